What follows belongs to an exercise in optimizing a design on an open flow for small area and a short achievable clock period; a production flow would make more cautious choices. In this exercise RTL edits were held to simulation tests only and were not proved equivalent to the original. The runs stand in the order in which they began. Some may have run side by side, so a run need not build on the results above it, and the first need not be the original design. The series may have gaps, and a smaller design here may also do less where the tests do not look.

`flow/config.mk`:
```
export PLATFORM = sky130hd
export DESIGN_NAME = ComplexALU
export DESIGN_NICKNAME = ComplexALU
export VERILOG_FILES = /design/flow/design.v
export SDC_FILE = /design/flow/constraint.sdc
export NUM_CORES = 4
export LEC_CHECK = 0
export CAP_MARGIN = 20
export CORE_MARGIN = 2
export CORE_UTILIZATION = 45
export PLACE_DENSITY = 0.6
export SLEW_MARGIN = 20
```
`flow/constraint.sdc`:
```
create_clock -name core_clock -period 190.0 [get_ports {clk}]
set_input_delay 38.0000 -clock core_clock [delete_from_list [all_inputs] [get_ports {clk}]]
set_output_delay 38.0000 -clock core_clock [all_outputs]
set_load 0.01 [all_outputs]
```
`flow/design.v`:
```
`timescale 1ns/1ps
  typedef struct packed {
  	logic [32-(10+1)-4:0]    tag;
  	logic [32-1:0]                  takenPC;
  	logic [2-1:0]              ctrlType;
  	logic                                 valid;
  } btbDataPkt;
typedef struct packed {
	logic                                 hit;
	logic [32-1:0]                  takenPC;
	logic [2-1:0]              ctrlType;
} btbPkt;
typedef struct packed {
	logic [31:0]                          seqNo;
	logic [32-1:0]                  pc;
	logic [64-1:0]         inst;
	logic                                 btbHit;
	logic [2-1:0]              ctrlType;
	logic [32-1:0]                  takenPC;
	logic                                 predDir;
  logic                                 valid;
} fs2Pkt;
typedef struct packed {
	logic [31:0]                          seqNo;
	logic [32-1:0]                  pc;
	logic [64-1:0]         inst;
	logic [2-1:0]              ctrlType;
	logic [32-1:0]                  predNPC;
	logic                                 predDir;
	logic [5-1:0]             ctiID;
	logic                                 valid;
} decPkt;
typedef struct packed {
	logic [6-1:0]             reg_id;
	logic                                 valid;
} log_reg;
typedef struct packed {
	logic [7-1:0]        reg_id;
	logic                                 valid;
} phys_reg;
typedef struct packed {
	logic [31:0]                          seqNo;
	logic [32-1:0]                  pc;
	logic [8-1:0]            opcode;
	logic [2-1:0]          fu;
	logic [6-1:0]             logDest;
	logic                                 logDestValid;
	logic [6-1:0]             logSrc1;
	logic                                 logSrc1Valid;
	logic [6-1:0]             logSrc2;
	logic                                 logSrc2Valid;
	logic [16-1:0]           immed;
	logic                                 immedValid;
	logic                                 isLoad;
	logic                                 isStore;
	logic [2-1:0]           ldstSize;
	logic [2-1:0]              ctrlType;
	logic [5-1:0]             ctiID;
	logic [32-1:0]                  predNPC;
	logic                                 predDir;
	logic                                 valid;
} renPkt;
typedef struct packed {
	logic [31:0]                          seqNo;
	logic [32-1:0]                  pc;
	logic [8-1:0]            opcode;
	logic [2-1:0]          fu;
	logic [6-1:0]             logDest;
	logic [7-1:0]        phyDest;
	logic                                 phyDestValid;
	logic [7-1:0]        phySrc1;
	logic                                 phySrc1Valid;
	logic [7-1:0]        phySrc2;
	logic                                 phySrc2Valid;
	logic [16-1:0]           immed;
	logic                                 immedValid;
	logic                                 isLoad;
	logic                                 isStore;
	logic [2-1:0]           ldstSize;
	logic [2-1:0]              ctrlType;
	logic [5-1:0]             ctiID;
	logic [32-1:0]                  predNPC;
	logic                                 predDir;
} disPkt;
typedef struct packed {
	logic [31:0]                          seqNo;
	logic                                 predLoadVio;
	logic [32-1:0]                  pc;
	logic [8-1:0]            opcode;
	logic [2-1:0]          fu;
	logic [6-1:0]             logDest;
	logic [7-1:0]        phyDest;
	logic                                 phyDestValid;
	logic [7-1:0]        phySrc1;
	logic                                 phySrc1Valid;
	logic [7-1:0]        phySrc2;
	logic                                 phySrc2Valid;
	logic [16-1:0]           immed;
	logic                                 immedValid;
	logic                                 isLoad;
	logic                                 isStore;
	logic [2-1:0]           ldstSize;
	logic                                 isSimple;
	logic [2-1:0]              ctrlType;
	logic [5-1:0]             ctiID;
	logic [32-1:0]                  predNPC;
	logic                                 predDir;
} iqPkt;
typedef struct packed {
	logic [31:0]                          seqNo;
	logic [32-1:0]                  pc;
	logic [6-1:0]             logDest;
	logic [7-1:0]        phyDest;
	logic                                 phyDestValid;
	logic                                 isLoad;
	logic                                 isStore;
} alPkt;
typedef struct packed {
	logic [31:0]                          seqNo;
	logic                                 predLoadVio;
	logic                                 isLoad;
	logic                                 isStore;
} lsqPkt;
typedef struct packed {
	logic [31:0]                          seqNo;
	logic [32-1:0]                  pc;
	logic [8-1:0]            opcode;
	logic [6-1:0]             logDest;
	logic [7-1:0]        phyDest;
	logic [7-1:0]        phySrc1;
	logic [7-1:0]        phySrc2;
	logic [4-1:0]             lsqID;
	logic [7-1:0]      alID;
	logic [16-1:0]           immed;
	logic [2-1:0]           ldstSize;
	logic                                 isSimple;
	logic [2-1:0]              ctrlType;
	logic [5-1:0]             ctiID;
	logic [32-1:0]                  predNPC;
	logic                                 predDir;
	logic                                 valid;
} payloadPkt;
typedef struct packed {
	logic [5-1:0]          id;
	logic                                 valid;
} iqEntryPkt;
typedef struct packed {
	logic [31:0]                          seqNo;
	logic [32-1:0]                  pc;
	logic [8-1:0]            opcode;
	logic [6-1:0]             logDest;
	logic [7-1:0]        phyDest;
	logic [7-1:0]        phySrc1;
	logic [32-1:0]                src1Data;
	logic [7-1:0]        phySrc2;
	logic [32-1:0]                src2Data;
	logic [4-1:0]             lsqID;
	logic [7-1:0]      alID;
	logic [16-1:0]           immed;
	logic                                 isSimple;
	logic [2-1:0]              ctrlType;
	logic [5-1:0]             ctiID;
	logic [32-1:0]                  predNPC;
	logic                                 predDir;
	logic                                 valid;
} fuPkt;
typedef struct packed {
	logic [6-1:0]             logDest;
	logic [7-1:0]        tag;
	logic [31:0]                          data;
	logic                                 valid;
} bypassPkt;
typedef struct packed {
	logic                                 isControl;    
	logic                                 ldSign;       
	logic                                 isPredicted;  
	logic                                 destValid;    
	logic                                 isFission;    
	logic                                 executed;     
	logic                                 exception;    
	logic                                 mispredict;   
} exeFlgs;
typedef struct packed {
	logic [31:0]                          seqNo;
	logic [32-1:0]                  pc;
	exeFlgs                               flags;
	logic [6-1:0]             logDest;
	logic [7-1:0]        phyDest;
	logic [32-1:0]                destData;
	logic [7-1:0]      alID;
	logic [32-1:0]                  nextPC;
	logic [2-1:0]              ctrlType;
	logic                                 ctrlDir;
	logic [5-1:0]             ctiID;
	logic                                 predDir;
	logic                                 valid;
} wbPkt;
typedef struct packed {
	logic [31:0]                          seqNo;
	logic [7-1:0]      alID;
	logic                                 valid;
} ldVioPkt;
typedef struct packed {
	logic [31:0]                          seqNo;
	logic [32-1:0]                  nextPC;
	logic [7-1:0]      alID;
	logic [8-1:0]          flags;
  logic                                 actualDir;
	logic                                 valid;
} ctrlPkt;
typedef struct packed {
	logic [31:0]                          seqNo;
	logic [32-1:0]                  pc;
	logic [8-1:0]          flags;
	logic [2-1:0]           ldstSize;
	logic [7-1:0]        phyDest;
	logic [32-1:0]                address;
	logic [32-1:0]                src2Data;
	logic [4-1:0]             lsqID;
	logic [7-1:0]      alID;
	logic                                 valid;
} memPkt;
typedef struct packed {
	logic [31:0]                          seqNo;
	logic [6-1:0]             logDest;
	logic [7-1:0]        phyDest;
	logic                                 valid;
} commitPkt;
typedef struct packed {
	logic [6-1:0]             logDest;
	logic [7-1:0]        phyDest;
} recoverPkt;
`timescale 1ns/1ps
`timescale 1ns/100ps
module DW03_pipe_reg #(
    parameter depth = 1,
    parameter width = 1
)(
    input              clk,
    input  [width-1:0] A,
    output [width-1:0] B
);
    logic [width-1:0] pipe [0:depth-1];
    always_ff @(posedge clk) begin
        pipe[0] <= A;
        for (int i = 1; i < depth; i = i + 1)
            pipe[i] <= pipe[i-1];
    end
    assign B = pipe[depth-1];
endmodule
module DW_mult_pipe #(
    parameter a_width    = 32,
    parameter b_width    = 32,
    parameter num_stages = 2,
    parameter stall_mode = 0,
    parameter rst_mode   = 2
)(
    input                          clk,
    input                          rst_n,
    input                          en,
    input                          tc,
    input  [a_width-1:0]           a,
    input  [b_width-1:0]           b,
    output [a_width+b_width-1:0]   product
);
    localparam W = a_width + b_width;
    logic [W-1:0] prod_c;
    logic [W-1:0] pipe [0:num_stages-2];
    always_comb begin
        if (tc)
            prod_c = $signed(a) * $signed(b);
        else
            prod_c = a * b;
    end
    always_ff @(posedge clk) begin
        if (!rst_n) begin
            for (int i = 0; i < num_stages-1; i = i + 1)
                pipe[i] <= '0;
        end
        else begin
            pipe[0] <= prod_c;
            for (int i = 1; i < num_stages-1; i = i + 1)
                pipe[i] <= pipe[i-1];
        end
    end
    assign product = pipe[num_stages-2];
endmodule
module DW_div_pipe #(
    parameter a_width    = 32,
    parameter b_width    = 32,
    parameter tc_mode    = 0,
    parameter rem_mode   = 1,
    parameter num_stages = 2,
    parameter stall_mode = 0,
    parameter rst_mode   = 2
)(
    input                  clk,
    input                  rst_n,
    input                  en,
    input  [a_width-1:0]   a,
    input  [b_width-1:0]   b,
    output [a_width-1:0]   quotient,
    output [b_width-1:0]   remainder,
    output                 divide_by_0
);
    logic [a_width-1:0] a_mag;
    logic [b_width-1:0] b_mag;
    logic               a_neg;
    logic               b_neg;
    logic [a_width-1:0] q_mag;
    logic [b_width:0]   r_mag;
    logic [a_width-1:0] q_c;
    logic [b_width-1:0] r_c;
    logic [a_width-1:0] qpipe [0:num_stages-2];
    logic [b_width-1:0] rpipe [0:num_stages-2];
    logic               zpipe [0:num_stages-2];
    always_comb begin
        a_neg = (tc_mode != 0) && a[a_width-1];
        b_neg = (tc_mode != 0) && b[b_width-1];
        a_mag = a_neg ? (~a + 1'b1) : a;
        b_mag = b_neg ? (~b + 1'b1) : b;
        r_mag = '0;
        q_mag = '0;
        for (int i = a_width-1; i >= 0; i = i - 1) begin
            r_mag = {r_mag[b_width-1:0], a_mag[i]};
            if (r_mag >= {1'b0, b_mag}) begin
                r_mag    = r_mag - {1'b0, b_mag};
                q_mag[i] = 1'b1;
            end
        end
        q_c = (a_neg ^ b_neg) ? (~q_mag + 1'b1) : q_mag;
        r_c = a_neg ? (~r_mag[b_width-1:0] + 1'b1) : r_mag[b_width-1:0];
    end
    always_ff @(posedge clk) begin
        if (!rst_n) begin
            for (int i = 0; i < num_stages-1; i = i + 1) begin
                qpipe[i] <= '0;
                rpipe[i] <= '0;
                zpipe[i] <= 1'b0;
            end
        end
        else begin
            qpipe[0] <= q_c;
            rpipe[0] <= r_c;
            zpipe[0] <= (b == '0);
            for (int i = 1; i < num_stages-1; i = i + 1) begin
                qpipe[i] <= qpipe[i-1];
                rpipe[i] <= rpipe[i-1];
                zpipe[i] <= zpipe[i-1];
            end
        end
    end
    assign quotient    = qpipe[num_stages-2];
    assign remainder   = rpipe[num_stages-2];
    assign divide_by_0 = zpipe[num_stages-2];
endmodule
`timescale 1ns/100ps
module Complex_ALU #(
    parameter DEPTH                     = 6
)(
    input                               clk,
    input                               reset,
    output                              toggleFlag_o, 
    input                               recoverFlag_i,
    input  fuPkt                        exePacket_i,
    input  [32-1:0]             data1_i,
    input  [32-1:0]             data2_i,
    input  [16-1:0]        immd_i,
    input  [8-1:0]         opcode_i,
    output wbPkt                        wbPacket_o
);
wire signed [32-1:0]        data1_s;
wire signed [32-1:0]        data2_s;
logic       [32-1:0]        signedProduct_l;
logic       [32-1:0]        signedProduct_h;
logic       [32-1:0]        unsignedProduct_l;
logic       [32-1:0]        unsignedProduct_h;
logic       [32-1:0]        signedQuotient;
logic       [32-1:0]        signedRemainder;
logic       [32-1:0]        unsignedQuotient;
logic       [32-1:0]        unsignedRemainder;
logic       [32-1:0]        divisor;
exeFlgs                             flags;
exeFlgs                             shiftFlagsOut;
logic [3:0]                         resultType;
logic [3:0]                         resultTypeShifted;
logic                               toggleFlag;
localparam SIGNED_PRODUCT_L     = 4'h0;
localparam SIGNED_PRODUCT_H     = 4'h1;
localparam UNSIGNED_PRODUCT_L   = 4'h2;
localparam UNSIGNED_PRODUCT_H   = 4'h3;
localparam SIGNED_QUOTIENT      = 4'h4;
localparam SIGNED_REMAINDER     = 4'h5;
localparam UNSIGNED_QUOTIENT    = 4'h6;
localparam UNSIGNED_REMAINDER   = 4'h7;
localparam TOGGLE               = 4'h8;
fuPkt                            shiftPacketOut;
logic [DEPTH:0]                     recoverFlag_reg;
always_ff @(posedge clk)
begin
    if (reset)
    begin
        recoverFlag_reg     <= 0;
    end
    else if (recoverFlag_i)
    begin
        recoverFlag_reg     <= {(DEPTH+1){1'h1}};
    end
    else
    begin
        recoverFlag_reg     <= recoverFlag_reg << 1;
    end
end
assign data1_s     = data1_i;
assign data2_s     = data2_i;
always_comb
begin
    if (recoverFlag_reg[DEPTH])
    begin
        wbPacket_o          = 0;
    end
    else
    begin
        wbPacket_o          = 0;
        wbPacket_o.logDest  = shiftPacketOut.logDest;
        wbPacket_o.phyDest  = shiftPacketOut.phyDest;
        wbPacket_o.alID     = shiftPacketOut.alID;
        wbPacket_o.flags    = shiftFlagsOut;
        wbPacket_o.valid    = shiftPacketOut.valid;
        case (resultTypeShifted)
            SIGNED_PRODUCT_L:   wbPacket_o.destData = signedProduct_l;
            SIGNED_PRODUCT_H:   wbPacket_o.destData = signedProduct_h;
            UNSIGNED_PRODUCT_L: wbPacket_o.destData = unsignedProduct_l;
            UNSIGNED_PRODUCT_H: wbPacket_o.destData = unsignedProduct_h;
            SIGNED_QUOTIENT:    wbPacket_o.destData = signedQuotient;
            SIGNED_REMAINDER:   wbPacket_o.destData = signedRemainder;
            UNSIGNED_QUOTIENT:  wbPacket_o.destData = unsignedQuotient;
            UNSIGNED_REMAINDER: wbPacket_o.destData = unsignedRemainder;
            TOGGLE            : wbPacket_o.destData = 0;
            default           : wbPacket_o.destData = 0;
        endcase
    end
end
always_comb
begin:ALU_OPERATION
    reg signed [32-1:0]  result1_s;
    reg signed [32-1:0]  result2_s;
    reg        [32-1:0]  result1;
    reg        [32-1:0]  result2;
    flags           = 0;
    resultType      = 4'h0;
    divisor         = 32'h1;
    toggleFlag      = 1'b0;
    case (opcode_i)
        16'hfe:
        begin
            flags.executed          = 1'h1;
            flags.isFission         = 1'h1;
            flags.destValid         = 1'h1;
            resultType              = SIGNED_PRODUCT_L;
        end
        16'hff:
        begin
            flags.executed          = 1'h1;
            flags.destValid         = 1'h1;
            resultType              = SIGNED_PRODUCT_H;
        end
        16'hfc:
        begin
            flags.executed          = 1'h1;
            flags.isFission         = 1'h1;
            flags.destValid         = 1'h1;
            resultType              = UNSIGNED_PRODUCT_L;
        end
        16'hfd:
        begin
            flags.executed          = 1'h1;
            flags.destValid         = 1'h1;
            resultType              = UNSIGNED_PRODUCT_H;
        end
        16'hfa:
        begin
            flags.exception         = (data2_s == 0) ? 1'b1 : 1'b0;
            flags.executed          = 1'h1;
            flags.isFission         = 1'h1;
            flags.destValid         = 1'h1;
            resultType              = SIGNED_QUOTIENT;
            divisor                 = data2_i;
        end
        16'hfb:
        begin
            flags.exception         = (data2_s == 0) ? 1'b1 : 1'b0;
            flags.executed          = 1'h1;
            flags.destValid         = 1'h1;
            resultType              = SIGNED_REMAINDER;
            divisor                 = data2_i;
        end
        16'hf8:
        begin
            flags.exception         = (data2_i == 0) ? 1'b1 : 1'b0;
            flags.executed          = 1'h1;
            flags.isFission         = 1'h1;
            flags.destValid         = 1'h1;
            resultType              = UNSIGNED_QUOTIENT;
            divisor                 = data2_i;
        end
        16'hf9:
        begin
            flags.exception         = (data2_i == 0) ? 1'b1 : 1'b0;
            flags.executed          = 1'h1;
            flags.destValid         = 1'h1;
            resultType              = UNSIGNED_REMAINDER;
            divisor                 = data2_i;
        end
        16'ha0:
        begin
            flags.executed          = 1'h1;
            flags.exception         = 1'h1;
        end
        16'he1:
        begin
            flags.executed          = 1'h1;
            flags.destValid         = 1'h1;
            resultType              = TOGGLE;
            toggleFlag              = 1'b1;
        end
    endcase
end
DW03_pipe_reg #(
    .depth          (DEPTH-1),   
    .width          (32+32+8+6+3*(7)+2*(32)+4+7+16+1+2+5+32+1+1)
)
    packetShifter ( 
    .clk            (clk), 
    .A              (exePacket_i), 
    .B              (shiftPacketOut) 
);
DW03_pipe_reg #(
    .depth          (DEPTH-1),   
    .width          (1)
)
    toggleShifter ( 
    .clk            (clk), 
    .A              (toggleFlag), 
    .B              (toggleFlag_o) 
);
DW03_pipe_reg #(
    .depth          (DEPTH-1),   
    .width          (8)
)
    flagShifter ( 
    .clk            (clk), 
    .A              (flags), 
    .B              (shiftFlagsOut) 
);
DW03_pipe_reg #(
    .depth          (DEPTH-1),   
    .width          (4)
)
    resultTypeShifter ( 
    .clk            (clk), 
    .A              (resultType), 
    .B              (resultTypeShifted) 
);
DW_mult_pipe #(
    .a_width        (32), 
    .b_width        (32), 
    .num_stages     (DEPTH),     
    .stall_mode     (0),         
    .rst_mode       (2)          
)
    signedMultiplier (
    .clk            (clk),
    .rst_n          (~reset),
    .en             (~reset),
    .tc             (1'h1),      
    .a              (data1_i),
    .b              (data2_i),
    .product        ({signedProduct_h, signedProduct_l}) 
);
DW_mult_pipe #(
    .a_width        (32), 
    .b_width        (32), 
    .num_stages     (DEPTH),     
    .stall_mode     (0),         
    .rst_mode       (2)          
)
    unsignedMultiplier (
    .clk            (clk),
    .rst_n          (~reset),
    .en             (~reset),
    .tc             (1'h0),      
    .a              (data1_i),
    .b              (data2_i),
    .product        ({unsignedProduct_h, unsignedProduct_l}) 
);
DW_div_pipe #(
    .a_width        (32),
    .b_width        (32),
    .tc_mode        (1),         
    .rem_mode       (1),         
    .num_stages     (DEPTH),     
    .stall_mode     (0),         
    .rst_mode       (2)          
)
    signedDivider (
    .clk            (clk),
    .rst_n          (~reset),
    .en             (~reset),
    .a              (data1_i),
    .b              (divisor),
    .quotient       (signedQuotient),
    .remainder      (signedRemainder),
    .divide_by_0    () 
);
DW_div_pipe #(
    .a_width        (32),
    .b_width        (32),
    .tc_mode        (0),         
    .rem_mode       (1),         
    .num_stages     (DEPTH),     
    .stall_mode     (0),         
    .rst_mode       (2)          
)
    unsignedDivider (
    .clk            (clk),
    .rst_n          (~reset),
    .en             (~reset),
    .a              (data1_i),
    .b              (divisor),
    .quotient       (unsignedQuotient),
    .remainder      (unsignedRemainder),
    .divide_by_0    () 
);
endmodule
`timescale 1ns/100ps
module ComplexALU (
    input                             clk,
    input                             reset,
    input                             recoverFlag_i,
    input                             valid_i,
    input  [8-1:0]       opcode_i,
    input  [32-1:0]           data1_i,
    input  [32-1:0]           data2_i,
    input  [6-1:0]        logDest_i,
    input  [7-1:0]   phyDest_i,
    input  [7-1:0] alID_i,
    output                            wbValid_o,
    output [7:0]                      wbFlags_o,
    output [32-1:0]           wbData_o,
    output [6-1:0]        wbLogDest_o,
    output [7-1:0]   wbPhyDest_o,
    output [7-1:0] wbAlID_o,
    output                            toggleFlag_o
);
fuPkt exePacket;
wbPkt wbPacket;
always_comb
begin
    exePacket         = '0;
    exePacket.opcode  = opcode_i;
    exePacket.logDest = logDest_i;
    exePacket.phyDest = phyDest_i;
    exePacket.src1Data = data1_i;
    exePacket.src2Data = data2_i;
    exePacket.alID    = alID_i;
    exePacket.valid   = valid_i;
end
Complex_ALU #(
    .DEPTH          (6)
)
    calu (
    .clk            (clk),
    .reset          (reset),
    .toggleFlag_o   (toggleFlag_o),
    .recoverFlag_i  (recoverFlag_i),
    .exePacket_i    (exePacket),
    .data1_i        (data1_i),
    .data2_i        (data2_i),
    .immd_i         ('0),
    .opcode_i       (opcode_i),
    .wbPacket_o     (wbPacket)
);
assign wbValid_o   = wbPacket.valid;
assign wbFlags_o   = wbPacket.flags;
assign wbData_o    = wbPacket.destData;
assign wbLogDest_o = wbPacket.logDest;
assign wbPhyDest_o = wbPacket.phyDest;
assign wbAlID_o    = wbPacket.alID;
endmodule
```
`flow/run.sh`:
```
#!/bin/bash
# synth_recipe.tcl (not shown) runs the flow's synth.tcl, then flattens the netlist and writes it again
# the make line also repeats each setting of config.mk as NAME=value (left out here)
make -C /OpenROAD-flow-scripts/flow DESIGN_CONFIG=/design/flow/config.mk WORK_HOME=/design/flow/orfs CLKGATE_MAP_FILE= SYNTH_SCRIPT=/design/flow/synth_recipe.tcl finish
```
==> results.txt, run 1 <==
- The run finished with no timing, DRC or antenna violations.
- The fraction of layout instances using a drive strength above 1 is between 20 and 30%.
- Of all nets on the critical path, the largest fanout is 28.
- The worst register-to-register path has a setup slack of 188.89 ns.
- The worst flop-to-flop path startpoint is calu.signedDivider.qpipe[0][22].
- The largest net degree at the start of global routing is between 150 and 200.
- For this configuration, the core starts out at a cell density of 45.2%.
- The number of cell instances on the worst register-to-register path is 1.
- The number of antenna violations at the first check in global routing is between 70 and 80.
- The area of all placed cells without fillers is roughly 270000 um^2.
- Grouping stages by cell kind, the critical path spends the most delay in compound AO/OA/AOI/OAI gates.
- After filler insertion, the fill cell instance count of the layout stands at between 40000 and 50000.
- The element type at the critical path end is a flip-flop.
- At the pin with the least slew margin, the transition time is 1.30 ns.
- In this run the horizontal extent of the chip is ~680 um.
- The synthesized design spends more area on one cell type than any other, namely sky130_fd_sc_hd__fa_1.
- The number of global-route vias before repair came to 204000.
- The share of the synthesized area in the top cell type is between 10% and 20%.
- The total routing resource utilization after global routing is 36.6%.
- The count of final max-slew check failures came to 0.
- The first global-routing pass estimated 1280000 um of wire.
- The TritonCTS clock tree is yes.
- Across the whole layout, storage elements account for 28600 um^2.
- STA puts the critical path data arrival time at 182.20 ns.
- For this block, wires on met1 add up to around 360000 um.
- The register with the most flip-flops in the layout has 320 of them.
- The clock sink count is roughly 1400.
- The post-synthesis instance area is roughly 200000 um^2.
- In this run the cell area measured after placement is around 260000 um^2.
- The depth of the worst hold-timing path is 0.
- The path with the worst hold slack has its endpoint at calu.packetShifter.pipe[1][151].
- The die height is 678 um.
- The post-route clock skew is 0.0421 ns.
- The final critical-path share of the clock period is between 90% and 100%.
- The critical path is of the in -> reg type.
- The tool flagged a number of max-cap violations equal to 0.
- The remaining max-slew budget at the tightest pin is between 10% and 20%.
- The maximum clock path buffer count is 3.
- The non-filler instance count after layout is approximately 37000.
- Following the worst setup path forward leads to its endpoint at calu.signedDivider.qpipe[0][30].
- The routed layout has just over 200k vias.
- The maximum clock frequency is 5.51 MHz.
- The first-pass iteration count of the detailed router is 9.
- The register containing the most flip-flops in the final layout is calu.unsignedMultiplier.pipe.
- In the detailed route, the total length drawn on met3 is a little under 80000 um.
- Among the stages of the critical path, the cell type that occurs most often is sky130_fd_sc_hd__o21ai_1.
- The master of the slowest instance on the critical path is sky130_fd_sc_hd__or4_1.
- The die outline area is 460000 um^2.
- The startpoint type of the worst setup path is an input pin.
- The count of buffers added on input and output ports is between 150 and 200.
- In the synthesized netlist the async set-or-reset flop fraction comes to 0%.
- The final routed wire length divided by cell count is between 20 and 25 um.
- The worst slack at placement is -17.99 ns.
- The top cell types in the final layout, fill and taps aside, are 6697 x sky130_fd_sc_hd__buf_4, 2747 x sky130_fd_sc_hd__inv_1, 2375 x sky130_fd_sc_hd__ha_1, 2158 x sky130_fd_sc_hd__nand2_1, 1981 x sky130_fd_sc_hd__nor2_1.
- The average cell area after synthesis is roughly 8.2 um^2.
- Wire segments on met2 add up to 378000 um in the final route.
- The synthesized design contains 0 enable-type register cells.
- The multi-input combinational cells in the finished layout cover a total of between 150000 and 200000 um^2.
- The capture point of the worst reg-to-reg path is calu.signedDivider.qpipe[1][22].
- In the final layout, the registers with the most flip-flops are calu.unsignedMultiplier.pipe: 320 flops, calu.signedMultiplier.pipe: 310 flops.
- The largest stage delay on the critical path is between 0.5 and 0.6 ns.
- For the worst-skew pair, the clock arrives at the later sink with an insertion delay of approximately 0.8 ns.
- The number of rows created at floorplan is approximately 250.
- The detail route stage leaves a number of antenna-violating nets equal to 0.
- After detailed routing, the number of vias per cell comes to between 5 and 6.
- Including well taps, the total number of placed cells is around 37000.
- The final worst slack is 8.47 ns.
- The final RePlAce weighted congestion is 1.04.
- The remaining design rule violation count is 0.
- After the last flow step, the layout net total stands at ~35000.
- The number of instances in the synthesized netlist is roughly 25000.
- The count of warnings emitted by yosys is 20.
- The critical path runs through a total of between 1000 and 1500 cells.
- The root buffer cell chosen for the clock tree is sky130_fd_sc_hd__clkbuf_16.
- The routed design has 870000 um of wire.
- The number of buffers created by CTS is ~140.
- Counting both buffers and inverters, the worst setup path holds a total of 53.
- Setup violations remaining at the end of the flow were counted as 0.
- The core area is 452000 um^2.
- After clock tree synthesis, the clock-pin slew on the worst setup and hold paths is roughly 0.070 ns.
- The critical path starts at data1_i[8].
- The library cell used most frequently in the layout, excluding fill and tap cells, is sky130_fd_sc_hd__buf_4.
- The hold buffer count at cts is 0.
- The highest metal layer with signal wires is met5.
- The first routing iteration left 18200 violations.
- The synthesized design contains about 1400 register bits.
- In this run the number of H-tree levels came out at 4.
- The tightest min-delay check is of the reg -> reg type.
- After synthesis, the netlist uses between 100 and 150 different library cells.
- Summed over all nets, the half-perimeter wirelength after detailed placement is 713000 um.
- The post-route core utilization is 59.5%.
- From synthesis to final layout, the design area changed by 31.6%.
- The number of top-level design ports is between 150 and 200.
- The critical hold path startpoint is calu.packetShifter.pipe[0][151].
- The leftover overflow at the end of global routing is 0.
- In the post-synthesis netlist, the biggest area contributors are sky130_fd_sc_hd__fa_1 15%, sky130_fd_sc_hd__ha_1 15%, sky130_fd_sc_hd__dfxtp_1 14%.
- The hold violation count in the final report is 0.
- The sequential-to-total area share from yosys stat is about 14%.
- The data required time of the worst path is 190.67 ns.
- The clock period minus final worst setup slack is about 180 ns.
- The predominant post-synthesis flop cell is sky130_fd_sc_hd__dfxtp_1.
## cell families after synthesis
kind of cell,synth area share (%)
and+or+nand+nor,18.1
AOI/OAI and AO/OA,16.7
adders and majority gates,29.6
buffers and inverters,6.77
muxes,8.52
xor gates and xnor gates,6.34
DFF,14.0
other,0.00183
## cells in the mapped netlist (all sizes together), types with 652 or more instances
library cell and n:
nor2 2007, xnor2 1008, a21oi 1239, nor2b 1248, fa 1534, dfxtp 1427
mux2 1285, inv 2760, ha 2377, nand2 2213, a21o 652, o21ai 1377
## routing by layer
metal | vias to the layer above | track usage, %
met4 | 38 | 18.8
li1 | 97700 | -
met2 | 8288 | 57.5
met1 | 99300 | 47.0
met5 | - | 0
met3 | 1874 | 8.40
## timing repair
item                                    in CTS  in global routing
buffers inserted                            26                 57
gates cloned                                 0                  1
gates resized for setup                    459                761
pin swaps                                   56                208
endpoints found under the setup margin      98                 99
## layout make-up
class	count	share of cell area [%]
antenna	51	0.0474
tap	5976	2.78
sequential	1427	10.6
timing repair buffer	6896	19.4
clock inverter	65	0.358
inverter	2770	3.87
multi-input combinational	19900	61.5
clock buffer	180	1.44
## per-stage QoR
stage | setup TNS [ns] | hold WS [ns]
6_report | 0 | 0.317
5_1_grt | -21.00 | 0.312
4_1_cts | 0 | 0.305
3_5_place_dp | -1296.79 | 0.312
3_3_place_gp | -1139.74 | 0.310
2_1_floorplan | 0 | 0.310
Power of run 1 is not shown: the default activity estimate is doubtful for this run.
==> inputs of run 2 (changes only) <==
==> flow/design.v (replaced) <==
`timescale 1ns/1ps
  typedef struct packed {
  	logic [32-(10+1)-4:0]    tag;
  	logic [32-1:0]                  takenPC;
  	logic [2-1:0]              ctrlType;
  	logic                                 valid;
  } btbDataPkt;
typedef struct packed {
	logic                                 hit;
	logic [32-1:0]                  takenPC;
	logic [2-1:0]              ctrlType;
} btbPkt;
typedef struct packed {
	logic [31:0]                          seqNo;
	logic [32-1:0]                  pc;
	logic [64-1:0]         inst;
	logic                                 btbHit;
	logic [2-1:0]              ctrlType;
	logic [32-1:0]                  takenPC;
	logic                                 predDir;
  logic                                 valid;
} fs2Pkt;
typedef struct packed {
	logic [31:0]                          seqNo;
	logic [32-1:0]                  pc;
	logic [64-1:0]         inst;
	logic [2-1:0]              ctrlType;
	logic [32-1:0]                  predNPC;
	logic                                 predDir;
	logic [5-1:0]             ctiID;
	logic                                 valid;
} decPkt;
typedef struct packed {
	logic [6-1:0]             reg_id;
	logic                                 valid;
} log_reg;
typedef struct packed {
	logic [7-1:0]        reg_id;
	logic                                 valid;
} phys_reg;
typedef struct packed {
	logic [31:0]                          seqNo;
	logic [32-1:0]                  pc;
	logic [8-1:0]            opcode;
	logic [2-1:0]          fu;
	logic [6-1:0]             logDest;
	logic                                 logDestValid;
	logic [6-1:0]             logSrc1;
	logic                                 logSrc1Valid;
	logic [6-1:0]             logSrc2;
	logic                                 logSrc2Valid;
	logic [16-1:0]           immed;
	logic                                 immedValid;
	logic                                 isLoad;
	logic                                 isStore;
	logic [2-1:0]           ldstSize;
	logic [2-1:0]              ctrlType;
	logic [5-1:0]             ctiID;
	logic [32-1:0]                  predNPC;
	logic                                 predDir;
	logic                                 valid;
} renPkt;
typedef struct packed {
	logic [31:0]                          seqNo;
	logic [32-1:0]                  pc;
	logic [8-1:0]            opcode;
	logic [2-1:0]          fu;
	logic [6-1:0]             logDest;
	logic [7-1:0]        phyDest;
	logic                                 phyDestValid;
	logic [7-1:0]        phySrc1;
	logic                                 phySrc1Valid;
	logic [7-1:0]        phySrc2;
	logic                                 phySrc2Valid;
	logic [16-1:0]           immed;
	logic                                 immedValid;
	logic                                 isLoad;
	logic                                 isStore;
	logic [2-1:0]           ldstSize;
	logic [2-1:0]              ctrlType;
	logic [5-1:0]             ctiID;
	logic [32-1:0]                  predNPC;
	logic                                 predDir;
} disPkt;
typedef struct packed {
	logic [31:0]                          seqNo;
	logic                                 predLoadVio;
	logic [32-1:0]                  pc;
	logic [8-1:0]            opcode;
	logic [2-1:0]          fu;
	logic [6-1:0]             logDest;
	logic [7-1:0]        phyDest;
	logic                                 phyDestValid;
	logic [7-1:0]        phySrc1;
	logic                                 phySrc1Valid;
	logic [7-1:0]        phySrc2;
	logic                                 phySrc2Valid;
	logic [16-1:0]           immed;
	logic                                 immedValid;
	logic                                 isLoad;
	logic                                 isStore;
	logic [2-1:0]           ldstSize;
	logic                                 isSimple;
	logic [2-1:0]              ctrlType;
	logic [5-1:0]             ctiID;
	logic [32-1:0]                  predNPC;
	logic                                 predDir;
} iqPkt;
typedef struct packed {
	logic [31:0]                          seqNo;
	logic [32-1:0]                  pc;
	logic [6-1:0]             logDest;
	logic [7-1:0]        phyDest;
	logic                                 phyDestValid;
	logic                                 isLoad;
	logic                                 isStore;
} alPkt;
typedef struct packed {
	logic [31:0]                          seqNo;
	logic                                 predLoadVio;
	logic                                 isLoad;
	logic                                 isStore;
} lsqPkt;
typedef struct packed {
	logic [31:0]                          seqNo;
	logic [32-1:0]                  pc;
	logic [8-1:0]            opcode;
	logic [6-1:0]             logDest;
	logic [7-1:0]        phyDest;
	logic [7-1:0]        phySrc1;
	logic [7-1:0]        phySrc2;
	logic [4-1:0]             lsqID;
	logic [7-1:0]      alID;
	logic [16-1:0]           immed;
	logic [2-1:0]           ldstSize;
	logic                                 isSimple;
	logic [2-1:0]              ctrlType;
	logic [5-1:0]             ctiID;
	logic [32-1:0]                  predNPC;
	logic                                 predDir;
	logic                                 valid;
} payloadPkt;
typedef struct packed {
	logic [5-1:0]          id;
	logic                                 valid;
} iqEntryPkt;
typedef struct packed {
	logic [31:0]                          seqNo;
	logic [32-1:0]                  pc;
	logic [8-1:0]            opcode;
	logic [6-1:0]             logDest;
	logic [7-1:0]        phyDest;
	logic [7-1:0]        phySrc1;
	logic [32-1:0]                src1Data;
	logic [7-1:0]        phySrc2;
	logic [32-1:0]                src2Data;
	logic [4-1:0]             lsqID;
	logic [7-1:0]      alID;
	logic [16-1:0]           immed;
	logic                                 isSimple;
	logic [2-1:0]              ctrlType;
	logic [5-1:0]             ctiID;
	logic [32-1:0]                  predNPC;
	logic                                 predDir;
	logic                                 valid;
} fuPkt;
typedef struct packed {
	logic [6-1:0]             logDest;
	logic [7-1:0]        tag;
	logic [31:0]                          data;
	logic                                 valid;
} bypassPkt;
typedef struct packed {
	logic                                 isControl;    
	logic                                 ldSign;       
	logic                                 isPredicted;  
	logic                                 destValid;    
	logic                                 isFission;    
	logic                                 executed;     
	logic                                 exception;    
	logic                                 mispredict;   
} exeFlgs;
typedef struct packed {
	logic [31:0]                          seqNo;
	logic [32-1:0]                  pc;
	exeFlgs                               flags;
	logic [6-1:0]             logDest;
	logic [7-1:0]        phyDest;
	logic [32-1:0]                destData;
	logic [7-1:0]      alID;
	logic [32-1:0]                  nextPC;
	logic [2-1:0]              ctrlType;
	logic                                 ctrlDir;
	logic [5-1:0]             ctiID;
	logic                                 predDir;
	logic                                 valid;
} wbPkt;
typedef struct packed {
	logic [31:0]                          seqNo;
	logic [7-1:0]      alID;
	logic                                 valid;
} ldVioPkt;
typedef struct packed {
	logic [31:0]                          seqNo;
	logic [32-1:0]                  nextPC;
	logic [7-1:0]      alID;
	logic [8-1:0]          flags;
  logic                                 actualDir;
	logic                                 valid;
} ctrlPkt;
typedef struct packed {
	logic [31:0]                          seqNo;
	logic [32-1:0]                  pc;
	logic [8-1:0]          flags;
	logic [2-1:0]           ldstSize;
	logic [7-1:0]        phyDest;
	logic [32-1:0]                address;
	logic [32-1:0]                src2Data;
	logic [4-1:0]             lsqID;
	logic [7-1:0]      alID;
	logic                                 valid;
} memPkt;
typedef struct packed {
	logic [31:0]                          seqNo;
	logic [6-1:0]             logDest;
	logic [7-1:0]        phyDest;
	logic                                 valid;
} commitPkt;
typedef struct packed {
	logic [6-1:0]             logDest;
	logic [7-1:0]        phyDest;
} recoverPkt;
`timescale 1ns/1ps
`timescale 1ns/100ps
module ComplexALU (
    input             clk,
    input             reset,
    input             recoverFlag_i,
    input             valid_i,
    input      [7:0]  opcode_i,
    input      [31:0] data1_i,
    input      [31:0] data2_i,
    input      [5:0]  logDest_i,
    input      [6:0]  phyDest_i,
    input      [6:0]  alID_i,
    output reg        wbValid_o,
    output     [7:0]  wbFlags_o,
    output reg [31:0] wbData_o,
    output reg [5:0]  wbLogDest_o,
    output reg [6:0]  wbPhyDest_o,
    output reg [6:0]  wbAlID_o,
    output reg        toggleFlag_o
);
reg [31:0] a0, b0;
reg [4:0]  op0;       
reg        v0;
reg [19:0] f0;        
always @(posedge clk) begin
    a0  <= data1_i;
    b0  <= data2_i;
    op0 <= {opcode_i[6], opcode_i[4], opcode_i[2], opcode_i[1], opcode_i[0]};
    v0  <= valid_i;
    f0  <= {alID_i, phyDest_i, logDest_i};
end
wire is_md  = op0[3];               
wire is_sys = ~op0[4];              
wire is_tog = op0[4] & ~op0[3];     
wire is_mul = op0[3] & op0[2];
wire is_sgn = op0[1];
wire is_hi  = op0[0];
wire a_neg = is_sgn & a0[31];
wire b_neg = is_sgn & b0[31];
wire [31:0] amag = a_neg ? (~a0 + 32'd1) : a0;
wire [31:0] bmag = b_neg ? (~b0 + 32'd1) : b0;
wire signed [32:0] ma = {a_neg, a0};
wire signed [32:0] mb = {b_neg, b0};
wire signed [63:0] prod = ma * mb;
wire [31:0] phalf = is_hi ? prod[63:32] : prod[31:0];
wire [5:0] c1_in;
assign c1_in[5] = is_tog;
assign c1_in[4] = is_sys;
assign c1_in[3] = is_mul;
assign c1_in[2] = is_hi;
assign c1_in[1] = ~is_mul & (is_hi ? a_neg : (a_neg ^ b_neg));
assign c1_in[0] = is_sys | (is_md & ~is_mul & (b0 == 32'd0));
wire [0:0] t0 = amag[31];
wire [1:0] d0 = {1'b0, t0} - {1'b0, bmag[0:0]};
wire qb0 = ~d0[1] & ~(|bmag[31:1]);
wire [0:0] r1 = qb0 ? d0[0:0] : t0;
wire [1:0] t1 = {r1, amag[30]};
wire [2:0] d1 = {1'b0, t1} - {1'b0, bmag[1:0]};
wire qb1 = ~d1[2] & ~(|bmag[31:2]);
wire [1:0] r2 = qb1 ? d1[1:0] : t1;
wire [2:0] t2 = {r2, amag[29]};
wire [3:0] d2 = {1'b0, t2} - {1'b0, bmag[2:0]};
wire qb2 = ~d2[3] & ~(|bmag[31:3]);
wire [2:0] r3 = qb2 ? d2[2:0] : t2;
wire [3:0] t3 = {r3, amag[28]};
wire [4:0] d3 = {1'b0, t3} - {1'b0, bmag[3:0]};
wire qb3 = ~d3[4] & ~(|bmag[31:4]);
wire [3:0] r4 = qb3 ? d3[3:0] : t3;
wire [4:0] t4 = {r4, amag[27]};
wire [5:0] d4 = {1'b0, t4} - {1'b0, bmag[4:0]};
wire qb4 = ~d4[5] & ~(|bmag[31:5]);
wire [4:0] r5 = qb4 ? d4[4:0] : t4;
wire [5:0] t5 = {r5, amag[26]};
wire [6:0] d5 = {1'b0, t5} - {1'b0, bmag[5:0]};
wire qb5 = ~d5[6] & ~(|bmag[31:6]);
wire [5:0] r6 = qb5 ? d5[5:0] : t5;
wire [6:0] t6 = {r6, amag[25]};
wire [7:0] d6 = {1'b0, t6} - {1'b0, bmag[6:0]};
wire qb6 = ~d6[7] & ~(|bmag[31:7]);
wire [6:0] r7 = qb6 ? d6[6:0] : t6;
wire [6:0] qn1 = {qb0, qb1, qb2, qb3, qb4, qb5, qb6};
reg [6:0] r_s1;
reg [6:0] q_s1;
reg [24:0] a_s1;
reg [31:0] d_s1;
reg [5:0]  c_s1;
reg        v_s1, t_s1;
reg [19:0] f_s1;
always @(posedge clk) begin
    r_s1 <= r7;
    q_s1 <= qn1;
    a_s1 <= amag[24:0];
    d_s1 <= is_mul ? phalf : bmag;
    t_s1 <= is_tog;
    c_s1 <= c1_in;
    v_s1 <= v0;
    f_s1 <= f0;
end
wire [7:0] t7 = {r_s1, a_s1[24]};
wire [8:0] d7 = {1'b0, t7} - {1'b0, d_s1[7:0]};
wire qb7 = ~d7[8] & ~(|d_s1[31:8]);
wire [7:0] r8 = qb7 ? d7[7:0] : t7;
wire [8:0] t8 = {r8, a_s1[23]};
wire [9:0] d8 = {1'b0, t8} - {1'b0, d_s1[8:0]};
wire qb8 = ~d8[9] & ~(|d_s1[31:9]);
wire [8:0] r9 = qb8 ? d8[8:0] : t8;
wire [9:0] t9 = {r9, a_s1[22]};
wire [10:0] d9 = {1'b0, t9} - {1'b0, d_s1[9:0]};
wire qb9 = ~d9[10] & ~(|d_s1[31:10]);
wire [9:0] r10 = qb9 ? d9[9:0] : t9;
wire [10:0] t10 = {r10, a_s1[21]};
wire [11:0] d10 = {1'b0, t10} - {1'b0, d_s1[10:0]};
wire qb10 = ~d10[11] & ~(|d_s1[31:11]);
wire [10:0] r11 = qb10 ? d10[10:0] : t10;
wire [11:0] t11 = {r11, a_s1[20]};
wire [12:0] d11 = {1'b0, t11} - {1'b0, d_s1[11:0]};
wire qb11 = ~d11[12] & ~(|d_s1[31:12]);
wire [11:0] r12 = qb11 ? d11[11:0] : t11;
wire [12:0] t12 = {r12, a_s1[19]};
wire [13:0] d12 = {1'b0, t12} - {1'b0, d_s1[12:0]};
wire qb12 = ~d12[13] & ~(|d_s1[31:13]);
wire [12:0] r13 = qb12 ? d12[12:0] : t12;
wire [13:0] t13 = {r13, a_s1[18]};
wire [14:0] d13 = {1'b0, t13} - {1'b0, d_s1[13:0]};
wire qb13 = ~d13[14] & ~(|d_s1[31:14]);
wire [13:0] r14 = qb13 ? d13[13:0] : t13;
wire [14:0] t14 = {r14, a_s1[17]};
wire [15:0] d14 = {1'b0, t14} - {1'b0, d_s1[14:0]};
wire qb14 = ~d14[15] & ~(|d_s1[31:15]);
wire [14:0] r15 = qb14 ? d14[14:0] : t14;
wire [14:0] qn2 = {q_s1, qb7, qb8, qb9, qb10, qb11, qb12, qb13, qb14};
reg [14:0] r_s2;
reg [14:0] q_s2;
reg [16:0] a_s2;
reg [31:0] d_s2;
reg [5:0]  c_s2;
reg        v_s2, t_s2;
reg [19:0] f_s2;
always @(posedge clk) begin
    r_s2 <= r15;
    q_s2 <= qn2;
    a_s2 <= a_s1[16:0];
    d_s2 <= d_s1;
    t_s2 <= t_s1;
    c_s2 <= c_s1;
    v_s2 <= v_s1;
    f_s2 <= f_s1;
end
wire [15:0] t15 = {r_s2, a_s2[16]};
wire [16:0] d15 = {1'b0, t15} - {1'b0, d_s2[15:0]};
wire qb15 = ~d15[16] & ~(|d_s2[31:16]);
wire [15:0] r16 = qb15 ? d15[15:0] : t15;
wire [16:0] t16 = {r16, a_s2[15]};
wire [17:0] d16 = {1'b0, t16} - {1'b0, d_s2[16:0]};
wire qb16 = ~d16[17] & ~(|d_s2[31:17]);
wire [16:0] r17 = qb16 ? d16[16:0] : t16;
wire [17:0] t17 = {r17, a_s2[14]};
wire [18:0] d17 = {1'b0, t17} - {1'b0, d_s2[17:0]};
wire qb17 = ~d17[18] & ~(|d_s2[31:18]);
wire [17:0] r18 = qb17 ? d17[17:0] : t17;
wire [18:0] t18 = {r18, a_s2[13]};
wire [19:0] d18 = {1'b0, t18} - {1'b0, d_s2[18:0]};
wire qb18 = ~d18[19] & ~(|d_s2[31:19]);
wire [18:0] r19 = qb18 ? d18[18:0] : t18;
wire [19:0] t19 = {r19, a_s2[12]};
wire [20:0] d19 = {1'b0, t19} - {1'b0, d_s2[19:0]};
wire qb19 = ~d19[20] & ~(|d_s2[31:20]);
wire [19:0] r20 = qb19 ? d19[19:0] : t19;
wire [20:0] t20 = {r20, a_s2[11]};
wire [21:0] d20 = {1'b0, t20} - {1'b0, d_s2[20:0]};
wire qb20 = ~d20[21] & ~(|d_s2[31:21]);
wire [20:0] r21 = qb20 ? d20[20:0] : t20;
wire [21:0] t21 = {r21, a_s2[10]};
wire [22:0] d21 = {1'b0, t21} - {1'b0, d_s2[21:0]};
wire qb21 = ~d21[22] & ~(|d_s2[31:22]);
wire [21:0] r22 = qb21 ? d21[21:0] : t21;
wire [22:0] t22 = {r22, a_s2[9]};
wire [23:0] d22 = {1'b0, t22} - {1'b0, d_s2[22:0]};
wire qb22 = ~d22[23] & ~(|d_s2[31:23]);
wire [22:0] r23 = qb22 ? d22[22:0] : t22;
wire [23:0] t23 = {r23, a_s2[8]};
wire [24:0] d23 = {1'b0, t23} - {1'b0, d_s2[23:0]};
wire qb23 = ~d23[24] & ~(|d_s2[31:24]);
wire [23:0] r24 = qb23 ? d23[23:0] : t23;
wire [23:0] qn3 = {q_s2, qb15, qb16, qb17, qb18, qb19, qb20, qb21, qb22, qb23};
reg [23:0] r_s3;
reg [23:0] q_s3;
reg [7:0] a_s3;
reg [31:0] d_s3;
reg [5:0]  c_s3;
reg        v_s3, t_s3;
reg [19:0] f_s3;
always @(posedge clk) begin
    r_s3 <= r24;
    q_s3 <= qn3;
    a_s3 <= a_s2[7:0];
    d_s3 <= d_s2;
    t_s3 <= t_s2;
    c_s3 <= c_s2;
    v_s3 <= v_s2;
    f_s3 <= f_s2;
end
wire [24:0] t24 = {r_s3, a_s3[7]};
wire [25:0] d24 = {1'b0, t24} - {1'b0, d_s3[24:0]};
wire qb24 = ~d24[25] & ~(|d_s3[31:25]);
wire [24:0] r25 = qb24 ? d24[24:0] : t24;
wire [25:0] t25 = {r25, a_s3[6]};
wire [26:0] d25 = {1'b0, t25} - {1'b0, d_s3[25:0]};
wire qb25 = ~d25[26] & ~(|d_s3[31:26]);
wire [25:0] r26 = qb25 ? d25[25:0] : t25;
wire [26:0] t26 = {r26, a_s3[5]};
wire [27:0] d26 = {1'b0, t26} - {1'b0, d_s3[26:0]};
wire qb26 = ~d26[27] & ~(|d_s3[31:27]);
wire [26:0] r27 = qb26 ? d26[26:0] : t26;
wire [27:0] t27 = {r27, a_s3[4]};
wire [28:0] d27 = {1'b0, t27} - {1'b0, d_s3[27:0]};
wire qb27 = ~d27[28] & ~(|d_s3[31:28]);
wire [27:0] r28 = qb27 ? d27[27:0] : t27;
wire [28:0] t28 = {r28, a_s3[3]};
wire [29:0] d28 = {1'b0, t28} - {1'b0, d_s3[28:0]};
wire qb28 = ~d28[29] & ~(|d_s3[31:29]);
wire [28:0] r29 = qb28 ? d28[28:0] : t28;
wire [29:0] t29 = {r29, a_s3[2]};
wire [30:0] d29 = {1'b0, t29} - {1'b0, d_s3[29:0]};
wire qb29 = ~d29[30] & ~(|d_s3[31:30]);
wire [29:0] r30 = qb29 ? d29[29:0] : t29;
wire [30:0] t30 = {r30, a_s3[1]};
wire [31:0] d30 = {1'b0, t30} - {1'b0, d_s3[30:0]};
wire qb30 = ~d30[31] & ~(|d_s3[31:31]);
wire [30:0] r31 = qb30 ? d30[30:0] : t30;
wire [31:0] t31 = {r31, a_s3[0]};
wire [32:0] d31 = {1'b0, t31} - {1'b0, d_s3[31:0]};
wire qb31 = ~d31[32];
wire [31:0] r32 = qb31 ? d31[31:0] : t31;
wire [31:0] qn4 = {q_s3, qb24, qb25, qb26, qb27, qb28, qb29, qb30, qb31};
wire [31:0] qmag = qn4;
wire [31:0] rmag = r32;
wire [31:0] dres = c_s3[2] ? rmag : qmag;
wire [31:0] dout = c_s3[1] ? (~dres + 32'd1) : dres;
reg [2:0] rec_cnt;    
always @(posedge clk) begin
    if (reset)
        rec_cnt <= 3'd0;
    else if (recoverFlag_i)
        rec_cnt <= 3'd6;
    else if (rec_cnt != 3'd0)
        rec_cnt <= rec_cnt - 3'd1;
end
reg [2:0] fl;    
always @(posedge clk) begin
    wbValid_o    <= v_s3 & ~recoverFlag_i & (rec_cnt == 3'd0);
    toggleFlag_o <= t_s3;
    wbData_o     <= c_s3[5] ? 32'd0 : (c_s3[3] ? d_s3 : dout);
    fl           <= {~c_s3[4], ~c_s3[4] & ~c_s3[5] & ~c_s3[2], c_s3[0]};
    {wbAlID_o, wbPhyDest_o, wbLogDest_o} <= f_s3;
end
assign wbFlags_o = {3'b000, fl[2], fl[1], 1'b1, fl[0], 1'b0};
endmodule
==> results.txt, run 2 <==
- The number of cell instances on the worst register-to-register path is 114 (was 1).
- Most used standard cells in the synthesized netlist: 1468 x sky130_fd_sc_hd__inv_1, 1243 x sky130_fd_sc_hd__nand2_1, 1156 x sky130_fd_sc_hd__fa_1, 744 x sky130_fd_sc_hd__ha_1, 553 x sky130_fd_sc_hd__nor2_1 (was 2755 x sky130_fd_sc_hd__inv_1, 2377 x sky130_fd_sc_hd__ha_1, 2212 x sky130_fd_sc_hd__nand2_1, 2006 x sky130_fd_sc_hd__nor2_1, 1534 x sky130_fd_sc_hd__fa_1).
- The library cell with the largest summed area after synthesis is sky130_fd_sc_hd__fa_1 (unchanged).
- The dominant delay contributor by cell family on the critical path is buffers and inverters (was compound AO/OA/AOI/OAI gates).
- The depth of the worst hold-timing path is 0 (unchanged).
- The final critical-path share of the clock period is 20.8% (was 95.5%).
- The reported max-cap violation count was 0 (unchanged).
- The hold violation count in the final report is 0 (unchanged).
- The worst flop-to-flop path startpoint is d_s2[1] (was calu.signedDivider.qpipe[0][22]).
- The synthesized flop and latch total came to 469 (was 1427).
- The number of nets with antenna violations after detailed routing is 0 (unchanged).
- The endpoint of the worst hold path is a_s2[2] (was calu.packetShifter.pipe[1][151]).
- The master of the slowest instance on the critical path is sky130_fd_sc_hd__clkdlybuf4s50_1 (was sky130_fd_sc_hd__or4_1).
- The count of filler cells inserted in the layout was 17500 (was 41000).
- The number of antenna violations at the first check in global routing is 6 (was 76).
- The initial standard-cell utilization of the core is 45.2% (about the same).
- Most used cells in the layout excluding fill and tap cells: 1467 x sky130_fd_sc_hd__inv_1, 1242 x sky130_fd_sc_hd__nand2_1, 1156 x sky130_fd_sc_hd__fa_1, 744 x sky130_fd_sc_hd__ha_1, 553 x sky130_fd_sc_hd__nor2_1 (was 6697 x sky130_fd_sc_hd__buf_4, 2747 x sky130_fd_sc_hd__inv_1, 2375 x sky130_fd_sc_hd__ha_1, 2158 x sky130_fd_sc_hd__nand2_1, 1981 x sky130_fd_sc_hd__nor2_1).
- The TritonCTS clock tree was yes (unchanged).
- The die outline area is 185000 um^2 (was 460000 um^2).
- The average cell area after synthesis is 8.37 um^2 (was 8.22 um^2).
- The number of rows created at floorplan is 156 (was 247).
- Traced cell by cell, the critical path runs through clkdlybuf4s50_1.
- The most frequent cell after synthesis is sky130_fd_sc_hd__inv_1 (unchanged).
- The later-pin clock latency in the skew report is 0.70 ns (was 0.81 ns).
- The number of instances in the synthesized netlist is 9745 (was 24900).
- The synthesis-to-finish area growth is 7.32% (was 31.6%).
- The number of stages on the worst setup path is 1 (was 1130).
- The leftover overflow at the end of global routing is 0 (unchanged).
- The core area came to 180000 um^2 (was 452000 um^2).
- The fraction of layout instances using a drive strength above 1 was 5.54% (was 29.4%).
- The maximum clock path buffer count came to 3 (unchanged).
- The transition time of the tightest slew-check pin came to 1.18 ns (was 1.30 ns).
- The post-route clock skew is 0.0839 ns (was 0.0421 ns).
- The count of warnings emitted by yosys was 1 (was 20).
- The worst hold-check path type is reg -> reg (unchanged).
- The iteration-0 DRC count of the detailed router is 4750 (was 18200).
- The total routing resource utilization after global routing came to 28.5% (was 36.6%).
- The clock period minus final worst setup slack is 39.60 ns (was 181.53 ns).
- The first-pass iteration count of the detailed router is 6 (was 9).
- The final RePlAce weighted congestion is 0.985 (was 1.04).
- The first-pass GRT wire length came to 408000 um (was 1280000 um).
- The number of enable-type register cells in the synthesized netlist is 0 (unchanged).
- The hold buffer count at cts is 0 (unchanged).
- The vias after detailed routing is 68600 (was 207000).
- The capture point of the worst reg-to-reg path is r_s3[19] (was calu.signedDivider.qpipe[1][22]).
- The wire length after detailed routing is 263000 um (was 870000 um).
- The count of buffering cells on the critical path with inverters included came to 1 (was 53).
- The number of top-level design ports was 158 (unchanged).
- The clock transition at the registers of the reported paths is 0.06 ns (was 0.07 ns).
- The data required time of the worst path was 152.00 ns (was 190.67 ns).
- The number of global-route vias before repair is 69900 (was 204000).
- The number of buffers created by CTS came to 57 (was 137).
- The post-synthesis instance area is 81500 um^2 (was 204000 um^2).
- The most frequent standard cell in the layout excluding fill and tap cells is sky130_fd_sc_hd__inv_1 (was sky130_fd_sc_hd__buf_4).
- The via density per instance came to 5.66 (was 5.56).
- The remaining max-slew budget at the tightest pin is 20.3% (was 12.9%).
- The maximum clock frequency is 25.2 MHz (was 5.51 MHz).
- The largest net degree at the start of global routing was 48 (was 190).
- The critical path class is reg -> out (was in -> reg).
- The sequential-to-total area share from yosys stat came to 11.5% (was 14.0%).
- The remaining design rule violation count was 0 (unchanged).
- Outcome: timing/DRC/antenna clean (unchanged).
- The maximum level of the CTS H-tree was 2 (was 4).
- The setup slack of the most critical reg-to-reg path is 156.84 ns (was 188.89 ns).
- The setup TNS is 0 ns (unchanged).
- The number of endpoints failing setup at the final stage is 0 (unchanged).
- The critical hold path startpoint is a_s1[2] (was calu.packetShifter.pipe[0][151]).
- The post-layout net count came to 11700 (was 35100).
- The post-cts sizing count was 0 (was 459).
- The share of the synthesized area in the top cell type is 28.4% (was 15.0%).
- The final routed wire length divided by cell count is 21.7 um (was 23.3 um).
- The data arrival time of the critical path was 1.60 ns (was 182.20 ns).
- The count of final max-slew check failures was 0 (unchanged).
- Most area-consuming cells after synthesis: sky130_fd_sc_hd__fa_1 28%, sky130_fd_sc_hd__dfxtp_1 12%, sky130_fd_sc_hd__ha_1 11% (was sky130_fd_sc_hd__fa_1 15%, sky130_fd_sc_hd__ha_1 15%, sky130_fd_sc_hd__dfxtp_1 14%).
- The largest stage delay on the critical path was 0.61 ns (was 0.58 ns).
- The width of the die is 430 um (was 678 um).
- The number of input and output port buffers inserted is 149 (was 153).
- The element type at the critical path end was a primary output (was flip-flop).
- The clock sink count came to 469 (was 1427).
- The predominant post-synthesis flop cell is sky130_fd_sc_hd__dfxtp_1 (unchanged).
- Setup repair after global routing left no endpoint under its margin.
- The share of flip-flops with an asynchronous set or reset is 0% (unchanged).
- The die height is 430 um (was 678 um).
- The post-DP HPWL is 210000 um (was 713000 um).
- The post-CTS setup repair buffer count came to 0 (was 26).
- The maximum fanout along the worst path came to 1 (was 28).
- The startpoint type of the worst setup path is a flip-flop (was input pin).
- The number of distinct library cell variants in the gate-level netlist after synthesis was 106 (was 130).
- The library cell used as clock root buffer is sky130_fd_sc_hd__clkbuf_16 (unchanged).
run 2: cell count changes in the layout (fill, tap and decap cells not counted), sizes merged, moves of 444 or more:
cell / delta
buf: -6664
o21ai: -995
nor2b: -1159
dfxtp: -958
a21oi: -719
mux2: -1140
nand2: -967
ha: -1633
a21boi: -444
inv: -1291
xnor2: -708
nor2: -1451
run 2: worst max path at each step:
| stage | startpoint | end | slack (ns) |
|---|---|---|---|
| 3_5_place_dp | wbData_o[0] | wbData_o[0] | 151.10 |
| 6_report | wbData_o[1] | wbData_o[1] | 150.40 |
| 3_3_place_gp | wbData_o[0] | wbData_o[0] | 151.10 |
| 4_1_cts | wbData_o[1] | wbData_o[1] | 150.32 |
| 5_1_grt | wbData_o[1] | wbData_o[1] | 150.33 |
| 2_1_floorplan | recoverFlag_i | rec_cnt[2] | 151.65 |
run 2: layer usage:
metal	wire [um]	global-route usage, %	vias up	share of wire [%]
met3	16300	3.94	470	6.2
met4	12700	11.9	0	4.8
met5	0	0	-	0
met2	127000	48.8	2156	48
li1	-	-	31800	-
met1	107000	35.9	34100	41
run 2: logic make-up (layout without fill, tap and decap cells):
family	Yosys count	count (layout)	share of synthesized area, %
compound gates	1949	1949	15.7
xor+xnor	485	485	5.21
fa+ha+maj	1900	1900	39.8
buf+inv	1879	1868	8.72
flops	469	469	11.5
mux	202	202	2.70
other cells	2	7	0.00921
simple gates	2859	2859	16.3
run 2: worst reg2reg max path: cells and delay by family (launching register included):
| kind | cells | cell delay (ns) |
|---|---|---|
| muxes | 2 | 0.76 |
| AOI/OAI and AO/OA | 77 | 22.26 |
| adders and majority gates | 9 | 3.37 |
| DFF | 1 | 0.64 |
| buffers and inverters | 10 | 3.59 |
| and+or+nand+nor | 16 | 2.55 |
run 2: metrics by stage:
step                setup WS [ns]  hold slack, ns  instances  area, um^2  utilization [%]
floorplan                  151.65           0.310       9748       81600                -
CTS                        150.32           0.321      12100       87500             48.5
global placement           151.10           0.310      12000       85600             47.4
global route               150.33           0.326      12100       87500             48.5
finish                     150.40           0.318      12100       87500             48.5
detailed placement         151.10           0.312      12000       85600             47.5
run 2: cell type report:
type | instances | area [um^2] | share of cell area [%]
Antenna cell | 2 | 5.00 | 0.00572
Clock buffer | 68 | 1520 | 1.73
Clock inverter | 34 | 402 | 0.459
Inverter | 1476 | 5540 | 6.33
Multi-Input combinational cell | 7400 | 65100 | 74.4
Sequential cell | 469 | 9420 | 10.8
Tap cell | 2370 | 2970 | 3.39
Timing Repair Buffer | 290 | 2550 | 2.91
Power of run 2 is left out: the tool's default activity adds up to more than one toggle a clock period on the data nets, which glitch-free logic cannot reach.
==> inputs of run 3 (changes only) <==
--- a/flow/design.v
+++ b/flow/design.v
@@ -271,10 +271,9 @@
 wire a_neg = is_sgn & a0[31];
 wire b_neg = is_sgn & b0[31];
 wire [31:0] amag = a_neg ? (~a0 + 32'd1) : a0;
-wire [31:0] bmag = b_neg ? (~b0 + 32'd1) : b0;
-wire signed [32:0] ma = {a_neg, a0};
-wire signed [32:0] mb = {b_neg, b0};
-wire signed [63:0] prod = ma * mb;
+wire [31:0] dn   = b_neg ? (b0 - 32'd1) : ~b0;    
+wire [63:0] prod;
+booth_mul mul (.ma({a_neg, a0}), .mb({b_neg, b0}), .p(prod));
 wire [31:0] phalf = is_hi ? prod[63:32] : prod[31:0];
 wire [5:0] c1_in;
 assign c1_in[5] = is_tog;
@@ -284,188 +283,476 @@
 assign c1_in[1] = ~is_mul & (is_hi ? a_neg : (a_neg ^ b_neg));
 assign c1_in[0] = is_sys | (is_md & ~is_mul & (b0 == 32'd0));
 wire [0:0] t0 = amag[31];
-wire [1:0] d0 = {1'b0, t0} - {1'b0, bmag[0:0]};
-wire qb0 = ~d0[1] & ~(|bmag[31:1]);
-wire [0:0] r1 = qb0 ? d0[0:0] : t0;
+wire [1:0] c0;
+wire [0:0] d0;
+assign c0[0] = 1'b1;
+assign d0[0] = t0[0] ^ dn[0] ^ c0[0];
+assign c0[1] = (t0[0] & dn[0]) | (c0[0] & (t0[0] | dn[0]));
+wire nb0 = c0[1];
+wire qb0 = nb0 & (&dn[31:1]);
+wire [0:0] r1 = qb0 ? d0 : t0;
 wire [1:0] t1 = {r1, amag[30]};
-wire [2:0] d1 = {1'b0, t1} - {1'b0, bmag[1:0]};
-wire qb1 = ~d1[2] & ~(|bmag[31:2]);
-wire [1:0] r2 = qb1 ? d1[1:0] : t1;
+wire [2:0] c1;
+wire [1:0] d1;
+assign c1[0] = 1'b1;
+assign d1[0] = t1[0] ^ dn[0] ^ c1[0];
+assign c1[1] = (t1[0] & dn[0]) | (c1[0] & (t1[0] | dn[0]));
+assign d1[1] = t1[1] ^ dn[1] ^ c1[1];
+assign c1[2] = (t1[1] & dn[1]) | (c1[1] & (t1[1] | dn[1]));
+wire nb1 = c1[2];
+wire qb1 = nb1 & (&dn[31:2]);
+wire [1:0] r2 = qb1 ? d1 : t1;
 wire [2:0] t2 = {r2, amag[29]};
-wire [3:0] d2 = {1'b0, t2} - {1'b0, bmag[2:0]};
-wire qb2 = ~d2[3] & ~(|bmag[31:3]);
-wire [2:0] r3 = qb2 ? d2[2:0] : t2;
+wire [3:0] c2;
+wire [2:0] d2;
+assign c2[0] = 1'b1;
+assign d2[0] = t2[0] ^ dn[0] ^ c2[0];
+assign c2[1] = (t2[0] & dn[0]) | (c2[0] & (t2[0] | dn[0]));
+assign d2[1] = t2[1] ^ dn[1] ^ c2[1];
+assign c2[2] = (t2[1] & dn[1]) | (c2[1] & (t2[1] | dn[1]));
+assign d2[2] = t2[2] ^ dn[2] ^ c2[2];
+assign c2[3] = (t2[2] & dn[2]) | (c2[2] & (t2[2] | dn[2]));
+wire nb2 = c2[3];
+wire qb2 = nb2 & (&dn[31:3]);
+wire [2:0] r3 = qb2 ? d2 : t2;
 wire [3:0] t3 = {r3, amag[28]};
-wire [4:0] d3 = {1'b0, t3} - {1'b0, bmag[3:0]};
-wire qb3 = ~d3[4] & ~(|bmag[31:4]);
-wire [3:0] r4 = qb3 ? d3[3:0] : t3;
+wire [4:0] c3;
+wire [3:0] d3;
+assign c3[0] = 1'b1;
+assign d3[0] = t3[0] ^ dn[0] ^ c3[0];
+assign c3[1] = (t3[0] & dn[0]) | (c3[0] & (t3[0] | dn[0]));
+assign d3[1] = t3[1] ^ dn[1] ^ c3[1];
+assign c3[2] = (t3[1] & dn[1]) | (c3[1] & (t3[1] | dn[1]));
+assign d3[2] = t3[2] ^ dn[2] ^ c3[2];
+assign c3[3] = (t3[2] & dn[2]) | (c3[2] & (t3[2] | dn[2]));
+assign d3[3] = t3[3] ^ dn[3] ^ c3[3];
+assign c3[4] = (t3[3] & dn[3]) | (c3[3] & (t3[3] | dn[3]));
+wire nb3 = c3[4];
+wire qb3 = nb3 & (&dn[31:4]);
+wire [3:0] r4 = qb3 ? d3 : t3;
 wire [4:0] t4 = {r4, amag[27]};
-wire [5:0] d4 = {1'b0, t4} - {1'b0, bmag[4:0]};
-wire qb4 = ~d4[5] & ~(|bmag[31:5]);
-wire [4:0] r5 = qb4 ? d4[4:0] : t4;
+wire [5:0] c4;
+wire [4:0] d4;
+assign c4[0] = 1'b1;
+assign d4[0] = t4[0] ^ dn[0] ^ c4[0];
+assign c4[1] = (t4[0] & dn[0]) | (c4[0] & (t4[0] | dn[0]));
+assign d4[1] = t4[1] ^ dn[1] ^ c4[1];
+assign c4[2] = (t4[1] & dn[1]) | (c4[1] & (t4[1] | dn[1]));
+assign d4[2] = t4[2] ^ dn[2] ^ c4[2];
+assign c4[3] = (t4[2] & dn[2]) | (c4[2] & (t4[2] | dn[2]));
+assign d4[3] = t4[3] ^ dn[3] ^ c4[3];
+assign c4[4] = (t4[3] & dn[3]) | (c4[3] & (t4[3] | dn[3]));
+assign d4[4] = t4[4] ^ dn[4] ^ c4[4];
+assign c4[5] = (t4[4] & dn[4]) | (c4[4] & (t4[4] | dn[4]));
+wire nb4 = c4[5];
+wire qb4 = nb4 & (&dn[31:5]);
+wire [4:0] r5 = qb4 ? d4 : t4;
 wire [5:0] t5 = {r5, amag[26]};
-wire [6:0] d5 = {1'b0, t5} - {1'b0, bmag[5:0]};
-wire qb5 = ~d5[6] & ~(|bmag[31:6]);
-wire [5:0] r6 = qb5 ? d5[5:0] : t5;
+wire [6:0] c5;
+wire [5:0] d5;
+assign c5[0] = 1'b1;
+assign d5[0] = t5[0] ^ dn[0] ^ c5[0];
+assign c5[1] = (t5[0] & dn[0]) | (c5[0] & (t5[0] | dn[0]));
+assign d5[1] = t5[1] ^ dn[1] ^ c5[1];
+assign c5[2] = (t5[1] & dn[1]) | (c5[1] & (t5[1] | dn[1]));
+assign d5[2] = t5[2] ^ dn[2] ^ c5[2];
+assign c5[3] = (t5[2] & dn[2]) | (c5[2] & (t5[2] | dn[2]));
+assign d5[3] = t5[3] ^ dn[3] ^ c5[3];
+assign c5[4] = (t5[3] & dn[3]) | (c5[3] & (t5[3] | dn[3]));
+assign d5[4] = t5[4] ^ dn[4] ^ c5[4];
+assign c5[5] = (t5[4] & dn[4]) | (c5[4] & (t5[4] | dn[4]));
+assign d5[5] = t5[5] ^ dn[5] ^ c5[5];
+assign c5[6] = (t5[5] & dn[5]) | (c5[5] & (t5[5] | dn[5]));
+wire nb5 = c5[6];
+wire qb5 = nb5 & (&dn[31:6]);
+wire [5:0] r6 = qb5 ? d5 : t5;
 wire [6:0] t6 = {r6, amag[25]};
-wire [7:0] d6 = {1'b0, t6} - {1'b0, bmag[6:0]};
-wire qb6 = ~d6[7] & ~(|bmag[31:7]);
-wire [6:0] r7 = qb6 ? d6[6:0] : t6;
-wire [6:0] qn1 = {qb0, qb1, qb2, qb3, qb4, qb5, qb6};
-reg [6:0] r_s1;
-reg [6:0] q_s1;
-reg [24:0] a_s1;
+wire [7:0] c6;
+wire [6:0] d6;
+assign c6[0] = 1'b1;
+assign d6[0] = t6[0] ^ dn[0] ^ c6[0];
+assign c6[1] = (t6[0] & dn[0]) | (c6[0] & (t6[0] | dn[0]));
+assign d6[1] = t6[1] ^ dn[1] ^ c6[1];
+assign c6[2] = (t6[1] & dn[1]) | (c6[1] & (t6[1] | dn[1]));
+assign d6[2] = t6[2] ^ dn[2] ^ c6[2];
+assign c6[3] = (t6[2] & dn[2]) | (c6[2] & (t6[2] | dn[2]));
+assign d6[3] = t6[3] ^ dn[3] ^ c6[3];
+assign c6[4] = (t6[3] & dn[3]) | (c6[3] & (t6[3] | dn[3]));
+assign d6[4] = t6[4] ^ dn[4] ^ c6[4];
+assign c6[5] = (t6[4] & dn[4]) | (c6[4] & (t6[4] | dn[4]));
+assign d6[5] = t6[5] ^ dn[5] ^ c6[5];
+assign c6[6] = (t6[5] & dn[5]) | (c6[5] & (t6[5] | dn[5]));
+assign d6[6] = t6[6] ^ dn[6] ^ c6[6];
+assign c6[7] = (t6[6] & dn[6]) | (c6[6] & (t6[6] | dn[6]));
+wire nb6 = c6[7];
+wire qb6 = nb6 & (&dn[31:7]);
+wire [6:0] r7 = qb6 ? d6 : t6;
+wire [7:0] t7 = {r7, amag[24]};
+wire [8:0] c7;
+wire [7:0] d7;
+assign c7[0] = 1'b1;
+assign d7[0] = t7[0] ^ dn[0] ^ c7[0];
+assign c7[1] = (t7[0] & dn[0]) | (c7[0] & (t7[0] | dn[0]));
+assign d7[1] = t7[1] ^ dn[1] ^ c7[1];
+assign c7[2] = (t7[1] & dn[1]) | (c7[1] & (t7[1] | dn[1]));
+assign d7[2] = t7[2] ^ dn[2] ^ c7[2];
+assign c7[3] = (t7[2] & dn[2]) | (c7[2] & (t7[2] | dn[2]));
+assign d7[3] = t7[3] ^ dn[3] ^ c7[3];
+assign c7[4] = (t7[3] & dn[3]) | (c7[3] & (t7[3] | dn[3]));
+assign d7[4] = t7[4] ^ dn[4] ^ c7[4];
+assign c7[5] = (t7[4] & dn[4]) | (c7[4] & (t7[4] | dn[4]));
+assign d7[5] = t7[5] ^ dn[5] ^ c7[5];
+assign c7[6] = (t7[5] & dn[5]) | (c7[5] & (t7[5] | dn[5]));
+assign d7[6] = t7[6] ^ dn[6] ^ c7[6];
+assign c7[7] = (t7[6] & dn[6]) | (c7[6] & (t7[6] | dn[6]));
+assign d7[7] = t7[7] ^ dn[7] ^ c7[7];
+assign c7[8] = (t7[7] & dn[7]) | (c7[7] & (t7[7] | dn[7]));
+wire nb7 = c7[8];
+wire qb7 = nb7 & (&dn[31:8]);
+wire [7:0] r8 = qb7 ? d7 : t7;
+wire [8:0] t8 = {r8, amag[23]};
+wire [9:0] c8;
+wire [8:0] d8;
+assign c8[0] = 1'b1;
+assign d8[0] = t8[0] ^ dn[0] ^ c8[0];
+assign c8[1] = (t8[0] & dn[0]) | (c8[0] & (t8[0] | dn[0]));
+assign d8[1] = t8[1] ^ dn[1] ^ c8[1];
+assign c8[2] = (t8[1] & dn[1]) | (c8[1] & (t8[1] | dn[1]));
+assign d8[2] = t8[2] ^ dn[2] ^ c8[2];
+assign c8[3] = (t8[2] & dn[2]) | (c8[2] & (t8[2] | dn[2]));
+assign d8[3] = t8[3] ^ dn[3] ^ c8[3];
+assign c8[4] = (t8[3] & dn[3]) | (c8[3] & (t8[3] | dn[3]));
+assign d8[4] = t8[4] ^ dn[4] ^ c8[4];
+assign c8[5] = (t8[4] & dn[4]) | (c8[4] & (t8[4] | dn[4]));
+assign d8[5] = t8[5] ^ dn[5] ^ c8[5];
+assign c8[6] = (t8[5] & dn[5]) | (c8[5] & (t8[5] | dn[5]));
+assign d8[6] = t8[6] ^ dn[6] ^ c8[6];
+assign c8[7] = (t8[6] & dn[6]) | (c8[6] & (t8[6] | dn[6]));
+assign d8[7] = t8[7] ^ dn[7] ^ c8[7];
+assign c8[8] = (t8[7] & dn[7]) | (c8[7] & (t8[7] | dn[7]));
+assign d8[8] = t8[8] ^ dn[8] ^ c8[8];
+assign c8[9] = (t8[8] & dn[8]) | (c8[8] & (t8[8] | dn[8]));
+wire nb8 = c8[9];
+wire qb8 = nb8 & (&dn[31:9]);
+wire [8:0] r9 = qb8 ? d8 : t8;
+wire [9:0] t9 = {r9, amag[22]};
+wire [10:0] c9;
+wire [9:0] d9;
+assign c9[0] = 1'b1;
+assign d9[0] = t9[0] ^ dn[0] ^ c9[0];
+assign c9[1] = (t9[0] & dn[0]) | (c9[0] & (t9[0] | dn[0]));
+assign d9[1] = t9[1] ^ dn[1] ^ c9[1];
+assign c9[2] = (t9[1] & dn[1]) | (c9[1] & (t9[1] | dn[1]));
+assign d9[2] = t9[2] ^ dn[2] ^ c9[2];
+assign c9[3] = (t9[2] & dn[2]) | (c9[2] & (t9[2] | dn[2]));
+assign d9[3] = t9[3] ^ dn[3] ^ c9[3];
+assign c9[4] = (t9[3] & dn[3]) | (c9[3] & (t9[3] | dn[3]));
+assign d9[4] = t9[4] ^ dn[4] ^ c9[4];
+assign c9[5] = (t9[4] & dn[4]) | (c9[4] & (t9[4] | dn[4]));
+assign d9[5] = t9[5] ^ dn[5] ^ c9[5];
+assign c9[6] = (t9[5] & dn[5]) | (c9[5] & (t9[5] | dn[5]));
+assign d9[6] = t9[6] ^ dn[6] ^ c9[6];
+assign c9[7] = (t9[6] & dn[6]) | (c9[6] & (t9[6] | dn[6]));
+assign d9[7] = t9[7] ^ dn[7] ^ c9[7];
+assign c9[8] = (t9[7] & dn[7]) | (c9[7] & (t9[7] | dn[7]));
+assign d9[8] = t9[8] ^ dn[8] ^ c9[8];
+assign c9[9] = (t9[8] & dn[8]) | (c9[8] & (t9[8] | dn[8]));
+assign d9[9] = t9[9] ^ dn[9] ^ c9[9];
+assign c9[10] = (t9[9] & dn[9]) | (c9[9] & (t9[9] | dn[9]));
+wire nb9 = c9[10];
+wire qb9 = nb9 & (&dn[31:10]);
+wire [9:0] r10 = qb9 ? d9 : t9;
+wire [9:0] qn1 = {qb0, qb1, qb2, qb3, qb4, qb5, qb6, qb7, qb8, qb9};
+reg [9:0] r_s1;
+reg [9:0] q_s1;
+reg [21:0] a_s1;
 reg [31:0] d_s1;
 reg [5:0]  c_s1;
 reg        v_s1, t_s1;
 reg [19:0] f_s1;
 always @(posedge clk) begin
-    r_s1 <= r7;
+    r_s1 <= r10;
     q_s1 <= qn1;
-    a_s1 <= amag[24:0];
-    d_s1 <= is_mul ? phalf : bmag;
+    a_s1 <= amag[21:0];
+    d_s1 <= is_mul ? phalf : dn;
     t_s1 <= is_tog;
     c_s1 <= c1_in;
     v_s1 <= v0;
     f_s1 <= f0;
 end
-wire [7:0] t7 = {r_s1, a_s1[24]};
-wire [8:0] d7 = {1'b0, t7} - {1'b0, d_s1[7:0]};
-wire qb7 = ~d7[8] & ~(|d_s1[31:8]);
-wire [7:0] r8 = qb7 ? d7[7:0] : t7;
-wire [8:0] t8 = {r8, a_s1[23]};
-wire [9:0] d8 = {1'b0, t8} - {1'b0, d_s1[8:0]};
-wire qb8 = ~d8[9] & ~(|d_s1[31:9]);
-wire [8:0] r9 = qb8 ? d8[8:0] : t8;
-wire [9:0] t9 = {r9, a_s1[22]};
-wire [10:0] d9 = {1'b0, t9} - {1'b0, d_s1[9:0]};
-wire qb9 = ~d9[10] & ~(|d_s1[31:10]);
-wire [9:0] r10 = qb9 ? d9[9:0] : t9;
-wire [10:0] t10 = {r10, a_s1[21]};
-wire [11:0] d10 = {1'b0, t10} - {1'b0, d_s1[10:0]};
-wire qb10 = ~d10[11] & ~(|d_s1[31:11]);
-wire [10:0] r11 = qb10 ? d10[10:0] : t10;
+wire [10:0] t10 = {r_s1, a_s1[21]};
+wire [11:0] c10;
+wire [10:0] d10;
+assign c10[0] = 1'b1;
+assign d10[0] = t10[0] ^ d_s1[0] ^ c10[0];
+assign c10[1] = (t10[0] & d_s1[0]) | (c10[0] & (t10[0] | d_s1[0]));
+assign d10[1] = t10[1] ^ d_s1[1] ^ c10[1];
+assign c10[2] = (t10[1] & d_s1[1]) | (c10[1] & (t10[1] | d_s1[1]));
+assign d10[2] = t10[2] ^ d_s1[2] ^ c10[2];
+assign c10[3] = (t10[2] & d_s1[2]) | (c10[2] & (t10[2] | d_s1[2]));
+assign d10[3] = t10[3] ^ d_s1[3] ^ c10[3];
+assign c10[4] = (t10[3] & d_s1[3]) | (c10[3] & (t10[3] | d_s1[3]));
+assign d10[4] = t10[4] ^ d_s1[4] ^ c10[4];
+assign c10[5] = (t10[4] & d_s1[4]) | (c10[4] & (t10[4] | d_s1[4]));
+assign d10[5] = t10[5] ^ d_s1[5] ^ c10[5];
+assign c10[6] = (t10[5] & d_s1[5]) | (c10[5] & (t10[5] | d_s1[5]));
+assign d10[6] = t10[6] ^ d_s1[6] ^ c10[6];
+assign c10[7] = (t10[6] & d_s1[6]) | (c10[6] & (t10[6] | d_s1[6]));
+assign d10[7] = t10[7] ^ d_s1[7] ^ c10[7];
+assign c10[8] = (t10[7] & d_s1[7]) | (c10[7] & (t10[7] | d_s1[7]));
+assign d10[8] = t10[8] ^ d_s1[8] ^ c10[8];
+assign c10[9] = (t10[8] & d_s1[8]) | (c10[8] & (t10[8] | d_s1[8]));
+assign d10[9] = t10[9] ^ d_s1[9] ^ c10[9];
+assign c10[10] = (t10[9] & d_s1[9]) | (c10[9] & (t10[9] | d_s1[9]));
+assign d10[10] = t10[10] ^ d_s1[10] ^ c10[10];
+assign c10[11] = (t10[10] & d_s1[10]) | (c10[10] & (t10[10] | d_s1[10]));
+wire nb10 = c10[11];
+wire qb10 = nb10 & (&d_s1[31:11]);
+wire [10:0] r11 = qb10 ? d10 : t10;
 wire [11:0] t11 = {r11, a_s1[20]};
-wire [12:0] d11 = {1'b0, t11} - {1'b0, d_s1[11:0]};
-wire qb11 = ~d11[12] & ~(|d_s1[31:12]);
-wire [11:0] r12 = qb11 ? d11[11:0] : t11;
+wire [12:0] c11;
+wire [11:0] d11;
+assign c11[0] = 1'b1;
+assign d11[0] = t11[0] ^ d_s1[0] ^ c11[0];
+assign c11[1] = (t11[0] & d_s1[0]) | (c11[0] & (t11[0] | d_s1[0]));
+assign d11[1] = t11[1] ^ d_s1[1] ^ c11[1];
+assign c11[2] = (t11[1] & d_s1[1]) | (c11[1] & (t11[1] | d_s1[1]));
+assign d11[2] = t11[2] ^ d_s1[2] ^ c11[2];
+assign c11[3] = (t11[2] & d_s1[2]) | (c11[2] & (t11[2] | d_s1[2]));
+assign d11[3] = t11[3] ^ d_s1[3] ^ c11[3];
+assign c11[4] = (t11[3] & d_s1[3]) | (c11[3] & (t11[3] | d_s1[3]));
+assign d11[4] = t11[4] ^ d_s1[4] ^ c11[4];
+assign c11[5] = (t11[4] & d_s1[4]) | (c11[4] & (t11[4] | d_s1[4]));
+assign d11[5] = t11[5] ^ d_s1[5] ^ c11[5];
+assign c11[6] = (t11[5] & d_s1[5]) | (c11[5] & (t11[5] | d_s1[5]));
+assign d11[6] = t11[6] ^ d_s1[6] ^ c11[6];
+assign c11[7] = (t11[6] & d_s1[6]) | (c11[6] & (t11[6] | d_s1[6]));
+assign d11[7] = t11[7] ^ d_s1[7] ^ c11[7];
+assign c11[8] = (t11[7] & d_s1[7]) | (c11[7] & (t11[7] | d_s1[7]));
+assign d11[8] = t11[8] ^ d_s1[8] ^ c11[8];
+assign c11[9] = (t11[8] & d_s1[8]) | (c11[8] & (t11[8] | d_s1[8]));
+assign d11[9] = t11[9] ^ d_s1[9] ^ c11[9];
+assign c11[10] = (t11[9] & d_s1[9]) | (c11[9] & (t11[9] | d_s1[9]));
+assign d11[10] = t11[10] ^ d_s1[10] ^ c11[10];
+assign c11[11] = (t11[10] & d_s1[10]) | (c11[10] & (t11[10] | d_s1[10]));
+assign d11[11] = t11[11] ^ d_s1[11] ^ c11[11];
+assign c11[12] = (t11[11] & d_s1[11]) | (c11[11] & (t11[11] | d_s1[11]));
+wire nb11 = c11[12];
+wire qb11 = nb11 & (&d_s1[31:12]);
+wire [11:0] r12 = qb11 ? d11 : t11;
 wire [12:0] t12 = {r12, a_s1[19]};
-wire [13:0] d12 = {1'b0, t12} - {1'b0, d_s1[12:0]};
-wire qb12 = ~d12[13] & ~(|d_s1[31:13]);
-wire [12:0] r13 = qb12 ? d12[12:0] : t12;
+wire [13:0] c12;
+wire [12:0] d12;
+assign c12[0] = 1'b1;
+assign d12[0] = t12[0] ^ d_s1[0] ^ c12[0];
+assign c12[1] = (t12[0] & d_s1[0]) | (c12[0] & (t12[0] | d_s1[0]));
+assign d12[1] = t12[1] ^ d_s1[1] ^ c12[1];
+assign c12[2] = (t12[1] & d_s1[1]) | (c12[1] & (t12[1] | d_s1[1]));
+assign d12[2] = t12[2] ^ d_s1[2] ^ c12[2];
+assign c12[3] = (t12[2] & d_s1[2]) | (c12[2] & (t12[2] | d_s1[2]));
+assign d12[3] = t12[3] ^ d_s1[3] ^ c12[3];
+assign c12[4] = (t12[3] & d_s1[3]) | (c12[3] & (t12[3] | d_s1[3]));
+assign d12[4] = t12[4] ^ d_s1[4] ^ c12[4];
+assign c12[5] = (t12[4] & d_s1[4]) | (c12[4] & (t12[4] | d_s1[4]));
+assign d12[5] = t12[5] ^ d_s1[5] ^ c12[5];
+assign c12[6] = (t12[5] & d_s1[5]) | (c12[5] & (t12[5] | d_s1[5]));
+assign d12[6] = t12[6] ^ d_s1[6] ^ c12[6];
+assign c12[7] = (t12[6] & d_s1[6]) | (c12[6] & (t12[6] | d_s1[6]));
+assign d12[7] = t12[7] ^ d_s1[7] ^ c12[7];
+assign c12[8] = (t12[7] & d_s1[7]) | (c12[7] & (t12[7] | d_s1[7]));
+assign d12[8] = t12[8] ^ d_s1[8] ^ c12[8];
+assign c12[9] = (t12[8] & d_s1[8]) | (c12[8] & (t12[8] | d_s1[8]));
+assign d12[9] = t12[9] ^ d_s1[9] ^ c12[9];
+assign c12[10] = (t12[9] & d_s1[9]) | (c12[9] & (t12[9] | d_s1[9]));
+assign d12[10] = t12[10] ^ d_s1[10] ^ c12[10];
+assign c12[11] = (t12[10] & d_s1[10]) | (c12[10] & (t12[10] | d_s1[10]));
+assign d12[11] = t12[11] ^ d_s1[11] ^ c12[11];
+assign c12[12] = (t12[11] & d_s1[11]) | (c12[11] & (t12[11] | d_s1[11]));
+assign d12[12] = t12[12] ^ d_s1[12] ^ c12[12];
+assign c12[13] = (t12[12] & d_s1[12]) | (c12[12] & (t12[12] | d_s1[12]));
+wire nb12 = c12[13];
+wire qb12 = nb12 & (&d_s1[31:13]);
+wire [12:0] r13 = qb12 ? d12 : t12;
 wire [13:0] t13 = {r13, a_s1[18]};
-wire [14:0] d13 = {1'b0, t13} - {1'b0, d_s1[13:0]};
-wire qb13 = ~d13[14] & ~(|d_s1[31:14]);
-wire [13:0] r14 = qb13 ? d13[13:0] : t13;
+wire [14:0] c13;
+wire [13:0] d13;
+assign c13[0] = 1'b1;
+assign d13[0] = t13[0] ^ d_s1[0] ^ c13[0];
+assign c13[1] = (t13[0] & d_s1[0]) | (c13[0] & (t13[0] | d_s1[0]));
+assign d13[1] = t13[1] ^ d_s1[1] ^ c13[1];
+assign c13[2] = (t13[1] & d_s1[1]) | (c13[1] & (t13[1] | d_s1[1]));
+assign d13[2] = t13[2] ^ d_s1[2] ^ c13[2];
+assign c13[3] = (t13[2] & d_s1[2]) | (c13[2] & (t13[2] | d_s1[2]));
+assign d13[3] = t13[3] ^ d_s1[3] ^ c13[3];
+assign c13[4] = (t13[3] & d_s1[3]) | (c13[3] & (t13[3] | d_s1[3]));
+assign d13[4] = t13[4] ^ d_s1[4] ^ c13[4];
+assign c13[5] = (t13[4] & d_s1[4]) | (c13[4] & (t13[4] | d_s1[4]));
+assign d13[5] = t13[5] ^ d_s1[5] ^ c13[5];
+assign c13[6] = (t13[5] & d_s1[5]) | (c13[5] & (t13[5] | d_s1[5]));
+assign d13[6] = t13[6] ^ d_s1[6] ^ c13[6];
+assign c13[7] = (t13[6] & d_s1[6]) | (c13[6] & (t13[6] | d_s1[6]));
+assign d13[7] = t13[7] ^ d_s1[7] ^ c13[7];
+assign c13[8] = (t13[7] & d_s1[7]) | (c13[7] & (t13[7] | d_s1[7]));
+assign d13[8] = t13[8] ^ d_s1[8] ^ c13[8];
+assign c13[9] = (t13[8] & d_s1[8]) | (c13[8] & (t13[8] | d_s1[8]));
+assign d13[9] = t13[9] ^ d_s1[9] ^ c13[9];
+assign c13[10] = (t13[9] & d_s1[9]) | (c13[9] & (t13[9] | d_s1[9]));
+assign d13[10] = t13[10] ^ d_s1[10] ^ c13[10];
+assign c13[11] = (t13[10] & d_s1[10]) | (c13[10] & (t13[10] | d_s1[10]));
+assign d13[11] = t13[11] ^ d_s1[11] ^ c13[11];
+assign c13[12] = (t13[11] & d_s1[11]) | (c13[11] & (t13[11] | d_s1[11]));
+assign d13[12] = t13[12] ^ d_s1[12] ^ c13[12];
+assign c13[13] = (t13[12] & d_s1[12]) | (c13[12] & (t13[12] | d_s1[12]));
+assign d13[13] = t13[13] ^ d_s1[13] ^ c13[13];
+assign c13[14] = (t13[13] & d_s1[13]) | (c13[13] & (t13[13] | d_s1[13]));
+wire nb13 = c13[14];
+wire qb13 = nb13 & (&d_s1[31:14]);
+wire [13:0] r14 = qb13 ? d13 : t13;
 wire [14:0] t14 = {r14, a_s1[17]};
-wire [15:0] d14 = {1'b0, t14} - {1'b0, d_s1[14:0]};
-wire qb14 = ~d14[15] & ~(|d_s1[31:15]);
-wire [14:0] r15 = qb14 ? d14[14:0] : t14;
-wire [14:0] qn2 = {q_s1, qb7, qb8, qb9, qb10, qb11, qb12, qb13, qb14};
-reg [14:0] r_s2;
-reg [14:0] q_s2;
-reg [16:0] a_s2;
+wire [15:0] s14 = {1'b0, t14} + {1'b0, d_s1[14:0]} + 16'd1;
+wire [14:0] d14 = s14[14:0];
+wire nb14 = s14[15];
+wire qb14 = nb14 & (&d_s1[31:15]);
+wire [14:0] r15 = qb14 ? d14 : t14;
+wire [15:0] t15 = {r15, a_s1[16]};
+wire [16:0] s15 = {1'b0, t15} + {1'b0, d_s1[15:0]} + 17'd1;
+wire [15:0] d15 = s15[15:0];
+wire nb15 = s15[16];
+wire qb15 = nb15 & (&d_s1[31:16]);
+wire [15:0] r16 = qb15 ? d15 : t15;
+wire [16:0] t16 = {r16, a_s1[15]};
+wire [17:0] s16 = {1'b0, t16} + {1'b0, d_s1[16:0]} + 18'd1;
+wire [16:0] d16 = s16[16:0];
+wire nb16 = s16[17];
+wire qb16 = nb16 & (&d_s1[31:17]);
+wire [16:0] r17 = qb16 ? d16 : t16;
+wire [17:0] t17 = {r17, a_s1[14]};
+wire [18:0] s17 = {1'b0, t17} + {1'b0, d_s1[17:0]} + 19'd1;
+wire [17:0] d17 = s17[17:0];
+wire nb17 = s17[18];
+wire qb17 = nb17 & (&d_s1[31:18]);
+wire [17:0] r18 = qb17 ? d17 : t17;
+wire [17:0] qn2 = {q_s1, qb10, qb11, qb12, qb13, qb14, qb15, qb16, qb17};
+reg [17:0] r_s2;
+reg [17:0] q_s2;
+reg [13:0] a_s2;
 reg [31:0] d_s2;
 reg [5:0]  c_s2;
 reg        v_s2, t_s2;
 reg [19:0] f_s2;
 always @(posedge clk) begin
-    r_s2 <= r15;
+    r_s2 <= r18;
     q_s2 <= qn2;
-    a_s2 <= a_s1[16:0];
+    a_s2 <= a_s1[13:0];
     d_s2 <= d_s1;
     t_s2 <= t_s1;
     c_s2 <= c_s1;
     v_s2 <= v_s1;
     f_s2 <= f_s1;
 end
-wire [15:0] t15 = {r_s2, a_s2[16]};
-wire [16:0] d15 = {1'b0, t15} - {1'b0, d_s2[15:0]};
-wire qb15 = ~d15[16] & ~(|d_s2[31:16]);
-wire [15:0] r16 = qb15 ? d15[15:0] : t15;
-wire [16:0] t16 = {r16, a_s2[15]};
-wire [17:0] d16 = {1'b0, t16} - {1'b0, d_s2[16:0]};
-wire qb16 = ~d16[17] & ~(|d_s2[31:17]);
-wire [16:0] r17 = qb16 ? d16[16:0] : t16;
-wire [17:0] t17 = {r17, a_s2[14]};
-wire [18:0] d17 = {1'b0, t17} - {1'b0, d_s2[17:0]};
-wire qb17 = ~d17[18] & ~(|d_s2[31:18]);
-wire [17:0] r18 = qb17 ? d17[17:0] : t17;
-wire [18:0] t18 = {r18, a_s2[13]};
-wire [19:0] d18 = {1'b0, t18} - {1'b0, d_s2[18:0]};
-wire qb18 = ~d18[19] & ~(|d_s2[31:19]);
-wire [18:0] r19 = qb18 ? d18[18:0] : t18;
+wire [18:0] t18 = {r_s2, a_s2[13]};
+wire [19:0] s18 = {1'b0, t18} + {1'b0, d_s2[18:0]} + 20'd1;
+wire [18:0] d18 = s18[18:0];
+wire nb18 = s18[19];
+wire qb18 = nb18 & (&d_s2[31:19]);
+wire [18:0] r19 = qb18 ? d18 : t18;
 wire [19:0] t19 = {r19, a_s2[12]};
-wire [20:0] d19 = {1'b0, t19} - {1'b0, d_s2[19:0]};
-wire qb19 = ~d19[20] & ~(|d_s2[31:20]);
-wire [19:0] r20 = qb19 ? d19[19:0] : t19;
+wire [20:0] s19 = {1'b0, t19} + {1'b0, d_s2[19:0]} + 21'd1;
+wire [19:0] d19 = s19[19:0];
+wire nb19 = s19[20];
+wire qb19 = nb19 & (&d_s2[31:20]);
+wire [19:0] r20 = qb19 ? d19 : t19;
 wire [20:0] t20 = {r20, a_s2[11]};
-wire [21:0] d20 = {1'b0, t20} - {1'b0, d_s2[20:0]};
-wire qb20 = ~d20[21] & ~(|d_s2[31:21]);
-wire [20:0] r21 = qb20 ? d20[20:0] : t20;
+wire [21:0] s20 = {1'b0, t20} + {1'b0, d_s2[20:0]} + 22'd1;
+wire [20:0] d20 = s20[20:0];
+wire nb20 = s20[21];
+wire qb20 = nb20 & (&d_s2[31:21]);
+wire [20:0] r21 = qb20 ? d20 : t20;
 wire [21:0] t21 = {r21, a_s2[10]};
-wire [22:0] d21 = {1'b0, t21} - {1'b0, d_s2[21:0]};
-wire qb21 = ~d21[22] & ~(|d_s2[31:22]);
-wire [21:0] r22 = qb21 ? d21[21:0] : t21;
+wire [22:0] s21 = {1'b0, t21} + {1'b0, d_s2[21:0]} + 23'd1;
+wire [21:0] d21 = s21[21:0];
+wire nb21 = s21[22];
+wire qb21 = nb21 & (&d_s2[31:22]);
+wire [21:0] r22 = qb21 ? d21 : t21;
 wire [22:0] t22 = {r22, a_s2[9]};
-wire [23:0] d22 = {1'b0, t22} - {1'b0, d_s2[22:0]};
-wire qb22 = ~d22[23] & ~(|d_s2[31:23]);
-wire [22:0] r23 = qb22 ? d22[22:0] : t22;
+wire [23:0] s22 = {1'b0, t22} + {1'b0, d_s2[22:0]} + 24'd1;
+wire [22:0] d22 = s22[22:0];
+wire nb22 = s22[23];
+wire qb22 = nb22 & (&d_s2[31:23]);
+wire [22:0] r23 = qb22 ? d22 : t22;
 wire [23:0] t23 = {r23, a_s2[8]};
-wire [24:0] d23 = {1'b0, t23} - {1'b0, d_s2[23:0]};
-wire qb23 = ~d23[24] & ~(|d_s2[31:24]);
-wire [23:0] r24 = qb23 ? d23[23:0] : t23;
-wire [23:0] qn3 = {q_s2, qb15, qb16, qb17, qb18, qb19, qb20, qb21, qb22, qb23};
-reg [23:0] r_s3;
-reg [23:0] q_s3;
-reg [7:0] a_s3;
+wire [24:0] s23 = {1'b0, t23} + {1'b0, d_s2[23:0]} + 25'd1;
+wire [23:0] d23 = s23[23:0];
+wire nb23 = s23[24];
+wire qb23 = nb23 & (&d_s2[31:24]);
+wire [23:0] r24 = qb23 ? d23 : t23;
+wire [24:0] t24 = {r24, a_s2[7]};
+wire [25:0] s24 = {1'b0, t24} + {1'b0, d_s2[24:0]} + 26'd1;
+wire [24:0] d24 = s24[24:0];
+wire nb24 = s24[25];
+wire qb24 = nb24 & (&d_s2[31:25]);
+wire [24:0] r25 = qb24 ? d24 : t24;
+wire [24:0] qn3 = {q_s2, qb18, qb19, qb20, qb21, qb22, qb23, qb24};
+reg [24:0] r_s3;
+reg [24:0] q_s3;
+reg [6:0] a_s3;
 reg [31:0] d_s3;
 reg [5:0]  c_s3;
 reg        v_s3, t_s3;
 reg [19:0] f_s3;
 always @(posedge clk) begin
-    r_s3 <= r24;
+    r_s3 <= r25;
     q_s3 <= qn3;
-    a_s3 <= a_s2[7:0];
+    a_s3 <= a_s2[6:0];
     d_s3 <= d_s2;
     t_s3 <= t_s2;
     c_s3 <= c_s2;
     v_s3 <= v_s2;
     f_s3 <= f_s2;
 end
-wire [24:0] t24 = {r_s3, a_s3[7]};
-wire [25:0] d24 = {1'b0, t24} - {1'b0, d_s3[24:0]};
-wire qb24 = ~d24[25] & ~(|d_s3[31:25]);
-wire [24:0] r25 = qb24 ? d24[24:0] : t24;
-wire [25:0] t25 = {r25, a_s3[6]};
-wire [26:0] d25 = {1'b0, t25} - {1'b0, d_s3[25:0]};
-wire qb25 = ~d25[26] & ~(|d_s3[31:26]);
-wire [25:0] r26 = qb25 ? d25[25:0] : t25;
+wire [25:0] t25 = {r_s3, a_s3[6]};
+wire [26:0] s25 = {1'b0, t25} + {1'b0, d_s3[25:0]} + 27'd1;
+wire [25:0] d25 = s25[25:0];
+wire nb25 = s25[26];
+wire qb25 = nb25 & (&d_s3[31:26]);
+wire [25:0] r26 = qb25 ? d25 : t25;
 wire [26:0] t26 = {r26, a_s3[5]};
-wire [27:0] d26 = {1'b0, t26} - {1'b0, d_s3[26:0]};
-wire qb26 = ~d26[27] & ~(|d_s3[31:27]);
-wire [26:0] r27 = qb26 ? d26[26:0] : t26;
+wire [27:0] s26 = {1'b0, t26} + {1'b0, d_s3[26:0]} + 28'd1;
+wire [26:0] d26 = s26[26:0];
+wire nb26 = s26[27];
+wire qb26 = nb26 & (&d_s3[31:27]);
+wire [26:0] r27 = qb26 ? d26 : t26;
 wire [27:0] t27 = {r27, a_s3[4]};
-wire [28:0] d27 = {1'b0, t27} - {1'b0, d_s3[27:0]};
-wire qb27 = ~d27[28] & ~(|d_s3[31:28]);
-wire [27:0] r28 = qb27 ? d27[27:0] : t27;
+wire [28:0] s27 = {1'b0, t27} + {1'b0, d_s3[27:0]} + 29'd1;
+wire [27:0] d27 = s27[27:0];
+wire nb27 = s27[28];
+wire qb27 = nb27 & (&d_s3[31:28]);
+wire [27:0] r28 = qb27 ? d27 : t27;
 wire [28:0] t28 = {r28, a_s3[3]};
-wire [29:0] d28 = {1'b0, t28} - {1'b0, d_s3[28:0]};
-wire qb28 = ~d28[29] & ~(|d_s3[31:29]);
-wire [28:0] r29 = qb28 ? d28[28:0] : t28;
+wire [29:0] s28 = {1'b0, t28} + {1'b0, d_s3[28:0]} + 30'd1;
+wire [28:0] d28 = s28[28:0];
+wire nb28 = s28[29];
+wire qb28 = nb28 & (&d_s3[31:29]);
+wire [28:0] r29 = qb28 ? d28 : t28;
 wire [29:0] t29 = {r29, a_s3[2]};
-wire [30:0] d29 = {1'b0, t29} - {1'b0, d_s3[29:0]};
-wire qb29 = ~d29[30] & ~(|d_s3[31:30]);
-wire [29:0] r30 = qb29 ? d29[29:0] : t29;
+wire [30:0] s29 = {1'b0, t29} + {1'b0, d_s3[29:0]} + 31'd1;
+wire [29:0] d29 = s29[29:0];
+wire nb29 = s29[30];
+wire qb29 = nb29 & (&d_s3[31:30]);
+wire [29:0] r30 = qb29 ? d29 : t29;
 wire [30:0] t30 = {r30, a_s3[1]};
-wire [31:0] d30 = {1'b0, t30} - {1'b0, d_s3[30:0]};
-wire qb30 = ~d30[31] & ~(|d_s3[31:31]);
-wire [30:0] r31 = qb30 ? d30[30:0] : t30;
+wire [31:0] s30 = {1'b0, t30} + {1'b0, d_s3[30:0]} + 32'd1;
+wire [30:0] d30 = s30[30:0];
+wire nb30 = s30[31];
+wire qb30 = nb30 & (&d_s3[31:31]);
+wire [30:0] r31 = qb30 ? d30 : t30;
 wire [31:0] t31 = {r31, a_s3[0]};
-wire [32:0] d31 = {1'b0, t31} - {1'b0, d_s3[31:0]};
-wire qb31 = ~d31[32];
-wire [31:0] r32 = qb31 ? d31[31:0] : t31;
-wire [31:0] qn4 = {q_s3, qb24, qb25, qb26, qb27, qb28, qb29, qb30, qb31};
+wire [32:0] s31 = {1'b0, t31} + {1'b0, d_s3[31:0]} + 33'd1;
+wire [31:0] d31 = s31[31:0];
+wire nb31 = s31[32];
+wire qb31 = nb31;
+wire [31:0] r32 = qb31 ? d31 : t31;
+wire [31:0] qn4 = {q_s3, qb25, qb26, qb27, qb28, qb29, qb30, qb31};
 wire [31:0] qmag = qn4;
 wire [31:0] rmag = r32;
 wire [31:0] dres = c_s3[2] ? rmag : qmag;
@@ -489,3 +776,130 @@
 end
 assign wbFlags_o = {3'b000, fl[2], fl[1], 1'b1, fl[0], 1'b0};
 endmodule
+module booth_mul(input [32:0] ma, input [32:0] mb, output [63:0] p);
+wire [34:0] a35 = {ma[32], ma[32], ma};
+wire [34:0] b35 = {mb[32], mb[32], mb};
+wire bl0 = 1'b0, bm0 = b35[0], bh0 = b35[1];
+wire s1_0 = bm0 ^ bl0;
+wire s2_0 = (bh0 & ~bm0 & ~bl0) | (~bh0 & bm0 & bl0);
+wire ng0 = bh0;
+wire [34:0] mg0 = ({35{s1_0}} & a35) | ({35{s2_0}} & {a35[33:0],1'b0});
+wire [34:0] pp0 = mg0 ^ {35{ng0}};
+wire [63:0] R0 = {28'd0, {~pp0[34], pp0}};
+wire bl1 = b35[1], bm1 = b35[2], bh1 = b35[3];
+wire s1_1 = bm1 ^ bl1;
+wire s2_1 = (bh1 & ~bm1 & ~bl1) | (~bh1 & bm1 & bl1);
+wire ng1 = bh1;
+wire [34:0] mg1 = ({35{s1_1}} & a35) | ({35{s2_1}} & {a35[33:0],1'b0});
+wire [34:0] pp1 = mg1 ^ {35{ng1}};
+wire [63:0] R1 = {26'd0, {~pp1[34], pp1}, 1'b0, ng0};
+wire bl2 = b35[3], bm2 = b35[4], bh2 = b35[5];
+wire s1_2 = bm2 ^ bl2;
+wire s2_2 = (bh2 & ~bm2 & ~bl2) | (~bh2 & bm2 & bl2);
+wire ng2 = bh2;
+wire [34:0] mg2 = ({35{s1_2}} & a35) | ({35{s2_2}} & {a35[33:0],1'b0});
+wire [34:0] pp2 = mg2 ^ {35{ng2}};
+wire [63:0] R2 = {24'd0, {~pp2[34], pp2}, 1'b0, ng1, 2'd0};
+wire bl3 = b35[5], bm3 = b35[6], bh3 = b35[7];
+wire s1_3 = bm3 ^ bl3;
+wire s2_3 = (bh3 & ~bm3 & ~bl3) | (~bh3 & bm3 & bl3);
+wire ng3 = bh3;
+wire [34:0] mg3 = ({35{s1_3}} & a35) | ({35{s2_3}} & {a35[33:0],1'b0});
+wire [34:0] pp3 = mg3 ^ {35{ng3}};
+wire [63:0] R3 = {22'd0, {~pp3[34], pp3}, 1'b0, ng2, 4'd0};
+wire bl4 = b35[7], bm4 = b35[8], bh4 = b35[9];
+wire s1_4 = bm4 ^ bl4;
+wire s2_4 = (bh4 & ~bm4 & ~bl4) | (~bh4 & bm4 & bl4);
+wire ng4 = bh4;
+wire [34:0] mg4 = ({35{s1_4}} & a35) | ({35{s2_4}} & {a35[33:0],1'b0});
+wire [34:0] pp4 = mg4 ^ {35{ng4}};
+wire [63:0] R4 = {20'd0, {~pp4[34], pp4}, 1'b0, ng3, 6'd0};
+wire bl5 = b35[9], bm5 = b35[10], bh5 = b35[11];
+wire s1_5 = bm5 ^ bl5;
+wire s2_5 = (bh5 & ~bm5 & ~bl5) | (~bh5 & bm5 & bl5);
+wire ng5 = bh5;
+wire [34:0] mg5 = ({35{s1_5}} & a35) | ({35{s2_5}} & {a35[33:0],1'b0});
+wire [34:0] pp5 = mg5 ^ {35{ng5}};
+wire [63:0] R5 = {18'd0, {~pp5[34], pp5}, 1'b0, ng4, 8'd0};
+wire bl6 = b35[11], bm6 = b35[12], bh6 = b35[13];
+wire s1_6 = bm6 ^ bl6;
+wire s2_6 = (bh6 & ~bm6 & ~bl6) | (~bh6 & bm6 & bl6);
+wire ng6 = bh6;
+wire [34:0] mg6 = ({35{s1_6}} & a35) | ({35{s2_6}} & {a35[33:0],1'b0});
+wire [34:0] pp6 = mg6 ^ {35{ng6}};
+wire [63:0] R6 = {16'd0, {~pp6[34], pp6}, 1'b0, ng5, 10'd0};
+wire bl7 = b35[13], bm7 = b35[14], bh7 = b35[15];
+wire s1_7 = bm7 ^ bl7;
+wire s2_7 = (bh7 & ~bm7 & ~bl7) | (~bh7 & bm7 & bl7);
+wire ng7 = bh7;
+wire [34:0] mg7 = ({35{s1_7}} & a35) | ({35{s2_7}} & {a35[33:0],1'b0});
+wire [34:0] pp7 = mg7 ^ {35{ng7}};
+wire [63:0] R7 = {14'd0, {~pp7[34], pp7}, 1'b0, ng6, 12'd0};
+wire bl8 = b35[15], bm8 = b35[16], bh8 = b35[17];
+wire s1_8 = bm8 ^ bl8;
+wire s2_8 = (bh8 & ~bm8 & ~bl8) | (~bh8 & bm8 & bl8);
+wire ng8 = bh8;
+wire [34:0] mg8 = ({35{s1_8}} & a35) | ({35{s2_8}} & {a35[33:0],1'b0});
+wire [34:0] pp8 = mg8 ^ {35{ng8}};
+wire [63:0] R8 = {12'd0, {~pp8[34], pp8}, 1'b0, ng7, 14'd0};
+wire bl9 = b35[17], bm9 = b35[18], bh9 = b35[19];
+wire s1_9 = bm9 ^ bl9;
+wire s2_9 = (bh9 & ~bm9 & ~bl9) | (~bh9 & bm9 & bl9);
+wire ng9 = bh9;
+wire [34:0] mg9 = ({35{s1_9}} & a35) | ({35{s2_9}} & {a35[33:0],1'b0});
+wire [34:0] pp9 = mg9 ^ {35{ng9}};
+wire [63:0] R9 = {10'd0, {~pp9[34], pp9}, 1'b0, ng8, 16'd0};
+wire bl10 = b35[19], bm10 = b35[20], bh10 = b35[21];
+wire s1_10 = bm10 ^ bl10;
+wire s2_10 = (bh10 & ~bm10 & ~bl10) | (~bh10 & bm10 & bl10);
+wire ng10 = bh10;
+wire [34:0] mg10 = ({35{s1_10}} & a35) | ({35{s2_10}} & {a35[33:0],1'b0});
+wire [34:0] pp10 = mg10 ^ {35{ng10}};
+wire [63:0] R10 = {8'd0, {~pp10[34], pp10}, 1'b0, ng9, 18'd0};
+wire bl11 = b35[21], bm11 = b35[22], bh11 = b35[23];
+wire s1_11 = bm11 ^ bl11;
+wire s2_11 = (bh11 & ~bm11 & ~bl11) | (~bh11 & bm11 & bl11);
+wire ng11 = bh11;
+wire [34:0] mg11 = ({35{s1_11}} & a35) | ({35{s2_11}} & {a35[33:0],1'b0});
+wire [34:0] pp11 = mg11 ^ {35{ng11}};
+wire [63:0] R11 = {6'd0, {~pp11[34], pp11}, 1'b0, ng10, 20'd0};
+wire bl12 = b35[23], bm12 = b35[24], bh12 = b35[25];
+wire s1_12 = bm12 ^ bl12;
+wire s2_12 = (bh12 & ~bm12 & ~bl12) | (~bh12 & bm12 & bl12);
+wire ng12 = bh12;
+wire [34:0] mg12 = ({35{s1_12}} & a35) | ({35{s2_12}} & {a35[33:0],1'b0});
+wire [34:0] pp12 = mg12 ^ {35{ng12}};
+wire [63:0] R12 = {4'd0, {~pp12[34], pp12}, 1'b0, ng11, 22'd0};
+wire bl13 = b35[25], bm13 = b35[26], bh13 = b35[27];
+wire s1_13 = bm13 ^ bl13;
+wire s2_13 = (bh13 & ~bm13 & ~bl13) | (~bh13 & bm13 & bl13);
+wire ng13 = bh13;
+wire [34:0] mg13 = ({35{s1_13}} & a35) | ({35{s2_13}} & {a35[33:0],1'b0});
+wire [34:0] pp13 = mg13 ^ {35{ng13}};
+wire [63:0] R13 = {2'd0, {~pp13[34], pp13}, 1'b0, ng12, 24'd0};
+wire bl14 = b35[27], bm14 = b35[28], bh14 = b35[29];
+wire s1_14 = bm14 ^ bl14;
+wire s2_14 = (bh14 & ~bm14 & ~bl14) | (~bh14 & bm14 & bl14);
+wire ng14 = bh14;
+wire [34:0] mg14 = ({35{s1_14}} & a35) | ({35{s2_14}} & {a35[33:0],1'b0});
+wire [34:0] pp14 = mg14 ^ {35{ng14}};
+wire [35:0] pp_r14 = {~pp14[34], pp14};
+wire [63:0] R14 = {pp_r14[35:0], 1'b0, ng13, 26'd0};
+wire bl15 = b35[29], bm15 = b35[30], bh15 = b35[31];
+wire s1_15 = bm15 ^ bl15;
+wire s2_15 = (bh15 & ~bm15 & ~bl15) | (~bh15 & bm15 & bl15);
+wire ng15 = bh15;
+wire [34:0] mg15 = ({35{s1_15}} & a35) | ({35{s2_15}} & {a35[33:0],1'b0});
+wire [34:0] pp15 = mg15 ^ {35{ng15}};
+wire [35:0] pp_r15 = {~pp15[34], pp15};
+wire [63:0] R15 = {pp_r15[33:0], 1'b0, ng14, 28'd0};
+wire bl16 = b35[31], bm16 = b35[32], bh16 = b35[33];
+wire s1_16 = bm16 ^ bl16;
+wire s2_16 = (bh16 & ~bm16 & ~bl16) | (~bh16 & bm16 & bl16);
+wire ng16 = bh16;
+wire [34:0] mg16 = ({35{s1_16}} & a35) | ({35{s2_16}} & {a35[33:0],1'b0});
+wire [34:0] pp16 = mg16 ^ {35{ng16}};
+wire [35:0] pp_r16 = {~pp16[34], pp16};
+wire [63:0] R16 = {pp_r16[31:0], 1'b0, ng15, 30'd0};
+assign p = R0 + R1 + R2 + R3 + R4 + R5 + R6 + R7 + R8 + R9 + R10 + R11 + R12 + R13 + R14 + R15 + R16 + 64'h5555555800000000 + {31'd0, ng16, 32'd0};
+endmodule
--- a/flow/config.mk
+++ b/flow/config.mk
@@ -5,6 +5,7 @@
 export SDC_FILE = /design/flow/constraint.sdc
 export NUM_CORES = 4
 export LEC_CHECK = 0
+export ABC_AREA = 1
 export CAP_MARGIN = 20
 export CORE_MARGIN = 2
 export CORE_UTILIZATION = 45
==> results.txt, run 3 <==
- Outcome: timing/DRC/antenna clean (unchanged).
- The data required time of the worst path came to 152.00 ns (about the same).
- The remaining max-slew budget at the tightest pin was 22.2% (was 20.3%).
- The first-pass GRT wire length is 407000 um (was 408000 um).
- The first-pass iteration count of the detailed router is 7 (was 6).
- The share of flip-flops with an asynchronous set or reset is 0% (unchanged).
- The initial standard-cell utilization of the core was 45.4% (was 45.2%).
- The setup TNS is 0 ns (unchanged).
- The dominant delay contributor by cell family on the critical path was buffers and inverters (unchanged).
- The final RePlAce weighted congestion is 0.984 (was 0.985).
- The via density per instance is 5.74 (was 5.66).
- The synthesized flop and latch total came to 476 (was 469).
- The critical hold path startpoint is f_s2[9] (was a_s1[2]).
- The post-cts sizing count is 0 (unchanged).
- The leftover overflow at the end of global routing is 0 (unchanged).
- The die height is 402 um (was 430 um).
- The critical path class is reg -> out (unchanged).
- The final routed wire length divided by cell count came to 22.6 um (was 21.7 um).
- The final critical-path share of the clock period was 20.8% (about the same).
- The largest stage delay on the critical path is 0.58 ns (was 0.61 ns).
- The most frequent cell after synthesis is sky130_fd_sc_hd__nand2_1 (was sky130_fd_sc_hd__inv_1).
- The number of cell instances on the worst register-to-register path was 135 (was 114).
- The clock sink count is 476 (was 469).
- The post-CTS setup repair buffer count came to 0 (unchanged).
- The number of global-route vias before repair was 67700 (was 69900).
- Most used cells in the layout excluding fill and tap cells: 1999 x sky130_fd_sc_hd__nand2_1, 1196 x sky130_fd_sc_hd__inv_1, 817 x sky130_fd_sc_hd__xor2_1, 700 x sky130_fd_sc_hd__ha_1, 648 x sky130_fd_sc_hd__a21oi_1 (was 1467 x sky130_fd_sc_hd__inv_1, 1242 x sky130_fd_sc_hd__nand2_1, 1156 x sky130_fd_sc_hd__fa_1, 744 x sky130_fd_sc_hd__ha_1, 553 x sky130_fd_sc_hd__nor2_1).
- The number of endpoints failing setup at the final stage was 0 (unchanged).
- The worst flop-to-flop path startpoint is d_s1[1] (was d_s2[1]).
- The post-layout net count was 11200 (was 11700).
- The hold violation count in the final report was 0 (unchanged).
- The sequential-to-total area share from yosys stat is 13.4% (was 11.5%).
- The die outline area is 161000 um^2 (was 185000 um^2).
- The later-pin clock latency in the skew report was 0.68 ns (was 0.70 ns).
- The width of the die is 402 um (was 430 um).
- The maximum fanout along the worst path is 1 (unchanged).
- The area of placed instances is 74500 um^2 (was 85600 um^2).
- The first element of the critical path is wbData_o[10] (was wbData_o[1]).
- Most used standard cells in the synthesized netlist: 2000 x sky130_fd_sc_hd__nand2_1, 1207 x sky130_fd_sc_hd__inv_1, 817 x sky130_fd_sc_hd__xor2_1, 700 x sky130_fd_sc_hd__ha_1, 648 x sky130_fd_sc_hd__a21oi_1 (was 1468 x sky130_fd_sc_hd__inv_1, 1243 x sky130_fd_sc_hd__nand2_1, 1156 x sky130_fd_sc_hd__fa_1, 744 x sky130_fd_sc_hd__ha_1, 553 x sky130_fd_sc_hd__nor2_1).
- The worst hold-check path type is reg -> reg (unchanged).
- The count of filler cells inserted in the layout was 15900 (was 17500).
- The wire length after detailed routing is 270000 um (was 263000 um).
- The post-DP HPWL is 212000 um (was 210000 um).
- The number of rows created at floorplan is 145 (was 156).
- The total routing resource utilization after global routing is 32.9% (was 28.5%).
- The element type at the critical path end is a primary output (unchanged).
- The clock period minus final worst setup slack was 39.53 ns (was 39.60 ns).
- The footprint of the multi-input gates is 55200 um^2 (was 65100 um^2).
- The number of input and output port buffers inserted is 149 (unchanged).
- The core area came to 157000 um^2 (was 180000 um^2).
- The count of final max-slew check failures is 0 (unchanged).
- The library cell with the largest summed area after synthesis is sky130_fd_sc_hd__fa_1 (unchanged).
- The number of distinct library cell variants in the gate-level netlist after synthesis is 78 (was 106).
- The hold buffer count at cts was 0 (unchanged).
- The most frequent standard cell in the layout excluding fill and tap cells was sky130_fd_sc_hd__nand2_1 (was sky130_fd_sc_hd__inv_1).
- The maximum clock path buffer count is 3 (unchanged).
- Unrepaired setup endpoints after global routing: no (unchanged).
- The vias after detailed routing is 68500 (was 68600).
- The master of the slowest instance on the critical path is sky130_fd_sc_hd__clkdlybuf4s50_1 (unchanged).
- The TritonCTS clock tree is yes (unchanged).
- The average cell area after synthesis was 7.20 um^2 (was 8.37 um^2).
- The number of instances in the synthesized netlist came to 9883 (was 9745).
- The number of antenna violations at the first check in global routing is 7 (was 6).
- Most area-consuming cells after synthesis: sky130_fd_sc_hd__fa_1 16%, sky130_fd_sc_hd__dfxtp_1 13%, sky130_fd_sc_hd__ha_1 12% (was sky130_fd_sc_hd__fa_1 28%, sky130_fd_sc_hd__dfxtp_1 12%, sky130_fd_sc_hd__ha_1 11%).
- The area of all placed cells without fillers is 76300 um^2 (was 87500 um^2).
- The maximum level of the CTS H-tree is 2 (unchanged).
- The post-synthesis instance area is 71200 um^2 (was 81500 um^2).
- The count of buffering cells on the critical path with inverters included is 1 (unchanged).
- The fraction of layout instances using a drive strength above 1 is 4.71% (was 5.54%).
- The share of the synthesized area in the top cell type is 15.6% (was 28.4%).
- The clock transition at the registers of the reported paths is 0.06 ns (about the same).
- The largest net degree at the start of global routing is 61 (was 48).
- The post-route clock skew came to 0.0507 ns (was 0.0839 ns).
- The number of buffers created by CTS is 53 (was 57).
- The transition time of the tightest slew-check pin is 1.16 ns (was 1.18 ns).
- The number of stages on the worst setup path is 1 (unchanged).
- The count of warnings emitted by yosys is 1 (unchanged).
- The maximum clock frequency is 25.3 MHz (was 25.2 MHz).
- The number of enable-type register cells in the synthesized netlist is 0 (unchanged).
- The iteration-0 DRC count of the detailed router is 5811 (was 4750).
- The synthesis-to-finish area growth is 7.19% (was 7.32%).
- The predominant post-synthesis flop cell is sky130_fd_sc_hd__dfxtp_1 (unchanged).
- The remaining design rule violation count was 0 (unchanged).
- The worst hold margin is 0.311 ns (was 0.318 ns).
- The number of top-level design ports is 158 (unchanged).
- The data arrival time of the critical path is 1.53 ns (was 1.60 ns).
- The startpoint type of the worst setup path is a flip-flop (unchanged).
- The library cell used as clock root buffer is sky130_fd_sc_hd__clkbuf_16 (unchanged).
- The depth of the worst hold-timing path is 0 (unchanged).
- Cell breakdown of the critical path: clkdlybuf4s50_1 (unchanged).
- The number of nets with antenna violations after detailed routing is 0 (unchanged).
- The reported max-cap violation count is 0 (unchanged).
- The total area of sequential cells is 9550 um^2 (was 9420 um^2).
-- run 3: changes by cell type in the layout (fill, tap and decap cells not counted), sizes merged, moves of 146 or more --
cell and change:
inv -244, fa -602, and2 -222, o22ai +496
nand3 +397, a21o -174, xor2 +633, nand2 +793
o21ai +146
-- run 3: worst reg2reg max path, delay by kind of cell, from the launching register on --
kind            cells  cell delay, ns
fa+ha+maj          49           17.40
flops               1            0.32
simple gates       37            4.98
buf+inv            18            2.48
compound gates     30            6.09
mux                 1            0.18
-- run 3: final timing paths --
path,endpoint,slack (ns)
min reg2reg,f_s3[9],0.31
max,wbData_o[10],150.47
max reg2reg,r_s2[15],158.43
min,f_s3[9],0.31
-- run 3: metal layers --
| layer | wire length (um) | vias up | global-route usage [%] |
|---|---|---|---|
| met1 | 105000 | 32100 | 39.0 |
| met3 | 21300 | 872 | 5.60 |
| met5 | 11 | - | 0 |
| met2 | 124000 | 2979 | 55.0 |
| li1 | - | 32500 | - |
| met4 | 20500 | 2 | 21.0 |
-- run 3: logic make-up (layout without fill, tap and decap cells) --
| kind of cell | Yosys count | after routing | share of synthesized area, % |
|---|---|---|---|
| fa+ha+maj | 1254 | 1254 | 27.9 |
| simple gates | 3511 | 3511 | 21.2 |
| mux | 6 | 6 | 0.0862 |
| compound gates | 1998 | 1998 | 16.2 |
| other cells | 2 | 13 | 0.0106 |
| flops | 476 | 476 | 13.4 |
| buf+inv | 1644 | 1627 | 9.00 |
| xor+xnor | 992 | 992 | 12.2 |
-- run 3: final cells by class --
class	instances	share of cell area, %
multi-input cells	7766	72.4
flip-flops and latches	476	12.5
inverters	1264	6.23
well taps	2058	3.38
repair buffers	266	3.11
clock buffers	72	2.02
clock inverters	25	0.312
diodes	8	0.0262
-- run 3: per-stage QoR --
step,utilization [%],setup WS (ns),std cells
finish,48.7,150.47,11900
global route,48.7,150.42,11900
CTS,48.7,150.42,11900
detailed placement,47.6,151.07,11800
global placement,47.6,151.08,11800
floorplan,-,151.66,9886
Power of run 3 is left out for the same reason.
--- run 4: outline of the changes from run 3 ---
flow/design.v: 905 -> 3033 lines; modules unchanged: 0
  ComplexALU: edited, 544 -> 1592 lines, shown in part
  booth_mul: edited, 127 -> 1207 lines, not shown
==> module ComplexALU, changes in run 4, first 45 of 1222 lines <==
@@ -375,27 +375,197 @@
 wire qb13 = nb13 & (&d_s1[31:14]);
 wire [13:0] r14 = qb13 ? d13 : t13;
 wire [14:0] t14 = {r14, a_s1[17]};
-wire [15:0] s14 = {1'b0, t14} + {1'b0, d_s1[14:0]} + 16'd1;
-wire [14:0] d14 = s14[14:0];
-wire nb14 = s14[15];
+wire [14:0] p14 = t14 ^ d_s1[14:0];
+wire [14:0] g14 = t14 & d_s1[14:0];
+wire [15:0] c14;
+wire [4:0] bc14;
+assign bc14[0] = 1'b1;
+wire gg14_0_0 = g14[0];
+wire gg14_0_1 = g14[1] | (p14[1] & gg14_0_0);
+wire gg14_0_2 = g14[2] | (p14[2] & gg14_0_1);
+wire gg14_0_3 = g14[3] | (p14[3] & gg14_0_2);
+assign bc14[1] = gg14_0_3 | ((&p14[3:0]) & bc14[0]);
+assign c14[0] = bc14[0];
+assign c14[1] = g14[0] | (p14[0] & c14[0]);
+assign c14[2] = g14[1] | (p14[1] & c14[1]);
+assign c14[3] = g14[2] | (p14[2] & c14[2]);
+wire gg14_1_4 = g14[4];
+wire gg14_1_5 = g14[5] | (p14[5] & gg14_1_4);
+wire gg14_1_6 = g14[6] | (p14[6] & gg14_1_5);
+wire gg14_1_7 = g14[7] | (p14[7] & gg14_1_6);
+assign bc14[2] = gg14_1_7 | ((&p14[7:4]) & bc14[1]);
+assign c14[4] = bc14[1];
+assign c14[5] = g14[4] | (p14[4] & c14[4]);
+assign c14[6] = g14[5] | (p14[5] & c14[5]);
+assign c14[7] = g14[6] | (p14[6] & c14[6]);
+wire gg14_2_8 = g14[8];
+wire gg14_2_9 = g14[9] | (p14[9] & gg14_2_8);
+wire gg14_2_10 = g14[10] | (p14[10] & gg14_2_9);
+wire gg14_2_11 = g14[11] | (p14[11] & gg14_2_10);
+assign bc14[3] = gg14_2_11 | ((&p14[11:8]) & bc14[2]);
+assign c14[8] = bc14[2];
+assign c14[9] = g14[8] | (p14[8] & c14[8]);
+assign c14[10] = g14[9] | (p14[9] & c14[9]);
+assign c14[11] = g14[10] | (p14[10] & c14[10]);
+wire gg14_3_12 = g14[12];
+wire gg14_3_13 = g14[13] | (p14[13] & gg14_3_12);
+wire gg14_3_14 = g14[14] | (p14[14] & gg14_3_13);
+assign bc14[4] = gg14_3_14 | ((&p14[14:12]) & bc14[3]);
+assign c14[12] = bc14[3];
+assign c14[13] = g14[12] | (p14[12] & c14[12]);
==> results.txt, run 4 <==
- The fraction of layout instances using a drive strength above 1 is 6.80% (was 4.71%).
- The transition time of the tightest slew-check pin is 1.15 ns (was 1.16 ns).
- The initial standard-cell utilization of the core was 45.4% (about the same).
- The maximum level of the CTS H-tree is 2 (unchanged).
- The synthesis-to-finish area growth is 8.05% (was 7.19%).
- The capture point of the worst reg-to-reg path is r_s2[15] (unchanged).
- The core area was 144000 um^2 (was 157000 um^2).
- The number of global-route vias before repair is 55500 (was 67700).
- The clock period minus final worst setup slack is 39.51 ns (was 39.53 ns).
- The number of endpoints failing setup at the final stage is 0 (unchanged).
- The final worst slack came to 150.49 ns (was 150.47 ns).
- The number of distinct library cell variants in the gate-level netlist after synthesis came to 73 (was 78).
- The iteration-0 DRC count of the detailed router was 4813 (was 5811).
- The maximum fanout along the worst path is 1 (unchanged).
- Outcome: timing/DRC/antenna clean (unchanged).
- The number of antenna violations at the first check in global routing is 6 (was 7).
- The final routed wire length divided by cell count came to 22.8 um (was 22.6 um).
- Most used cells in the layout excluding fill and tap cells: 1219 x sky130_fd_sc_hd__inv_1, 1173 x sky130_fd_sc_hd__nand2_1, 931 x sky130_fd_sc_hd__fa_1, 638 x sky130_fd_sc_hd__xor2_1, 540 x sky130_fd_sc_hd__o22ai_1 (was 1999 x sky130_fd_sc_hd__nand2_1, 1196 x sky130_fd_sc_hd__inv_1, 817 x sky130_fd_sc_hd__xor2_1, 700 x sky130_fd_sc_hd__ha_1, 648 x sky130_fd_sc_hd__a21oi_1).
- The remaining max-slew budget at the tightest pin is 22.7% (was 22.2%).
- The average cell area after synthesis is 8.38 um^2 (was 7.20 um^2).
- The count of warnings emitted by yosys is 1 (unchanged).
- The library cell with the largest summed area after synthesis is sky130_fd_sc_hd__fa_1 (unchanged).
- The TritonCTS clock tree is yes (unchanged).
- The element type at the critical path end is a primary output (unchanged).
- The critical hold path startpoint is q_s2[1] (was f_s2[9]).
- Most used standard cells in the synthesized netlist: 1229 x sky130_fd_sc_hd__inv_1, 1173 x sky130_fd_sc_hd__nand2_1, 931 x sky130_fd_sc_hd__fa_1, 640 x sky130_fd_sc_hd__xor2_1, 540 x sky130_fd_sc_hd__o22ai_1 (was 2000 x sky130_fd_sc_hd__nand2_1, 1207 x sky130_fd_sc_hd__inv_1, 817 x sky130_fd_sc_hd__xor2_1, 700 x sky130_fd_sc_hd__ha_1, 648 x sky130_fd_sc_hd__a21oi_1).
- The number of top-level design ports is 158 (unchanged).
- The number of rows created at floorplan is 139 (was 145).
- The dominant delay contributor by cell family on the critical path is buffers and inverters (unchanged).
- The post-cts sizing count is 0 (unchanged).
- The post-synthesis simple-gate area fraction was 15.0% (was 21.2%).
- The post-CTS setup repair buffer count is 0 (unchanged).
- The adder-cell share of the synthesized area is 38.9% (was 27.9%).
- The number of instances in the synthesized netlist was 7777 (was 9883).
- The count of buffering cells on the critical path with inverters included is 1 (unchanged).
- The hold buffer count at cts is 0 (unchanged).
- The reported max-cap violation count was 0 (unchanged).
- The data arrival time of the critical path came to 1.51 ns (was 1.53 ns).
- The worst hold-check path type was reg -> reg (unchanged).
- The clock sink count is 476 (unchanged).
- The compound-gate portion of the synthesized area is 11.7% (was 16.2%).
- The number of buffers created by CTS is 52 (was 53).
- The master of the slowest instance on the critical path is sky130_fd_sc_hd__clkdlybuf4s50_1 (unchanged).
- The final critical-path share of the clock period came to 20.8% (about the same).
- The largest stage delay on the critical path is 0.54 ns (was 0.58 ns).
- The library cell used as clock root buffer is sky130_fd_sc_hd__clkbuf_16 (unchanged).
- The share of the synthesized area in the top cell type is 28.6% (was 15.6%).
- The later-pin clock latency in the skew report is 0.68 ns (about the same).
- The most frequent cell after synthesis is sky130_fd_sc_hd__inv_1 (was sky130_fd_sc_hd__nand2_1).
- The number of cell instances on the worst register-to-register path came to 140 (was 135).
- The endpoint of the worst hold path is q_s3[8] (was f_s3[9]).
- The post-route core utilization is 49.0% (was 48.7%).
- The count of final max-slew check failures is 0 (unchanged).
- The count of filler cells inserted in the layout is 13900 (was 15900).
- The most frequent standard cell in the layout excluding fill and tap cells was sky130_fd_sc_hd__inv_1 (was sky130_fd_sc_hd__nand2_1).
- The share of flip-flops with an asynchronous set or reset was 0% (unchanged).
- The final RePlAce weighted congestion is 0.979 (was 0.984).
- The predominant post-synthesis flop cell was sky130_fd_sc_hd__dfxtp_1 (unchanged).
- The synthesized flop and latch total is 476 (unchanged).
- The width of the die is 385 um (was 402 um).
- The die height was 385 um (was 402 um).
- Cell breakdown of the critical path: clkdlybuf4s50_1 (unchanged).
- The vias after detailed routing is 54200 (was 68500).
- The maximum clock path buffer count is 3 (unchanged).
- The worst flop-to-flop path startpoint is d_s1[0] (was d_s1[1]).
- The die outline area was 148000 um^2 (was 161000 um^2).
- The hold violation count in the final report was 0 (unchanged).
- The combinational family with the most area after synthesis is adder cells (unchanged).
- The setup TNS is 0 ns (unchanged).
- The number of input and output port buffers inserted is 149 (unchanged).
- The maximum clock frequency came to 25.3 MHz (about the same).
- The remaining design rule violation count was 0 (unchanged).
- The post-synthesis instance area came to 65200 um^2 (was 71200 um^2).
- The data required time of the worst path is 152.00 ns (about the same).
- The worst slack at placement is 151.04 ns (was 151.07 ns).
- The via density per instance was 5.58 (was 5.74).
- The clock transition at the registers of the reported paths was 0.06 ns (about the same).
- The first-pass iteration count of the detailed router was 18 (was 7).
- The critical path class is reg -> out (unchanged).
- The leftover overflow at the end of global routing is 0 (unchanged).
- The total routing resource utilization after global routing is 30.2% (was 32.9%).
- The first-pass GRT wire length is 338000 um (was 407000 um).
- The number of nets with antenna violations after detailed routing is 0 (unchanged).
- The post-route clock skew is 0.0654 ns (was 0.0507 ns).
- The largest net degree at the start of global routing is 60 (was 61).
- The setup slack of the most critical reg-to-reg path is 155.76 ns (was 158.43 ns).
- The number of enable-type register cells in the synthesized netlist is 0 (unchanged).
- The depth of the worst hold-timing path came to 0 (unchanged).
- The share of synthesized area spent on multiplexers is 0.148% (was 0.0862%).
- The wire length after detailed routing is 221000 um (was 270000 um).
- Most area-consuming cells after synthesis: sky130_fd_sc_hd__fa_1 29%, sky130_fd_sc_hd__dfxtp_1 15%, sky130_fd_sc_hd__ha_1 10% (was sky130_fd_sc_hd__fa_1 16%, sky130_fd_sc_hd__dfxtp_1 13%, sky130_fd_sc_hd__ha_1 12%).
- The post-layout net count is 9322 (was 11200).
- The startpoint type of the worst setup path is a flip-flop (unchanged).
- The sequential-to-total area share from yosys stat is 14.6% (was 13.4%).
- The synthesized-area fraction occupied by xor and xnor cells is 9.64% (was 12.2%).
- The post-DP HPWL is 170000 um (was 212000 um).
- Unrepaired setup endpoints after global routing: no (unchanged).
## run 4: cell types whose count changed after synthesis, sizes merged, moves of 34 or more
cell | previous run | this run
nand2 | 2039 | 1247
a21oi | 653 | 238
fa | 554 | 931
nor2 | 588 | 371
o21ai | 528 | 330
nand3 | 517 | 340
xor2 | 818 | 643
ha | 700 | 536
xnor2 | 174 | 72
and2 | 73 | 27
nor3 | 78 | 33
a31oi | 55 | 17
a21boi | 40 | 6
## run 4: area by class of cell
type                    count  area [um^2]  share of cell area (%)
diodes                      5         12.5                  0.0178
clock buffers              64         1410                    2.00
inverters                1295         4860                    6.91
well taps                1903         2380                    3.38
flip-flops and latches    476         9530                    13.5
clock inverters            29          363                   0.515
repair buffers            310         2710                    3.85
multi-input cells        5624        49200                    69.8
## run 4: through the flow
| step | instance area [um^2] | hold WS [ns] | std cells |
|---|---|---|---|
| 3_3_place_gp | 68600 | 0.309 | 9606 |
| 5_1_grt | 70400 | 0.294 | 9701 |
| 4_1_cts | 70400 | 0.291 | 9699 |
| 6_report | 70400 | 0.298 | 9706 |
| 3_5_place_dp | 68600 | 0.312 | 9606 |
| 2_1_floorplan | 65200 | 0.310 | 7780 |
## run 4: worst max path at each step
stage,startpoint,endpoint,slack [ns],cells after the start
finish,fl[2],wbFlags_o[4],150.49,1
global route,wbData_o[1],wbData_o[1],150.41,1
CTS,wbLogDest_o[0],wbLogDest_o[0],150.42,1
detailed placement,recoverFlag_i,rec_cnt[1],151.04,4
global placement,recoverFlag_i,rec_cnt[1],151.09,4
floorplan,recoverFlag_i,rec_cnt[1],151.66,3
## run 4: cells by family after synthesis
group / Yosys count
AO/OA/AOI/OAI: 1270
AND/OR/NAND/NOR: 2159
flip-flops: 476
other: 2
buffers and inverters: 1680
multiplexers: 8
adder cells (fa/ha/maj): 1467
XOR/XNOR: 715
## run 4: per-layer routing
metal	track usage (%)	vias up	share of wire, %
met5	0	-	0.024
met1	36.0	26300	38
met4	18.4	8	7.7
met3	6.76	718	8.8
li1	-	24700	-
met2	49.6	2442	46
Power of run 4 is left out for the same reason.
==> inputs of run 5 (changes only) <==
--- a/flow/config.mk
+++ b/flow/config.mk
@@ -8,6 +8,6 @@
 export ABC_AREA = 1
 export CAP_MARGIN = 20
 export CORE_MARGIN = 2
-export CORE_UTILIZATION = 45
-export PLACE_DENSITY = 0.6
+export CORE_UTILIZATION = 60
+export PLACE_DENSITY = 0.7
 export SLEW_MARGIN = 20
==> results.txt, run 5 <==
- Outcome: timing/DRC/antenna clean (unchanged).
- The footprint of the multi-input gates is 49200 um^2 (about the same).
- The count of warnings emitted by yosys was 1 (unchanged).
- The number of cell instances on the worst register-to-register path was 140 (unchanged).
- The predominant post-synthesis flop cell is sky130_fd_sc_hd__dfxtp_1 (unchanged).
- The final critical-path share of the clock period is 20.8% (about the same).
- The share of flip-flops with an asynchronous set or reset was 0% (unchanged).
- The area of all placed cells without fillers came to 69600 um^2 (was 70400 um^2).
- The remaining max-slew budget at the tightest pin is 15.2% (was 22.7%).
- Most used standard cells in the synthesized netlist: 1229 x sky130_fd_sc_hd__inv_1, 1173 x sky130_fd_sc_hd__nand2_1, 931 x sky130_fd_sc_hd__fa_1, 640 x sky130_fd_sc_hd__xor2_1, 540 x sky130_fd_sc_hd__o22ai_1 (unchanged).
- The core area is 107000 um^2 (was 144000 um^2).
- The number of antenna violations at the first check in global routing came to 13 (was 6).
- The worst hold-check path type was reg -> reg (unchanged).
- The total area of sequential cells is 9530 um^2 (unchanged).
- The startpoint type of the worst setup path is a flip-flop (unchanged).
- The initial standard-cell utilization of the core is 60.7% (was 45.4%).
- The number of instances in the synthesized netlist is 7777 (unchanged).
- Most used cells in the layout excluding fill and tap cells: 1227 x sky130_fd_sc_hd__inv_1, 1172 x sky130_fd_sc_hd__nand2_1, 931 x sky130_fd_sc_hd__fa_1, 639 x sky130_fd_sc_hd__xor2_1, 540 x sky130_fd_sc_hd__o22ai_1 (was 1219 x sky130_fd_sc_hd__inv_1, 1173 x sky130_fd_sc_hd__nand2_1, 931 x sky130_fd_sc_hd__fa_1, 638 x sky130_fd_sc_hd__xor2_1, 540 x sky130_fd_sc_hd__o22ai_1).
- The hold buffer count at cts is 0 (unchanged).
- The number of endpoints failing setup at the final stage is 0 (unchanged).
- The average cell area after synthesis is 8.38 um^2 (unchanged).
- The later-pin clock latency in the skew report came to 0.65 ns (was 0.68 ns).
- The first-pass iteration count of the detailed router is 11 (was 18).
- The synthesis-to-finish area growth is 6.83% (was 8.05%).
- The number of enable-type register cells in the synthesized netlist is 0 (unchanged).
- The number of global-route vias before repair was 57300 (was 55500).
- The post-cts sizing count is 0 (unchanged).
- The count of filler cells inserted in the layout came to 9222 (was 13900).
- The hold violation count in the final report came to 0 (unchanged).
- The total routing resource utilization after global routing is 40.2% (was 30.2%).
- The number of input and output port buffers inserted is 149 (unchanged).
- The library cell with the largest summed area after synthesis is sky130_fd_sc_hd__fa_1 (unchanged).
- The non-filler instance count after layout is 9185 (was 9706).
- The data required time of the worst path is 152.00 ns (about the same).
- The leftover overflow at the end of global routing is 0 (unchanged).
- The most frequent standard cell in the layout excluding fill and tap cells is sky130_fd_sc_hd__inv_1 (unchanged).
- The reported max-cap violation count came to 0 (unchanged).
- The TritonCTS clock tree is yes (unchanged).
- The largest stage delay on the critical path is 0.55 ns (was 0.54 ns).
- Cell breakdown of the critical path: clkdlybuf4s50_1 (unchanged).
- The sequential-to-total area share from yosys stat is 14.6% (unchanged).
- The vias after detailed routing is 55600 (was 54200).
- The final RePlAce weighted congestion is 1.05 (was 0.979).
- The transition time of the tightest slew-check pin is 1.27 ns (was 1.15 ns).
- The number of distinct library cell variants in the gate-level netlist after synthesis came to 73 (unchanged).
- The synthesized flop and latch total is 476 (unchanged).
- The remaining design rule violation count is 0 (unchanged).
- The number of buffers created by CTS is 48 (was 52).
- The post-synthesis instance area is 65200 um^2 (unchanged).
- The final routed wire length divided by cell count is 24.1 um (was 22.8 um).
- The number of nets with antenna violations after detailed routing is 0 (unchanged).
- The count of buffering cells on the critical path with inverters included is 1 (unchanged).
- The clock transition at the registers of the reported paths is 0.06 ns (about the same).
- The maximum level of the CTS H-tree is 2 (unchanged).
- The depth of the worst hold-timing path is 0 (unchanged).
- The dominant delay contributor by cell family on the critical path is buffers and inverters (unchanged).
- The maximum clock frequency is 25.3 MHz (about the same).
- The via density per instance came to 6.05 (was 5.58).
- The first-pass GRT wire length is 338000 um (about the same).
- The die outline area came to 111000 um^2 (was 148000 um^2).
- The post-layout net count came to 9302 (was 9322).
- The setup TNS is 0 ns (unchanged).
- The area of placed instances is 67900 um^2 (was 68600 um^2).
- The post-CTS setup repair buffer count is 0 (unchanged).
- The cell count after placement came to 9091 (was 9606).
- The die height is 334 um (was 385 um).
- The library cell used as clock root buffer is sky130_fd_sc_hd__clkbuf_16 (unchanged).
- Unrepaired setup endpoints after global routing: no (unchanged).
- The maximum clock path buffer count came to 3 (unchanged).
- Most area-consuming cells after synthesis: sky130_fd_sc_hd__fa_1 29%, sky130_fd_sc_hd__dfxtp_1 15%, sky130_fd_sc_hd__ha_1 10% (unchanged).
- The setup slack of the most critical reg-to-reg path is 155.67 ns (was 155.76 ns).
- The largest net degree at the start of global routing is 61 (was 60).
- The number of stages on the worst setup path came to 1 (unchanged).
- The post-route clock skew is 0.0156 ns (was 0.0654 ns).
- The most frequent cell after synthesis is sky130_fd_sc_hd__inv_1 (unchanged).
- The clock sink count is 476 (unchanged).
- The master of the slowest instance on the critical path is sky130_fd_sc_hd__clkdlybuf4s50_1 (unchanged).
- The fraction of layout instances using a drive strength above 1 is 6.52% (was 6.80%).
- The maximum fanout along the worst path was 1 (unchanged).
- The first element of the critical path is wbPhyDest_o[1] (was fl[2]).
- The number of top-level design ports is 158 (unchanged).
- The post-DP HPWL came to 165000 um (was 170000 um).
- The data arrival time of the critical path is 1.51 ns (about the same).
- The element type at the critical path end is a primary output (unchanged).
- The wire length after detailed routing is 221000 um (about the same).
- The count of final max-slew check failures is 0 (unchanged).
- The worst flop-to-flop path startpoint was d_s1[0] (unchanged).
- The critical path class is reg -> out (unchanged).
- The iteration-0 DRC count of the detailed router came to 5389 (was 4813).
- The critical hold path startpoint is f0[4] (was q_s2[1]).
- The clock period minus final worst setup slack is 39.51 ns (about the same).
- The share of the synthesized area in the top cell type was 28.6% (unchanged).
- The number of rows created at floorplan is 120 (was 139).
- The width of the die is 334 um (was 385 um).
run 5: changes by cell type in the layout (fill, tap and decap cells not counted), moves of 2 or more:
cell / previous run / this run
sky130_fd_sc_hd__clkinv_1: 40 / 33
sky130_fd_sc_hd__clkinvlp_4: 5 / 3
sky130_fd_sc_hd__clkbuf_1: 6 / 8
sky130_fd_sc_hd__inv_1: 1219 / 1227
sky130_fd_sc_hd__clkinv_2: 8 / 5
sky130_fd_sc_hd__buf_4: 159 / 144
sky130_fd_sc_hd__clkbuf_16: 52 / 48
sky130_fd_sc_hd__clkinv_16: 3 / 0
sky130_fd_sc_hd__bufinv_16: 3 / 6
sky130_fd_sc_hd__clkbuf_8: 6 / 11
sky130_fd_sc_hd__inv_6: 7 / 3
run 5: layer usage:
layer | wire length [um] | track usage (%) | part of all wire, %
met3 | 24100 | 11.9 | 11
met4 | 23000 | 32.9 | 10
met5 | 210 | 0.695 | 0.095
met1 | 76200 | 45.1 | 34
met2 | 97600 | 63.4 | 44
run 5: final timing paths:
check / to
worst min register to register: f_s1[4]
worst min-delay path: f_s1[4]
worst max register to register: r_s2[15]
worst max-delay path: wbPhyDest_o[1]
run 5: cell type report:
class | count | share of cell area [%]
Multi-Input combinational cell | 5624 | 70.6
Sequential cell | 476 | 13.7
Inverter | 1295 | 6.99
Timing Repair Buffer | 294 | 3.72
Tap cell | 1403 | 2.52
Clock buffer | 67 | 1.99
Clock inverter | 22 | 0.483
Antenna cell | 4 | 0.0144
run 5: metrics by stage:
| step | hold WS, ns | util (%) | worst slack [ns] |
|---|---|---|---|
| finish | 0.320 | 64.9 | 150.49 |
| global route | 0.327 | 64.8 | 150.44 |
| CTS | 0.317 | 64.8 | 150.45 |
| detailed placement | 0.312 | 63.2 | 151.07 |
| global placement | 0.310 | 63.2 | 151.09 |
| floorplan | 0.310 | - | 151.66 |
run 5: logic make-up after synthesis:
logic type | Yosys count | share of synthesized area, %
AOI/OAI and AO/OA | 1270 | 11.7
and+or+nand+nor | 2159 | 15.0
xor gates and xnor gates | 715 | 9.64
adders and majority gates | 1467 | 38.9
muxes | 8 | 0.148
buffers and inverters | 1680 | 10.0
DFF | 476 | 14.6
other | 2 | 0.0115
Power of run 5 is left out for the same reason.
--- run 6: outline of the changes from run 5 ---
flow/design.v: 3033 -> 3031 lines; modules unchanged: 0
  ComplexALU: edited, 1592 -> 1600 lines
  booth_mul: edited, 1207 -> 1197 lines, shown in part
==> module ComplexALU, changes in run 6 <==
@@ -1570,7 +1570,15 @@
 wire [31:0] qmag = qn4;
 wire [31:0] rmag = r32;
 wire [31:0] dres = c_s3[2] ? rmag : qmag;
-wire [31:0] dout = c_s3[1] ? (~dres + 32'd1) : dres;
+wire [31:0] dx = dres ^ {32{c_s3[1]}};
+wire [32:0] nc;
+wire [31:0] dout;
+assign nc[0] = c_s3[1];
+genvar gn;
+generate for (gn = 0; gn < 32; gn = gn + 1) begin : negc
+    assign dout[gn]   = dx[gn] ^ nc[gn];
+    assign nc[gn + 1] = dx[gn] & nc[gn];
+end endgenerate
 reg [2:0] rec_cnt;    
 always @(posedge clk) begin
     if (reset)
==> module booth_mul, changes in run 6, first 39 of 2222 lines <==
@@ -81,1127 +81,1117 @@
 wire s2_15 = (bh15 & ~bm15 & ~bl15) | (~bh15 & bm15 & bl15);
 wire ng15 = bh15;
 wire [34:0] pp15 = (({35{s1_15}} & a35) | ({35{s2_15}} & {a35[33:0],1'b0})) ^ {35{ng15}};
-wire bl16 = b36[31], bm16 = b36[32], bh16 = b36[33];
-wire s1_16 = bm16 ^ bl16;
-wire s2_16 = (bh16 & ~bm16 & ~bl16) | (~bh16 & bm16 & bl16);
-wire ng16 = bh16;
-wire [34:0] pp16 = (({35{s1_16}} & a35) | ({35{s2_16}} & {a35[33:0],1'b0})) ^ {35{ng16}};
+wire u16 = mb[31] & ~mb[32];
 wire fs0 = pp0[24] ^ pp1[22];
 wire fc0 = pp0[24] & pp1[22];
 wire fs1 = pp0[25] ^ pp1[23];
 wire fc1 = pp0[25] & pp1[23];
-wire fs2 = pp0[26] ^ pp1[24] ^ pp2[22];
-wire fc2 = (pp0[26] & pp1[24]) | (pp0[26] & pp2[22]) | (pp1[24] & pp2[22]);
+wire fs2, fc2;
+assign {fc2, fs2} = {1'b0, pp0[26]} + {1'b0, pp1[24]} + {1'b0, pp2[22]};
 wire fs3 = pp3[20] ^ pp4[18];
 wire fc3 = pp3[20] & pp4[18];
-wire fs4 = pp0[27] ^ pp1[25] ^ pp2[23];
-wire fc4 = (pp0[27] & pp1[25]) | (pp0[27] & pp2[23]) | (pp1[25] & pp2[23]);
+wire fs4, fc4;
+assign {fc4, fs4} = {1'b0, pp0[27]} + {1'b0, pp1[25]} + {1'b0, pp2[23]};
 wire fs5 = pp3[21] ^ pp4[19];
 wire fc5 = pp3[21] & pp4[19];
-wire fs6 = pp0[28] ^ pp1[26] ^ pp2[24];
-wire fc6 = (pp0[28] & pp1[26]) | (pp0[28] & pp2[24]) | (pp1[26] & pp2[24]);
-wire fs7 = pp3[22] ^ pp4[20] ^ pp5[18];
-wire fc7 = (pp3[22] & pp4[20]) | (pp3[22] & pp5[18]) | (pp4[20] & pp5[18]);
+wire fs6, fc6;
+assign {fc6, fs6} = {1'b0, pp0[28]} + {1'b0, pp1[26]} + {1'b0, pp2[24]};
+wire fs7, fc7;
+assign {fc7, fs7} = {1'b0, pp3[22]} + {1'b0, pp4[20]} + {1'b0, pp5[18]};
 wire fs8 = pp6[16] ^ pp7[14];
 wire fc8 = pp6[16] & pp7[14];
-wire fs9 = pp0[29] ^ pp1[27] ^ pp2[25];
-wire fc9 = (pp0[29] & pp1[27]) | (pp0[29] & pp2[25]) | (pp1[27] & pp2[25]);
-wire fs10 = pp3[23] ^ pp4[21] ^ pp5[19];
--- a/flow/config.mk
+++ b/flow/config.mk
@@ -8,6 +8,6 @@
 export ABC_AREA = 1
 export CAP_MARGIN = 20
 export CORE_MARGIN = 2
-export CORE_UTILIZATION = 60
-export PLACE_DENSITY = 0.7
+export CORE_UTILIZATION = 50
+export PLACE_DENSITY = 0.65
 export SLEW_MARGIN = 20
==> results.txt, run 6 <==
- Outcome: timing/DRC/antenna clean (unchanged).
- The final RePlAce weighted congestion is 1.09 (was 1.05).
- The synthesized flop and latch total is 476 (unchanged).
- Most used cells in the layout excluding fill and tap cells: 1245 x sky130_fd_sc_hd__nand2_1, 950 x sky130_fd_sc_hd__inv_1, 932 x sky130_fd_sc_hd__fa_1, 635 x sky130_fd_sc_hd__xor2_1, 562 x sky130_fd_sc_hd__ha_1 (was 1227 x sky130_fd_sc_hd__inv_1, 1172 x sky130_fd_sc_hd__nand2_1, 931 x sky130_fd_sc_hd__fa_1, 639 x sky130_fd_sc_hd__xor2_1, 540 x sky130_fd_sc_hd__o22ai_1).
- The leftover overflow at the end of global routing is 0 (unchanged).
- The most frequent standard cell in the layout excluding fill and tap cells is sky130_fd_sc_hd__nand2_1 (was sky130_fd_sc_hd__inv_1).
- The largest stage delay on the critical path is 0.55 ns (about the same).
- The clock transition at the registers of the reported paths was 0.06 ns (about the same).
- The maximum level of the CTS H-tree is 2 (unchanged).
- The post-CTS setup repair buffer count is 0 (unchanged).
- The most frequent cell after synthesis is sky130_fd_sc_hd__nand2_1 (was sky130_fd_sc_hd__inv_1).
- The first-pass GRT wire length is 343000 um (was 338000 um).
- The number of enable-type register cells in the synthesized netlist was 0 (unchanged).
- The number of input and output port buffers inserted is 149 (unchanged).
- The die height is 362 um (was 334 um).
- The reported max-cap violation count is 0 (unchanged).
- Most used standard cells in the synthesized netlist: 1245 x sky130_fd_sc_hd__nand2_1, 961 x sky130_fd_sc_hd__inv_1, 932 x sky130_fd_sc_hd__fa_1, 635 x sky130_fd_sc_hd__xor2_1, 562 x sky130_fd_sc_hd__ha_1 (was 1229 x sky130_fd_sc_hd__inv_1, 1173 x sky130_fd_sc_hd__nand2_1, 931 x sky130_fd_sc_hd__fa_1, 640 x sky130_fd_sc_hd__xor2_1, 540 x sky130_fd_sc_hd__o22ai_1).
- The post-layout net count is 9087 (was 9302).
- The fraction of layout instances using a drive strength above 1 was 6.69% (was 6.52%).
- The predominant post-synthesis flop cell is sky130_fd_sc_hd__dfxtp_1 (unchanged).
- The wire length after detailed routing is 227000 um (was 221000 um).
- The number of antenna violations at the first check in global routing is 18 (was 13).
- The cell count after placement is 9105 (was 9091).
- The met3 capacity usage during global routing came to 9.15% (was 11.9%).
- The total routing resource utilization after global routing is 34.9% (was 40.2%).
- The maximum clock path buffer count is 3 (unchanged).
- The non-filler instance count after layout came to 9203 (was 9185).
- The synthesis-to-finish area growth is 7.93% (was 6.83%).
- The number of distinct library cell variants in the gate-level netlist after synthesis is 72 (was 73).
- The final critical-path share of the clock period is 20.8% (about the same).
- The maximum clock frequency is 25.3 MHz (about the same).
- The worst hold-check path type is reg -> reg (unchanged).
- The fraction of met1 tracks used by global routing was 43.0% (was 45.1%).
- The initial standard-cell utilization of the core is 50.3% (was 60.7%).
- The count of buffering cells on the critical path with inverters included came to 1 (unchanged).
- The fraction of met2 tracks used by global routing is 54.7% (was 63.4%).
- The largest net degree at the start of global routing came to 65 (was 61).
- The width of the die is 362 um (was 334 um).
- The library cell used as clock root buffer is sky130_fd_sc_hd__clkbuf_16 (unchanged).
- The iteration-0 DRC count of the detailed router is 5575 (was 5389).
- The number of nets with antenna violations after detailed routing was 0 (unchanged).
- The clock sink count came to 476 (unchanged).
- The sequential-to-total area share from yosys stat came to 14.9% (was 14.6%).
- The final routed wire length divided by cell count is 24.6 um (was 24.1 um).
- The data arrival time of the critical path was 1.53 ns (was 1.51 ns).
- The hold violation count in the final report was 0 (unchanged).
- The number of instances in the synthesized netlist is 7509 (was 7777).
- The number of rows created at floorplan is 131 (was 120).
- The core area was 127000 um^2 (was 107000 um^2).
- The share of flip-flops with an asynchronous set or reset is 0% (unchanged).
- The count of final max-slew check failures is 0 (unchanged).
- The hold buffer count at cts came to 0 (unchanged).
- The master of the slowest instance on the critical path is sky130_fd_sc_hd__clkdlybuf4s50_1 (unchanged).
- The startpoint type of the worst setup path is a flip-flop (unchanged).
- The library cell with the largest summed area after synthesis is sky130_fd_sc_hd__fa_1 (unchanged).
- The number of buffers created by CTS came to 51 (was 48).
- The number of global-route vias before repair is 55200 (was 57300).
- The number of endpoints failing setup at the final stage is 0 (unchanged).
- The critical path class was reg -> out (unchanged).
- The die outline area was 131000 um^2 (was 111000 um^2).
- The via density per instance is 5.89 (was 6.05).
- The post-synthesis instance area is 64100 um^2 (was 65200 um^2).
- The remaining design rule violation count is 0 (unchanged).
- The dominant delay contributor by cell family on the critical path is buffers and inverters (unchanged).
- Most area-consuming cells after synthesis: sky130_fd_sc_hd__fa_1 29%, sky130_fd_sc_hd__dfxtp_1 15%, sky130_fd_sc_hd__ha_1 11% (was sky130_fd_sc_hd__fa_1 29%, sky130_fd_sc_hd__dfxtp_1 15%, sky130_fd_sc_hd__ha_1 10%).
- The post-route clock skew is 0.0670 ns (was 0.0156 ns).
- The TritonCTS clock tree is yes (unchanged).
- The layer with the highest usage after global routing is met2 (unchanged).
- The maximum fanout along the worst path is 1 (unchanged).
- The element type at the critical path end is a primary output (unchanged).
- The later-pin clock latency in the skew report came to 0.69 ns (was 0.65 ns).
- The first-pass iteration count of the detailed router is 6 (was 11).
- Unrepaired setup endpoints after global routing: no (unchanged).
- The clock period minus final worst setup slack is 39.53 ns (was 39.51 ns).
- The share of the synthesized area in the top cell type is 29.1% (was 28.6%).
- The setup TNS is 0 ns (unchanged).
- The transition time of the tightest slew-check pin came to 1.01 ns (was 1.27 ns).
- The data required time of the worst path is 152.00 ns (about the same).
- Cell breakdown of the critical path: clkdlybuf4s50_1 (unchanged).
- The remaining max-slew budget at the tightest pin is 32.9% (was 15.2%).
- The post-DP HPWL is 171000 um (was 165000 um).
- The count of warnings emitted by yosys came to 1 (unchanged).
- The post-cts sizing count came to 0 (unchanged).
- The average cell area after synthesis was 8.53 um^2 (was 8.38 um^2).
- The vias after detailed routing is 54200 (was 55600).
- The number of top-level design ports came to 158 (unchanged).
==> run 6: worst paths after layout <==
check / to / cells after the start / slack [ns] / from
max: wbData_o[0] / 1 / 150.47 / wbData_o[0]
max reg2reg: r_s2[15] / 139 / 156.79 / d_s1[0]
min reg2reg: q_s2[11] / 0 / 0.30 / q_s1[3]
min: q_s2[11] / 0 / 0.30 / q_s1[3]
==> run 6: logic make-up (layout without fill, tap and decap cells) <==
family / after synthesis / in the layout / synth area share, %
AND/OR/NAND/NOR: 2239 / 2239 / 15.6
adder cells (fa/ha/maj): 1494 / 1494 / 40.1
buffers and inverters: 1413 / 1439 / 8.45
AO/OA/AOI/OAI: 1160 / 1160 / 10.9
XOR/XNOR: 717 / 717 / 9.84
flip-flops: 476 / 476 / 14.9
multiplexers: 8 / 8 / 0.133
other: 2 / 8 / 0.0117
==> run 6: final cells by class <==
type	instances	area (um^2)
fill	11800	58200
multi-input combinational	5623	49100
sequential	476	9530
inverter	1024	3850
timing repair buffer	321	2780
tap	1662	2080
clock buffer	64	1420
clock inverter	30	335
antenna	3	7.51
==> run 6: metrics by stage <==
step           worst slack, ns  hold slack [ns]  utilization (%)  area [um^2]
2_1_floorplan           151.66            0.310                -        64100
3_3_place_gp            151.09            0.310             52.9        67400
3_5_place_dp            151.06            0.312             52.9        67400
4_1_cts                 150.43            0.304             54.3        69100
5_1_grt                 150.43            0.317             54.3        69100
6_report                150.47            0.301             54.3        69100
==> run 6: layer usage <==
metal  vias to the layer above  wire length [um]  part of all wire [%]
met5                         -               106                 0.047
met4                        16             17500                   7.7
met3                       851             24000                    11
met2                      2925             99900                    44
met1                     26200             84900                    37
li1                      24200                 -                     -
Power of run 6 is left out for the same reason.
==> inputs of run 7 (changes only) <==
--- a/flow/design.v
+++ b/flow/design.v
@@ -1179,70 +1179,59 @@
 wire qb23 = nb23 & (&d_s2[31:24]);
 wire [23:0] r24 = qb23 ? d23 : t23;
 wire [24:0] t24 = {r24, a_s2[7]};
-wire [24:0] p24 = t24 ^ d_s2[24:0];
-wire [24:0] g24 = t24 & d_s2[24:0];
 wire [25:0] c24;
-wire [7:0] bc24;
-assign bc24[0] = 1'b1;
-wire gg24_0_0 = g24[0];
-wire gg24_0_1 = g24[1] | (p24[1] & gg24_0_0);
-wire gg24_0_2 = g24[2] | (p24[2] & gg24_0_1);
-wire gg24_0_3 = g24[3] | (p24[3] & gg24_0_2);
-assign bc24[1] = gg24_0_3 | ((&p24[3:0]) & bc24[0]);
-assign c24[0] = bc24[0];
-assign c24[1] = g24[0] | (p24[0] & c24[0]);
-assign c24[2] = g24[1] | (p24[1] & c24[1]);
-assign c24[3] = g24[2] | (p24[2] & c24[2]);
-wire gg24_1_4 = g24[4];
-wire gg24_1_5 = g24[5] | (p24[5] & gg24_1_4);
-wire gg24_1_6 = g24[6] | (p24[6] & gg24_1_5);
-wire gg24_1_7 = g24[7] | (p24[7] & gg24_1_6);
-assign bc24[2] = gg24_1_7 | ((&p24[7:4]) & bc24[1]);
-assign c24[4] = bc24[1];
-assign c24[5] = g24[4] | (p24[4] & c24[4]);
-assign c24[6] = g24[5] | (p24[5] & c24[5]);
-assign c24[7] = g24[6] | (p24[6] & c24[6]);
-wire gg24_2_8 = g24[8];
-wire gg24_2_9 = g24[9] | (p24[9] & gg24_2_8);
-wire gg24_2_10 = g24[10] | (p24[10] & gg24_2_9);
-wire gg24_2_11 = g24[11] | (p24[11] & gg24_2_10);
-assign bc24[3] = gg24_2_11 | ((&p24[11:8]) & bc24[2]);
-assign c24[8] = bc24[2];
-assign c24[9] = g24[8] | (p24[8] & c24[8]);
-assign c24[10] = g24[9] | (p24[9] & c24[9]);
-assign c24[11] = g24[10] | (p24[10] & c24[10]);
-wire gg24_3_12 = g24[12];
-wire gg24_3_13 = g24[13] | (p24[13] & gg24_3_12);
-wire gg24_3_14 = g24[14] | (p24[14] & gg24_3_13);
-wire gg24_3_15 = g24[15] | (p24[15] & gg24_3_14);
-assign bc24[4] = gg24_3_15 | ((&p24[15:12]) & bc24[3]);
-assign c24[12] = bc24[3];
-assign c24[13] = g24[12] | (p24[12] & c24[12]);
-assign c24[14] = g24[13] | (p24[13] & c24[13]);
-assign c24[15] = g24[14] | (p24[14] & c24[14]);
-wire gg24_4_16 = g24[16];
-wire gg24_4_17 = g24[17] | (p24[17] & gg24_4_16);
-wire gg24_4_18 = g24[18] | (p24[18] & gg24_4_17);
-wire gg24_4_19 = g24[19] | (p24[19] & gg24_4_18);
-assign bc24[5] = gg24_4_19 | ((&p24[19:16]) & bc24[4]);
-assign c24[16] = bc24[4];
-assign c24[17] = g24[16] | (p24[16] & c24[16]);
-assign c24[18] = g24[17] | (p24[17] & c24[17]);
-assign c24[19] = g24[18] | (p24[18] & c24[18]);
-wire gg24_5_20 = g24[20];
-wire gg24_5_21 = g24[21] | (p24[21] & gg24_5_20);
-wire gg24_5_22 = g24[22] | (p24[22] & gg24_5_21);
-wire gg24_5_23 = g24[23] | (p24[23] & gg24_5_22);
-assign bc24[6] = gg24_5_23 | ((&p24[23:20]) & bc24[5]);
-assign c24[20] = bc24[5];
-assign c24[21] = g24[20] | (p24[20] & c24[20]);
-assign c24[22] = g24[21] | (p24[21] & c24[21]);
-assign c24[23] = g24[22] | (p24[22] & c24[22]);
-wire gg24_6_24 = g24[24];
-assign bc24[7] = gg24_6_24 | ((&p24[24:24]) & bc24[6]);
-assign c24[24] = bc24[6];
-assign c24[25] = bc24[7];
-wire [24:0] d24 = p24 ^ c24[24:0];
+wire [24:0] d24;
+assign c24[0] = 1'b1;
+assign d24[0] = t24[0] ^ d_s2[0] ^ c24[0];
+assign c24[1] = (t24[0] & d_s2[0]) | (c24[0] & (t24[0] | d_s2[0]));
+assign d24[1] = t24[1] ^ d_s2[1] ^ c24[1];
+assign c24[2] = (t24[1] & d_s2[1]) | (c24[1] & (t24[1] | d_s2[1]));
+assign d24[2] = t24[2] ^ d_s2[2] ^ c24[2];
+assign c24[3] = (t24[2] & d_s2[2]) | (c24[2] & (t24[2] | d_s2[2]));
+assign d24[3] = t24[3] ^ d_s2[3] ^ c24[3];
+assign c24[4] = (t24[3] & d_s2[3]) | (c24[3] & (t24[3] | d_s2[3]));
+assign d24[4] = t24[4] ^ d_s2[4] ^ c24[4];
+assign c24[5] = (t24[4] & d_s2[4]) | (c24[4] & (t24[4] | d_s2[4]));
+assign d24[5] = t24[5] ^ d_s2[5] ^ c24[5];
+assign c24[6] = (t24[5] & d_s2[5]) | (c24[5] & (t24[5] | d_s2[5]));
+assign d24[6] = t24[6] ^ d_s2[6] ^ c24[6];
+assign c24[7] = (t24[6] & d_s2[6]) | (c24[6] & (t24[6] | d_s2[6]));
+assign d24[7] = t24[7] ^ d_s2[7] ^ c24[7];
+assign c24[8] = (t24[7] & d_s2[7]) | (c24[7] & (t24[7] | d_s2[7]));
+assign d24[8] = t24[8] ^ d_s2[8] ^ c24[8];
+assign c24[9] = (t24[8] & d_s2[8]) | (c24[8] & (t24[8] | d_s2[8]));
+assign d24[9] = t24[9] ^ d_s2[9] ^ c24[9];
+assign c24[10] = (t24[9] & d_s2[9]) | (c24[9] & (t24[9] | d_s2[9]));
+assign d24[10] = t24[10] ^ d_s2[10] ^ c24[10];
+assign c24[11] = (t24[10] & d_s2[10]) | (c24[10] & (t24[10] | d_s2[10]));
+assign d24[11] = t24[11] ^ d_s2[11] ^ c24[11];
+assign c24[12] = (t24[11] & d_s2[11]) | (c24[11] & (t24[11] | d_s2[11]));
+assign d24[12] = t24[12] ^ d_s2[12] ^ c24[12];
+assign c24[13] = (t24[12] & d_s2[12]) | (c24[12] & (t24[12] | d_s2[12]));
+assign d24[13] = t24[13] ^ d_s2[13] ^ c24[13];
+assign c24[14] = (t24[13] & d_s2[13]) | (c24[13] & (t24[13] | d_s2[13]));
+assign d24[14] = t24[14] ^ d_s2[14] ^ c24[14];
+assign c24[15] = (t24[14] & d_s2[14]) | (c24[14] & (t24[14] | d_s2[14]));
+assign d24[15] = t24[15] ^ d_s2[15] ^ c24[15];
+assign c24[16] = (t24[15] & d_s2[15]) | (c24[15] & (t24[15] | d_s2[15]));
+assign d24[16] = t24[16] ^ d_s2[16] ^ c24[16];
+assign c24[17] = (t24[16] & d_s2[16]) | (c24[16] & (t24[16] | d_s2[16]));
+assign d24[17] = t24[17] ^ d_s2[17] ^ c24[17];
+assign c24[18] = (t24[17] & d_s2[17]) | (c24[17] & (t24[17] | d_s2[17]));
+assign d24[18] = t24[18] ^ d_s2[18] ^ c24[18];
+assign c24[19] = (t24[18] & d_s2[18]) | (c24[18] & (t24[18] | d_s2[18]));
+assign d24[19] = t24[19] ^ d_s2[19] ^ c24[19];
+assign c24[20] = (t24[19] & d_s2[19]) | (c24[19] & (t24[19] | d_s2[19]));
+assign d24[20] = t24[20] ^ d_s2[20] ^ c24[20];
+assign c24[21] = (t24[20] & d_s2[20]) | (c24[20] & (t24[20] | d_s2[20]));
+assign d24[21] = t24[21] ^ d_s2[21] ^ c24[21];
+assign c24[22] = (t24[21] & d_s2[21]) | (c24[21] & (t24[21] | d_s2[21]));
+assign d24[22] = t24[22] ^ d_s2[22] ^ c24[22];
+assign c24[23] = (t24[22] & d_s2[22]) | (c24[22] & (t24[22] | d_s2[22]));
+assign d24[23] = t24[23] ^ d_s2[23] ^ c24[23];
+assign c24[24] = (t24[23] & d_s2[23]) | (c24[23] & (t24[23] | d_s2[23]));
+assign d24[24] = t24[24] ^ d_s2[24] ^ c24[24];
+assign c24[25] = (t24[24] & d_s2[24]) | (c24[24] & (t24[24] | d_s2[24]));
 wire nb24 = c24[25];
 wire qb24 = nb24 & (&d_s2[31:25]);
 wire [24:0] r25 = qb24 ? d24 : t24;
@@ -1718,85 +1707,73 @@
 wire qb30 = nb30 & (&d_s3[31:31]);
 wire [30:0] r31 = qb30 ? d30 : t30;
 wire [31:0] t31 = {r31, a_s3[0]};
-wire [31:0] p31 = t31 ^ d_s3[31:0];
-wire [31:0] g31 = t31 & d_s3[31:0];
 wire [32:0] c31;
-wire [8:0] bc31;
-assign bc31[0] = 1'b1;
-wire gg31_0_0 = g31[0];
-wire gg31_0_1 = g31[1] | (p31[1] & gg31_0_0);
-wire gg31_0_2 = g31[2] | (p31[2] & gg31_0_1);
-wire gg31_0_3 = g31[3] | (p31[3] & gg31_0_2);
-assign bc31[1] = gg31_0_3 | ((&p31[3:0]) & bc31[0]);
-assign c31[0] = bc31[0];
-assign c31[1] = g31[0] | (p31[0] & c31[0]);
-assign c31[2] = g31[1] | (p31[1] & c31[1]);
-assign c31[3] = g31[2] | (p31[2] & c31[2]);
-wire gg31_1_4 = g31[4];
-wire gg31_1_5 = g31[5] | (p31[5] & gg31_1_4);
-wire gg31_1_6 = g31[6] | (p31[6] & gg31_1_5);
-wire gg31_1_7 = g31[7] | (p31[7] & gg31_1_6);
-assign bc31[2] = gg31_1_7 | ((&p31[7:4]) & bc31[1]);
-assign c31[4] = bc31[1];
-assign c31[5] = g31[4] | (p31[4] & c31[4]);
-assign c31[6] = g31[5] | (p31[5] & c31[5]);
-assign c31[7] = g31[6] | (p31[6] & c31[6]);
-wire gg31_2_8 = g31[8];
-wire gg31_2_9 = g31[9] | (p31[9] & gg31_2_8);
-wire gg31_2_10 = g31[10] | (p31[10] & gg31_2_9);
-wire gg31_2_11 = g31[11] | (p31[11] & gg31_2_10);
-assign bc31[3] = gg31_2_11 | ((&p31[11:8]) & bc31[2]);
-assign c31[8] = bc31[2];
-assign c31[9] = g31[8] | (p31[8] & c31[8]);
-assign c31[10] = g31[9] | (p31[9] & c31[9]);
-assign c31[11] = g31[10] | (p31[10] & c31[10]);
-wire gg31_3_12 = g31[12];
-wire gg31_3_13 = g31[13] | (p31[13] & gg31_3_12);
-wire gg31_3_14 = g31[14] | (p31[14] & gg31_3_13);
-wire gg31_3_15 = g31[15] | (p31[15] & gg31_3_14);
-assign bc31[4] = gg31_3_15 | ((&p31[15:12]) & bc31[3]);
-assign c31[12] = bc31[3];
-assign c31[13] = g31[12] | (p31[12] & c31[12]);
-assign c31[14] = g31[13] | (p31[13] & c31[13]);
-assign c31[15] = g31[14] | (p31[14] & c31[14]);
-wire gg31_4_16 = g31[16];
-wire gg31_4_17 = g31[17] | (p31[17] & gg31_4_16);
-wire gg31_4_18 = g31[18] | (p31[18] & gg31_4_17);
-wire gg31_4_19 = g31[19] | (p31[19] & gg31_4_18);
-assign bc31[5] = gg31_4_19 | ((&p31[19:16]) & bc31[4]);
-assign c31[16] = bc31[4];
-assign c31[17] = g31[16] | (p31[16] & c31[16]);
-assign c31[18] = g31[17] | (p31[17] & c31[17]);
-assign c31[19] = g31[18] | (p31[18] & c31[18]);
-wire gg31_5_20 = g31[20];
-wire gg31_5_21 = g31[21] | (p31[21] & gg31_5_20);
-wire gg31_5_22 = g31[22] | (p31[22] & gg31_5_21);
-wire gg31_5_23 = g31[23] | (p31[23] & gg31_5_22);
-assign bc31[6] = gg31_5_23 | ((&p31[23:20]) & bc31[5]);
-assign c31[20] = bc31[5];
-assign c31[21] = g31[20] | (p31[20] & c31[20]);
-assign c31[22] = g31[21] | (p31[21] & c31[21]);
-assign c31[23] = g31[22] | (p31[22] & c31[22]);
-wire gg31_6_24 = g31[24];
-wire gg31_6_25 = g31[25] | (p31[25] & gg31_6_24);
-wire gg31_6_26 = g31[26] | (p31[26] & gg31_6_25);
-wire gg31_6_27 = g31[27] | (p31[27] & gg31_6_26);
-assign bc31[7] = gg31_6_27 | ((&p31[27:24]) & bc31[6]);
-assign c31[24] = bc31[6];
-assign c31[25] = g31[24] | (p31[24] & c31[24]);
-assign c31[26] = g31[25] | (p31[25] & c31[25]);
-assign c31[27] = g31[26] | (p31[26] & c31[26]);
-wire gg31_7_28 = g31[28];
-wire gg31_7_29 = g31[29] | (p31[29] & gg31_7_28);
-wire gg31_7_30 = g31[30] | (p31[30] & gg31_7_29);
-wire gg31_7_31 = g31[31] | (p31[31] & gg31_7_30);
-assign bc31[8] = gg31_7_31 | ((&p31[31:28]) & bc31[7]);
-assign c31[28] = bc31[7];
-assign c31[29] = g31[28] | (p31[28] & c31[28]);
-assign c31[30] = g31[29] | (p31[29] & c31[29]);
-assign c31[31] = g31[30] | (p31[30] & c31[30]);
-assign c31[32] = bc31[8];
-wire [31:0] d31 = p31 ^ c31[31:0];
+wire [31:0] d31;
+assign c31[0] = 1'b1;
+assign d31[0] = t31[0] ^ d_s3[0] ^ c31[0];
+assign c31[1] = (t31[0] & d_s3[0]) | (c31[0] & (t31[0] | d_s3[0]));
+assign d31[1] = t31[1] ^ d_s3[1] ^ c31[1];
+assign c31[2] = (t31[1] & d_s3[1]) | (c31[1] & (t31[1] | d_s3[1]));
+assign d31[2] = t31[2] ^ d_s3[2] ^ c31[2];
+assign c31[3] = (t31[2] & d_s3[2]) | (c31[2] & (t31[2] | d_s3[2]));
+assign d31[3] = t31[3] ^ d_s3[3] ^ c31[3];
+assign c31[4] = (t31[3] & d_s3[3]) | (c31[3] & (t31[3] | d_s3[3]));
+assign d31[4] = t31[4] ^ d_s3[4] ^ c31[4];
+assign c31[5] = (t31[4] & d_s3[4]) | (c31[4] & (t31[4] | d_s3[4]));
+assign d31[5] = t31[5] ^ d_s3[5] ^ c31[5];
+assign c31[6] = (t31[5] & d_s3[5]) | (c31[5] & (t31[5] | d_s3[5]));
+assign d31[6] = t31[6] ^ d_s3[6] ^ c31[6];
+assign c31[7] = (t31[6] & d_s3[6]) | (c31[6] & (t31[6] | d_s3[6]));
+assign d31[7] = t31[7] ^ d_s3[7] ^ c31[7];
+assign c31[8] = (t31[7] & d_s3[7]) | (c31[7] & (t31[7] | d_s3[7]));
+assign d31[8] = t31[8] ^ d_s3[8] ^ c31[8];
+assign c31[9] = (t31[8] & d_s3[8]) | (c31[8] & (t31[8] | d_s3[8]));
+assign d31[9] = t31[9] ^ d_s3[9] ^ c31[9];
+assign c31[10] = (t31[9] & d_s3[9]) | (c31[9] & (t31[9] | d_s3[9]));
+assign d31[10] = t31[10] ^ d_s3[10] ^ c31[10];
+assign c31[11] = (t31[10] & d_s3[10]) | (c31[10] & (t31[10] | d_s3[10]));
+assign d31[11] = t31[11] ^ d_s3[11] ^ c31[11];
+assign c31[12] = (t31[11] & d_s3[11]) | (c31[11] & (t31[11] | d_s3[11]));
+assign d31[12] = t31[12] ^ d_s3[12] ^ c31[12];
+assign c31[13] = (t31[12] & d_s3[12]) | (c31[12] & (t31[12] | d_s3[12]));
+assign d31[13] = t31[13] ^ d_s3[13] ^ c31[13];
+assign c31[14] = (t31[13] & d_s3[13]) | (c31[13] & (t31[13] | d_s3[13]));
+assign d31[14] = t31[14] ^ d_s3[14] ^ c31[14];
+assign c31[15] = (t31[14] & d_s3[14]) | (c31[14] & (t31[14] | d_s3[14]));
+assign d31[15] = t31[15] ^ d_s3[15] ^ c31[15];
+assign c31[16] = (t31[15] & d_s3[15]) | (c31[15] & (t31[15] | d_s3[15]));
+assign d31[16] = t31[16] ^ d_s3[16] ^ c31[16];
+assign c31[17] = (t31[16] & d_s3[16]) | (c31[16] & (t31[16] | d_s3[16]));
+assign d31[17] = t31[17] ^ d_s3[17] ^ c31[17];
+assign c31[18] = (t31[17] & d_s3[17]) | (c31[17] & (t31[17] | d_s3[17]));
+assign d31[18] = t31[18] ^ d_s3[18] ^ c31[18];
+assign c31[19] = (t31[18] & d_s3[18]) | (c31[18] & (t31[18] | d_s3[18]));
+assign d31[19] = t31[19] ^ d_s3[19] ^ c31[19];
+assign c31[20] = (t31[19] & d_s3[19]) | (c31[19] & (t31[19] | d_s3[19]));
+assign d31[20] = t31[20] ^ d_s3[20] ^ c31[20];
+assign c31[21] = (t31[20] & d_s3[20]) | (c31[20] & (t31[20] | d_s3[20]));
+assign d31[21] = t31[21] ^ d_s3[21] ^ c31[21];
+assign c31[22] = (t31[21] & d_s3[21]) | (c31[21] & (t31[21] | d_s3[21]));
+assign d31[22] = t31[22] ^ d_s3[22] ^ c31[22];
+assign c31[23] = (t31[22] & d_s3[22]) | (c31[22] & (t31[22] | d_s3[22]));
+assign d31[23] = t31[23] ^ d_s3[23] ^ c31[23];
+assign c31[24] = (t31[23] & d_s3[23]) | (c31[23] & (t31[23] | d_s3[23]));
+assign d31[24] = t31[24] ^ d_s3[24] ^ c31[24];
+assign c31[25] = (t31[24] & d_s3[24]) | (c31[24] & (t31[24] | d_s3[24]));
+assign d31[25] = t31[25] ^ d_s3[25] ^ c31[25];
+assign c31[26] = (t31[25] & d_s3[25]) | (c31[25] & (t31[25] | d_s3[25]));
+assign d31[26] = t31[26] ^ d_s3[26] ^ c31[26];
+assign c31[27] = (t31[26] & d_s3[26]) | (c31[26] & (t31[26] | d_s3[26]));
+assign d31[27] = t31[27] ^ d_s3[27] ^ c31[27];
+assign c31[28] = (t31[27] & d_s3[27]) | (c31[27] & (t31[27] | d_s3[27]));
+assign d31[28] = t31[28] ^ d_s3[28] ^ c31[28];
+assign c31[29] = (t31[28] & d_s3[28]) | (c31[28] & (t31[28] | d_s3[28]));
+assign d31[29] = t31[29] ^ d_s3[29] ^ c31[29];
+assign c31[30] = (t31[29] & d_s3[29]) | (c31[29] & (t31[29] | d_s3[29]));
+assign d31[30] = t31[30] ^ d_s3[30] ^ c31[30];
+assign c31[31] = (t31[30] & d_s3[30]) | (c31[30] & (t31[30] | d_s3[30]));
+assign d31[31] = t31[31] ^ d_s3[31] ^ c31[31];
+assign c31[32] = (t31[31] & d_s3[31]) | (c31[31] & (t31[31] | d_s3[31]));
 wire nb31 = c31[32];
 wire qb31 = nb31;
 wire [31:0] r32 = qb31 ? d31 : t31;
==> results.txt, run 7 <==
- Outcome: timing/DRC/antenna clean (unchanged).
- Most used standard cells in the synthesized netlist: 1169 x sky130_fd_sc_hd__nand2_1, 945 x sky130_fd_sc_hd__fa_1, 936 x sky130_fd_sc_hd__inv_1, 647 x sky130_fd_sc_hd__xor2_1, 534 x sky130_fd_sc_hd__o22ai_1 (was 1245 x sky130_fd_sc_hd__nand2_1, 961 x sky130_fd_sc_hd__inv_1, 932 x sky130_fd_sc_hd__fa_1, 635 x sky130_fd_sc_hd__xor2_1, 562 x sky130_fd_sc_hd__ha_1).
- The post-DP HPWL is 162000 um (was 171000 um).
- The area of placed instances is 65500 um^2 (was 67400 um^2).
- The wire length after detailed routing is 218000 um (was 227000 um).
- The most frequent cell after synthesis is sky130_fd_sc_hd__nand2_1 (unchanged).
- Most used cells in the layout excluding fill and tap cells: 1169 x sky130_fd_sc_hd__nand2_1, 945 x sky130_fd_sc_hd__fa_1, 930 x sky130_fd_sc_hd__inv_1, 647 x sky130_fd_sc_hd__xor2_1, 534 x sky130_fd_sc_hd__o22ai_1 (was 1245 x sky130_fd_sc_hd__nand2_1, 950 x sky130_fd_sc_hd__inv_1, 932 x sky130_fd_sc_hd__fa_1, 635 x sky130_fd_sc_hd__xor2_1, 562 x sky130_fd_sc_hd__ha_1).
- The data required time of the worst path is 190.52 ns (was 152.00 ns).
- The TritonCTS clock tree is yes (unchanged).
- The startpoint type of the worst setup path was a flip-flop (unchanged).
- The via density per instance came to 5.87 (was 5.89).
- The post-cts sizing count came to 0 (unchanged).
- The setup TNS is 0 ns (unchanged).
- The number of distinct library cell variants in the gate-level netlist after synthesis was 66 (was 72).
- The width of the die is 357 um (was 362 um).
- The library cell with the largest summed area after synthesis is sky130_fd_sc_hd__fa_1 (unchanged).
- The maximum fanout along the worst path is 51 (was 1).
- The depth of the worst hold-timing path is 0 (unchanged).
- The count of final max-slew check failures came to 0 (unchanged).
- The number of cell instances on the worst register-to-register path is 200 (was 139).
- The share of flip-flops with an asynchronous set or reset is 0% (unchanged).
- The number of buffers created by CTS came to 51 (unchanged).
- The library cell used as clock root buffer is sky130_fd_sc_hd__clkbuf_16 (unchanged).
- The first element of the critical path is d_s3[1] (was wbData_o[0]).
- The critical hold path startpoint is q_s2[14] (was q_s1[3]).
- The predominant post-synthesis flop cell was sky130_fd_sc_hd__dfxtp_1 (unchanged).
- The maximum clock frequency was 24.9 MHz (was 25.3 MHz).
- The total routing resource utilization after global routing was 34.7% (was 34.9%).
- The number of top-level design ports is 158 (unchanged).
- The sequential-to-total area share from yosys stat is 15.3% (was 14.9%).
- The maximum clock path buffer count was 3 (unchanged).
- The setup slack of the most critical reg-to-reg path is 149.88 ns (was 156.79 ns).
- The capture point of the worst reg-to-reg path is wbData_o[31] (was r_s2[15]).
- The synthesis-to-finish area growth came to 7.93% (about the same).
- The count of warnings emitted by yosys is 1 (unchanged).
- The area of all placed cells without fillers is 67300 um^2 (was 69100 um^2).
- The number of rows created at floorplan is 129 (was 131).
- The iteration-0 DRC count of the detailed router came to 5278 (was 5575).
- The final RePlAce weighted congestion is 1.04 (was 1.09).
- The hold violation count in the final report is 0 (unchanged).
- The largest net degree at the start of global routing is 69 (was 65).
- The transition time of the tightest slew-check pin is 0.985 ns (was 1.01 ns).
- The number of nets with antenna violations after detailed routing was 0 (unchanged).
- The leftover overflow at the end of global routing is 0 (unchanged).
- The first-pass GRT wire length is 331000 um (was 343000 um).
- The count of buffering cells on the critical path with inverters included was 19 (was 1).
- The count of filler cells inserted in the layout was 11500 (was 11800).
- The final critical-path share of the clock period is 21.1% (was 20.8%).
- The maximum level of the CTS H-tree is 2 (unchanged).
- The endpoint of the worst hold path is q_s3[21] (was q_s2[11]).
- Most area-consuming cells after synthesis: sky130_fd_sc_hd__fa_1 30%, sky130_fd_sc_hd__dfxtp_1 15%, sky130_fd_sc_hd__ha_1 10% (was sky130_fd_sc_hd__fa_1 29%, sky130_fd_sc_hd__dfxtp_1 15%, sky130_fd_sc_hd__ha_1 11%).
- The core area came to 124000 um^2 (was 127000 um^2).
- The remaining max-slew budget at the tightest pin came to 34.2% (was 32.9%).
- The synthesized flop and latch total is 476 (unchanged).
- The share of the synthesized area in the top cell type is 30.4% (was 29.1%).
- The later-pin clock latency in the skew report was 0.71 ns (was 0.69 ns).
- The clock sink count is 476 (unchanged).
- The most frequent standard cell in the layout excluding fill and tap cells is sky130_fd_sc_hd__nand2_1 (unchanged).
- The number of global-route vias before repair came to 53800 (was 55200).
- The most used cell along the critical path is sky130_fd_sc_hd__nand2_1.
- The data arrival time of the critical path is 40.65 ns (was 1.53 ns).
- The footprint of the multi-input gates is 47600 um^2 (was 49100 um^2).
- The clock transition at the registers of the reported paths is 0.06 ns (about the same).
- The hold buffer count at cts is 0 (unchanged).
- The number of endpoints failing setup at the final stage is 0 (unchanged).
- The worst flop-to-flop path startpoint is d_s3[1] (was d_s1[0]).
- The number of antenna violations at the first check in global routing is 14 (was 18).
- The dominant delay contributor by cell family on the critical path is adder cells (was buffers and inverters).
- The final routed wire length divided by cell count is 24.5 um (was 24.6 um).
- The critical path class was reg -> reg (was reg -> out).
- The post-synthesis instance area is 62300 um^2 (was 64100 um^2).
- The element type at the critical path end is a flip-flop (was primary output).
- The vias after detailed routing came to 52400 (was 54200).
- The clock period minus final worst setup slack is 40.12 ns (was 39.53 ns).
- The die outline area is 127000 um^2 (was 131000 um^2).
- The reported max-cap violation count is 0 (unchanged).
- Unrepaired setup endpoints after global routing: no (unchanged).
- The die height is 357 um (was 362 um).
- The post-route clock skew is 0.0883 ns (was 0.0670 ns).
- The worst hold-check path type is reg -> reg (unchanged).
- The remaining design rule violation count is 0 (unchanged).
- The initial standard-cell utilization of the core came to 50.4% (was 50.3%).
- The post-layout net count is 8788 (was 9087).
- The number of enable-type register cells in the synthesized netlist was 0 (unchanged).
- The average cell area after synthesis was 8.59 um^2 (was 8.53 um^2).
- The total area of sequential cells was 9530 um^2 (unchanged).
- The master of the slowest instance on the critical path is sky130_fd_sc_hd__dfxtp_1 (was sky130_fd_sc_hd__clkdlybuf4s50_1).
- The first-pass iteration count of the detailed router is 9 (was 6).
- The number of instances in the synthesized netlist is 7260 (was 7509).
- The largest stage delay on the critical path is 0.86 ns (was 0.55 ns).
- The post-CTS setup repair buffer count came to 0 (unchanged).
- The fraction of layout instances using a drive strength above 1 is 5.65% (was 6.69%).
- The number of input and output port buffers inserted is 149 (unchanged).
==> run 7: cell count changes after synthesis, moves of 30 or more <==
cell,delta
sky130_fd_sc_hd__nor2_1,+84
sky130_fd_sc_hd__nand2_1,-76
sky130_fd_sc_hd__nand3_1,-68
sky130_fd_sc_hd__ha_1,-55
sky130_fd_sc_hd__o21ai_0,+55
sky130_fd_sc_hd__o21ai_1,-35
sky130_fd_sc_hd__a21oi_1,-30
==> run 7: kinds of logic after synthesis <==
family | synth area share, %
AOI/OAI and AO/OA | 11.0
xor gates and xnor gates | 10.1
adders and majority gates | 40.5
buffers and inverters | 8.44
and+or+nand+nor | 14.4
other | 0.0120
DFF | 15.3
muxes | 0.219
==> run 7: worst max-delay path by stage <==
stage / end / slack, ns / depth (start not counted)
finish: wbData_o[31] / 149.88 / 200
global route: wbData_o[31] / 147.10 / 200
CTS: wbData_o[31] / 150.10 / 200
detailed placement: wbData_o[31] / 150.28 / 200
global placement: wbData_o[31] / 150.66 / 199
floorplan: rec_cnt[1] / 151.66 / 3
==> run 7: layout make-up <==
| cell class | count | area share, % |
|---|---|---|
| Multi-Input combinational cell | 5416 | 70.7 |
| Tap cell | 1637 | 3.04 |
| Clock buffer | 63 | 2.04 |
| Timing Repair Buffer | 307 | 3.98 |
| Antenna cell | 4 | 0.0149 |
| Clock inverter | 30 | 0.521 |
| Inverter | 988 | 5.53 |
| Sequential cell | 476 | 14.2 |
==> run 7: metrics by stage <==
step | hold WS, ns | util (%) | setup WS [ns] | std cells
detailed placement | 0.312 | 53.0 | 150.28 | 8824
CTS | 0.264 | 54.4 | 150.10 | 8917
global route | 0.283 | 54.4 | 147.10 | 8917
finish | 0.259 | 54.4 | 149.88 | 8921
global placement | 0.310 | 53.0 | 150.66 | 8824
floorplan | 0.310 | - | 151.66 | 7263
==> run 7: routing by layer <==
layer	track usage [%]	vias to the layer above	part of all wire (%)	routed length, um
li1	-	23300	-	-
met1	42.4	25300	37	81000
met2	54.5	2840	44	96200
met3	9.68	918	11	23800
met4	21.4	20	7.9	17300
met5	0	-	0.059	129
Power of run 7 is left out for the same reason.
==> inputs of run 8 (changes only) <==
--- a/flow/design.v
+++ b/flow/design.v
@@ -462,54 +462,54 @@
 wire nb9 = c9[10];
 wire qb9 = nb9 & (&dn[31:10]);
 wire [9:0] r10 = qb9 ? d9 : t9;
-wire [9:0] qn1 = {qb0, qb1, qb2, qb3, qb4, qb5, qb6, qb7, qb8, qb9};
-reg [9:0] r_s1;
-reg [9:0] q_s1;
-reg [21:0] a_s1;
+wire [10:0] t10 = {r10, amag[21]};
+wire [11:0] c10;
+wire [10:0] d10;
+assign c10[0] = 1'b1;
+assign d10[0] = t10[0] ^ dn[0] ^ c10[0];
+assign c10[1] = (t10[0] & dn[0]) | (c10[0] & (t10[0] | dn[0]));
+assign d10[1] = t10[1] ^ dn[1] ^ c10[1];
+assign c10[2] = (t10[1] & dn[1]) | (c10[1] & (t10[1] | dn[1]));
+assign d10[2] = t10[2] ^ dn[2] ^ c10[2];
+assign c10[3] = (t10[2] & dn[2]) | (c10[2] & (t10[2] | dn[2]));
+assign d10[3] = t10[3] ^ dn[3] ^ c10[3];
+assign c10[4] = (t10[3] & dn[3]) | (c10[3] & (t10[3] | dn[3]));
+assign d10[4] = t10[4] ^ dn[4] ^ c10[4];
+assign c10[5] = (t10[4] & dn[4]) | (c10[4] & (t10[4] | dn[4]));
+assign d10[5] = t10[5] ^ dn[5] ^ c10[5];
+assign c10[6] = (t10[5] & dn[5]) | (c10[5] & (t10[5] | dn[5]));
+assign d10[6] = t10[6] ^ dn[6] ^ c10[6];
+assign c10[7] = (t10[6] & dn[6]) | (c10[6] & (t10[6] | dn[6]));
+assign d10[7] = t10[7] ^ dn[7] ^ c10[7];
+assign c10[8] = (t10[7] & dn[7]) | (c10[7] & (t10[7] | dn[7]));
+assign d10[8] = t10[8] ^ dn[8] ^ c10[8];
+assign c10[9] = (t10[8] & dn[8]) | (c10[8] & (t10[8] | dn[8]));
+assign d10[9] = t10[9] ^ dn[9] ^ c10[9];
+assign c10[10] = (t10[9] & dn[9]) | (c10[9] & (t10[9] | dn[9]));
+assign d10[10] = t10[10] ^ dn[10] ^ c10[10];
+assign c10[11] = (t10[10] & dn[10]) | (c10[10] & (t10[10] | dn[10]));
+wire nb10 = c10[11];
+wire qb10 = nb10 & (&dn[31:11]);
+wire [10:0] r11 = qb10 ? d10 : t10;
+wire [10:0] qn1 = {qb0, qb1, qb2, qb3, qb4, qb5, qb6, qb7, qb8, qb9, qb10};
+reg [10:0] r_s1;
+reg [10:0] q_s1;
+reg [20:0] a_s1;
 reg [31:0] d_s1;
 reg [5:0]  c_s1;
 reg        v_s1, t_s1;
 reg [19:0] f_s1;
 always @(posedge clk) begin
-    r_s1 <= r10;
+    r_s1 <= r11;
     q_s1 <= qn1;
-    a_s1 <= amag[21:0];
+    a_s1 <= amag[20:0];
     d_s1 <= is_mul ? phalf : dn;
     t_s1 <= is_tog;
     c_s1 <= c1_in;
     v_s1 <= v0;
     f_s1 <= f0;
 end
-wire [10:0] t10 = {r_s1, a_s1[21]};
-wire [11:0] c10;
-wire [10:0] d10;
-assign c10[0] = 1'b1;
-assign d10[0] = t10[0] ^ d_s1[0] ^ c10[0];
-assign c10[1] = (t10[0] & d_s1[0]) | (c10[0] & (t10[0] | d_s1[0]));
-assign d10[1] = t10[1] ^ d_s1[1] ^ c10[1];
-assign c10[2] = (t10[1] & d_s1[1]) | (c10[1] & (t10[1] | d_s1[1]));
-assign d10[2] = t10[2] ^ d_s1[2] ^ c10[2];
-assign c10[3] = (t10[2] & d_s1[2]) | (c10[2] & (t10[2] | d_s1[2]));
-assign d10[3] = t10[3] ^ d_s1[3] ^ c10[3];
-assign c10[4] = (t10[3] & d_s1[3]) | (c10[3] & (t10[3] | d_s1[3]));
-assign d10[4] = t10[4] ^ d_s1[4] ^ c10[4];
-assign c10[5] = (t10[4] & d_s1[4]) | (c10[4] & (t10[4] | d_s1[4]));
-assign d10[5] = t10[5] ^ d_s1[5] ^ c10[5];
-assign c10[6] = (t10[5] & d_s1[5]) | (c10[5] & (t10[5] | d_s1[5]));
-assign d10[6] = t10[6] ^ d_s1[6] ^ c10[6];
-assign c10[7] = (t10[6] & d_s1[6]) | (c10[6] & (t10[6] | d_s1[6]));
-assign d10[7] = t10[7] ^ d_s1[7] ^ c10[7];
-assign c10[8] = (t10[7] & d_s1[7]) | (c10[7] & (t10[7] | d_s1[7]));
-assign d10[8] = t10[8] ^ d_s1[8] ^ c10[8];
-assign c10[9] = (t10[8] & d_s1[8]) | (c10[8] & (t10[8] | d_s1[8]));
-assign d10[9] = t10[9] ^ d_s1[9] ^ c10[9];
-assign c10[10] = (t10[9] & d_s1[9]) | (c10[9] & (t10[9] | d_s1[9]));
-assign d10[10] = t10[10] ^ d_s1[10] ^ c10[10];
-assign c10[11] = (t10[10] & d_s1[10]) | (c10[10] & (t10[10] | d_s1[10]));
-wire nb10 = c10[11];
-wire qb10 = nb10 & (&d_s1[31:11]);
-wire [10:0] r11 = qb10 ? d10 : t10;
-wire [11:0] t11 = {r11, a_s1[20]};
+wire [11:0] t11 = {r_s1, a_s1[20]};
 wire [12:0] c11;
 wire [11:0] d11;
 assign c11[0] = 1'b1;
@@ -609,47 +609,39 @@
 wire qb13 = nb13 & (&d_s1[31:14]);
 wire [13:0] r14 = qb13 ? d13 : t13;
 wire [14:0] t14 = {r14, a_s1[17]};
-wire [14:0] p14 = t14 ^ d_s1[14:0];
-wire [14:0] g14 = t14 & d_s1[14:0];
 wire [15:0] c14;
-wire [4:0] bc14;
-assign bc14[0] = 1'b1;
-wire gg14_0_0 = g14[0];
-wire gg14_0_1 = g14[1] | (p14[1] & gg14_0_0);
-wire gg14_0_2 = g14[2] | (p14[2] & gg14_0_1);
-wire gg14_0_3 = g14[3] | (p14[3] & gg14_0_2);
-assign bc14[1] = gg14_0_3 | ((&p14[3:0]) & bc14[0]);
-assign c14[0] = bc14[0];
-assign c14[1] = g14[0] | (p14[0] & c14[0]);
-assign c14[2] = g14[1] | (p14[1] & c14[1]);
-assign c14[3] = g14[2] | (p14[2] & c14[2]);
-wire gg14_1_4 = g14[4];
-wire gg14_1_5 = g14[5] | (p14[5] & gg14_1_4);
-wire gg14_1_6 = g14[6] | (p14[6] & gg14_1_5);
-wire gg14_1_7 = g14[7] | (p14[7] & gg14_1_6);
-assign bc14[2] = gg14_1_7 | ((&p14[7:4]) & bc14[1]);
-assign c14[4] = bc14[1];
-assign c14[5] = g14[4] | (p14[4] & c14[4]);
-assign c14[6] = g14[5] | (p14[5] & c14[5]);
-assign c14[7] = g14[6] | (p14[6] & c14[6]);
-wire gg14_2_8 = g14[8];
-wire gg14_2_9 = g14[9] | (p14[9] & gg14_2_8);
-wire gg14_2_10 = g14[10] | (p14[10] & gg14_2_9);
-wire gg14_2_11 = g14[11] | (p14[11] & gg14_2_10);
-assign bc14[3] = gg14_2_11 | ((&p14[11:8]) & bc14[2]);
-assign c14[8] = bc14[2];
-assign c14[9] = g14[8] | (p14[8] & c14[8]);
-assign c14[10] = g14[9] | (p14[9] & c14[9]);
-assign c14[11] = g14[10] | (p14[10] & c14[10]);
-wire gg14_3_12 = g14[12];
-wire gg14_3_13 = g14[13] | (p14[13] & gg14_3_12);
-wire gg14_3_14 = g14[14] | (p14[14] & gg14_3_13);
-assign bc14[4] = gg14_3_14 | ((&p14[14:12]) & bc14[3]);
-assign c14[12] = bc14[3];
-assign c14[13] = g14[12] | (p14[12] & c14[12]);
-assign c14[14] = g14[13] | (p14[13] & c14[13]);
-assign c14[15] = bc14[4];
-wire [14:0] d14 = p14 ^ c14[14:0];
+wire [14:0] d14;
+assign c14[0] = 1'b1;
+assign d14[0] = t14[0] ^ d_s1[0] ^ c14[0];
+assign c14[1] = (t14[0] & d_s1[0]) | (c14[0] & (t14[0] | d_s1[0]));
+assign d14[1] = t14[1] ^ d_s1[1] ^ c14[1];
+assign c14[2] = (t14[1] & d_s1[1]) | (c14[1] & (t14[1] | d_s1[1]));
+assign d14[2] = t14[2] ^ d_s1[2] ^ c14[2];
+assign c14[3] = (t14[2] & d_s1[2]) | (c14[2] & (t14[2] | d_s1[2]));
+assign d14[3] = t14[3] ^ d_s1[3] ^ c14[3];
+assign c14[4] = (t14[3] & d_s1[3]) | (c14[3] & (t14[3] | d_s1[3]));
+assign d14[4] = t14[4] ^ d_s1[4] ^ c14[4];
+assign c14[5] = (t14[4] & d_s1[4]) | (c14[4] & (t14[4] | d_s1[4]));
+assign d14[5] = t14[5] ^ d_s1[5] ^ c14[5];
+assign c14[6] = (t14[5] & d_s1[5]) | (c14[5] & (t14[5] | d_s1[5]));
+assign d14[6] = t14[6] ^ d_s1[6] ^ c14[6];
+assign c14[7] = (t14[6] & d_s1[6]) | (c14[6] & (t14[6] | d_s1[6]));
+assign d14[7] = t14[7] ^ d_s1[7] ^ c14[7];
+assign c14[8] = (t14[7] & d_s1[7]) | (c14[7] & (t14[7] | d_s1[7]));
+assign d14[8] = t14[8] ^ d_s1[8] ^ c14[8];
+assign c14[9] = (t14[8] & d_s1[8]) | (c14[8] & (t14[8] | d_s1[8]));
+assign d14[9] = t14[9] ^ d_s1[9] ^ c14[9];
+assign c14[10] = (t14[9] & d_s1[9]) | (c14[9] & (t14[9] | d_s1[9]));
+assign d14[10] = t14[10] ^ d_s1[10] ^ c14[10];
+assign c14[11] = (t14[10] & d_s1[10]) | (c14[10] & (t14[10] | d_s1[10]));
+assign d14[11] = t14[11] ^ d_s1[11] ^ c14[11];
+assign c14[12] = (t14[11] & d_s1[11]) | (c14[11] & (t14[11] | d_s1[11]));
+assign d14[12] = t14[12] ^ d_s1[12] ^ c14[12];
+assign c14[13] = (t14[12] & d_s1[12]) | (c14[12] & (t14[12] | d_s1[12]));
+assign d14[13] = t14[13] ^ d_s1[13] ^ c14[13];
+assign c14[14] = (t14[13] & d_s1[13]) | (c14[13] & (t14[13] | d_s1[13]));
+assign d14[14] = t14[14] ^ d_s1[14] ^ c14[14];
+assign c14[15] = (t14[14] & d_s1[14]) | (c14[14] & (t14[14] | d_s1[14]));
 wire nb14 = c14[15];
 wire qb14 = nb14 & (&d_s1[31:15]);
 wire [14:0] r15 = qb14 ? d14 : t14;
@@ -802,7 +794,7 @@
 wire nb17 = c17[18];
 wire qb17 = nb17 & (&d_s1[31:18]);
 wire [17:0] r18 = qb17 ? d17 : t17;
-wire [17:0] qn2 = {q_s1, qb10, qb11, qb12, qb13, qb14, qb15, qb16, qb17};
+wire [17:0] qn2 = {q_s1, qb11, qb12, qb13, qb14, qb15, qb16, qb17};
 reg [17:0] r_s2;
 reg [17:0] q_s2;
 reg [13:0] a_s2;
@@ -1707,73 +1699,85 @@
 wire qb30 = nb30 & (&d_s3[31:31]);
 wire [30:0] r31 = qb30 ? d30 : t30;
 wire [31:0] t31 = {r31, a_s3[0]};
+wire [31:0] p31 = t31 ^ d_s3[31:0];
+wire [31:0] g31 = t31 & d_s3[31:0];
 wire [32:0] c31;
-wire [31:0] d31;
-assign c31[0] = 1'b1;
-assign d31[0] = t31[0] ^ d_s3[0] ^ c31[0];
-assign c31[1] = (t31[0] & d_s3[0]) | (c31[0] & (t31[0] | d_s3[0]));
-assign d31[1] = t31[1] ^ d_s3[1] ^ c31[1];
-assign c31[2] = (t31[1] & d_s3[1]) | (c31[1] & (t31[1] | d_s3[1]));
-assign d31[2] = t31[2] ^ d_s3[2] ^ c31[2];
-assign c31[3] = (t31[2] & d_s3[2]) | (c31[2] & (t31[2] | d_s3[2]));
-assign d31[3] = t31[3] ^ d_s3[3] ^ c31[3];
-assign c31[4] = (t31[3] & d_s3[3]) | (c31[3] & (t31[3] | d_s3[3]));
-assign d31[4] = t31[4] ^ d_s3[4] ^ c31[4];
-assign c31[5] = (t31[4] & d_s3[4]) | (c31[4] & (t31[4] | d_s3[4]));
-assign d31[5] = t31[5] ^ d_s3[5] ^ c31[5];
-assign c31[6] = (t31[5] & d_s3[5]) | (c31[5] & (t31[5] | d_s3[5]));
-assign d31[6] = t31[6] ^ d_s3[6] ^ c31[6];
-assign c31[7] = (t31[6] & d_s3[6]) | (c31[6] & (t31[6] | d_s3[6]));
-assign d31[7] = t31[7] ^ d_s3[7] ^ c31[7];
-assign c31[8] = (t31[7] & d_s3[7]) | (c31[7] & (t31[7] | d_s3[7]));
-assign d31[8] = t31[8] ^ d_s3[8] ^ c31[8];
-assign c31[9] = (t31[8] & d_s3[8]) | (c31[8] & (t31[8] | d_s3[8]));
-assign d31[9] = t31[9] ^ d_s3[9] ^ c31[9];
-assign c31[10] = (t31[9] & d_s3[9]) | (c31[9] & (t31[9] | d_s3[9]));
-assign d31[10] = t31[10] ^ d_s3[10] ^ c31[10];
-assign c31[11] = (t31[10] & d_s3[10]) | (c31[10] & (t31[10] | d_s3[10]));
-assign d31[11] = t31[11] ^ d_s3[11] ^ c31[11];
-assign c31[12] = (t31[11] & d_s3[11]) | (c31[11] & (t31[11] | d_s3[11]));
-assign d31[12] = t31[12] ^ d_s3[12] ^ c31[12];
-assign c31[13] = (t31[12] & d_s3[12]) | (c31[12] & (t31[12] | d_s3[12]));
-assign d31[13] = t31[13] ^ d_s3[13] ^ c31[13];
-assign c31[14] = (t31[13] & d_s3[13]) | (c31[13] & (t31[13] | d_s3[13]));
-assign d31[14] = t31[14] ^ d_s3[14] ^ c31[14];
-assign c31[15] = (t31[14] & d_s3[14]) | (c31[14] & (t31[14] | d_s3[14]));
-assign d31[15] = t31[15] ^ d_s3[15] ^ c31[15];
-assign c31[16] = (t31[15] & d_s3[15]) | (c31[15] & (t31[15] | d_s3[15]));
-assign d31[16] = t31[16] ^ d_s3[16] ^ c31[16];
-assign c31[17] = (t31[16] & d_s3[16]) | (c31[16] & (t31[16] | d_s3[16]));
-assign d31[17] = t31[17] ^ d_s3[17] ^ c31[17];
-assign c31[18] = (t31[17] & d_s3[17]) | (c31[17] & (t31[17] | d_s3[17]));
-assign d31[18] = t31[18] ^ d_s3[18] ^ c31[18];
-assign c31[19] = (t31[18] & d_s3[18]) | (c31[18] & (t31[18] | d_s3[18]));
-assign d31[19] = t31[19] ^ d_s3[19] ^ c31[19];
-assign c31[20] = (t31[19] & d_s3[19]) | (c31[19] & (t31[19] | d_s3[19]));
-assign d31[20] = t31[20] ^ d_s3[20] ^ c31[20];
-assign c31[21] = (t31[20] & d_s3[20]) | (c31[20] & (t31[20] | d_s3[20]));
-assign d31[21] = t31[21] ^ d_s3[21] ^ c31[21];
-assign c31[22] = (t31[21] & d_s3[21]) | (c31[21] & (t31[21] | d_s3[21]));
-assign d31[22] = t31[22] ^ d_s3[22] ^ c31[22];
-assign c31[23] = (t31[22] & d_s3[22]) | (c31[22] & (t31[22] | d_s3[22]));
-assign d31[23] = t31[23] ^ d_s3[23] ^ c31[23];
-assign c31[24] = (t31[23] & d_s3[23]) | (c31[23] & (t31[23] | d_s3[23]));
-assign d31[24] = t31[24] ^ d_s3[24] ^ c31[24];
-assign c31[25] = (t31[24] & d_s3[24]) | (c31[24] & (t31[24] | d_s3[24]));
-assign d31[25] = t31[25] ^ d_s3[25] ^ c31[25];
-assign c31[26] = (t31[25] & d_s3[25]) | (c31[25] & (t31[25] | d_s3[25]));
-assign d31[26] = t31[26] ^ d_s3[26] ^ c31[26];
-assign c31[27] = (t31[26] & d_s3[26]) | (c31[26] & (t31[26] | d_s3[26]));
-assign d31[27] = t31[27] ^ d_s3[27] ^ c31[27];
-assign c31[28] = (t31[27] & d_s3[27]) | (c31[27] & (t31[27] | d_s3[27]));
-assign d31[28] = t31[28] ^ d_s3[28] ^ c31[28];
-assign c31[29] = (t31[28] & d_s3[28]) | (c31[28] & (t31[28] | d_s3[28]));
-assign d31[29] = t31[29] ^ d_s3[29] ^ c31[29];
-assign c31[30] = (t31[29] & d_s3[29]) | (c31[29] & (t31[29] | d_s3[29]));
-assign d31[30] = t31[30] ^ d_s3[30] ^ c31[30];
-assign c31[31] = (t31[30] & d_s3[30]) | (c31[30] & (t31[30] | d_s3[30]));
-assign d31[31] = t31[31] ^ d_s3[31] ^ c31[31];
-assign c31[32] = (t31[31] & d_s3[31]) | (c31[31] & (t31[31] | d_s3[31]));
+wire [8:0] bc31;
+assign bc31[0] = 1'b1;
+wire gg31_0_0 = g31[0];
+wire gg31_0_1 = g31[1] | (p31[1] & gg31_0_0);
+wire gg31_0_2 = g31[2] | (p31[2] & gg31_0_1);
+wire gg31_0_3 = g31[3] | (p31[3] & gg31_0_2);
+assign bc31[1] = gg31_0_3 | ((&p31[3:0]) & bc31[0]);
+assign c31[0] = bc31[0];
+assign c31[1] = g31[0] | (p31[0] & c31[0]);
+assign c31[2] = g31[1] | (p31[1] & c31[1]);
+assign c31[3] = g31[2] | (p31[2] & c31[2]);
+wire gg31_1_4 = g31[4];
+wire gg31_1_5 = g31[5] | (p31[5] & gg31_1_4);
+wire gg31_1_6 = g31[6] | (p31[6] & gg31_1_5);
+wire gg31_1_7 = g31[7] | (p31[7] & gg31_1_6);
+assign bc31[2] = gg31_1_7 | ((&p31[7:4]) & bc31[1]);
+assign c31[4] = bc31[1];
+assign c31[5] = g31[4] | (p31[4] & c31[4]);
+assign c31[6] = g31[5] | (p31[5] & c31[5]);
+assign c31[7] = g31[6] | (p31[6] & c31[6]);
+wire gg31_2_8 = g31[8];
+wire gg31_2_9 = g31[9] | (p31[9] & gg31_2_8);
+wire gg31_2_10 = g31[10] | (p31[10] & gg31_2_9);
+wire gg31_2_11 = g31[11] | (p31[11] & gg31_2_10);
+assign bc31[3] = gg31_2_11 | ((&p31[11:8]) & bc31[2]);
+assign c31[8] = bc31[2];
+assign c31[9] = g31[8] | (p31[8] & c31[8]);
+assign c31[10] = g31[9] | (p31[9] & c31[9]);
+assign c31[11] = g31[10] | (p31[10] & c31[10]);
+wire gg31_3_12 = g31[12];
+wire gg31_3_13 = g31[13] | (p31[13] & gg31_3_12);
+wire gg31_3_14 = g31[14] | (p31[14] & gg31_3_13);
+wire gg31_3_15 = g31[15] | (p31[15] & gg31_3_14);
+assign bc31[4] = gg31_3_15 | ((&p31[15:12]) & bc31[3]);
+assign c31[12] = bc31[3];
+assign c31[13] = g31[12] | (p31[12] & c31[12]);
+assign c31[14] = g31[13] | (p31[13] & c31[13]);
+assign c31[15] = g31[14] | (p31[14] & c31[14]);
+wire gg31_4_16 = g31[16];
+wire gg31_4_17 = g31[17] | (p31[17] & gg31_4_16);
+wire gg31_4_18 = g31[18] | (p31[18] & gg31_4_17);
+wire gg31_4_19 = g31[19] | (p31[19] & gg31_4_18);
+assign bc31[5] = gg31_4_19 | ((&p31[19:16]) & bc31[4]);
+assign c31[16] = bc31[4];
+assign c31[17] = g31[16] | (p31[16] & c31[16]);
+assign c31[18] = g31[17] | (p31[17] & c31[17]);
+assign c31[19] = g31[18] | (p31[18] & c31[18]);
+wire gg31_5_20 = g31[20];
+wire gg31_5_21 = g31[21] | (p31[21] & gg31_5_20);
+wire gg31_5_22 = g31[22] | (p31[22] & gg31_5_21);
+wire gg31_5_23 = g31[23] | (p31[23] & gg31_5_22);
+assign bc31[6] = gg31_5_23 | ((&p31[23:20]) & bc31[5]);
+assign c31[20] = bc31[5];
+assign c31[21] = g31[20] | (p31[20] & c31[20]);
+assign c31[22] = g31[21] | (p31[21] & c31[21]);
+assign c31[23] = g31[22] | (p31[22] & c31[22]);
+wire gg31_6_24 = g31[24];
+wire gg31_6_25 = g31[25] | (p31[25] & gg31_6_24);
+wire gg31_6_26 = g31[26] | (p31[26] & gg31_6_25);
+wire gg31_6_27 = g31[27] | (p31[27] & gg31_6_26);
+assign bc31[7] = gg31_6_27 | ((&p31[27:24]) & bc31[6]);
+assign c31[24] = bc31[6];
+assign c31[25] = g31[24] | (p31[24] & c31[24]);
+assign c31[26] = g31[25] | (p31[25] & c31[25]);
+assign c31[27] = g31[26] | (p31[26] & c31[26]);
+wire gg31_7_28 = g31[28];
+wire gg31_7_29 = g31[29] | (p31[29] & gg31_7_28);
+wire gg31_7_30 = g31[30] | (p31[30] & gg31_7_29);
+wire gg31_7_31 = g31[31] | (p31[31] & gg31_7_30);
+assign bc31[8] = gg31_7_31 | ((&p31[31:28]) & bc31[7]);
+assign c31[28] = bc31[7];
+assign c31[29] = g31[28] | (p31[28] & c31[28]);
+assign c31[30] = g31[29] | (p31[29] & c31[29]);
+assign c31[31] = g31[30] | (p31[30] & c31[30]);
+assign c31[32] = bc31[8];
+wire [31:0] d31 = p31 ^ c31[31:0];
 wire nb31 = c31[32];
 wire qb31 = nb31;
 wire [31:0] r32 = qb31 ? d31 : t31;
==> results.txt, run 8 <==
- The first-pass GRT wire length is 342000 um (was 331000 um).
- The width of the die is 359 um (was 357 um).
- The post-CTS setup repair buffer count came to 0 (unchanged).
- The number of nets with antenna violations after detailed routing is 0 (unchanged).
- The iteration-0 DRC count of the detailed router is 5155 (was 5278).
- The synthesis-to-finish area growth is 8.20% (was 7.93%).
- The number of endpoints failing setup at the final stage was 0 (unchanged).
- The element type at the critical path end is a primary output (was flip-flop).
- The most frequent cell after synthesis was sky130_fd_sc_hd__nand2_1 (unchanged).
- The vias after detailed routing is 53900 (was 52400).
- The maximum clock path buffer count is 3 (unchanged).
- The post-route clock skew came to 0.0787 ns (was 0.0883 ns).
- The clock period minus final worst setup slack is 39.53 ns (was 40.12 ns).
- Most used cells in the layout excluding fill and tap cells: 1307 x sky130_fd_sc_hd__nand2_1, 942 x sky130_fd_sc_hd__fa_1, 932 x sky130_fd_sc_hd__inv_1, 627 x sky130_fd_sc_hd__xor2_1, 534 x sky130_fd_sc_hd__o22ai_1 (was 1169 x sky130_fd_sc_hd__nand2_1, 945 x sky130_fd_sc_hd__fa_1, 930 x sky130_fd_sc_hd__inv_1, 647 x sky130_fd_sc_hd__xor2_1, 534 x sky130_fd_sc_hd__o22ai_1).
- The number of instances in the synthesized netlist is 7446 (was 7260).
- The data arrival time of the critical path was 1.53 ns (was 40.65 ns).
- The final critical-path share of the clock period is 20.8% (was 21.1%).
- The count of buffering cells on the critical path with inverters included is 1 (was 19).
- The count of warnings emitted by yosys came to 1 (unchanged).
- The transition time of the tightest slew-check pin is 1.16 ns (was 0.985 ns).
- The fraction of layout instances using a drive strength above 1 came to 6.11% (was 5.65%).
- The post-DP HPWL is 170000 um (was 162000 um).
- The initial standard-cell utilization of the core is 50.4% (about the same).
- The first-pass iteration count of the detailed router is 6 (was 9).
- The worst hold-check path type is reg -> reg (unchanged).
- The number of distinct library cell variants in the gate-level netlist after synthesis is 68 (was 66).
- The final RePlAce weighted congestion came to 1.06 (was 1.04).
- The number of enable-type register cells in the synthesized netlist is 0 (unchanged).
- Most area-consuming cells after synthesis: sky130_fd_sc_hd__fa_1 30%, sky130_fd_sc_hd__dfxtp_1 15%, sky130_fd_sc_hd__ha_1 10% (unchanged).
- The leftover overflow at the end of global routing is 0 (unchanged).
- The TritonCTS clock tree is yes (unchanged).
- The cell count after placement is 9032 (was 8824).
- The largest stage delay on the critical path is 0.54 ns (was 0.86 ns).
- The maximum fanout along the worst path is 1 (was 51).
- The later-pin clock latency in the skew report was 0.70 ns (was 0.71 ns).
- The remaining design rule violation count is 0 (unchanged).
- The library cell with the largest summed area after synthesis is sky130_fd_sc_hd__fa_1 (unchanged).
- The number of buffers created by CTS is 51 (unchanged).
- The sequential-to-total area share from yosys stat is 15.1% (was 15.3%).
- The critical path class is reg -> out (was reg -> reg).
- The hold buffer count at cts is 0 (unchanged).
- Outcome: timing/DRC/antenna clean (unchanged).
- The wire length after detailed routing came to 227000 um (was 218000 um).
- The reported max-cap violation count came to 0 (unchanged).
- The library cell used as clock root buffer was sky130_fd_sc_hd__clkbuf_16 (unchanged).
- The count of final max-slew check failures is 0 (unchanged).
- The signal on the critical path passes through clkdlybuf4s50_1.
- The share of the synthesized area in the top cell type was 29.9% (was 30.4%).
- The synthesized flop and latch total is 477 (was 476).
- The number of rows created at floorplan is 130 (was 129).
- The data required time of the worst path was 152.00 ns (was 190.52 ns).
- The startpoint type of the worst setup path is a flip-flop (unchanged).
- The largest net degree at the start of global routing was 56 (was 69).
- The area of placed instances came to 66500 um^2 (was 65500 um^2).
- The final routed wire length divided by cell count is 24.9 um (was 24.5 um).
- The clock transition at the registers of the reported paths came to 0.06 ns (about the same).
- Unrepaired setup endpoints after global routing: no (unchanged).
- The share of flip-flops with an asynchronous set or reset was 0% (unchanged).
- The maximum level of the CTS H-tree came to 2 (unchanged).
- The die outline area was 129000 um^2 (was 127000 um^2).
- The maximum clock frequency is 25.3 MHz (was 24.9 MHz).
- The number of antenna violations at the first check in global routing is 11 (was 14).
- Most used standard cells in the synthesized netlist: 1307 x sky130_fd_sc_hd__nand2_1, 943 x sky130_fd_sc_hd__inv_1, 942 x sky130_fd_sc_hd__fa_1, 627 x sky130_fd_sc_hd__xor2_1, 534 x sky130_fd_sc_hd__o22ai_1 (was 1169 x sky130_fd_sc_hd__nand2_1, 945 x sky130_fd_sc_hd__fa_1, 936 x sky130_fd_sc_hd__inv_1, 647 x sky130_fd_sc_hd__xor2_1, 534 x sky130_fd_sc_hd__o22ai_1).
- The total routing resource utilization after global routing is 35.3% (was 34.7%).
- The clock sink count is 477 (was 476).
- The via density per instance is 5.90 (was 5.87).
- The number of global-route vias before repair came to 54600 (was 53800).
- The non-filler instance count after layout came to 9138 (was 8921).
- The post-layout net count is 8996 (was 8788).
- The count of filler cells inserted in the layout is 11500 (about the same).
- The most frequent standard cell in the layout excluding fill and tap cells is sky130_fd_sc_hd__nand2_1 (unchanged).
- The dominant delay contributor by cell family on the critical path is buffers and inverters (was adder cells).
- The predominant post-synthesis flop cell is sky130_fd_sc_hd__dfxtp_1 (unchanged).
- The post-synthesis instance area is 63200 um^2 (was 62300 um^2).
- The number of top-level design ports is 158 (unchanged).
- The remaining max-slew budget at the tightest pin is 22.1% (was 34.2%).
- The die height is 359 um (was 357 um).
- The hold violation count in the final report was 0 (unchanged).
- The number of input and output port buffers inserted is 149 (unchanged).
- The post-cts sizing count is 0 (unchanged).
- The area of all placed cells without fillers was 68300 um^2 (was 67300 um^2).
- The average cell area after synthesis was 8.48 um^2 (was 8.59 um^2).
- The setup TNS is 0 ns (unchanged).
- The core area is 125000 um^2 (was 124000 um^2).
- The master of the slowest instance on the critical path was sky130_fd_sc_hd__clkdlybuf4s50_1 (was sky130_fd_sc_hd__dfxtp_1).
## run 8: routing by layer
metal,global-route usage [%],vias to the layer above,part of all wire [%]
li1,-,23900,-
met1,42.7,26000,37
met2,55.6,3041,44
met3,9.49,882,11
met4,22.6,12,8.1
met5,0,-,0.032
## run 8: path summary, 6_finish.rpt
kind	start	to	slack, ns	cells past startpoint
worst max-delay path	wbData_o[31]	wbData_o[31]	150.47	1
worst min register to register	c_s1[2]	c_s2[2]	0.28	0
worst min-delay path	c_s1[2]	c_s2[2]	0.28	0
worst max register to register	d_s1[0]	r_s2[15]	157.07	128
## run 8: kinds of logic after synthesis
logic type | Yosys count | synth area share [%]
adder cells (fa/ha/maj) | 1465 | 40.2
AO/OA/AOI/OAI | 1101 | 10.5
other | 2 | 0.0119
multiplexers | 11 | 0.184
AND/OR/NAND/NOR | 2316 | 16.0
XOR/XNOR | 698 | 9.70
buffers and inverters | 1376 | 8.34
flip-flops | 477 | 15.1
## run 8: through the flow
| stage | hold WS [ns] | utilization [%] | setup WS, ns |
|---|---|---|---|
| final | 0.283 | 54.5 | 150.47 |
| after global routing | 0.311 | 54.5 | 150.44 |
| after CTS | 0.276 | 54.5 | 150.43 |
| after detailed placement | 0.312 | 53.0 | 151.08 |
| after global placement | 0.310 | 53.0 | 151.09 |
| after floorplan | 0.310 | - | 151.66 |
## run 8: cell type report
class                   count  area (um^2)  share of cell area [%]
flip-flops and latches    477         9550                    14.0
inverters                 985         3710                    5.42
clock buffers              57         1330                    1.94
multi-input cells        5596        48400                    70.8
diodes                     13         32.5                  0.0476
well taps                1650         2060                    3.02
clock inverters            36          480                   0.703
repair buffers            324         2810                    4.10
Power of run 8 is left out for the same reason.
==> inputs of run 9 (changes only) <==
--- a/flow/design.v
+++ b/flow/design.v
@@ -462,54 +462,54 @@
 wire nb9 = c9[10];
 wire qb9 = nb9 & (&dn[31:10]);
 wire [9:0] r10 = qb9 ? d9 : t9;
-wire [10:0] t10 = {r10, amag[21]};
-wire [11:0] c10;
-wire [10:0] d10;
-assign c10[0] = 1'b1;
-assign d10[0] = t10[0] ^ dn[0] ^ c10[0];
-assign c10[1] = (t10[0] & dn[0]) | (c10[0] & (t10[0] | dn[0]));
-assign d10[1] = t10[1] ^ dn[1] ^ c10[1];
-assign c10[2] = (t10[1] & dn[1]) | (c10[1] & (t10[1] | dn[1]));
-assign d10[2] = t10[2] ^ dn[2] ^ c10[2];
-assign c10[3] = (t10[2] & dn[2]) | (c10[2] & (t10[2] | dn[2]));
-assign d10[3] = t10[3] ^ dn[3] ^ c10[3];
-assign c10[4] = (t10[3] & dn[3]) | (c10[3] & (t10[3] | dn[3]));
-assign d10[4] = t10[4] ^ dn[4] ^ c10[4];
-assign c10[5] = (t10[4] & dn[4]) | (c10[4] & (t10[4] | dn[4]));
-assign d10[5] = t10[5] ^ dn[5] ^ c10[5];
-assign c10[6] = (t10[5] & dn[5]) | (c10[5] & (t10[5] | dn[5]));
-assign d10[6] = t10[6] ^ dn[6] ^ c10[6];
-assign c10[7] = (t10[6] & dn[6]) | (c10[6] & (t10[6] | dn[6]));
-assign d10[7] = t10[7] ^ dn[7] ^ c10[7];
-assign c10[8] = (t10[7] & dn[7]) | (c10[7] & (t10[7] | dn[7]));
-assign d10[8] = t10[8] ^ dn[8] ^ c10[8];
-assign c10[9] = (t10[8] & dn[8]) | (c10[8] & (t10[8] | dn[8]));
-assign d10[9] = t10[9] ^ dn[9] ^ c10[9];
-assign c10[10] = (t10[9] & dn[9]) | (c10[9] & (t10[9] | dn[9]));
-assign d10[10] = t10[10] ^ dn[10] ^ c10[10];
-assign c10[11] = (t10[10] & dn[10]) | (c10[10] & (t10[10] | dn[10]));
-wire nb10 = c10[11];
-wire qb10 = nb10 & (&dn[31:11]);
-wire [10:0] r11 = qb10 ? d10 : t10;
-wire [10:0] qn1 = {qb0, qb1, qb2, qb3, qb4, qb5, qb6, qb7, qb8, qb9, qb10};
-reg [10:0] r_s1;
-reg [10:0] q_s1;
-reg [20:0] a_s1;
+wire [9:0] qn1 = {qb0, qb1, qb2, qb3, qb4, qb5, qb6, qb7, qb8, qb9};
+reg [9:0] r_s1;
+reg [9:0] q_s1;
+reg [21:0] a_s1;
 reg [31:0] d_s1;
 reg [5:0]  c_s1;
 reg        v_s1, t_s1;
 reg [19:0] f_s1;
 always @(posedge clk) begin
-    r_s1 <= r11;
+    r_s1 <= r10;
     q_s1 <= qn1;
-    a_s1 <= amag[20:0];
+    a_s1 <= amag[21:0];
     d_s1 <= is_mul ? phalf : dn;
     t_s1 <= is_tog;
     c_s1 <= c1_in;
     v_s1 <= v0;
     f_s1 <= f0;
 end
-wire [11:0] t11 = {r_s1, a_s1[20]};
+wire [10:0] t10 = {r_s1, a_s1[21]};
+wire [11:0] c10;
+wire [10:0] d10;
+assign c10[0] = 1'b1;
+assign d10[0] = t10[0] ^ d_s1[0] ^ c10[0];
+assign c10[1] = (t10[0] & d_s1[0]) | (c10[0] & (t10[0] | d_s1[0]));
+assign d10[1] = t10[1] ^ d_s1[1] ^ c10[1];
+assign c10[2] = (t10[1] & d_s1[1]) | (c10[1] & (t10[1] | d_s1[1]));
+assign d10[2] = t10[2] ^ d_s1[2] ^ c10[2];
+assign c10[3] = (t10[2] & d_s1[2]) | (c10[2] & (t10[2] | d_s1[2]));
+assign d10[3] = t10[3] ^ d_s1[3] ^ c10[3];
+assign c10[4] = (t10[3] & d_s1[3]) | (c10[3] & (t10[3] | d_s1[3]));
+assign d10[4] = t10[4] ^ d_s1[4] ^ c10[4];
+assign c10[5] = (t10[4] & d_s1[4]) | (c10[4] & (t10[4] | d_s1[4]));
+assign d10[5] = t10[5] ^ d_s1[5] ^ c10[5];
+assign c10[6] = (t10[5] & d_s1[5]) | (c10[5] & (t10[5] | d_s1[5]));
+assign d10[6] = t10[6] ^ d_s1[6] ^ c10[6];
+assign c10[7] = (t10[6] & d_s1[6]) | (c10[6] & (t10[6] | d_s1[6]));
+assign d10[7] = t10[7] ^ d_s1[7] ^ c10[7];
+assign c10[8] = (t10[7] & d_s1[7]) | (c10[7] & (t10[7] | d_s1[7]));
+assign d10[8] = t10[8] ^ d_s1[8] ^ c10[8];
+assign c10[9] = (t10[8] & d_s1[8]) | (c10[8] & (t10[8] | d_s1[8]));
+assign d10[9] = t10[9] ^ d_s1[9] ^ c10[9];
+assign c10[10] = (t10[9] & d_s1[9]) | (c10[9] & (t10[9] | d_s1[9]));
+assign d10[10] = t10[10] ^ d_s1[10] ^ c10[10];
+assign c10[11] = (t10[10] & d_s1[10]) | (c10[10] & (t10[10] | d_s1[10]));
+wire nb10 = c10[11];
+wire qb10 = nb10 & (&d_s1[31:11]);
+wire [10:0] r11 = qb10 ? d10 : t10;
+wire [11:0] t11 = {r11, a_s1[20]};
 wire [12:0] c11;
 wire [11:0] d11;
 assign c11[0] = 1'b1;
@@ -609,39 +609,47 @@
 wire qb13 = nb13 & (&d_s1[31:14]);
 wire [13:0] r14 = qb13 ? d13 : t13;
 wire [14:0] t14 = {r14, a_s1[17]};
+wire [14:0] p14 = t14 ^ d_s1[14:0];
+wire [14:0] g14 = t14 & d_s1[14:0];
 wire [15:0] c14;
-wire [14:0] d14;
-assign c14[0] = 1'b1;
-assign d14[0] = t14[0] ^ d_s1[0] ^ c14[0];
-assign c14[1] = (t14[0] & d_s1[0]) | (c14[0] & (t14[0] | d_s1[0]));
-assign d14[1] = t14[1] ^ d_s1[1] ^ c14[1];
-assign c14[2] = (t14[1] & d_s1[1]) | (c14[1] & (t14[1] | d_s1[1]));
-assign d14[2] = t14[2] ^ d_s1[2] ^ c14[2];
-assign c14[3] = (t14[2] & d_s1[2]) | (c14[2] & (t14[2] | d_s1[2]));
-assign d14[3] = t14[3] ^ d_s1[3] ^ c14[3];
-assign c14[4] = (t14[3] & d_s1[3]) | (c14[3] & (t14[3] | d_s1[3]));
-assign d14[4] = t14[4] ^ d_s1[4] ^ c14[4];
-assign c14[5] = (t14[4] & d_s1[4]) | (c14[4] & (t14[4] | d_s1[4]));
-assign d14[5] = t14[5] ^ d_s1[5] ^ c14[5];
-assign c14[6] = (t14[5] & d_s1[5]) | (c14[5] & (t14[5] | d_s1[5]));
-assign d14[6] = t14[6] ^ d_s1[6] ^ c14[6];
-assign c14[7] = (t14[6] & d_s1[6]) | (c14[6] & (t14[6] | d_s1[6]));
-assign d14[7] = t14[7] ^ d_s1[7] ^ c14[7];
-assign c14[8] = (t14[7] & d_s1[7]) | (c14[7] & (t14[7] | d_s1[7]));
-assign d14[8] = t14[8] ^ d_s1[8] ^ c14[8];
-assign c14[9] = (t14[8] & d_s1[8]) | (c14[8] & (t14[8] | d_s1[8]));
-assign d14[9] = t14[9] ^ d_s1[9] ^ c14[9];
-assign c14[10] = (t14[9] & d_s1[9]) | (c14[9] & (t14[9] | d_s1[9]));
-assign d14[10] = t14[10] ^ d_s1[10] ^ c14[10];
-assign c14[11] = (t14[10] & d_s1[10]) | (c14[10] & (t14[10] | d_s1[10]));
-assign d14[11] = t14[11] ^ d_s1[11] ^ c14[11];
-assign c14[12] = (t14[11] & d_s1[11]) | (c14[11] & (t14[11] | d_s1[11]));
-assign d14[12] = t14[12] ^ d_s1[12] ^ c14[12];
-assign c14[13] = (t14[12] & d_s1[12]) | (c14[12] & (t14[12] | d_s1[12]));
-assign d14[13] = t14[13] ^ d_s1[13] ^ c14[13];
-assign c14[14] = (t14[13] & d_s1[13]) | (c14[13] & (t14[13] | d_s1[13]));
-assign d14[14] = t14[14] ^ d_s1[14] ^ c14[14];
-assign c14[15] = (t14[14] & d_s1[14]) | (c14[14] & (t14[14] | d_s1[14]));
+wire [4:0] bc14;
+assign bc14[0] = 1'b1;
+wire gg14_0_0 = g14[0];
+wire gg14_0_1 = g14[1] | (p14[1] & gg14_0_0);
+wire gg14_0_2 = g14[2] | (p14[2] & gg14_0_1);
+wire gg14_0_3 = g14[3] | (p14[3] & gg14_0_2);
+assign bc14[1] = gg14_0_3 | ((&p14[3:0]) & bc14[0]);
+assign c14[0] = bc14[0];
+assign c14[1] = g14[0] | (p14[0] & c14[0]);
+assign c14[2] = g14[1] | (p14[1] & c14[1]);
+assign c14[3] = g14[2] | (p14[2] & c14[2]);
+wire gg14_1_4 = g14[4];
+wire gg14_1_5 = g14[5] | (p14[5] & gg14_1_4);
+wire gg14_1_6 = g14[6] | (p14[6] & gg14_1_5);
+wire gg14_1_7 = g14[7] | (p14[7] & gg14_1_6);
+assign bc14[2] = gg14_1_7 | ((&p14[7:4]) & bc14[1]);
+assign c14[4] = bc14[1];
+assign c14[5] = g14[4] | (p14[4] & c14[4]);
+assign c14[6] = g14[5] | (p14[5] & c14[5]);
+assign c14[7] = g14[6] | (p14[6] & c14[6]);
+wire gg14_2_8 = g14[8];
+wire gg14_2_9 = g14[9] | (p14[9] & gg14_2_8);
+wire gg14_2_10 = g14[10] | (p14[10] & gg14_2_9);
+wire gg14_2_11 = g14[11] | (p14[11] & gg14_2_10);
+assign bc14[3] = gg14_2_11 | ((&p14[11:8]) & bc14[2]);
+assign c14[8] = bc14[2];
+assign c14[9] = g14[8] | (p14[8] & c14[8]);
+assign c14[10] = g14[9] | (p14[9] & c14[9]);
+assign c14[11] = g14[10] | (p14[10] & c14[10]);
+wire gg14_3_12 = g14[12];
+wire gg14_3_13 = g14[13] | (p14[13] & gg14_3_12);
+wire gg14_3_14 = g14[14] | (p14[14] & gg14_3_13);
+assign bc14[4] = gg14_3_14 | ((&p14[14:12]) & bc14[3]);
+assign c14[12] = bc14[3];
+assign c14[13] = g14[12] | (p14[12] & c14[12]);
+assign c14[14] = g14[13] | (p14[13] & c14[13]);
+assign c14[15] = bc14[4];
+wire [14:0] d14 = p14 ^ c14[14:0];
 wire nb14 = c14[15];
 wire qb14 = nb14 & (&d_s1[31:15]);
 wire [14:0] r15 = qb14 ? d14 : t14;
@@ -794,7 +802,7 @@
 wire nb17 = c17[18];
 wire qb17 = nb17 & (&d_s1[31:18]);
 wire [17:0] r18 = qb17 ? d17 : t17;
-wire [17:0] qn2 = {q_s1, qb11, qb12, qb13, qb14, qb15, qb16, qb17};
+wire [17:0] qn2 = {q_s1, qb10, qb11, qb12, qb13, qb14, qb15, qb16, qb17};
 reg [17:0] r_s2;
 reg [17:0] q_s2;
 reg [13:0] a_s2;
@@ -1699,85 +1707,73 @@
 wire qb30 = nb30 & (&d_s3[31:31]);
 wire [30:0] r31 = qb30 ? d30 : t30;
 wire [31:0] t31 = {r31, a_s3[0]};
-wire [31:0] p31 = t31 ^ d_s3[31:0];
-wire [31:0] g31 = t31 & d_s3[31:0];
 wire [32:0] c31;
-wire [8:0] bc31;
-assign bc31[0] = 1'b1;
-wire gg31_0_0 = g31[0];
-wire gg31_0_1 = g31[1] | (p31[1] & gg31_0_0);
-wire gg31_0_2 = g31[2] | (p31[2] & gg31_0_1);
-wire gg31_0_3 = g31[3] | (p31[3] & gg31_0_2);
-assign bc31[1] = gg31_0_3 | ((&p31[3:0]) & bc31[0]);
-assign c31[0] = bc31[0];
-assign c31[1] = g31[0] | (p31[0] & c31[0]);
-assign c31[2] = g31[1] | (p31[1] & c31[1]);
-assign c31[3] = g31[2] | (p31[2] & c31[2]);
-wire gg31_1_4 = g31[4];
-wire gg31_1_5 = g31[5] | (p31[5] & gg31_1_4);
-wire gg31_1_6 = g31[6] | (p31[6] & gg31_1_5);
-wire gg31_1_7 = g31[7] | (p31[7] & gg31_1_6);
-assign bc31[2] = gg31_1_7 | ((&p31[7:4]) & bc31[1]);
-assign c31[4] = bc31[1];
-assign c31[5] = g31[4] | (p31[4] & c31[4]);
-assign c31[6] = g31[5] | (p31[5] & c31[5]);
-assign c31[7] = g31[6] | (p31[6] & c31[6]);
-wire gg31_2_8 = g31[8];
-wire gg31_2_9 = g31[9] | (p31[9] & gg31_2_8);
-wire gg31_2_10 = g31[10] | (p31[10] & gg31_2_9);
-wire gg31_2_11 = g31[11] | (p31[11] & gg31_2_10);
-assign bc31[3] = gg31_2_11 | ((&p31[11:8]) & bc31[2]);
-assign c31[8] = bc31[2];
-assign c31[9] = g31[8] | (p31[8] & c31[8]);
-assign c31[10] = g31[9] | (p31[9] & c31[9]);
-assign c31[11] = g31[10] | (p31[10] & c31[10]);
-wire gg31_3_12 = g31[12];
-wire gg31_3_13 = g31[13] | (p31[13] & gg31_3_12);
-wire gg31_3_14 = g31[14] | (p31[14] & gg31_3_13);
-wire gg31_3_15 = g31[15] | (p31[15] & gg31_3_14);
-assign bc31[4] = gg31_3_15 | ((&p31[15:12]) & bc31[3]);
-assign c31[12] = bc31[3];
-assign c31[13] = g31[12] | (p31[12] & c31[12]);
-assign c31[14] = g31[13] | (p31[13] & c31[13]);
-assign c31[15] = g31[14] | (p31[14] & c31[14]);
-wire gg31_4_16 = g31[16];
-wire gg31_4_17 = g31[17] | (p31[17] & gg31_4_16);
-wire gg31_4_18 = g31[18] | (p31[18] & gg31_4_17);
-wire gg31_4_19 = g31[19] | (p31[19] & gg31_4_18);
-assign bc31[5] = gg31_4_19 | ((&p31[19:16]) & bc31[4]);
-assign c31[16] = bc31[4];
-assign c31[17] = g31[16] | (p31[16] & c31[16]);
-assign c31[18] = g31[17] | (p31[17] & c31[17]);
-assign c31[19] = g31[18] | (p31[18] & c31[18]);
-wire gg31_5_20 = g31[20];
-wire gg31_5_21 = g31[21] | (p31[21] & gg31_5_20);
-wire gg31_5_22 = g31[22] | (p31[22] & gg31_5_21);
-wire gg31_5_23 = g31[23] | (p31[23] & gg31_5_22);
-assign bc31[6] = gg31_5_23 | ((&p31[23:20]) & bc31[5]);
-assign c31[20] = bc31[5];
-assign c31[21] = g31[20] | (p31[20] & c31[20]);
-assign c31[22] = g31[21] | (p31[21] & c31[21]);
-assign c31[23] = g31[22] | (p31[22] & c31[22]);
-wire gg31_6_24 = g31[24];
-wire gg31_6_25 = g31[25] | (p31[25] & gg31_6_24);
-wire gg31_6_26 = g31[26] | (p31[26] & gg31_6_25);
-wire gg31_6_27 = g31[27] | (p31[27] & gg31_6_26);
-assign bc31[7] = gg31_6_27 | ((&p31[27:24]) & bc31[6]);
-assign c31[24] = bc31[6];
-assign c31[25] = g31[24] | (p31[24] & c31[24]);
-assign c31[26] = g31[25] | (p31[25] & c31[25]);
-assign c31[27] = g31[26] | (p31[26] & c31[26]);
-wire gg31_7_28 = g31[28];
-wire gg31_7_29 = g31[29] | (p31[29] & gg31_7_28);
-wire gg31_7_30 = g31[30] | (p31[30] & gg31_7_29);
-wire gg31_7_31 = g31[31] | (p31[31] & gg31_7_30);
-assign bc31[8] = gg31_7_31 | ((&p31[31:28]) & bc31[7]);
-assign c31[28] = bc31[7];
-assign c31[29] = g31[28] | (p31[28] & c31[28]);
-assign c31[30] = g31[29] | (p31[29] & c31[29]);
-assign c31[31] = g31[30] | (p31[30] & c31[30]);
-assign c31[32] = bc31[8];
-wire [31:0] d31 = p31 ^ c31[31:0];
+wire [31:0] d31;
+assign c31[0] = 1'b1;
+assign d31[0] = t31[0] ^ d_s3[0] ^ c31[0];
+assign c31[1] = (t31[0] & d_s3[0]) | (c31[0] & (t31[0] | d_s3[0]));
+assign d31[1] = t31[1] ^ d_s3[1] ^ c31[1];
+assign c31[2] = (t31[1] & d_s3[1]) | (c31[1] & (t31[1] | d_s3[1]));
+assign d31[2] = t31[2] ^ d_s3[2] ^ c31[2];
+assign c31[3] = (t31[2] & d_s3[2]) | (c31[2] & (t31[2] | d_s3[2]));
+assign d31[3] = t31[3] ^ d_s3[3] ^ c31[3];
+assign c31[4] = (t31[3] & d_s3[3]) | (c31[3] & (t31[3] | d_s3[3]));
+assign d31[4] = t31[4] ^ d_s3[4] ^ c31[4];
+assign c31[5] = (t31[4] & d_s3[4]) | (c31[4] & (t31[4] | d_s3[4]));
+assign d31[5] = t31[5] ^ d_s3[5] ^ c31[5];
+assign c31[6] = (t31[5] & d_s3[5]) | (c31[5] & (t31[5] | d_s3[5]));
+assign d31[6] = t31[6] ^ d_s3[6] ^ c31[6];
+assign c31[7] = (t31[6] & d_s3[6]) | (c31[6] & (t31[6] | d_s3[6]));
+assign d31[7] = t31[7] ^ d_s3[7] ^ c31[7];
+assign c31[8] = (t31[7] & d_s3[7]) | (c31[7] & (t31[7] | d_s3[7]));
+assign d31[8] = t31[8] ^ d_s3[8] ^ c31[8];
+assign c31[9] = (t31[8] & d_s3[8]) | (c31[8] & (t31[8] | d_s3[8]));
+assign d31[9] = t31[9] ^ d_s3[9] ^ c31[9];
+assign c31[10] = (t31[9] & d_s3[9]) | (c31[9] & (t31[9] | d_s3[9]));
+assign d31[10] = t31[10] ^ d_s3[10] ^ c31[10];
+assign c31[11] = (t31[10] & d_s3[10]) | (c31[10] & (t31[10] | d_s3[10]));
+assign d31[11] = t31[11] ^ d_s3[11] ^ c31[11];
+assign c31[12] = (t31[11] & d_s3[11]) | (c31[11] & (t31[11] | d_s3[11]));
+assign d31[12] = t31[12] ^ d_s3[12] ^ c31[12];
+assign c31[13] = (t31[12] & d_s3[12]) | (c31[12] & (t31[12] | d_s3[12]));
+assign d31[13] = t31[13] ^ d_s3[13] ^ c31[13];
+assign c31[14] = (t31[13] & d_s3[13]) | (c31[13] & (t31[13] | d_s3[13]));
+assign d31[14] = t31[14] ^ d_s3[14] ^ c31[14];
+assign c31[15] = (t31[14] & d_s3[14]) | (c31[14] & (t31[14] | d_s3[14]));
+assign d31[15] = t31[15] ^ d_s3[15] ^ c31[15];
+assign c31[16] = (t31[15] & d_s3[15]) | (c31[15] & (t31[15] | d_s3[15]));
+assign d31[16] = t31[16] ^ d_s3[16] ^ c31[16];
+assign c31[17] = (t31[16] & d_s3[16]) | (c31[16] & (t31[16] | d_s3[16]));
+assign d31[17] = t31[17] ^ d_s3[17] ^ c31[17];
+assign c31[18] = (t31[17] & d_s3[17]) | (c31[17] & (t31[17] | d_s3[17]));
+assign d31[18] = t31[18] ^ d_s3[18] ^ c31[18];
+assign c31[19] = (t31[18] & d_s3[18]) | (c31[18] & (t31[18] | d_s3[18]));
+assign d31[19] = t31[19] ^ d_s3[19] ^ c31[19];
+assign c31[20] = (t31[19] & d_s3[19]) | (c31[19] & (t31[19] | d_s3[19]));
+assign d31[20] = t31[20] ^ d_s3[20] ^ c31[20];
+assign c31[21] = (t31[20] & d_s3[20]) | (c31[20] & (t31[20] | d_s3[20]));
+assign d31[21] = t31[21] ^ d_s3[21] ^ c31[21];
+assign c31[22] = (t31[21] & d_s3[21]) | (c31[21] & (t31[21] | d_s3[21]));
+assign d31[22] = t31[22] ^ d_s3[22] ^ c31[22];
+assign c31[23] = (t31[22] & d_s3[22]) | (c31[22] & (t31[22] | d_s3[22]));
+assign d31[23] = t31[23] ^ d_s3[23] ^ c31[23];
+assign c31[24] = (t31[23] & d_s3[23]) | (c31[23] & (t31[23] | d_s3[23]));
+assign d31[24] = t31[24] ^ d_s3[24] ^ c31[24];
+assign c31[25] = (t31[24] & d_s3[24]) | (c31[24] & (t31[24] | d_s3[24]));
+assign d31[25] = t31[25] ^ d_s3[25] ^ c31[25];
+assign c31[26] = (t31[25] & d_s3[25]) | (c31[25] & (t31[25] | d_s3[25]));
+assign d31[26] = t31[26] ^ d_s3[26] ^ c31[26];
+assign c31[27] = (t31[26] & d_s3[26]) | (c31[26] & (t31[26] | d_s3[26]));
+assign d31[27] = t31[27] ^ d_s3[27] ^ c31[27];
+assign c31[28] = (t31[27] & d_s3[27]) | (c31[27] & (t31[27] | d_s3[27]));
+assign d31[28] = t31[28] ^ d_s3[28] ^ c31[28];
+assign c31[29] = (t31[28] & d_s3[28]) | (c31[28] & (t31[28] | d_s3[28]));
+assign d31[29] = t31[29] ^ d_s3[29] ^ c31[29];
+assign c31[30] = (t31[29] & d_s3[29]) | (c31[29] & (t31[29] | d_s3[29]));
+assign d31[30] = t31[30] ^ d_s3[30] ^ c31[30];
+assign c31[31] = (t31[30] & d_s3[30]) | (c31[30] & (t31[30] | d_s3[30]));
+assign d31[31] = t31[31] ^ d_s3[31] ^ c31[31];
+assign c31[32] = (t31[31] & d_s3[31]) | (c31[31] & (t31[31] | d_s3[31]));
 wire nb31 = c31[32];
 wire qb31 = nb31;
 wire [31:0] r32 = qb31 ? d31 : t31;
@@ -1785,15 +1781,7 @@
 wire [31:0] qmag = qn4;
 wire [31:0] rmag = r32;
 wire [31:0] dres = c_s3[2] ? rmag : qmag;
-wire [31:0] dx = dres ^ {32{c_s3[1]}};
-wire [32:0] nc;
-wire [31:0] dout;
-assign nc[0] = c_s3[1];
-genvar gn;
-generate for (gn = 0; gn < 32; gn = gn + 1) begin : negc
-    assign dout[gn]   = dx[gn] ^ nc[gn];
-    assign nc[gn + 1] = dx[gn] & nc[gn];
-end endgenerate
+wire [31:0] dout = c_s3[1] ? (~dres + 32'd1) : dres;
 reg [2:0] rec_cnt;    
 always @(posedge clk) begin
     if (reset)
==> results.txt, run 9 <==
- Outcome: timing/DRC/antenna clean (unchanged).
- The synthesized flop and latch total is 476 (was 477).
- The maximum clock path buffer count is 3 (unchanged).
- The die outline area is 129000 um^2 (about the same).
- The number of enable-type register cells in the synthesized netlist came to 0 (unchanged).
- The number of rows created at floorplan is 130 (unchanged).
- The number of buffers created by CTS was 52 (was 51).
- The area of all placed cells without fillers was 68200 um^2 (was 68300 um^2).
- The hold violation count in the final report came to 0 (unchanged).
- The TritonCTS clock tree is yes (unchanged).
- The depth of the worst hold-timing path came to 0 (unchanged).
- The number of distinct library cell variants in the gate-level netlist after synthesis came to 73 (was 68).
- The number of cell instances on the worst register-to-register path is 145 (was 128).
- The final worst slack came to 150.48 ns (was 150.47 ns).
- The critical hold path startpoint is q_s1[1] (was c_s1[2]).
- The final routed wire length divided by cell count came to 23.6 um (was 24.9 um).
- The number of nets with antenna violations after detailed routing is 0 (unchanged).
- The most frequent standard cell in the layout excluding fill and tap cells is sky130_fd_sc_hd__nand2_1 (unchanged).
- The library cell used as clock root buffer was sky130_fd_sc_hd__clkbuf_16 (unchanged).
- The first-pass iteration count of the detailed router is 7 (was 6).
- The synthesized-area fraction occupied by xor and xnor cells was 9.74% (was 9.70%).
- The remaining design rule violation count came to 0 (unchanged).
- The post-cts sizing count is 0 (unchanged).
- The remaining max-slew budget at the tightest pin is 18.5% (was 22.1%).
- The transition time of the tightest slew-check pin is 1.22 ns (was 1.16 ns).
- The master of the slowest instance on the critical path was sky130_fd_sc_hd__clkdlybuf4s50_1 (unchanged).
- Unrepaired setup endpoints after global routing: no (unchanged).
- The post-CTS setup repair buffer count is 0 (unchanged).
- The number of global-route vias before repair is 54300 (was 54600).
- The clock period minus final worst setup slack is 39.52 ns (was 39.53 ns).
- The width of the die came to 360 um (was 359 um).
- The core area came to 126000 um^2 (was 125000 um^2).
- The dominant delay contributor by cell family on the critical path was buffers and inverters (unchanged).
- The first-pass GRT wire length is 330000 um (was 342000 um).
- The largest net degree at the start of global routing came to 47 (was 56).
- The reported max-cap violation count is 0 (unchanged).
- The hold buffer count at cts is 0 (unchanged).
- The critical path class is reg -> out (unchanged).
- The post-layout net count is 8953 (was 8996).
- The capture point of the worst reg-to-reg path is r_s2[7] (was r_s2[15]).
- The leftover overflow at the end of global routing came to 0 (unchanged).
- The share of synthesized area spent on multiplexers is 0.344% (was 0.184%).
- The vias after detailed routing is 52800 (was 53900).
- The maximum clock frequency is 25.3 MHz (about the same).
- The most frequent cell after synthesis was sky130_fd_sc_hd__nand2_1 (unchanged).
- The final RePlAce weighted congestion is 1.01 (was 1.06).
- The number of instances in the synthesized netlist is 7462 (was 7446).
- The wire length after detailed routing is 216000 um (was 227000 um).
- The number of endpoints failing setup at the final stage is 0 (unchanged).
- The initial standard-cell utilization of the core is 50.4% (about the same).
- The setup TNS is 0 ns (unchanged).
- The combinational family with the most area after synthesis is adder cells (unchanged).
- The share of the synthesized area in the top cell type is 29.9% (about the same).
- The endpoint of the worst hold path is q_s2[9] (was c_s2[2]).
- Most used standard cells in the synthesized netlist: 1115 x sky130_fd_sc_hd__nand2_1, 1105 x sky130_fd_sc_hd__inv_1, 944 x sky130_fd_sc_hd__fa_1, 629 x sky130_fd_sc_hd__xor2_1, 539 x sky130_fd_sc_hd__o22ai_1 (was 1307 x sky130_fd_sc_hd__nand2_1, 943 x sky130_fd_sc_hd__inv_1, 942 x sky130_fd_sc_hd__fa_1, 627 x sky130_fd_sc_hd__xor2_1, 534 x sky130_fd_sc_hd__o22ai_1).
- The number of input and output port buffers inserted is 149 (unchanged).
- The final critical-path share of the clock period is 20.8% (about the same).
- The number of antenna violations at the first check in global routing came to 7 (was 11).
- The worst hold-check path type is reg -> reg (unchanged).
- The clock sink count is 476 (was 477).
- The worst slack at placement was 151.05 ns (was 151.08 ns).
- The via density per instance came to 5.79 (was 5.90).
- The iteration-0 DRC count of the detailed router came to 4962 (was 5155).
- The average cell area after synthesis is 8.48 um^2 (about the same).
- The worst flop-to-flop path startpoint is d_s1[0] (unchanged).
- The count of buffering cells on the critical path with inverters included is 1 (unchanged).
- The data arrival time of the critical path was 1.52 ns (was 1.53 ns).
- The post-route clock skew is 0.0376 ns (was 0.0787 ns).
- The die height came to 360 um (was 359 um).
- The element type at the critical path end is a primary output (unchanged).
- The post-synthesis instance area is 63300 um^2 (was 63200 um^2).
- The setup slack of the most critical reg-to-reg path was 156.35 ns (was 157.07 ns).
- The startpoint type of the worst setup path is a flip-flop (unchanged).
- The area of placed instances came to 66300 um^2 (was 66500 um^2).
- The post-synthesis simple-gate area fraction is 14.9% (was 16.0%).
- The maximum fanout along the worst path is 1 (unchanged).
- The fraction of layout instances using a drive strength above 1 is 6.66% (was 6.11%).
- The count of final max-slew check failures was 0 (unchanged).
- The predominant post-synthesis flop cell is sky130_fd_sc_hd__dfxtp_1 (unchanged).
- The number of top-level design ports is 158 (unchanged).
- The maximum level of the CTS H-tree was 2 (unchanged).
- The post-DP HPWL is 163000 um (was 170000 um).
- Most used cells in the layout excluding fill and tap cells: 1115 x sky130_fd_sc_hd__nand2_1, 1091 x sky130_fd_sc_hd__inv_1, 944 x sky130_fd_sc_hd__fa_1, 627 x sky130_fd_sc_hd__xor2_1, 539 x sky130_fd_sc_hd__o22ai_1 (was 1307 x sky130_fd_sc_hd__nand2_1, 942 x sky130_fd_sc_hd__fa_1, 932 x sky130_fd_sc_hd__inv_1, 627 x sky130_fd_sc_hd__xor2_1, 534 x sky130_fd_sc_hd__o22ai_1).
- The clock transition at the registers of the reported paths is 0.07 ns (was 0.06 ns).
- The library cell with the largest summed area after synthesis is sky130_fd_sc_hd__fa_1 (unchanged).
- The data required time of the worst path was 152.00 ns (about the same).
- The later-pin clock latency in the skew report is 0.66 ns (was 0.70 ns).
- Cell breakdown of the critical path: clkdlybuf4s50_1 (unchanged).
- The total routing resource utilization after global routing is 33.4% (was 35.3%).
- The share of flip-flops with an asynchronous set or reset came to 0% (unchanged).
- The largest stage delay on the critical path is 0.54 ns (about the same).
- Most area-consuming cells after synthesis: sky130_fd_sc_hd__fa_1 30%, sky130_fd_sc_hd__dfxtp_1 15%, sky130_fd_sc_hd__ha_1 9.5% (was sky130_fd_sc_hd__fa_1 30%, sky130_fd_sc_hd__dfxtp_1 15%, sky130_fd_sc_hd__ha_1 10%).
- The count of warnings emitted by yosys is 1 (unchanged).
- The post-route core utilization is 54.3% (was 54.5%).
- The sequential-to-total area share from yosys stat is 15.1% (about the same).
- The adder-cell share of the synthesized area is 39.3% (was 40.2%).
- The synthesis-to-finish area growth is 7.81% (was 8.20%).
- The compound-gate portion of the synthesized area came to 11.0% (was 10.5%).
run 9: changes by cell type after synthesis, sizes merged, moves of 12 or more:
| cell | before | now |
|---|---|---|
| a211oi | 20 | 0 |
| a31oi | 23 | 11 |
| and2 | 66 | 21 |
| buf | 103 | 139 |
| clkbuf | 288 | 249 |
| ha | 523 | 478 |
| inv | 959 | 1137 |
| nand2 | 1316 | 1180 |
| nand3 | 397 | 332 |
| nand4 | 42 | 59 |
| nor2 | 314 | 411 |
| o21a | 8 | 35 |
| o21ai | 222 | 288 |
| or2 | 121 | 61 |
run 9: per-stage QoR:
| stage | instances | hold WS (ns) |
|---|---|---|
| floorplan | 7465 | 0.310 |
| global placement | 9028 | 0.310 |
| detailed placement | 9028 | 0.312 |
| CTS | 9125 | 0.308 |
| global route | 9128 | 0.314 |
| finish | 9131 | 0.313 |
run 9: area by class of cell:
class / count / area [um^2]
clock buffer: 66 / 1430
multi-input combinational: 5435 / 47700
inverter: 1165 / 4380
timing repair buffer: 305 / 2670
antenna: 3 / 7.51
fill: 11700 / 57300
clock inverter: 31 / 450
tap: 1650 / 2060
sequential: 476 / 9530
run 9: how the worst max path moves through the flow:
| stage | from | end | slack, ns | cells after the start |
|---|---|---|---|---|
| 3_3_place_gp | recoverFlag_i | rec_cnt[1] | 151.09 | 4 |
| 6_report | wbValid_o | wbValid_o | 150.48 | 1 |
| 5_1_grt | wbData_o[30] | wbData_o[30] | 150.42 | 1 |
| 4_1_cts | fl[1] | wbFlags_o[3] | 150.42 | 1 |
| 2_1_floorplan | recoverFlag_i | rec_cnt[1] | 151.66 | 3 |
| 3_5_place_dp | recoverFlag_i | rec_cnt[1] | 151.05 | 4 |
run 9: cell families after synthesis:
logic type	after synthesis
adder cells (fa/ha/maj)	1422
AO/OA/AOI/OAI	1166
other	2
flip-flops	476
multiplexers	21
XOR/XNOR	703
AND/OR/NAND/NOR	2118
buffers and inverters	1554
run 9: metal layers:
layer / wire (um) / up-vias / GRT usage (%)
li1: - / 23700 / -
met1: 79100 / 25400 / 39.3
met2: 97500 / 2748 / 54.2
met3: 20500 / 924 / 8.14
met4: 18500 / 6 / 22.2
met5: 47 / - / 0
Power of run 9 is left out for the same reason.
==> inputs of run 10 (changes only) <==
--- a/flow/design.v
+++ b/flow/design.v
@@ -462,54 +462,54 @@
 wire nb9 = c9[10];
 wire qb9 = nb9 & (&dn[31:10]);
 wire [9:0] r10 = qb9 ? d9 : t9;
-wire [9:0] qn1 = {qb0, qb1, qb2, qb3, qb4, qb5, qb6, qb7, qb8, qb9};
-reg [9:0] r_s1;
-reg [9:0] q_s1;
-reg [21:0] a_s1;
+wire [10:0] t10 = {r10, amag[21]};
+wire [11:0] c10;
+wire [10:0] d10;
+assign c10[0] = 1'b1;
+assign d10[0] = t10[0] ^ dn[0] ^ c10[0];
+assign c10[1] = (t10[0] & dn[0]) | (c10[0] & (t10[0] | dn[0]));
+assign d10[1] = t10[1] ^ dn[1] ^ c10[1];
+assign c10[2] = (t10[1] & dn[1]) | (c10[1] & (t10[1] | dn[1]));
+assign d10[2] = t10[2] ^ dn[2] ^ c10[2];
+assign c10[3] = (t10[2] & dn[2]) | (c10[2] & (t10[2] | dn[2]));
+assign d10[3] = t10[3] ^ dn[3] ^ c10[3];
+assign c10[4] = (t10[3] & dn[3]) | (c10[3] & (t10[3] | dn[3]));
+assign d10[4] = t10[4] ^ dn[4] ^ c10[4];
+assign c10[5] = (t10[4] & dn[4]) | (c10[4] & (t10[4] | dn[4]));
+assign d10[5] = t10[5] ^ dn[5] ^ c10[5];
+assign c10[6] = (t10[5] & dn[5]) | (c10[5] & (t10[5] | dn[5]));
+assign d10[6] = t10[6] ^ dn[6] ^ c10[6];
+assign c10[7] = (t10[6] & dn[6]) | (c10[6] & (t10[6] | dn[6]));
+assign d10[7] = t10[7] ^ dn[7] ^ c10[7];
+assign c10[8] = (t10[7] & dn[7]) | (c10[7] & (t10[7] | dn[7]));
+assign d10[8] = t10[8] ^ dn[8] ^ c10[8];
+assign c10[9] = (t10[8] & dn[8]) | (c10[8] & (t10[8] | dn[8]));
+assign d10[9] = t10[9] ^ dn[9] ^ c10[9];
+assign c10[10] = (t10[9] & dn[9]) | (c10[9] & (t10[9] | dn[9]));
+assign d10[10] = t10[10] ^ dn[10] ^ c10[10];
+assign c10[11] = (t10[10] & dn[10]) | (c10[10] & (t10[10] | dn[10]));
+wire nb10 = c10[11];
+wire qb10 = nb10 & (&dn[31:11]);
+wire [10:0] r11 = qb10 ? d10 : t10;
+wire [10:0] qn1 = {qb0, qb1, qb2, qb3, qb4, qb5, qb6, qb7, qb8, qb9, qb10};
+reg [10:0] r_s1;
+reg [10:0] q_s1;
+reg [20:0] a_s1;
 reg [31:0] d_s1;
 reg [5:0]  c_s1;
 reg        v_s1, t_s1;
 reg [19:0] f_s1;
 always @(posedge clk) begin
-    r_s1 <= r10;
+    r_s1 <= r11;
     q_s1 <= qn1;
-    a_s1 <= amag[21:0];
+    a_s1 <= amag[20:0];
     d_s1 <= is_mul ? phalf : dn;
     t_s1 <= is_tog;
     c_s1 <= c1_in;
     v_s1 <= v0;
     f_s1 <= f0;
 end
-wire [10:0] t10 = {r_s1, a_s1[21]};
-wire [11:0] c10;
-wire [10:0] d10;
-assign c10[0] = 1'b1;
-assign d10[0] = t10[0] ^ d_s1[0] ^ c10[0];
-assign c10[1] = (t10[0] & d_s1[0]) | (c10[0] & (t10[0] | d_s1[0]));
-assign d10[1] = t10[1] ^ d_s1[1] ^ c10[1];
-assign c10[2] = (t10[1] & d_s1[1]) | (c10[1] & (t10[1] | d_s1[1]));
-assign d10[2] = t10[2] ^ d_s1[2] ^ c10[2];
-assign c10[3] = (t10[2] & d_s1[2]) | (c10[2] & (t10[2] | d_s1[2]));
-assign d10[3] = t10[3] ^ d_s1[3] ^ c10[3];
-assign c10[4] = (t10[3] & d_s1[3]) | (c10[3] & (t10[3] | d_s1[3]));
-assign d10[4] = t10[4] ^ d_s1[4] ^ c10[4];
-assign c10[5] = (t10[4] & d_s1[4]) | (c10[4] & (t10[4] | d_s1[4]));
-assign d10[5] = t10[5] ^ d_s1[5] ^ c10[5];
-assign c10[6] = (t10[5] & d_s1[5]) | (c10[5] & (t10[5] | d_s1[5]));
-assign d10[6] = t10[6] ^ d_s1[6] ^ c10[6];
-assign c10[7] = (t10[6] & d_s1[6]) | (c10[6] & (t10[6] | d_s1[6]));
-assign d10[7] = t10[7] ^ d_s1[7] ^ c10[7];
-assign c10[8] = (t10[7] & d_s1[7]) | (c10[7] & (t10[7] | d_s1[7]));
-assign d10[8] = t10[8] ^ d_s1[8] ^ c10[8];
-assign c10[9] = (t10[8] & d_s1[8]) | (c10[8] & (t10[8] | d_s1[8]));
-assign d10[9] = t10[9] ^ d_s1[9] ^ c10[9];
-assign c10[10] = (t10[9] & d_s1[9]) | (c10[9] & (t10[9] | d_s1[9]));
-assign d10[10] = t10[10] ^ d_s1[10] ^ c10[10];
-assign c10[11] = (t10[10] & d_s1[10]) | (c10[10] & (t10[10] | d_s1[10]));
-wire nb10 = c10[11];
-wire qb10 = nb10 & (&d_s1[31:11]);
-wire [10:0] r11 = qb10 ? d10 : t10;
-wire [11:0] t11 = {r11, a_s1[20]};
+wire [11:0] t11 = {r_s1, a_s1[20]};
 wire [12:0] c11;
 wire [11:0] d11;
 assign c11[0] = 1'b1;
@@ -609,47 +609,39 @@
 wire qb13 = nb13 & (&d_s1[31:14]);
 wire [13:0] r14 = qb13 ? d13 : t13;
 wire [14:0] t14 = {r14, a_s1[17]};
-wire [14:0] p14 = t14 ^ d_s1[14:0];
-wire [14:0] g14 = t14 & d_s1[14:0];
 wire [15:0] c14;
-wire [4:0] bc14;
-assign bc14[0] = 1'b1;
-wire gg14_0_0 = g14[0];
-wire gg14_0_1 = g14[1] | (p14[1] & gg14_0_0);
-wire gg14_0_2 = g14[2] | (p14[2] & gg14_0_1);
-wire gg14_0_3 = g14[3] | (p14[3] & gg14_0_2);
-assign bc14[1] = gg14_0_3 | ((&p14[3:0]) & bc14[0]);
-assign c14[0] = bc14[0];
-assign c14[1] = g14[0] | (p14[0] & c14[0]);
-assign c14[2] = g14[1] | (p14[1] & c14[1]);
-assign c14[3] = g14[2] | (p14[2] & c14[2]);
-wire gg14_1_4 = g14[4];
-wire gg14_1_5 = g14[5] | (p14[5] & gg14_1_4);
-wire gg14_1_6 = g14[6] | (p14[6] & gg14_1_5);
-wire gg14_1_7 = g14[7] | (p14[7] & gg14_1_6);
-assign bc14[2] = gg14_1_7 | ((&p14[7:4]) & bc14[1]);
-assign c14[4] = bc14[1];
-assign c14[5] = g14[4] | (p14[4] & c14[4]);
-assign c14[6] = g14[5] | (p14[5] & c14[5]);
-assign c14[7] = g14[6] | (p14[6] & c14[6]);
-wire gg14_2_8 = g14[8];
-wire gg14_2_9 = g14[9] | (p14[9] & gg14_2_8);
-wire gg14_2_10 = g14[10] | (p14[10] & gg14_2_9);
-wire gg14_2_11 = g14[11] | (p14[11] & gg14_2_10);
-assign bc14[3] = gg14_2_11 | ((&p14[11:8]) & bc14[2]);
-assign c14[8] = bc14[2];
-assign c14[9] = g14[8] | (p14[8] & c14[8]);
-assign c14[10] = g14[9] | (p14[9] & c14[9]);
-assign c14[11] = g14[10] | (p14[10] & c14[10]);
-wire gg14_3_12 = g14[12];
-wire gg14_3_13 = g14[13] | (p14[13] & gg14_3_12);
-wire gg14_3_14 = g14[14] | (p14[14] & gg14_3_13);
-assign bc14[4] = gg14_3_14 | ((&p14[14:12]) & bc14[3]);
-assign c14[12] = bc14[3];
-assign c14[13] = g14[12] | (p14[12] & c14[12]);
-assign c14[14] = g14[13] | (p14[13] & c14[13]);
-assign c14[15] = bc14[4];
-wire [14:0] d14 = p14 ^ c14[14:0];
+wire [14:0] d14;
+assign c14[0] = 1'b1;
+assign d14[0] = t14[0] ^ d_s1[0] ^ c14[0];
+assign c14[1] = (t14[0] & d_s1[0]) | (c14[0] & (t14[0] | d_s1[0]));
+assign d14[1] = t14[1] ^ d_s1[1] ^ c14[1];
+assign c14[2] = (t14[1] & d_s1[1]) | (c14[1] & (t14[1] | d_s1[1]));
+assign d14[2] = t14[2] ^ d_s1[2] ^ c14[2];
+assign c14[3] = (t14[2] & d_s1[2]) | (c14[2] & (t14[2] | d_s1[2]));
+assign d14[3] = t14[3] ^ d_s1[3] ^ c14[3];
+assign c14[4] = (t14[3] & d_s1[3]) | (c14[3] & (t14[3] | d_s1[3]));
+assign d14[4] = t14[4] ^ d_s1[4] ^ c14[4];
+assign c14[5] = (t14[4] & d_s1[4]) | (c14[4] & (t14[4] | d_s1[4]));
+assign d14[5] = t14[5] ^ d_s1[5] ^ c14[5];
+assign c14[6] = (t14[5] & d_s1[5]) | (c14[5] & (t14[5] | d_s1[5]));
+assign d14[6] = t14[6] ^ d_s1[6] ^ c14[6];
+assign c14[7] = (t14[6] & d_s1[6]) | (c14[6] & (t14[6] | d_s1[6]));
+assign d14[7] = t14[7] ^ d_s1[7] ^ c14[7];
+assign c14[8] = (t14[7] & d_s1[7]) | (c14[7] & (t14[7] | d_s1[7]));
+assign d14[8] = t14[8] ^ d_s1[8] ^ c14[8];
+assign c14[9] = (t14[8] & d_s1[8]) | (c14[8] & (t14[8] | d_s1[8]));
+assign d14[9] = t14[9] ^ d_s1[9] ^ c14[9];
+assign c14[10] = (t14[9] & d_s1[9]) | (c14[9] & (t14[9] | d_s1[9]));
+assign d14[10] = t14[10] ^ d_s1[10] ^ c14[10];
+assign c14[11] = (t14[10] & d_s1[10]) | (c14[10] & (t14[10] | d_s1[10]));
+assign d14[11] = t14[11] ^ d_s1[11] ^ c14[11];
+assign c14[12] = (t14[11] & d_s1[11]) | (c14[11] & (t14[11] | d_s1[11]));
+assign d14[12] = t14[12] ^ d_s1[12] ^ c14[12];
+assign c14[13] = (t14[12] & d_s1[12]) | (c14[12] & (t14[12] | d_s1[12]));
+assign d14[13] = t14[13] ^ d_s1[13] ^ c14[13];
+assign c14[14] = (t14[13] & d_s1[13]) | (c14[13] & (t14[13] | d_s1[13]));
+assign d14[14] = t14[14] ^ d_s1[14] ^ c14[14];
+assign c14[15] = (t14[14] & d_s1[14]) | (c14[14] & (t14[14] | d_s1[14]));
 wire nb14 = c14[15];
 wire qb14 = nb14 & (&d_s1[31:15]);
 wire [14:0] r15 = qb14 ? d14 : t14;
@@ -802,7 +794,7 @@
 wire nb17 = c17[18];
 wire qb17 = nb17 & (&d_s1[31:18]);
 wire [17:0] r18 = qb17 ? d17 : t17;
-wire [17:0] qn2 = {q_s1, qb10, qb11, qb12, qb13, qb14, qb15, qb16, qb17};
+wire [17:0] qn2 = {q_s1, qb11, qb12, qb13, qb14, qb15, qb16, qb17};
 reg [17:0] r_s2;
 reg [17:0] q_s2;
 reg [13:0] a_s2;
==> results.txt, run 10 <==
- The predominant post-synthesis flop cell is sky130_fd_sc_hd__dfxtp_1 (unchanged).
- The master of the slowest instance on the critical path is sky130_fd_sc_hd__clkdlybuf4s50_1 (unchanged).
- The maximum fanout along the worst path is 1 (unchanged).
- The post-route clock skew came to 0.0457 ns (was 0.0376 ns).
- The largest net degree at the start of global routing was 59 (was 47).
- The count of final max-slew check failures is 0 (unchanged).
- The average cell area after synthesis is 8.49 um^2 (was 8.48 um^2).
- The later-pin clock latency in the skew report came to 0.69 ns (was 0.66 ns).
- The hold buffer count at cts came to 0 (unchanged).
- The most frequent cell after synthesis is sky130_fd_sc_hd__nand2_1 (unchanged).
- The reported max-cap violation count is 0 (unchanged).
- The first-pass GRT wire length came to 328000 um (was 330000 um).
- The number of nets with antenna violations after detailed routing was 0 (unchanged).
- The setup TNS is 0 ns (unchanged).
- Cell breakdown of the critical path: clkdlybuf4s50_1 (unchanged).
- The worst hold-check path type is reg -> reg (unchanged).
- The number of global-route vias before repair is 54000 (was 54300).
- The library cell with the largest summed area after synthesis is sky130_fd_sc_hd__fa_1 (unchanged).
- The cell count after placement is 8944 (was 9028).
- The count of warnings emitted by yosys is 1 (unchanged).
- The leftover overflow at the end of global routing came to 0 (unchanged).
- Most used standard cells in the synthesized netlist: 1086 x sky130_fd_sc_hd__nand2_1, 1072 x sky130_fd_sc_hd__inv_1, 948 x sky130_fd_sc_hd__fa_1, 627 x sky130_fd_sc_hd__xor2_1, 534 x sky130_fd_sc_hd__o22ai_1 (was 1115 x sky130_fd_sc_hd__nand2_1, 1105 x sky130_fd_sc_hd__inv_1, 944 x sky130_fd_sc_hd__fa_1, 629 x sky130_fd_sc_hd__xor2_1, 539 x sky130_fd_sc_hd__o22ai_1).
- The most frequent standard cell in the layout excluding fill and tap cells was sky130_fd_sc_hd__nand2_1 (unchanged).
- The dominant delay contributor by cell family on the critical path is buffers and inverters (unchanged).
- The number of rows created at floorplan is 129 (was 130).
- The worst slack at placement is 151.08 ns (was 151.05 ns).
- Unrepaired setup endpoints after global routing: no (unchanged).
- The post-cts sizing count was 0 (unchanged).
- The number of instances in the synthesized netlist is 7377 (was 7462).
- The final RePlAce weighted congestion came to 1.05 (was 1.01).
- The number of distinct library cell variants in the gate-level netlist after synthesis is 69 (was 73).
- The count of buffering cells on the critical path with inverters included was 1 (unchanged).
- The number of buffers created by CTS is 51 (was 52).
- The share of the synthesized area in the top cell type is 30.3% (was 29.9%).
- The critical path class is reg -> out (unchanged).
- The remaining design rule violation count came to 0 (unchanged).
- The synthesized flop and latch total is 477 (was 476).
- The TritonCTS clock tree is yes (unchanged).
- The number of top-level design ports was 158 (unchanged).
- The clock sink count is 477 (was 476).
- The number of endpoints failing setup at the final stage is 0 (unchanged).
- The core area came to 124000 um^2 (was 126000 um^2).
- The fraction of layout instances using a drive strength above 1 is 6.27% (was 6.66%).
- The hold violation count in the final report is 0 (unchanged).
- The first-pass iteration count of the detailed router is 6 (was 7).
- The final routed wire length divided by cell count came to 23.8 um (was 23.6 um).
- The synthesis-to-finish area growth came to 8.11% (was 7.81%).
- The final worst slack was 150.46 ns (was 150.48 ns).
- The clock period minus final worst setup slack is 39.54 ns (was 39.52 ns).
- The maximum clock frequency is 25.3 MHz (about the same).
- Outcome: timing/DRC/antenna clean (unchanged).
- The data required time of the worst path was 152.00 ns (about the same).
- The number of input and output port buffers inserted came to 149 (unchanged).
- The width of the die came to 358 um (was 360 um).
- The post-DP HPWL was 162000 um (was 163000 um).
- The iteration-0 DRC count of the detailed router is 5119 (was 4962).
- The final critical-path share of the clock period is 20.8% (about the same).
- The via density per instance is 5.79 (about the same).
- The largest stage delay on the critical path came to 0.56 ns (was 0.54 ns).
- Most area-consuming cells after synthesis: sky130_fd_sc_hd__fa_1 30%, sky130_fd_sc_hd__dfxtp_1 15%, sky130_fd_sc_hd__ha_1 9.2% (was sky130_fd_sc_hd__fa_1 30%, sky130_fd_sc_hd__dfxtp_1 15%, sky130_fd_sc_hd__ha_1 9.5%).
- The die height is 358 um (was 360 um).
- The die outline area is 128000 um^2 (was 129000 um^2).
- The post-synthesis instance area is 62600 um^2 (was 63300 um^2).
- The wire length after detailed routing is 215000 um (was 216000 um).
- The element type at the critical path end is a primary output (unchanged).
- The sequential-to-total area share from yosys stat is 15.2% (was 15.1%).
- The post-CTS setup repair buffer count is 0 (unchanged).
- The non-filler instance count after layout was 9051 (was 9131).
- The clock transition at the registers of the reported paths is 0.07 ns (about the same).
- The startpoint type of the worst setup path is a flip-flop (unchanged).
- The transition time of the tightest slew-check pin is 1.09 ns (was 1.22 ns).
- The number of enable-type register cells in the synthesized netlist is 0 (unchanged).
- The maximum clock path buffer count is 3 (unchanged).
- The total routing resource utilization after global routing came to 34.1% (was 33.4%).
- The maximum level of the CTS H-tree is 2 (unchanged).
- The initial standard-cell utilization of the core came to 50.5% (was 50.4%).
- The post-route core utilization is 54.6% (was 54.3%).
- The post-layout net count is 8867 (was 8953).
- The share of flip-flops with an asynchronous set or reset is 0% (unchanged).
- The remaining max-slew budget at the tightest pin is 26.9% (was 18.5%).
- The number of antenna violations at the first check in global routing is 16 (was 7).
- Most used cells in the layout excluding fill and tap cells: 1086 x sky130_fd_sc_hd__nand2_1, 1054 x sky130_fd_sc_hd__inv_1, 948 x sky130_fd_sc_hd__fa_1, 627 x sky130_fd_sc_hd__xor2_1, 534 x sky130_fd_sc_hd__o22ai_1 (was 1115 x sky130_fd_sc_hd__nand2_1, 1091 x sky130_fd_sc_hd__inv_1, 944 x sky130_fd_sc_hd__fa_1, 627 x sky130_fd_sc_hd__xor2_1, 539 x sky130_fd_sc_hd__o22ai_1).
- The data arrival time of the critical path is 1.54 ns (was 1.52 ns).
- The vias after detailed routing is 52400 (was 52800).
- The library cell used as clock root buffer is sky130_fd_sc_hd__clkbuf_16 (unchanged).
==> run 10: cell count changes after synthesis, moves of 15 or more <==
cell,change
sky130_fd_sc_hd__buf_4,-15
sky130_fd_sc_hd__o21ai_1,-18
sky130_fd_sc_hd__ha_1,-15
sky130_fd_sc_hd__mux2i_1,+15
sky130_fd_sc_hd__inv_1,-33
sky130_fd_sc_hd__nor2_1,+50
sky130_fd_sc_hd__nand3_2,-15
sky130_fd_sc_hd__nand2_1,-29
sky130_fd_sc_hd__nand2_2,-25
sky130_fd_sc_hd__clkbuf_1,+32
==> run 10: routing by layer <==
metal | wire length (um) | track usage [%] | vias up
met3 | 21000 | 8.21 | 936
met2 | 95300 | 53.9 | 2802
met5 | 82 | 0 | -
li1 | - | - | 23500
met4 | 19400 | 24.4 | 14
met1 | 79600 | 40.7 | 25100
==> run 10: cells by family (layout without fill, tap and decap cells) <==
logic type,count (synthesis),count (layout),share of synthesized area (%)
AOI/OAI and AO/OA,1144,1144,10.9
xor gates and xnor gates,700,700,9.81
adders and majority gates,1411,1411,39.5
buffers and inverters,1507,1529,9.28
DFF,477,477,15.2
muxes,37,37,0.605
other,2,17,0.0120
and+or+nand+nor,2099,2099,14.6
==> run 10: metrics by stage <==
step,hold slack [ns],instance area (um^2)
finish,0.315,67700
global route,0.329,67700
floorplan,0.310,62700
global placement,0.310,65900
detailed placement,0.312,65900
CTS,0.314,67700
==> run 10: worst paths after layout <==
path,startpoint,end,slack [ns],depth (start not counted)
setup / recovery,fl[1],wbFlags_o[3],150.46,1
hold / removal,f_s1[14],f_s2[14],0.32,0
setup reg to reg,d_s1[0],r_s2[0],157.44,133
hold reg to reg,f_s1[14],f_s2[14],0.32,0
==> run 10: area by class of cell <==
type	instances	area, um^2
timing repair buffer	313	2720
fill	11500	56200
inverter	1121	4230
clock buffer	63	1390
clock inverter	32	444
multi-input combinational	5396	47300
antenna	12	30.0
tap	1637	2050
sequential	477	9550
Power of run 10 is left out for the same reason.
==> inputs of run 11 (changes only) <==
--- a/flow/config.mk
+++ b/flow/config.mk
@@ -9,5 +9,7 @@
 export CAP_MARGIN = 20
 export CORE_MARGIN = 2
 export CORE_UTILIZATION = 50
+export CTS_CLUSTER_DIAMETER = 60
+export CTS_CLUSTER_SIZE = 24
 export PLACE_DENSITY = 0.65
 export SLEW_MARGIN = 20
==> results.txt, run 11 <==
- The maximum clock path buffer count came to 3 (unchanged).
- The post-cts sizing count is 0 (unchanged).
- The predominant post-synthesis flop cell was sky130_fd_sc_hd__dfxtp_1 (unchanged).
- The critical path class was reg -> out (unchanged).
- The count of buffering cells on the critical path with inverters included came to 1 (unchanged).
- The post-DP HPWL is 162000 um (unchanged).
- The data arrival time of the critical path was 1.52 ns (was 1.54 ns).
- The final RePlAce weighted congestion was 1.05 (unchanged).
- The first element of the critical path is wbLogDest_o[4] (was fl[1]).
- Most area-consuming cells after synthesis: sky130_fd_sc_hd__fa_1 30%, sky130_fd_sc_hd__dfxtp_1 15%, sky130_fd_sc_hd__ha_1 9.2% (unchanged).
- The number of input and output port buffers inserted came to 149 (unchanged).
- The most frequent cell after synthesis is sky130_fd_sc_hd__nand2_1 (unchanged).
- Outcome: timing/DRC/antenna clean (unchanged).
- The number of global-route vias before repair is 53900 (was 54000).
- The count of warnings emitted by yosys is 1 (unchanged).
- The clock period minus final worst setup slack was 39.52 ns (was 39.54 ns).
- The leftover overflow at the end of global routing came to 0 (unchanged).
- The startpoint type of the worst setup path is a flip-flop (unchanged).
- The share of the synthesized area in the top cell type is 30.3% (unchanged).
- Unrepaired setup endpoints after global routing: no (unchanged).
- The data required time of the worst path is 152.00 ns (about the same).
- The worst flop-to-flop path startpoint is d_s1[0] (unchanged).
- The number of distinct library cell variants in the gate-level netlist after synthesis is 69 (unchanged).
- The non-filler instance count after layout was 9026 (was 9051).
- The fraction of layout instances using a drive strength above 1 is 6.04% (was 6.27%).
- The setup slack of the most critical reg-to-reg path is 157.40 ns (was 157.44 ns).
- The maximum clock frequency is 25.3 MHz (about the same).
- Cell breakdown of the critical path: clkdlybuf4s50_1 (unchanged).
- The number of rows created at floorplan is 129 (unchanged).
- The number of nets with antenna violations after detailed routing is 0 (unchanged).
- The clock transition at the registers of the reported paths is 0.08 ns (was 0.07 ns).
- The critical hold path startpoint is f_s2[5] (was f_s1[14]).
- The library cell with the largest summed area after synthesis was sky130_fd_sc_hd__fa_1 (unchanged).
- The sequential-to-total area share from yosys stat is 15.2% (unchanged).
- The width of the die is 358 um (unchanged).
- The capture point of the worst reg-to-reg path is r_s2[0] (unchanged).
- The post-layout net count was 8858 (was 8867).
- The number of enable-type register cells in the synthesized netlist is 0 (unchanged).
- The die outline area is 128000 um^2 (unchanged).
- The setup TNS came to 0 ns (unchanged).
- The final routed wire length divided by cell count is 23.8 um (about the same).
- The core area is 124000 um^2 (unchanged).
- The largest stage delay on the critical path was 0.55 ns (was 0.56 ns).
- The later-pin clock latency in the skew report is 0.66 ns (was 0.69 ns).
- The maximum fanout along the worst path came to 1 (unchanged).
- The termination of the worst setup path is wbLogDest_o[4] (was wbFlags_o[3]).
- The library cell used as clock root buffer is sky130_fd_sc_hd__clkbuf_16 (unchanged).
- The post-CTS setup repair buffer count is 0 (unchanged).
- The number of antenna violations at the first check in global routing was 16 (unchanged).
- The dominant delay contributor by cell family on the critical path was buffers and inverters (unchanged).
- The clock sink count is 477 (unchanged).
- The final critical-path share of the clock period came to 20.8% (about the same).
- The master of the slowest instance on the critical path is sky130_fd_sc_hd__clkdlybuf4s50_1 (unchanged).
- The number of buffers created by CTS is 42 (was 51).
- The initial standard-cell utilization of the core is 50.5% (unchanged).
- The transition time of the tightest slew-check pin is 1.11 ns (was 1.09 ns).
- The post-synthesis instance area is 62600 um^2 (unchanged).
- The number of endpoints failing setup at the final stage is 0 (unchanged).
- The reported max-cap violation count was 0 (unchanged).
- The hold violation count in the final report is 0 (unchanged).
- The average cell area after synthesis is 8.49 um^2 (unchanged).
- The maximum level of the CTS H-tree is 2 (unchanged).
- The first-pass GRT wire length came to 327000 um (was 328000 um).
- The share of flip-flops with an asynchronous set or reset is 0% (unchanged).
- The synthesis-to-finish area growth is 7.70% (was 8.11%).
- The synthesized flop and latch total is 477 (unchanged).
- The via density per instance is 5.79 (about the same).
- The number of top-level design ports is 158 (unchanged).
- Most used standard cells in the synthesized netlist: 1086 x sky130_fd_sc_hd__nand2_1, 1072 x sky130_fd_sc_hd__inv_1, 948 x sky130_fd_sc_hd__fa_1, 627 x sky130_fd_sc_hd__xor2_1, 534 x sky130_fd_sc_hd__o22ai_1 (unchanged).
- The count of final max-slew check failures came to 0 (unchanged).
- The remaining design rule violation count is 0 (unchanged).
- Most used cells in the layout excluding fill and tap cells: 1086 x sky130_fd_sc_hd__nand2_1, 1054 x sky130_fd_sc_hd__inv_1, 948 x sky130_fd_sc_hd__fa_1, 627 x sky130_fd_sc_hd__xor2_1, 534 x sky130_fd_sc_hd__o22ai_1 (unchanged).
- The wire length after detailed routing is 215000 um (about the same).
- The cell count after placement is 8944 (unchanged).
- The post-route clock skew is 0.0537 ns (was 0.0457 ns).
- The remaining max-slew budget at the tightest pin is 25.5% (was 26.9%).
- The iteration-0 DRC count of the detailed router came to 5281 (was 5119).
- The number of cell instances on the worst register-to-register path is 133 (unchanged).
- The hold buffer count at cts came to 0 (unchanged).
- The worst hold-check path type was reg -> reg (unchanged).
- The die height is 358 um (unchanged).
- The vias after detailed routing is 52300 (was 52400).
- The largest net degree at the start of global routing is 59 (unchanged).
- The element type at the critical path end is a primary output (unchanged).
- The number of stages on the worst setup path is 1 (unchanged).
- The TritonCTS clock tree is yes (unchanged).
- The number of instances in the synthesized netlist was 7377 (unchanged).
- The total routing resource utilization after global routing is 34.0% (was 34.1%).
- The most frequent standard cell in the layout excluding fill and tap cells was sky130_fd_sc_hd__nand2_1 (unchanged).
- The first-pass iteration count of the detailed router is 6 (unchanged).
[run 11: worst min path at each step]
stage | endpoint | depth (start not counted)
after floorplan | a_s2[0] | 0
after global placement | f_s1[1] | 0
after detailed placement | c_s3[2] | 0
after CTS | f_s3[5] | 0
after global routing | f_s1[5] | 0
final | f_s3[5] | 0
[run 11: layer usage]
metal  track usage, %  vias to the layer above  part of all wire [%]
met5                0                        -                 0.039
li1                 -                    23500                     -
met2             53.7                     2791                    44
met1             40.6                    25100                    37
met3             8.21                      895                   9.9
met4             24.4                       14                   9.1
[run 11: kinds of logic (layout without fill, tap and decap cells)]
logic type | Yosys count | count (layout) | share of synthesized area (%)
and+or+nand+nor | 2099 | 2099 | 14.6
buffers and inverters | 1507 | 1508 | 9.28
adders and majority gates | 1411 | 1411 | 39.5
AOI/OAI and AO/OA | 1144 | 1144 | 10.9
xor gates and xnor gates | 700 | 700 | 9.81
DFF | 477 | 477 | 15.2
muxes | 37 | 37 | 0.605
other | 2 | 13 | 0.0120
[run 11: stage by stage]
step	area (um^2)	hold WS (ns)	utilization, %	setup slack, ns
global placement	65900	0.310	53.1	151.09
detailed placement	65900	0.312	53.1	151.08
finish	67500	0.312	54.4	150.48
global route	67500	0.314	54.4	150.41
floorplan	62700	0.310	-	151.66
CTS	67500	0.315	54.4	150.43
[run 11: final cells by class]
| type | instances | area [um^2] |
|---|---|---|
| clock buffer | 45 | 1080 |
| clock inverter | 29 | 505 |
| multi-input combinational | 5396 | 47300 |
| sequential | 477 | 9550 |
| antenna | 8 | 20.0 |
| inverter | 1121 | 4230 |
| timing repair buffer | 313 | 2720 |
| tap | 1637 | 2050 |
| fill | 11500 | 56500 |
Power of run 11 is left out for the same reason.

[port drivers added, routing unchanged]
The results above use ideal ports. As a check the final layouts listed here were re-extracted and re-timed, cells and wires unchanged. Step 1 (the two cells are an assumption about what drives the block):
set clk [get_ports {clk}]
set_driving_cell -lib_cell sky130_fd_sc_hd__clkbuf_16 $clk
set_driving_cell -lib_cell sky130_fd_sc_hd__buf_2 [delete_from_list [all_inputs] $clk]
Step 2 adds t to the input delays and takes it off the output delays; t is the mean of the earliest and latest rising clock arrival at the registers after step 1. Input paths then give back, and output paths get back, about the clock's delay inside the block. Slacks: no drivers / after step 1 / after step 2; pairs: no drivers / after step 1.
run	t (ns)	setup WS [ns]	hold slack, ns	clock arrival spread, ns
run 1	0.867	8.473 / 8.519 / 7.653	0.317 / 0.317 / 0.317	0.065 / 0.065
run 2	0.750	150.396 / 150.306 / 151.056	0.318 / 0.318 / 0.318	0.084 / 0.083
run 3	0.724	150.473 / 150.399 / 151.069	0.311 / 0.311 / 0.311	0.055 / 0.055
run 4	0.728	150.489 / 150.408 / 151.028	0.298 / 0.298 / 0.298	0.066 / 0.065
run 5	0.720	150.490 / 150.413 / 151.051	0.320 / 0.320 / 0.320	0.024 / 0.024
run 6	0.735	150.473 / 150.396 / 150.979	0.301 / 0.301 / 0.301	0.070 / 0.070
run 7	0.740	149.877 / 149.877 / 149.877	0.259 / 0.259 / 0.259	0.090 / 0.090
run 8	0.733	150.473 / 150.400 / 151.021	0.283 / 0.283 / 0.283	0.080 / 0.080
run 9	0.719	150.484 / 150.410 / 151.060	0.313 / 0.313 / 0.313	0.043 / 0.042
run 10	0.744	150.464 / 150.385 / 151.024	0.315 / 0.315 / 0.315	0.049 / 0.048
run 11	0.711	150.476 / 150.397 / 151.042	0.312 / 0.312 / 0.312	0.054 / 0.054
After both steps setup and hold are still met in every run listed. The setup slack of run 1, which loses most, moves by +0.046 ns with the drivers and by -0.820 ns with both steps.
